Context: an optimization exercise on an open-source flow, tuned for small area, a short achievable clock period and few clock cycles per item. The choices shown serve that exercise and are no tape-out recipe.
RTL that was checked went through simulation tests only; none was proved equivalent to the original.
Order is by start time. A run may have started before the one above it ended, and the first run may already hold edits.
Some runs may be left out. An edit can pass the tests and still lose a function that they never use.
For run 1, only the layout was checked, not whether the RTL still works.

==> flow/design.v <==
module xcorr_sdp_ram #(parameter AW = 6,
                       parameter DW = 18)
                      (input clk,
                       input we,
                       input [AW-1:0] waddr,
                       input [DW-1:0] din,
                       input [AW-1:0] raddr,
                       output reg [DW-1:0] dout);
    reg [DW-1:0] mem [0:(1<<AW)-1];
    always @(posedge clk) begin
        if (we)
            mem[waddr] <= din;
        dout <= mem[raddr];
    end
endmodule
module mic_data_store #(parameter N = 64,
                        parameter AW = 6)
                       (input clk,
                        input rst_n,
                        input signed [17:0]mic_1,
                        input start,
                        input finish_left_or_right,
                        input [AW-1:0]adb_cnt,
                        output signed [17:0]out_data,
                        output output_done_flag);
    reg start_temp;
    reg start_flag;
    reg done_flag;
    reg [AW-1:0]ada_cnt;
    assign output_done_flag = done_flag;
    always @(posedge clk or negedge rst_n)begin
        if (!rst_n)
            start_temp <= 0;
        else
            start_temp <= start;
    end
    always @(posedge clk or negedge rst_n)begin
        if (!rst_n)begin
            start_flag <= 0;
            done_flag  <= 0;
        end
        else if (!start_temp&start&!start_flag&!done_flag) 
            start_flag <= 1'b1;
        else if (start_flag&finish_left_or_right&(ada_cnt == N-1))
        begin
            start_flag <= 1'b0;
            done_flag  <= 1'b1;
        end
    end
    always @(posedge clk or negedge rst_n)begin
        if (!rst_n)
            ada_cnt <= 0;
        else if (start_flag)
        begin
            if (finish_left_or_right)
                ada_cnt <= ada_cnt+1'b1;
        end
        else
            ada_cnt <= 0;
    end
    xcorr_sdp_ram #(.AW(AW), .DW(18)) ram_inst(
    .clk(clk),
    .we(start_flag&finish_left_or_right),
    .waddr(ada_cnt),
    .din(mic_1),
    .raddr(adb_cnt),
    .dout(out_data)
    );
endmodule
module xcorr(input clk,
             input rst_n,
             input start_flag,
             input finish_left,
             input finish_right,
             input signed[17:0]mic_1,
             input signed[17:0]mic_2,
             output reg[5:0]sequence_num,
             output reg finished,
             output reg finished_temp1);
    localparam N    = 256;          
    localparam AW   = 8;            
    localparam MAXS = 30;           
    localparam AccW = 36+AW;        
    reg finished_temp;
    wire data_ok_1_flag;
    wire data_ok_2_flag;
    wire data_ok_all_flag = data_ok_1_flag & data_ok_2_flag;
    reg [AW-1:0]mic_1_cnt;
    reg [AW-1:0]mic_2_cnt;
    reg [AW:0]remain;
    reg [5:0]shift_index;
    reg rd_valid;
    reg signed[AccW-1:0] mul_add_result;
    reg signed[AccW-1:0] mul_add_max;
    wire signed[17:0]data_out_1;
    wire signed[17:0]data_out_2;
    wire signed[35:0]product = data_out_1*data_out_2;
    wire [5:0]next_index = shift_index+6'd1;
    wire [5:0]next_back  = next_index-MAXS;
    localparam state_0 = 3'd0;   
    localparam state_1 = 3'd1;   
    localparam state_2 = 3'd2;   
    localparam state_3 = 3'd3;   
    localparam state_4 = 3'd4;   
    reg [2:0]state;
    always @(posedge clk or negedge rst_n) begin
        if (!rst_n)
        begin
            finished_temp  <= 0;
            finished_temp1 <= 0;
        end
        else
        begin
            finished_temp  <= finished;
            finished_temp1 <= finished_temp;
        end
    end
    always @(posedge clk or negedge rst_n) begin
        if (!rst_n)
            rd_valid <= 0;
        else
            rd_valid <= (state == state_1);
    end
    always @(posedge clk or negedge rst_n) begin
        if (!rst_n)
        begin
            state          <= state_0;
            mic_1_cnt      <= 0;
            mic_2_cnt      <= 0;
            remain         <= 0;
            shift_index    <= 0;
            finished       <= 0;
            mul_add_max    <= 0;
            mul_add_result <= 0;
            sequence_num   <= 0;
        end
        else
        begin
            if (rd_valid)
                mul_add_result <= mul_add_result+{{(AccW-36){product[35]}},product};
            case (state)
                state_0:
                begin
                    if (data_ok_all_flag)
                    begin
                        mic_1_cnt      <= 0;
                        mic_2_cnt      <= 0;
                        remain         <= N;
                        shift_index    <= 0;
                        mul_add_result <= 0;
                        state          <= state_1;
                    end
                end
                state_1:
                begin
                    mic_1_cnt <= mic_1_cnt+1'b1;
                    mic_2_cnt <= mic_2_cnt+1'b1;
                    remain    <= remain-1'b1;
                    if (remain == 1)
                        state <= state_2;
                end
                state_2:
                    state <= state_3;
                state_3:
                begin
                    if (mul_add_result > mul_add_max)
                    begin
                        mul_add_max  <= mul_add_result;
                        sequence_num <= shift_index;
                    end
                    mul_add_result <= 0;
                    shift_index    <= next_index;
                    if (next_index <= MAXS)
                    begin
                        state     <= state_1;
                        mic_1_cnt <= 0;
                        mic_2_cnt <= next_index;
                        remain    <= N-next_index;
                    end
                    else if (next_index <= 2*MAXS)
                    begin
                        state     <= state_1;
                        mic_1_cnt <= next_back;
                        mic_2_cnt <= 0;
                        remain    <= N-next_back;
                    end
                    else
                        state <= state_4;
                end
                state_4:
                    finished <= 1;
                default:
                    state <= state_0;
            endcase
        end
    end
    mic_data_store #(.N(N), .AW(AW)) mic_data_store_inst1(
    .clk(clk),
    .rst_n(rst_n),
    .mic_1(mic_1),
    .start(start_flag),
    .finish_left_or_right(finish_right),
    .adb_cnt(mic_1_cnt),
    .out_data(data_out_1),
    .output_done_flag(data_ok_1_flag));
    mic_data_store #(.N(N), .AW(AW)) mic_data_store_inst2(
    .clk(clk),
    .rst_n(rst_n),
    .mic_1(mic_2),
    .start(start_flag),
    .finish_left_or_right(finish_left),
    .adb_cnt(mic_2_cnt),
    .out_data(data_out_2),
    .output_done_flag(data_ok_2_flag));
endmodule
==> flow/run.sh <==
#!/bin/bash
# synth_recipe.tcl (not shown) runs the flow's synth.tcl, then flattens the netlist and writes it again
# the make line also repeats each setting of config.mk as NAME=value (left out here)
make -C /OpenROAD-flow-scripts/flow DESIGN_CONFIG=/design/flow/config.mk WORK_HOME=/design/flow/orfs CLKGATE_MAP_FILE= SYNTH_SCRIPT=/design/flow/synth_recipe.tcl finish
==> flow/config.mk <==
export PLATFORM = sky130hd
export DESIGN_NAME = xcorr
export DESIGN_NICKNAME = xcorr
export VERILOG_FILES = /design/flow/design.v
export SDC_FILE = /design/flow/constraint.sdc
export NUM_CORES = 4
export LEC_CHECK = 0
export CAP_MARGIN = 20
export CORE_MARGIN = 2
export CORE_UTILIZATION = 40
export PLACE_DENSITY = 0.6
export SLEW_MARGIN = 20
export SYNTH_MEMORY_MAX_BITS = 16384
==> flow/constraint.sdc <==
create_clock -name core_clock -period 12.0 [get_ports {clk}]
set_input_delay 2.4000 -clock core_clock [delete_from_list [all_inputs] [get_ports {clk}]]
set_output_delay 2.4000 -clock core_clock [all_outputs]
set_load 0.01 [all_outputs]
==> out/results.tsv, run 1 <==
stage	metric	value	unit
detailed_routing	drt_first_pass_iters	6	
detailed_routing	drt-initial-drc-count	20600	
worst_hold_path	hold_depth	0	
global_route	met3_usage_grt	3.21	%
sta	achievable_freq	106	MHz
global_route	first_pass_grt_wire_length	1330000	um
cts	clock_sink_count	9405	
critical_path	timing.reg2reg.worst_path_depth	29	
cts	tritoncts_clock_tree	yes	
floorplan	initial_core_util	40.1	%
final_layout	finish.net_count	17500	
synth	avgSynthCellArea	23.2	sq um
floorplan	die_w	971	um
global_route	largest_net_degree_at_the_start_of_global_routing	177	
critical_path	crit_path_start_kind	register	
critical_path	critical_path.max_stage_delay	770	ps
critical_path	endpoint_kind	register	
critical_path	cp_slowest_cell	xnor2_1	
detailed_routing	remaining_drcs	0	
floorplan	dieHeight	971	um
synth	post_synth_num_cell_types	62	
global_route	antenna_found_initial	65	
final_layout	layout-area-overhead-vs-synth	13.4	%
synth	syn_nets	16700	
floorplan	boundaryPins	49	
detailed_routing	route.detailed.wl_per_inst	30.9	um
sta	final.period_utilization	78.9	%
synth	synth_seq_cells	9405	
critical_path	worst_path_arrival	10430	ps
cts	post-cts-setup-buffer-count	0	
sta	final_hold_viols	0	
final_layout	layout.filler_cells	76800	
cts	cts-buffers-inserted	949	
sta	fin_setup_tns	0	ps
placement	globalplace.congestion	0.793	
final_layout	final_common_cell	edfxtp_1	
global_route	vias_in_the_first_global_route	173000	
sta	slew_viol_final	0	
detailed_routing	drt-vias-per-instance	5.71	
floorplan	rows	355	
sta	worst_clock_skew	192	ps
synth	yosysSeqAreaShare	75.2	%
global_route	grt_busiest_layer	met2	
cts	ctsResizeCount	0	
cts	cts.htree.levels	6	
detailed_routing	routed-via-count	173000	
final_layout	most-common-layout-cells	edfxtp_1 (9216), mux4_2 (3060), clkbuf_16 (956)	
critical_path	cp.depth	29	
floorplan	core	0.933	sq mm
synth	synthArstFlopShare	1.63	%
sta	max_slew_margin	21.5	%
synth	synth_edf_count	9216	
sta	timing.final.crit_period	9460	ps
synth	post_synthesis_cell_area	0.374	sq mm
synth	ys.flop_type	edfxtp_1	
critical_path	critical-path-top-delay-family	adder cells	
floorplan	dieArea	0.943	sq mm
outcome	run_status	finished clean	
placement	io_buffer_count	48	
detailed_routing	detail-route-antenna-nets	0	
cts	number_of_buffers_on_the_longest_clock_path	5	
critical_path	crit_required	12960	ps
worst_hold_path	holdCritPathClass	register to register	
detailed_routing	wl	935000	um
global_route	grt_resource_usage_total	19.5	%
critical_path	worst-setup-path-type	register to register	
final_layout	drive_gt1_share	31.1	%
global_route	grt.overflow.total	0	
cts	cts_root_buffer	clkbuf_16	
synth	syn-instance-count	16100	
sta	grt_setup_unrepaired	false	
placement	dpl.hpwl	541000	um
cts	cts.reportedPaths.clkPinSlew	60	ps
synth	yosys_warnings	3	
sta	timing_worst_slew_pin_value	1180	ps
global_route	groute.layer.met1.usage	28.0	%
cts	cts_hold_buf	0	
cts	clock_latency_on_the_worst_skew_pair	1180	ps
sta	report.final.setup_viol	0	
critical_path	peak_fanout_along_the_critical_path	18	
critical_path	worstPathBufferInverterCount	5	
job	cap_violations	0	
global_route	groute.layer.met2.usage	31.3	%
synthesized netlist by cell type (10+ instances only):
| cell type | number | share of area [%] |
|---|---|---|
| buf_1 | 67 | 0.067 |
| and3_1 | 18 | 0.030 |
| mux2_2 | 50 | 0.15 |
| xnor2_1 | 66 | 0.15 |
| and2_1 | 196 | 0.33 |
| a211oi_1 | 11 | 0.022 |
| a31oi_1 | 19 | 0.032 |
| a21oi_1 | 87 | 0.12 |
| o21bai_1 | 10 | 0.020 |
| dfxtp_1 | 36 | 0.19 |
| nor3_1 | 23 | 0.031 |
| mux4_2 | 3060 | 18 |
| o21ai_0 | 85 | 0.11 |
| edfxtp_1 | 9216 | 74 |
| clkbuf_1 | 558 | 0.56 |
| xor2_1 | 28 | 0.066 |
| nor2_1 | 631 | 0.63 |
| dfrtp_1 | 153 | 1.0 |
| ha_1 | 201 | 0.67 |
| a21o_1 | 58 | 0.12 |
| nand3_1 | 39 | 0.052 |
| inv_1 | 440 | 0.44 |
| or3_1 | 11 | 0.018 |
| o21a_1 | 11 | 0.022 |
| nand4_1 | 26 | 0.043 |
| nand2b_1 | 23 | 0.038 |
| mux2i_1 | 45 | 0.12 |
| buf_2 | 214 | 0.29 |
| o211ai_1 | 10 | 0.020 |
| fa_1 | 330 | 1.8 |
| nor2b_1 | 24 | 0.040 |
| nand2_1 | 273 | 0.27 |
through the flow:
step | std cells | setup slack [ps] | hold WS (ps) | instance area [sq um] | util (%)
final | 30200 | 2540 | 336 | 425000 | 45.5
after global routing | 30200 | 1710 | 355 | 424000 | 45.5
after CTS | 30200 | 2460 | 333 | 424000 | 45.5
after detailed placement | 28400 | 2520 | 344 | 394000 | 42.2
after global placement | 28400 | 2470 | 345 | 394000 | 42.2
after floorplan | 16100 | 3580 | 331 | 374000 | -
worst paths after layout:
path / start / end / slack (ps)
worst max-delay path: mic_data_store_inst1.ram_inst.dout[17] / mul_add_result[43] / 2540
worst min-delay path: finished_temp / finished_temp1 / 340
worst max register to register: mic_data_store_inst1.ram_inst.dout[17] / mul_add_result[43] / 2540
worst min register to register: finished_temp / finished_temp1 / 340
max in group asynchronous: rst_n / mul_add_max[10] / 9260
min in group asynchronous: rst_n / mic_data_store_inst2.ada_cnt[4] / 1180
metal layers:
metal | up-vias | part of all wire, %
met2 | 6832 | 48
met1 | 95100 | 41
li1 | 69400 | -
met3 | 1247 | 7.5
met5 | - | 0.015
met4 | 20 | 2.8
worst register-to-register path: cells and delay by family (launching register included):
kind / cells / cell delay [ps]
adder cells (fa/ha/maj): 8 / 4070
AND/OR/NAND/NOR: 7 / 1590
AO/OA/AOI/OAI: 6 / 1350
XOR/XNOR: 1 / 770
flip-flops: 1 / 730
buffers and inverters: 5 / 480
multiplexers: 2 / 400
registers in the layout, indices dropped and copies added, names as in the netlist, 3 cells and up:
name and count:
mic_data_store_inst1.ada_cnt 8, mic_1_cnt 8, state 3, mul_add_max 44, mic_2_cnt 8, shift_index 6
mic_data_store_inst1.ram_inst.mem 4608, mic_data_store_inst2.ram_inst.mem 4608, mic_data_store_inst1.ram_inst.dout 18, sequence_num 6, remain 9, mul_add_result 44
mic_data_store_inst2.ada_cnt 8, mic_data_store_inst2.ram_inst.dout 18
cell type report:
class	instances	area [sq um]	share of cell area, %
sequential	9405	281000	66.3
multi-input combinational	5411	89200	21.0
clock buffer	1170	24900	5.87
tap	12500	15600	3.68
timing repair buffer	691	6060	1.43
clock inverter	565	5540	1.30
inverter	440	1650	0.389
antenna	47	118	0.0277
logic make-up after synthesis:
kind of cell / count (synthesis) / synth area share (%)
DFF: 9405 / 75.2
adders and majority gates: 531 / 2.44
AOI/OAI and AO/OA: 341 / 0.578
muxes: 3155 / 18.7
buffers and inverters: 1281 / 1.36
xor gates and xnor gates: 94 / 0.220
and+or+nand+nor: 1290 / 1.54
Power of run 1 is not shown: the default activity estimate is doubtful for this run.
==> inputs of run 2 (changes only) <==
==> flow/design.v (replaced) <==
module xcorr_sdp_ram #(parameter N = 256,
                       parameter DW = 18,
                       parameter NT = 31)
                      (input clk,
                       input shift,
                       input rot,
                       input [DW-1:0] din,
                       output [NT*DW-1:0] taps);
    reg [N*DW-1:0] mem;
    always @(posedge clk) begin
        if (shift)
            mem <= {mem[(N-1)*DW-1:0], rot ? mem[N*DW-1 -: DW] : din};
    end
    assign taps = mem[NT*DW-1:0];
endmodule
module mic_data_store #(parameter N = 256,
                        parameter AW = 8,
                        parameter NT = 31)
                       (input clk,
                        input rst_n,
                        input signed [17:0]mic_1,
                        input start,
                        input finish_left_or_right,
                        input step,
                        input drain,
                        input rot,
                        output reg p0_v,
                        output reg p1_v,
                        output [NT*18-1:0]taps,
                        output output_done_flag);
    reg start_temp;
    reg start_flag;
    reg done_flag;
    reg [AW-1:0]ada_cnt;
    assign output_done_flag = done_flag;
    always @(posedge clk or negedge rst_n)begin
        if (!rst_n)
            start_temp <= 0;
        else
            start_temp <= start;
    end
    always @(posedge clk or negedge rst_n)begin
        if (!rst_n)begin
            start_flag <= 0;
            done_flag  <= 0;
        end
        else if (!start_temp&start&!start_flag&!done_flag) 
            start_flag <= 1'b1;
        else if (start_flag&finish_left_or_right&(ada_cnt == N-1))
        begin
            start_flag <= 1'b0;
            done_flag  <= 1'b1;
        end
    end
    always @(posedge clk or negedge rst_n)begin
        if (!rst_n)
            ada_cnt <= 0;
        else if (start_flag)
        begin
            if (finish_left_or_right)
                ada_cnt <= ada_cnt+1'b1;
        end
        else
            ada_cnt <= 0;
    end
    wire take = start_flag & finish_left_or_right;
    reg [17:0] p0_d;
    reg [17:0] p1_d;
    wire pop = p0_v & (step | drain | p1_v);
    always @(posedge clk or negedge rst_n)begin
        if (!rst_n)begin
            p0_v <= 0;
            p1_v <= 0;
        end
        else if (pop)begin
            p0_v <= p1_v | take;
            p1_v <= p1_v & take;
        end
        else if (!p0_v)
            p0_v <= take;
        else
            p1_v <= take;
    end
    always @(posedge clk)begin
        p1_d <= mic_1;
        if (pop)
            p0_d <= p1_v ? p1_d : mic_1;
        else if (!p0_v)
            p0_d <= mic_1;
    end
    xcorr_sdp_ram #(.N(N), .DW(18), .NT(NT)) ram_inst(
    .clk(clk),
    .shift(pop | rot),
    .rot(rot),
    .din(p0_d),
    .taps(taps)
    );
endmodule
module xcorr(input clk,
             input rst_n,
             input start_flag,
             input finish_left,
             input finish_right,
             input signed[17:0]mic_1,
             input signed[17:0]mic_2,
             output reg[5:0]sequence_num,
             output reg finished,
             output reg finished_temp1);
    localparam N    = 256;          
    localparam AW   = 8;            
    localparam MAXS = 30;           
    localparam NT   = MAXS+1;       
    localparam AccW = 36+AW;        
    localparam NM   = 8;            
    reg finished_temp;
    always @(posedge clk or negedge rst_n) begin
        if (!rst_n)
        begin
            finished_temp  <= 0;
            finished_temp1 <= 0;
        end
        else
        begin
            finished_temp  <= finished;
            finished_temp1 <= finished_temp;
        end
    end
    wire p0_v1, p1_v1, p0_v2, p1_v2;
    wire done1, done2;
    wire [NT*18-1:0] t1;
    wire [NT*18-1:0] t2;
    reg [2:0] fc;           
    reg issuing;            
    reg [AW:0] kn;          
    reg [AW-1:0] k;         
    reg brk;                
    reg fb;                 
    wire can_start = (!issuing | (fc == 3'd7)) & ((kn == 0) | (fc == 3'd7)) & !kn[AW];
    wire ev_s = !brk & !fb & p0_v1 & p0_v2 & can_start;
    wire ev_f = fb & can_start;
    wire ev   = ev_s | ev_f;
    mic_data_store #(.N(N), .AW(AW), .NT(NT)) mic_data_store_inst1(
    .clk(clk),
    .rst_n(rst_n),
    .mic_1(mic_1),
    .start(start_flag),
    .finish_left_or_right(finish_right),
    .step(ev_s),
    .drain(brk),
    .rot(ev_f),
    .p0_v(p0_v1),
    .p1_v(p1_v1),
    .taps(t1),
    .output_done_flag(done1));
    mic_data_store #(.N(N), .AW(AW), .NT(NT)) mic_data_store_inst2(
    .clk(clk),
    .rst_n(rst_n),
    .mic_1(mic_2),
    .start(start_flag),
    .finish_left_or_right(finish_left),
    .step(ev_s),
    .drain(brk),
    .rot(ev_f),
    .p0_v(p0_v2),
    .p1_v(p1_v2),
    .taps(t2),
    .output_done_flag(done2));
    always @(posedge clk or negedge rst_n) begin
        if (!rst_n)
        begin
            fc      <= 0;
            issuing <= 0;
            kn      <= 0;
            k       <= 0;
            brk     <= 0;
            fb      <= 0;
        end
        else
        begin
            fc <= ev ? 3'd0 : fc+3'd1;
            if (ev)
                issuing <= 1'b1;
            else if (fc == 3'd7)
                issuing <= 1'b0;
            if (ev)
                k <= kn[AW-1:0];
            if (!fb & (p1_v1 | p1_v2) & !ev_s)
                brk <= 1'b1;
            if (brk & !fb & done1 & done2 & !p0_v1 & !p0_v2)
            begin
                fb <= 1'b1;
                kn <= 0;
            end
            else if (ev)
                kn <= kn+1'b1;
        end
    end
    wire first_i = issuing & (k == 0);
    wire last_i  = issuing & (k == N-1);
    reg first_o, first_p, last_o, last_p, last_a;
    always @(posedge clk or negedge rst_n) begin
        if (!rst_n)
        begin
            first_o <= 0;
            first_p <= 0;
            last_o  <= 0;
            last_p  <= 0;
            last_a  <= 0;
        end
        else
        begin
            first_o <= first_i;
            first_p <= first_o;
            last_o  <= last_i;
            last_p  <= last_o;
            last_a  <= last_p;
        end
    end
    wire [NM*AccW-1:0] head;    
    genvar m;
    generate
        for (m = 0; m < NM; m = m+1) begin : mac
            reg signed [17:0] opa;
            reg signed [17:0] opb;
            reg signed [26:0] plo;
            reg signed [26:0] phi;
            reg signed [AccW-1:0] acc [0:7];
            wire signed [9:0] blo = {1'b0, opb[8:0]};
            wire signed [8:0] bhi = opb[17:9];
            reg signed [17:0] a_n;
            reg signed [17:0] b_n;
            integer c, l;
            always @(*) begin
                a_n = 0;
                b_n = 0;
                for (c = 0; c < 8; c = c+1) begin
                    l = 8*c+m;
                    if (fc == c) begin
                        if (l <= MAXS) begin
                            a_n = t2[17:0];
                            b_n = (k >= l) ? t1[18*l +: 18] : 18'd0;
                        end
                        else if (l <= 2*MAXS) begin
                            a_n = t1[17:0];
                            b_n = (k >= l-MAXS) ? t2[18*(l-MAXS) +: 18] : 18'd0;
                        end
                    end
                end
                if (!issuing) begin
                    a_n = 0;
                    b_n = 0;
                end
            end
            always @(posedge clk) begin
                opa <= a_n;
                opb <= b_n;
                plo <= opa * blo;
                phi <= opa * bhi;
                acc[0] <= (first_p ? {AccW{1'b0}} : acc[7])
                          + {{(AccW-27){plo[26]}}, plo}
                          + {{(AccW-36){phi[26]}}, phi, 9'd0};
                acc[1] <= acc[0];
                acc[2] <= acc[1];
                acc[3] <= acc[2];
                acc[4] <= acc[3];
                acc[5] <= acc[4];
                acc[6] <= acc[5];
                acc[7] <= acc[6];
            end
            assign head[m*AccW +: AccW] = acc[0];
        end
    endgenerate
    reg v1, v2, v3;
    reg signed [AccW-1:0] w1 [0:3];
    reg [3:0] i1;
    reg signed [AccW-1:0] w2 [0:1];
    reg [1:0] i2hi;
    reg [1:0] i2lo;
    reg signed [AccW-1:0] w3;
    reg [2:0] i3;
    reg [2:0] grp;
    reg signed [AccW-1:0] best;
    reg [5:0] bidx;
    wire signed [AccW-1:0] h0 = head[0*AccW +: AccW];
    wire signed [AccW-1:0] h1 = head[1*AccW +: AccW];
    wire signed [AccW-1:0] h2 = head[2*AccW +: AccW];
    wire signed [AccW-1:0] h3 = head[3*AccW +: AccW];
    wire signed [AccW-1:0] h4 = head[4*AccW +: AccW];
    wire signed [AccW-1:0] h5 = head[5*AccW +: AccW];
    wire signed [AccW-1:0] h6 = head[6*AccW +: AccW];
    wire signed [AccW-1:0] h7 = head[7*AccW +: AccW];
    wire s10 = h1 > h0;
    wire s11 = h3 > h2;
    wire s12 = h5 > h4;
    wire s13 = h7 > h6;
    wire s20 = w1[1] > w1[0];
    wire s21 = w1[3] > w1[2];
    wire s3  = w2[1] > w2[0];
    wire sb  = w3 > best;
    wire [5:0] nidx = {grp, i3};
    always @(posedge clk) begin
        w1[0] <= s10 ? h1 : h0;
        w1[1] <= s11 ? h3 : h2;
        w1[2] <= s12 ? h5 : h4;
        w1[3] <= s13 ? h7 : h6;
        i1    <= {s13, s12, s11, s10};
        w2[0] <= s20 ? w1[1] : w1[0];
        w2[1] <= s21 ? w1[3] : w1[2];
        i2lo  <= {s21 ? i1[3] : i1[2], s20 ? i1[1] : i1[0]};
        i2hi  <= {s21, s20};
        w3    <= s3 ? w2[1] : w2[0];
        i3    <= s3 ? {1'b1, i2hi[1], i2lo[1]} : {1'b0, i2hi[0], i2lo[0]};
    end
    always @(posedge clk or negedge rst_n) begin
        if (!rst_n)
        begin
            v1           <= 0;
            v2           <= 0;
            v3           <= 0;
            grp          <= 0;
            best         <= 0;
            bidx         <= 0;
            finished     <= 0;
            sequence_num <= 0;
        end
        else
        begin
            v1 <= last_a;
            v2 <= v1;
            v3 <= v2;
            if (ev & (kn == N-1))
            begin
                grp  <= 0;
                best <= 0;
                bidx <= 0;
            end
            else if (v3)
            begin
                grp <= grp+3'd1;
                if (sb)
                begin
                    best <= w3;
                    bidx <= nidx;
                end
                if (grp == 3'd7)
                begin
                    finished     <= 1'b1;
                    sequence_num <= sb ? nidx : bidx;
                end
            end
        end
    end
endmodule
==> run 2 against run 1 <==
Via count is 37% higher. Area after synthesis is 32% higher. Sequential share of layout area is 2.5 points lower. Critical path type unchanged.
==> out/results.tsv, run 2 <==
stage	metric	value	unit	change
sta	timing_worst_slew_pin_value	1350	ps	was 1180 ps
synth	post_synthesis_cell_area	0.495	sq mm	was 0.374 sq mm
placement	globalplace.congestion	0.921		was 0.793
synth	synth_seq_cells	13200		was 9405
global_route	antenna_found_initial	122		was 65
synth	largest_family_of_logic_cells_by_synthesized_area	adder cells		was multiplexers
synth	post_synth_mux_area_share	0.835	%	was 18.7%
final_layout	reg.largest.list	mic_data_store_inst1.ram_inst.mem (4608), mic_data_store_inst2.ram_inst.mem (4608), mac.acc (2816)		was mic_data_store_inst1.ram_inst.mem (4608), mic_data_store_inst2.ram_inst.mem (4608)
sta	final.period_utilization	60.6	%	was 78.9%
global_route	largest_net_degree_at_the_start_of_global_routing	223		was 177
detailed_routing	wl	1050000	um	was 935000 um
floorplan	dieHeight	1120	um	was 971 um
sta	max_slew_margin	10.1	%	was 21.5%
sta	report.final.setup_viol	0		unchanged
floorplan	initial_core_util	40.1	%	about the same
synth	syn_nets	33900		was 16700
critical_path	worst-setup-path-type	register to register		unchanged
detailed_routing	drt-vias-per-instance	4.88		was 5.71
final_layout	finish.net_count	34900		was 17500
sta	grt_setup_unrepaired	false		unchanged
synth	avgSynthCellArea	16.6	sq um	was 23.2 sq um
synth	yosysSeqAreaShare	72.1	%	was 75.2%
synth	yosys_warnings	13		was 3
detailed_routing	drt-initial-drc-count	21700		was 20600
critical_path	peak_fanout_along_the_critical_path	37		was 18
synth	yosysMostFrequentCell	edfxtp_1		unchanged
critical_path	crit_path_start_kind	register		unchanged
cts	clock_sink_count	13200		was 9405
synth	synth_edf_count	9252		was 9216
outcome	run_status	finished clean		unchanged
sta	final_hold_viols	0		unchanged
synth	synth_area_leader_cell	edfxtp_1		unchanged
synth	yosys.area_share.simple	5.17	%	was 1.54%
final_layout	register_area	0.357	sq mm	was 0.281 sq mm
cts	cts_hold_buf	0		unchanged
cts	cts_root_buffer	clkbuf_16		unchanged
critical_path	endpoint_kind	register		unchanged
floorplan	die_w	1120	um	was 971 um
placement	io_buffer_count	48		unchanged
job	cap_violations	0		unchanged
final_layout	multi_input_gate_area_in_the_final_layout	0.126	sq mm	was 0.0892 sq mm
synth	synthArstFlopShare	0.896	%	was 1.63%
global_route	first_pass_grt_wire_length	1570000	um	was 1330000 um
critical_path	cp_slowest_cell	a2111oi_0		was xnor2_1
placement	dpl.hpwl	695000	um	was 541000 um
critical_path	worst_path_arrival	8370	ps	was 10430 ps
final_layout	layout-area-overhead-vs-synth	13.2	%	was 13.4%
synth	syn-instance-count	29800		was 16100
synth	fraction_of_the_mapped_netlist_area_in_compound_gates	4.00	%	was 0.578%
sta	timing.final.crit_period	7280	ps	was 9460 ps
floorplan	core	1.23	sq mm	was 0.933 sq mm
global_route	grt.overflow.total	0		unchanged
critical_path	crit_required	13090	ps	was 12960 ps
cts	cts-buffers-inserted	1378		was 949
worst_hold_path	holdCritPathClass	register to register		unchanged
final_layout	drive_gt1_share	8.75	%	was 31.1%
global_route	grt_resource_usage_total	16.6	%	was 19.5%
cts	cts.htree.levels	7		was 6
sta	hold_slack	230	ps	was 336 ps
cts	tritoncts_clock_tree	yes		unchanged
sta	fin_setup_tns	0	ps	unchanged
cts	clock_latency_on_the_worst_skew_pair	1280	ps	was 1180 ps
global_route	vias_in_the_first_global_route	243000		was 173000
sta	achievable_freq	137	MHz	was 106 MHz
synth	yosys_top_cell_area_share	56.2	%	was 74.0%
floorplan	boundaryPins	49		unchanged
sta	worst_clock_skew	129	ps	was 192 ps
final_layout	finish.cell_count_without_fillers	48300		was 30200
synth	synthXorXnorAreaFrac	1.37	%	was 0.220%
sta	slew_viol_final	0		unchanged
synth	synth_fa_ha_area_share	14.0	%	was 2.44%
cts	number_of_buffers_on_the_longest_clock_path	6		was 5
cts	ctsResizeCount	0		unchanged
synth	post_synth_num_cell_types	84		was 62
floorplan	dieArea	1.25	sq mm	was 0.943 sq mm
synth	synth_commonest_cells	edfxtp_1 (9252), dfxtp_1 (3801), inv_1 (2480)		was edfxtp_1 (9216), mux4_2 (3060), nor2_1 (631)
final_layout	final_common_cell	edfxtp_1		unchanged
critical_path	worstPathCellList	buf_4 -> buf_4 -> buf_4 -> and2_1 -> ha_1 -> inv_1 -> fa_1 -> inv_1 -> fa_1 -> fa_1 -> inv_1 -> fa_1 -> inv_1 -> ha_1 -> nand3_1 -> a211oi_1 -> o21a_1 -> a21oi_1 -> a2111oi_0 -> buf_4 -> o21a_1 -> o21ai_0 -> a21oi_1 -> xnor2_1		
floorplan	rows	408		was 355
cts	cts.reportedPaths.clkPinSlew	60	ps	about the same
detailed_routing	drt_first_pass_iters	8		was 6
cts	post-cts-setup-buffer-count	0		unchanged
detailed_routing	routed-via-count	236000		was 173000
placement	placed_cells_incl_taps	45800		was 28400
detailed_routing	route.detailed.wl_per_inst	21.8	um	was 30.9 um
final_layout	most-common-layout-cells	edfxtp_1 (9252), dfxtp_1 (3769), inv_1 (2480)		was edfxtp_1 (9216), mux4_2 (3060), clkbuf_16 (956)
synth	ys.flop_type	edfxtp_1		unchanged
critical_path	critical_path.max_stage_delay	680	ps	was 770 ps
final_layout	layout.filler_cells	106000		was 76800
detailed_routing	detail-route-antenna-nets	0		unchanged
synth	top_post_synthesis_cells_by_area	edfxtp_1 (56%), dfxtp_1 (15%), fa_1 (9.7%)		was edfxtp_1 (74%), mux4_2 (18%), fa_1 (1.8%)
detailed_routing	remaining_drcs	0		unchanged
## run 2: cell count changes after synthesis, moves of 521 or more
cell,previous run,this run
inv_1,440,2480
o21ai_0,85,663
a21oi_1,87,796
nand2_1,273,1717
xnor2_1,66,587
mux4_2,3060,0
fa_1,330,2408
and2_1,196,1470
dfxtp_1,36,3801
ha_1,201,1693
## run 2: critical path: cells and delay by family (launching register included)
family,cells,cell delay (ps)
buf+inv,8,1930
simple gates,2,310
compound gates,7,2020
fa+ha+maj,6,2390
flops,1,310
xor+xnor,1,100
## run 2: metrics by stage
step           worst slack [ps]  util (%)  area (sq um)
2_1_floorplan            -22020         -        495000
4_1_cts                    4690      45.4        560000
5_1_grt                    4250      45.4        560000
3_3_place_gp               4460      41.8        516000
6_report                   4720      45.4        560000
3_5_place_dp               4770      41.8        516000
## run 2: area by class of cell
class,count,share of cell area (%)
Timing Repair Buffer,362,0.612
Multi-Input combinational cell,13400,22.5
Clock buffer,1717,6.57
Clock inverter,664,1.18
Tap cell,16400,3.66
Sequential cell,13200,63.7
Antenna cell,98,0.0438
Inverter,2481,1.66
## run 2: worst paths after layout
path	end	cells past startpoint	startpoint	slack, ps
setup reg to reg	mac[3].plo[26]	24	mac[4].opa[1]	4720
max in group asynchronous	k[2]	2	rst_n	9620
min in group asynchronous	v1	1	rst_n	1060
setup / recovery	mac[3].plo[26]	24	mac[4].opa[1]	4720
hold / removal	mac[4].acc[5][36]	0	mac[4].acc[4][36]	230
hold reg to reg	mac[4].acc[5][36]	0	mac[4].acc[4][36]	230
## run 2: metal layers
layer | track usage, % | part of all wire (%)
met1 | 24.2 | 46
met2 | 25.0 | 44
met3 | 2.74 | 5.9
met4 | 6.93 | 4.5
met5 | 0 | 0.0094
## run 2: cell families (layout without fill, tap and decap cells)
| kind of cell | count (synthesis) | count (layout) |
|---|---|---|
| and+or+nand+nor | 5072 | 5072 |
| DFF | 13200 | 13200 |
| buffers and inverters | 3246 | 5224 |
| other | 0 | 98 |
| xor gates and xnor gates | 776 | 776 |
| muxes | 369 | 369 |
| adders and majority gates | 4101 | 4101 |
| AOI/OAI and AO/OA | 3047 | 3047 |
Testbench counts for the RTL of run 2, summed over its fixed seeds: cycles 65,952, items 32.
Power of run 2 is not shown: the default activity estimate is doubtful for this run.
==> inputs of run 3 (changes only) <==
--- a/flow/design.v
+++ b/flow/design.v
@@ -13,6 +13,515 @@
     end
     assign taps = mem[NT*DW-1:0];
 endmodule
+module xcorr_benc(input [17:0] b,
+                  output [8:0] one,
+                  output [8:0] two,
+                  output [8:0] neg);
+    wire [18:0] bx = {b, 1'b0};
+    genvar j;
+    generate
+        for (j = 0; j < 9; j = j+1) begin : dig
+            assign one[j] = bx[2*j+1] ^ bx[2*j];
+            assign two[j] = (bx[2*j+2] & ~bx[2*j+1] & ~bx[2*j]) | (~bx[2*j+2] & bx[2*j+1] & bx[2*j]);
+            assign neg[j] = bx[2*j+2];
+        end
+    endgenerate
+endmodule
+module xcorr_bmul(input [17:0] a,
+                  input [8:0] one,
+                  input [8:0] two,
+                  input [8:0] neg,
+                  output [35:0] s,
+                  output [35:0] c);
+    wire one0 = one[0];
+    wire two0 = two[0];
+    wire neg0 = neg[0];
+    wire one1 = one[1];
+    wire two1 = two[1];
+    wire neg1 = neg[1];
+    wire one2 = one[2];
+    wire two2 = two[2];
+    wire neg2 = neg[2];
+    wire one3 = one[3];
+    wire two3 = two[3];
+    wire neg3 = neg[3];
+    wire one4 = one[4];
+    wire two4 = two[4];
+    wire neg4 = neg[4];
+    wire one5 = one[5];
+    wire two5 = two[5];
+    wire neg5 = neg[5];
+    wire one6 = one[6];
+    wire two6 = two[6];
+    wire neg6 = neg[6];
+    wire one7 = one[7];
+    wire two7 = two[7];
+    wire neg7 = neg[7];
+    wire one8 = one[8];
+    wire two8 = two[8];
+    wire neg8 = neg[8];
+    wire pp0_0 = (((one0 & a[0]) | (two0 & 1'b0)) ^ neg0);
+    wire pp0_1 = (((one0 & a[1]) | (two0 & a[0])) ^ neg0);
+    wire pp0_2 = (((one0 & a[2]) | (two0 & a[1])) ^ neg0);
+    wire pp0_3 = (((one0 & a[3]) | (two0 & a[2])) ^ neg0);
+    wire pp0_4 = (((one0 & a[4]) | (two0 & a[3])) ^ neg0);
+    wire pp0_5 = (((one0 & a[5]) | (two0 & a[4])) ^ neg0);
+    wire pp0_6 = (((one0 & a[6]) | (two0 & a[5])) ^ neg0);
+    wire pp0_7 = (((one0 & a[7]) | (two0 & a[6])) ^ neg0);
+    wire pp0_8 = (((one0 & a[8]) | (two0 & a[7])) ^ neg0);
+    wire pp0_9 = (((one0 & a[9]) | (two0 & a[8])) ^ neg0);
+    wire pp0_10 = (((one0 & a[10]) | (two0 & a[9])) ^ neg0);
+    wire pp0_11 = (((one0 & a[11]) | (two0 & a[10])) ^ neg0);
+    wire pp0_12 = (((one0 & a[12]) | (two0 & a[11])) ^ neg0);
+    wire pp0_13 = (((one0 & a[13]) | (two0 & a[12])) ^ neg0);
+    wire pp0_14 = (((one0 & a[14]) | (two0 & a[13])) ^ neg0);
+    wire pp0_15 = (((one0 & a[15]) | (two0 & a[14])) ^ neg0);
+    wire pp0_16 = (((one0 & a[16]) | (two0 & a[15])) ^ neg0);
+    wire pp0_17 = (((one0 & a[17]) | (two0 & a[16])) ^ neg0);
+    wire pp0_18 = ~(((one0 & a[17]) | (two0 & a[17])) ^ neg0);
+    wire pp1_0 = (((one1 & a[0]) | (two1 & 1'b0)) ^ neg1);
+    wire pp1_1 = (((one1 & a[1]) | (two1 & a[0])) ^ neg1);
+    wire pp1_2 = (((one1 & a[2]) | (two1 & a[1])) ^ neg1);
+    wire pp1_3 = (((one1 & a[3]) | (two1 & a[2])) ^ neg1);
+    wire pp1_4 = (((one1 & a[4]) | (two1 & a[3])) ^ neg1);
+    wire pp1_5 = (((one1 & a[5]) | (two1 & a[4])) ^ neg1);
+    wire pp1_6 = (((one1 & a[6]) | (two1 & a[5])) ^ neg1);
+    wire pp1_7 = (((one1 & a[7]) | (two1 & a[6])) ^ neg1);
+    wire pp1_8 = (((one1 & a[8]) | (two1 & a[7])) ^ neg1);
+    wire pp1_9 = (((one1 & a[9]) | (two1 & a[8])) ^ neg1);
+    wire pp1_10 = (((one1 & a[10]) | (two1 & a[9])) ^ neg1);
+    wire pp1_11 = (((one1 & a[11]) | (two1 & a[10])) ^ neg1);
+    wire pp1_12 = (((one1 & a[12]) | (two1 & a[11])) ^ neg1);
+    wire pp1_13 = (((one1 & a[13]) | (two1 & a[12])) ^ neg1);
+    wire pp1_14 = (((one1 & a[14]) | (two1 & a[13])) ^ neg1);
+    wire pp1_15 = (((one1 & a[15]) | (two1 & a[14])) ^ neg1);
+    wire pp1_16 = (((one1 & a[16]) | (two1 & a[15])) ^ neg1);
+    wire pp1_17 = (((one1 & a[17]) | (two1 & a[16])) ^ neg1);
+    wire pp1_18 = ~(((one1 & a[17]) | (two1 & a[17])) ^ neg1);
+    wire pp2_0 = (((one2 & a[0]) | (two2 & 1'b0)) ^ neg2);
+    wire pp2_1 = (((one2 & a[1]) | (two2 & a[0])) ^ neg2);
+    wire pp2_2 = (((one2 & a[2]) | (two2 & a[1])) ^ neg2);
+    wire pp2_3 = (((one2 & a[3]) | (two2 & a[2])) ^ neg2);
+    wire pp2_4 = (((one2 & a[4]) | (two2 & a[3])) ^ neg2);
+    wire pp2_5 = (((one2 & a[5]) | (two2 & a[4])) ^ neg2);
+    wire pp2_6 = (((one2 & a[6]) | (two2 & a[5])) ^ neg2);
+    wire pp2_7 = (((one2 & a[7]) | (two2 & a[6])) ^ neg2);
+    wire pp2_8 = (((one2 & a[8]) | (two2 & a[7])) ^ neg2);
+    wire pp2_9 = (((one2 & a[9]) | (two2 & a[8])) ^ neg2);
+    wire pp2_10 = (((one2 & a[10]) | (two2 & a[9])) ^ neg2);
+    wire pp2_11 = (((one2 & a[11]) | (two2 & a[10])) ^ neg2);
+    wire pp2_12 = (((one2 & a[12]) | (two2 & a[11])) ^ neg2);
+    wire pp2_13 = (((one2 & a[13]) | (two2 & a[12])) ^ neg2);
+    wire pp2_14 = (((one2 & a[14]) | (two2 & a[13])) ^ neg2);
+    wire pp2_15 = (((one2 & a[15]) | (two2 & a[14])) ^ neg2);
+    wire pp2_16 = (((one2 & a[16]) | (two2 & a[15])) ^ neg2);
+    wire pp2_17 = (((one2 & a[17]) | (two2 & a[16])) ^ neg2);
+    wire pp2_18 = ~(((one2 & a[17]) | (two2 & a[17])) ^ neg2);
+    wire pp3_0 = (((one3 & a[0]) | (two3 & 1'b0)) ^ neg3);
+    wire pp3_1 = (((one3 & a[1]) | (two3 & a[0])) ^ neg3);
+    wire pp3_2 = (((one3 & a[2]) | (two3 & a[1])) ^ neg3);
+    wire pp3_3 = (((one3 & a[3]) | (two3 & a[2])) ^ neg3);
+    wire pp3_4 = (((one3 & a[4]) | (two3 & a[3])) ^ neg3);
+    wire pp3_5 = (((one3 & a[5]) | (two3 & a[4])) ^ neg3);
+    wire pp3_6 = (((one3 & a[6]) | (two3 & a[5])) ^ neg3);
+    wire pp3_7 = (((one3 & a[7]) | (two3 & a[6])) ^ neg3);
+    wire pp3_8 = (((one3 & a[8]) | (two3 & a[7])) ^ neg3);
+    wire pp3_9 = (((one3 & a[9]) | (two3 & a[8])) ^ neg3);
+    wire pp3_10 = (((one3 & a[10]) | (two3 & a[9])) ^ neg3);
+    wire pp3_11 = (((one3 & a[11]) | (two3 & a[10])) ^ neg3);
+    wire pp3_12 = (((one3 & a[12]) | (two3 & a[11])) ^ neg3);
+    wire pp3_13 = (((one3 & a[13]) | (two3 & a[12])) ^ neg3);
+    wire pp3_14 = (((one3 & a[14]) | (two3 & a[13])) ^ neg3);
+    wire pp3_15 = (((one3 & a[15]) | (two3 & a[14])) ^ neg3);
+    wire pp3_16 = (((one3 & a[16]) | (two3 & a[15])) ^ neg3);
+    wire pp3_17 = (((one3 & a[17]) | (two3 & a[16])) ^ neg3);
+    wire pp3_18 = ~(((one3 & a[17]) | (two3 & a[17])) ^ neg3);
+    wire pp4_0 = (((one4 & a[0]) | (two4 & 1'b0)) ^ neg4);
+    wire pp4_1 = (((one4 & a[1]) | (two4 & a[0])) ^ neg4);
+    wire pp4_2 = (((one4 & a[2]) | (two4 & a[1])) ^ neg4);
+    wire pp4_3 = (((one4 & a[3]) | (two4 & a[2])) ^ neg4);
+    wire pp4_4 = (((one4 & a[4]) | (two4 & a[3])) ^ neg4);
+    wire pp4_5 = (((one4 & a[5]) | (two4 & a[4])) ^ neg4);
+    wire pp4_6 = (((one4 & a[6]) | (two4 & a[5])) ^ neg4);
+    wire pp4_7 = (((one4 & a[7]) | (two4 & a[6])) ^ neg4);
+    wire pp4_8 = (((one4 & a[8]) | (two4 & a[7])) ^ neg4);
+    wire pp4_9 = (((one4 & a[9]) | (two4 & a[8])) ^ neg4);
+    wire pp4_10 = (((one4 & a[10]) | (two4 & a[9])) ^ neg4);
+    wire pp4_11 = (((one4 & a[11]) | (two4 & a[10])) ^ neg4);
+    wire pp4_12 = (((one4 & a[12]) | (two4 & a[11])) ^ neg4);
+    wire pp4_13 = (((one4 & a[13]) | (two4 & a[12])) ^ neg4);
+    wire pp4_14 = (((one4 & a[14]) | (two4 & a[13])) ^ neg4);
+    wire pp4_15 = (((one4 & a[15]) | (two4 & a[14])) ^ neg4);
+    wire pp4_16 = (((one4 & a[16]) | (two4 & a[15])) ^ neg4);
+    wire pp4_17 = (((one4 & a[17]) | (two4 & a[16])) ^ neg4);
+    wire pp4_18 = ~(((one4 & a[17]) | (two4 & a[17])) ^ neg4);
+    wire pp5_0 = (((one5 & a[0]) | (two5 & 1'b0)) ^ neg5);
+    wire pp5_1 = (((one5 & a[1]) | (two5 & a[0])) ^ neg5);
+    wire pp5_2 = (((one5 & a[2]) | (two5 & a[1])) ^ neg5);
+    wire pp5_3 = (((one5 & a[3]) | (two5 & a[2])) ^ neg5);
+    wire pp5_4 = (((one5 & a[4]) | (two5 & a[3])) ^ neg5);
+    wire pp5_5 = (((one5 & a[5]) | (two5 & a[4])) ^ neg5);
+    wire pp5_6 = (((one5 & a[6]) | (two5 & a[5])) ^ neg5);
+    wire pp5_7 = (((one5 & a[7]) | (two5 & a[6])) ^ neg5);
+    wire pp5_8 = (((one5 & a[8]) | (two5 & a[7])) ^ neg5);
+    wire pp5_9 = (((one5 & a[9]) | (two5 & a[8])) ^ neg5);
+    wire pp5_10 = (((one5 & a[10]) | (two5 & a[9])) ^ neg5);
+    wire pp5_11 = (((one5 & a[11]) | (two5 & a[10])) ^ neg5);
+    wire pp5_12 = (((one5 & a[12]) | (two5 & a[11])) ^ neg5);
+    wire pp5_13 = (((one5 & a[13]) | (two5 & a[12])) ^ neg5);
+    wire pp5_14 = (((one5 & a[14]) | (two5 & a[13])) ^ neg5);
+    wire pp5_15 = (((one5 & a[15]) | (two5 & a[14])) ^ neg5);
+    wire pp5_16 = (((one5 & a[16]) | (two5 & a[15])) ^ neg5);
+    wire pp5_17 = (((one5 & a[17]) | (two5 & a[16])) ^ neg5);
+    wire pp5_18 = ~(((one5 & a[17]) | (two5 & a[17])) ^ neg5);
+    wire pp6_0 = (((one6 & a[0]) | (two6 & 1'b0)) ^ neg6);
+    wire pp6_1 = (((one6 & a[1]) | (two6 & a[0])) ^ neg6);
+    wire pp6_2 = (((one6 & a[2]) | (two6 & a[1])) ^ neg6);
+    wire pp6_3 = (((one6 & a[3]) | (two6 & a[2])) ^ neg6);
+    wire pp6_4 = (((one6 & a[4]) | (two6 & a[3])) ^ neg6);
+    wire pp6_5 = (((one6 & a[5]) | (two6 & a[4])) ^ neg6);
+    wire pp6_6 = (((one6 & a[6]) | (two6 & a[5])) ^ neg6);
+    wire pp6_7 = (((one6 & a[7]) | (two6 & a[6])) ^ neg6);
+    wire pp6_8 = (((one6 & a[8]) | (two6 & a[7])) ^ neg6);
+    wire pp6_9 = (((one6 & a[9]) | (two6 & a[8])) ^ neg6);
+    wire pp6_10 = (((one6 & a[10]) | (two6 & a[9])) ^ neg6);
+    wire pp6_11 = (((one6 & a[11]) | (two6 & a[10])) ^ neg6);
+    wire pp6_12 = (((one6 & a[12]) | (two6 & a[11])) ^ neg6);
+    wire pp6_13 = (((one6 & a[13]) | (two6 & a[12])) ^ neg6);
+    wire pp6_14 = (((one6 & a[14]) | (two6 & a[13])) ^ neg6);
+    wire pp6_15 = (((one6 & a[15]) | (two6 & a[14])) ^ neg6);
+    wire pp6_16 = (((one6 & a[16]) | (two6 & a[15])) ^ neg6);
+    wire pp6_17 = (((one6 & a[17]) | (two6 & a[16])) ^ neg6);
+    wire pp6_18 = ~(((one6 & a[17]) | (two6 & a[17])) ^ neg6);
+    wire pp7_0 = (((one7 & a[0]) | (two7 & 1'b0)) ^ neg7);
+    wire pp7_1 = (((one7 & a[1]) | (two7 & a[0])) ^ neg7);
+    wire pp7_2 = (((one7 & a[2]) | (two7 & a[1])) ^ neg7);
+    wire pp7_3 = (((one7 & a[3]) | (two7 & a[2])) ^ neg7);
+    wire pp7_4 = (((one7 & a[4]) | (two7 & a[3])) ^ neg7);
+    wire pp7_5 = (((one7 & a[5]) | (two7 & a[4])) ^ neg7);
+    wire pp7_6 = (((one7 & a[6]) | (two7 & a[5])) ^ neg7);
+    wire pp7_7 = (((one7 & a[7]) | (two7 & a[6])) ^ neg7);
+    wire pp7_8 = (((one7 & a[8]) | (two7 & a[7])) ^ neg7);
+    wire pp7_9 = (((one7 & a[9]) | (two7 & a[8])) ^ neg7);
+    wire pp7_10 = (((one7 & a[10]) | (two7 & a[9])) ^ neg7);
+    wire pp7_11 = (((one7 & a[11]) | (two7 & a[10])) ^ neg7);
+    wire pp7_12 = (((one7 & a[12]) | (two7 & a[11])) ^ neg7);
+    wire pp7_13 = (((one7 & a[13]) | (two7 & a[12])) ^ neg7);
+    wire pp7_14 = (((one7 & a[14]) | (two7 & a[13])) ^ neg7);
+    wire pp7_15 = (((one7 & a[15]) | (two7 & a[14])) ^ neg7);
+    wire pp7_16 = (((one7 & a[16]) | (two7 & a[15])) ^ neg7);
+    wire pp7_17 = (((one7 & a[17]) | (two7 & a[16])) ^ neg7);
+    wire pp7_18 = ~(((one7 & a[17]) | (two7 & a[17])) ^ neg7);
+    wire pp8_0 = (((one8 & a[0]) | (two8 & 1'b0)) ^ neg8);
+    wire pp8_1 = (((one8 & a[1]) | (two8 & a[0])) ^ neg8);
+    wire pp8_2 = (((one8 & a[2]) | (two8 & a[1])) ^ neg8);
+    wire pp8_3 = (((one8 & a[3]) | (two8 & a[2])) ^ neg8);
+    wire pp8_4 = (((one8 & a[4]) | (two8 & a[3])) ^ neg8);
+    wire pp8_5 = (((one8 & a[5]) | (two8 & a[4])) ^ neg8);
+    wire pp8_6 = (((one8 & a[6]) | (two8 & a[5])) ^ neg8);
+    wire pp8_7 = (((one8 & a[7]) | (two8 & a[6])) ^ neg8);
+    wire pp8_8 = (((one8 & a[8]) | (two8 & a[7])) ^ neg8);
+    wire pp8_9 = (((one8 & a[9]) | (two8 & a[8])) ^ neg8);
+    wire pp8_10 = (((one8 & a[10]) | (two8 & a[9])) ^ neg8);
+    wire pp8_11 = (((one8 & a[11]) | (two8 & a[10])) ^ neg8);
+    wire pp8_12 = (((one8 & a[12]) | (two8 & a[11])) ^ neg8);
+    wire pp8_13 = (((one8 & a[13]) | (two8 & a[12])) ^ neg8);
+    wire pp8_14 = (((one8 & a[14]) | (two8 & a[13])) ^ neg8);
+    wire pp8_15 = (((one8 & a[15]) | (two8 & a[14])) ^ neg8);
+    wire pp8_16 = (((one8 & a[16]) | (two8 & a[15])) ^ neg8);
+    wire pp8_17 = (((one8 & a[17]) | (two8 & a[16])) ^ neg8);
+    wire pp8_18 = ~(((one8 & a[17]) | (two8 & a[17])) ^ neg8);
+    wire s1 = pp0_16 ^ pp1_14;
+    wire c2 = pp0_16 & pp1_14;
+    wire s3 = pp0_17 ^ pp1_15;
+    wire c4 = pp0_17 & pp1_15;
+    wire s5 = pp0_18 ^ pp1_16 ^ pp2_14;
+    wire c6 = (pp0_18 & pp1_16) | (pp0_18 & pp2_14) | (pp1_16 & pp2_14);
+    wire s7 = pp1_17 ^ pp2_15;
+    wire c8 = pp1_17 & pp2_15;
+    wire s9 = pp0_10 ^ pp1_8;
+    wire c10 = pp0_10 & pp1_8;
+    wire s11 = pp0_11 ^ pp1_9;
+    wire c12 = pp0_11 & pp1_9;
+    wire s13 = pp0_12 ^ pp1_10 ^ pp2_8;
+    wire c14 = (pp0_12 & pp1_10) | (pp0_12 & pp2_8) | (pp1_10 & pp2_8);
+    wire s15 = pp3_6 ^ pp4_4;
+    wire c16 = pp3_6 & pp4_4;
+    wire s17 = pp0_13 ^ pp1_11 ^ pp2_9;
+    wire c18 = (pp0_13 & pp1_11) | (pp0_13 & pp2_9) | (pp1_11 & pp2_9);
+    wire s19 = pp3_7 ^ pp4_5;
+    wire c20 = pp3_7 & pp4_5;
+    wire s21 = pp0_14 ^ pp1_12 ^ pp2_10;
+    wire c22 = (pp0_14 & pp1_12) | (pp0_14 & pp2_10) | (pp1_12 & pp2_10);
+    wire s23 = pp3_8 ^ pp4_6 ^ pp5_4;
+    wire c24 = (pp3_8 & pp4_6) | (pp3_8 & pp5_4) | (pp4_6 & pp5_4);
+    wire s25 = pp6_2 ^ pp7_0;
+    wire c26 = pp6_2 & pp7_0;
+    wire s27 = pp0_15 ^ pp1_13 ^ pp2_11;
+    wire c28 = (pp0_15 & pp1_13) | (pp0_15 & pp2_11) | (pp1_13 & pp2_11);
+    wire s29 = pp3_9 ^ pp4_7 ^ pp5_5;
+    wire c30 = (pp3_9 & pp4_7) | (pp3_9 & pp5_5) | (pp4_7 & pp5_5);
+    wire s31 = pp6_3 ^ pp7_1;
+    wire c32 = pp6_3 & pp7_1;
+    wire s33 = s1 ^ pp2_12 ^ pp3_10;
+    wire c34 = (s1 & pp2_12) | (s1 & pp3_10) | (pp2_12 & pp3_10);
+    wire s35 = pp4_8 ^ pp5_6 ^ pp6_4;
+    wire c36 = (pp4_8 & pp5_6) | (pp4_8 & pp6_4) | (pp5_6 & pp6_4);
+    wire s37 = pp7_2 ^ pp8_0 ^ neg8;
+    wire c38 = (pp7_2 & pp8_0) | (pp7_2 & neg8) | (pp8_0 & neg8);
+    wire s39 = c2 ^ s3 ^ pp2_13;
+    wire c40 = (c2 & s3) | (c2 & pp2_13) | (s3 & pp2_13);
+    wire s41 = pp3_11 ^ pp4_9 ^ pp5_7;
+    wire c42 = (pp3_11 & pp4_9) | (pp3_11 & pp5_7) | (pp4_9 & pp5_7);
+    wire s43 = pp6_5 ^ pp7_3 ^ pp8_1;
+    wire c44 = (pp6_5 & pp7_3) | (pp6_5 & pp8_1) | (pp7_3 & pp8_1);
+    wire s45 = c4 ^ s5 ^ pp3_12;
+    wire c46 = (c4 & s5) | (c4 & pp3_12) | (s5 & pp3_12);
+    wire s47 = pp4_10 ^ pp5_8 ^ pp6_6;
+    wire c48 = (pp4_10 & pp5_8) | (pp4_10 & pp6_6) | (pp5_8 & pp6_6);
+    wire s49 = pp7_4 ^ pp8_2 ^ 1'b1;
+    wire c50 = (pp7_4 & pp8_2) | (pp7_4 & 1'b1) | (pp8_2 & 1'b1);
+    wire s51 = c6 ^ s7 ^ pp3_13;
+    wire c52 = (c6 & s7) | (c6 & pp3_13) | (s7 & pp3_13);
+    wire s53 = pp4_11 ^ pp5_9 ^ pp6_7;
+    wire c54 = (pp4_11 & pp5_9) | (pp4_11 & pp6_7) | (pp5_9 & pp6_7);
+    wire s55 = pp7_5 ^ pp8_3 ^ 1'b1;
+    wire c56 = (pp7_5 & pp8_3) | (pp7_5 & 1'b1) | (pp8_3 & 1'b1);
+    wire s57 = c8 ^ pp1_18 ^ pp2_16;
+    wire c58 = (c8 & pp1_18) | (c8 & pp2_16) | (pp1_18 & pp2_16);
+    wire s59 = pp3_14 ^ pp4_12 ^ pp5_10;
+    wire c60 = (pp3_14 & pp4_12) | (pp3_14 & pp5_10) | (pp4_12 & pp5_10);
+    wire s61 = pp6_8 ^ pp7_6 ^ pp8_4;
+    wire c62 = (pp6_8 & pp7_6) | (pp6_8 & pp8_4) | (pp7_6 & pp8_4);
+    wire s63 = pp2_17 ^ pp3_15 ^ pp4_13;
+    wire c64 = (pp2_17 & pp3_15) | (pp2_17 & pp4_13) | (pp3_15 & pp4_13);
+    wire s65 = pp5_11 ^ pp6_9 ^ pp7_7;
+    wire c66 = (pp5_11 & pp6_9) | (pp5_11 & pp7_7) | (pp6_9 & pp7_7);
+    wire s67 = pp8_5 ^ 1'b1;
+    wire c68 = pp8_5 & 1'b1;
+    wire s69 = pp2_18 ^ pp3_16 ^ pp4_14;
+    wire c70 = (pp2_18 & pp3_16) | (pp2_18 & pp4_14) | (pp3_16 & pp4_14);
+    wire s71 = pp5_12 ^ pp6_10 ^ pp7_8;
+    wire c72 = (pp5_12 & pp6_10) | (pp5_12 & pp7_8) | (pp6_10 & pp7_8);
+    wire s73 = pp3_17 ^ pp4_15 ^ pp5_13;
+    wire c74 = (pp3_17 & pp4_15) | (pp3_17 & pp5_13) | (pp4_15 & pp5_13);
+    wire s75 = pp6_11 ^ pp7_9;
+    wire c76 = pp6_11 & pp7_9;
+    wire s77 = pp3_18 ^ pp4_16 ^ pp5_14;
+    wire c78 = (pp3_18 & pp4_16) | (pp3_18 & pp5_14) | (pp4_16 & pp5_14);
+    wire s79 = pp4_17 ^ pp5_15;
+    wire c80 = pp4_17 & pp5_15;
+    wire s81 = pp0_6 ^ pp1_4;
+    wire c82 = pp0_6 & pp1_4;
+    wire s83 = pp0_7 ^ pp1_5;
+    wire c84 = pp0_7 & pp1_5;
+    wire s85 = pp0_8 ^ pp1_6 ^ pp2_4;
+    wire c86 = (pp0_8 & pp1_6) | (pp0_8 & pp2_4) | (pp1_6 & pp2_4);
+    wire s87 = pp3_2 ^ pp4_0;
+    wire c88 = pp3_2 & pp4_0;
+    wire s89 = pp0_9 ^ pp1_7 ^ pp2_5;
+    wire c90 = (pp0_9 & pp1_7) | (pp0_9 & pp2_5) | (pp1_7 & pp2_5);
+    wire s91 = pp3_3 ^ pp4_1;
+    wire c92 = pp3_3 & pp4_1;
+    wire s93 = s9 ^ pp2_6 ^ pp3_4;
+    wire c94 = (s9 & pp2_6) | (s9 & pp3_4) | (pp2_6 & pp3_4);
+    wire s95 = pp4_2 ^ pp5_0 ^ neg5;
+    wire c96 = (pp4_2 & pp5_0) | (pp4_2 & neg5) | (pp5_0 & neg5);
+    wire s97 = c10 ^ s11 ^ pp2_7;
+    wire c98 = (c10 & s11) | (c10 & pp2_7) | (s11 & pp2_7);
+    wire s99 = pp3_5 ^ pp4_3 ^ pp5_1;
+    wire c100 = (pp3_5 & pp4_3) | (pp3_5 & pp5_1) | (pp4_3 & pp5_1);
+    wire s101 = c12 ^ s13 ^ s15;
+    wire c102 = (c12 & s13) | (c12 & s15) | (s13 & s15);
+    wire s103 = pp5_2 ^ pp6_0 ^ neg6;
+    wire c104 = (pp5_2 & pp6_0) | (pp5_2 & neg6) | (pp6_0 & neg6);
+    wire s105 = c14 ^ c16 ^ s17;
+    wire c106 = (c14 & c16) | (c14 & s17) | (c16 & s17);
+    wire s107 = s19 ^ pp5_3 ^ pp6_1;
+    wire c108 = (s19 & pp5_3) | (s19 & pp6_1) | (pp5_3 & pp6_1);
+    wire s109 = c18 ^ c20 ^ s21;
+    wire c110 = (c18 & c20) | (c18 & s21) | (c20 & s21);
+    wire s111 = s23 ^ s25 ^ neg7;
+    wire c112 = (s23 & s25) | (s23 & neg7) | (s25 & neg7);
+    wire s113 = c22 ^ c24 ^ c26;
+    wire c114 = (c22 & c24) | (c22 & c26) | (c24 & c26);
+    wire s115 = s27 ^ s29 ^ s31;
+    wire c116 = (s27 & s29) | (s27 & s31) | (s29 & s31);
+    wire s117 = c28 ^ c30 ^ c32;
+    wire c118 = (c28 & c30) | (c28 & c32) | (c30 & c32);
+    wire s119 = s33 ^ s35 ^ s37;
+    wire c120 = (s33 & s35) | (s33 & s37) | (s35 & s37);
+    wire s121 = c34 ^ c36 ^ c38;
+    wire c122 = (c34 & c36) | (c34 & c38) | (c36 & c38);
+    wire s123 = s39 ^ s41 ^ s43;
+    wire c124 = (s39 & s41) | (s39 & s43) | (s41 & s43);
+    wire s125 = c40 ^ c42 ^ c44;
+    wire c126 = (c40 & c42) | (c40 & c44) | (c42 & c44);
+    wire s127 = s45 ^ s47 ^ s49;
+    wire c128 = (s45 & s47) | (s45 & s49) | (s47 & s49);
+    wire s129 = c46 ^ c48 ^ c50;
+    wire c130 = (c46 & c48) | (c46 & c50) | (c48 & c50);
+    wire s131 = s51 ^ s53 ^ s55;
+    wire c132 = (s51 & s53) | (s51 & s55) | (s53 & s55);
+    wire s133 = c52 ^ c54 ^ c56;
+    wire c134 = (c52 & c54) | (c52 & c56) | (c54 & c56);
+    wire s135 = s57 ^ s59 ^ s61;
+    wire c136 = (s57 & s59) | (s57 & s61) | (s59 & s61);
+    wire s137 = c58 ^ c60 ^ c62;
+    wire c138 = (c58 & c60) | (c58 & c62) | (c60 & c62);
+    wire s139 = s63 ^ s65 ^ s67;
+    wire c140 = (s63 & s65) | (s63 & s67) | (s65 & s67);
+    wire s141 = c64 ^ c66 ^ c68;
+    wire c142 = (c64 & c66) | (c64 & c68) | (c66 & c68);
+    wire s143 = s69 ^ s71 ^ pp8_6;
+    wire c144 = (s69 & s71) | (s69 & pp8_6) | (s71 & pp8_6);
+    wire s145 = c70 ^ c72 ^ s73;
+    wire c146 = (c70 & c72) | (c70 & s73) | (c72 & s73);
+    wire s147 = s75 ^ pp8_7 ^ 1'b1;
+    wire c148 = (s75 & pp8_7) | (s75 & 1'b1) | (pp8_7 & 1'b1);
+    wire s149 = c74 ^ c76 ^ s77;
+    wire c150 = (c74 & c76) | (c74 & s77) | (c76 & s77);
+    wire s151 = pp6_12 ^ pp7_10 ^ pp8_8;
+    wire c152 = (pp6_12 & pp7_10) | (pp6_12 & pp8_8) | (pp7_10 & pp8_8);
+    wire s153 = c78 ^ s79 ^ pp6_13;
+    wire c154 = (c78 & s79) | (c78 & pp6_13) | (s79 & pp6_13);
+    wire s155 = pp7_11 ^ pp8_9 ^ 1'b1;
+    wire c156 = (pp7_11 & pp8_9) | (pp7_11 & 1'b1) | (pp8_9 & 1'b1);
+    wire s157 = c80 ^ pp4_18 ^ pp5_16;
+    wire c158 = (c80 & pp4_18) | (c80 & pp5_16) | (pp4_18 & pp5_16);
+    wire s159 = pp6_14 ^ pp7_12 ^ pp8_10;
+    wire c160 = (pp6_14 & pp7_12) | (pp6_14 & pp8_10) | (pp7_12 & pp8_10);
+    wire s161 = pp5_17 ^ pp6_15 ^ pp7_13;
+    wire c162 = (pp5_17 & pp6_15) | (pp5_17 & pp7_13) | (pp6_15 & pp7_13);
+    wire s163 = pp8_11 ^ 1'b1;
+    wire c164 = pp8_11 & 1'b1;
+    wire s165 = pp5_18 ^ pp6_16 ^ pp7_14;
+    wire c166 = (pp5_18 & pp6_16) | (pp5_18 & pp7_14) | (pp6_16 & pp7_14);
+    wire s167 = pp6_17 ^ pp7_15;
+    wire c168 = pp6_17 & pp7_15;
+    wire s169 = pp0_4 ^ pp1_2;
+    wire c170 = pp0_4 & pp1_2;
+    wire s171 = pp0_5 ^ pp1_3;
+    wire c172 = pp0_5 & pp1_3;
+    wire s173 = s81 ^ pp2_2 ^ pp3_0;
+    wire c174 = (s81 & pp2_2) | (s81 & pp3_0) | (pp2_2 & pp3_0);
+    wire s175 = c82 ^ s83 ^ pp2_3;
+    wire c176 = (c82 & s83) | (c82 & pp2_3) | (s83 & pp2_3);
+    wire s177 = c84 ^ s85 ^ s87;
+    wire c178 = (c84 & s85) | (c84 & s87) | (s85 & s87);
+    wire s179 = c86 ^ c88 ^ s89;
+    wire c180 = (c86 & c88) | (c86 & s89) | (c88 & s89);
+    wire s181 = c90 ^ c92 ^ s93;
+    wire c182 = (c90 & c92) | (c90 & s93) | (c92 & s93);
+    wire s183 = c94 ^ c96 ^ s97;
+    wire c184 = (c94 & c96) | (c94 & s97) | (c96 & s97);
+    wire s185 = c98 ^ c100 ^ s101;
+    wire c186 = (c98 & c100) | (c98 & s101) | (c100 & s101);
+    wire s187 = c102 ^ c104 ^ s105;
+    wire c188 = (c102 & c104) | (c102 & s105) | (c104 & s105);
+    wire s189 = c106 ^ c108 ^ s109;
+    wire c190 = (c106 & c108) | (c106 & s109) | (c108 & s109);
+    wire s191 = c110 ^ c112 ^ s113;
+    wire c192 = (c110 & c112) | (c110 & s113) | (c112 & s113);
+    wire s193 = c114 ^ c116 ^ s117;
+    wire c194 = (c114 & c116) | (c114 & s117) | (c116 & s117);
+    wire s195 = c118 ^ c120 ^ s121;
+    wire c196 = (c118 & c120) | (c118 & s121) | (c120 & s121);
+    wire s197 = c122 ^ c124 ^ s125;
+    wire c198 = (c122 & c124) | (c122 & s125) | (c124 & s125);
+    wire s199 = c126 ^ c128 ^ s129;
+    wire c200 = (c126 & c128) | (c126 & s129) | (c128 & s129);
+    wire s201 = c130 ^ c132 ^ s133;
+    wire c202 = (c130 & c132) | (c130 & s133) | (c132 & s133);
+    wire s203 = c134 ^ c136 ^ s137;
+    wire c204 = (c134 & c136) | (c134 & s137) | (c136 & s137);
+    wire s205 = c138 ^ c140 ^ s141;
+    wire c206 = (c138 & c140) | (c138 & s141) | (c140 & s141);
+    wire s207 = c142 ^ c144 ^ s145;
+    wire c208 = (c142 & c144) | (c142 & s145) | (c144 & s145);
+    wire s209 = c146 ^ c148 ^ s149;
+    wire c210 = (c146 & c148) | (c146 & s149) | (c148 & s149);
+    wire s211 = c150 ^ c152 ^ s153;
+    wire c212 = (c150 & c152) | (c150 & s153) | (c152 & s153);
+    wire s213 = c154 ^ c156 ^ s157;
+    wire c214 = (c154 & c156) | (c154 & s157) | (c156 & s157);
+    wire s215 = c158 ^ c160 ^ s161;
+    wire c216 = (c158 & c160) | (c158 & s161) | (c160 & s161);
+    wire s217 = c162 ^ c164 ^ s165;
+    wire c218 = (c162 & c164) | (c162 & s165) | (c164 & s165);
+    wire s219 = c166 ^ s167 ^ pp8_13;
+    wire c220 = (c166 & s167) | (c166 & pp8_13) | (s167 & pp8_13);
+    wire s221 = c168 ^ pp6_18 ^ pp7_16;
+    wire c222 = (c168 & pp6_18) | (c168 & pp7_16) | (pp6_18 & pp7_16);
+    wire s223 = pp7_17 ^ pp8_15;
+    wire c224 = pp7_17 & pp8_15;
+    wire s225 = pp0_2 ^ pp1_0;
+    wire c226 = pp0_2 & pp1_0;
+    wire s227 = pp0_3 ^ pp1_1;
+    wire c228 = pp0_3 & pp1_1;
+    wire s229 = s169 ^ pp2_0 ^ neg2;
+    wire c230 = (s169 & pp2_0) | (s169 & neg2) | (pp2_0 & neg2);
+    wire s231 = c170 ^ s171 ^ pp2_1;
+    wire c232 = (c170 & s171) | (c170 & pp2_1) | (s171 & pp2_1);
+    wire s233 = c172 ^ s173 ^ neg3;
+    wire c234 = (c172 & s173) | (c172 & neg3) | (s173 & neg3);
+    wire s235 = c174 ^ s175 ^ pp3_1;
+    wire c236 = (c174 & s175) | (c174 & pp3_1) | (s175 & pp3_1);
+    wire s237 = c176 ^ s177 ^ neg4;
+    wire c238 = (c176 & s177) | (c176 & neg4) | (s177 & neg4);
+    wire s239 = c178 ^ s179 ^ s91;
+    wire c240 = (c178 & s179) | (c178 & s91) | (s179 & s91);
+    wire s241 = c180 ^ s181 ^ s95;
+    wire c242 = (c180 & s181) | (c180 & s95) | (s181 & s95);
+    wire s243 = c182 ^ s183 ^ s99;
+    wire c244 = (c182 & s183) | (c182 & s99) | (s183 & s99);
+    wire s245 = c184 ^ s185 ^ s103;
+    wire c246 = (c184 & s185) | (c184 & s103) | (s185 & s103);
+    wire s247 = c186 ^ s187 ^ s107;
+    wire c248 = (c186 & s187) | (c186 & s107) | (s187 & s107);
+    wire s249 = c188 ^ s189 ^ s111;
+    wire c250 = (c188 & s189) | (c188 & s111) | (s189 & s111);
+    wire s251 = c190 ^ s191 ^ s115;
+    wire c252 = (c190 & s191) | (c190 & s115) | (s191 & s115);
+    wire s253 = c192 ^ s193 ^ s119;
+    wire c254 = (c192 & s193) | (c192 & s119) | (s193 & s119);
+    wire s255 = c194 ^ s195 ^ s123;
+    wire c256 = (c194 & s195) | (c194 & s123) | (s195 & s123);
+    wire s257 = c196 ^ s197 ^ s127;
+    wire c258 = (c196 & s197) | (c196 & s127) | (s197 & s127);
+    wire s259 = c198 ^ s199 ^ s131;
+    wire c260 = (c198 & s199) | (c198 & s131) | (s199 & s131);
+    wire s261 = c200 ^ s201 ^ s135;
+    wire c262 = (c200 & s201) | (c200 & s135) | (s201 & s135);
+    wire s263 = c202 ^ s203 ^ s139;
+    wire c264 = (c202 & s203) | (c202 & s139) | (s203 & s139);
+    wire s265 = c204 ^ s205 ^ s143;
+    wire c266 = (c204 & s205) | (c204 & s143) | (s205 & s143);
+    wire s267 = c206 ^ s207 ^ s147;
+    wire c268 = (c206 & s207) | (c206 & s147) | (s207 & s147);
+    wire s269 = c208 ^ s209 ^ s151;
+    wire c270 = (c208 & s209) | (c208 & s151) | (s209 & s151);
+    wire s271 = c210 ^ s211 ^ s155;
+    wire c272 = (c210 & s211) | (c210 & s155) | (s211 & s155);
+    wire s273 = c212 ^ s213 ^ s159;
+    wire c274 = (c212 & s213) | (c212 & s159) | (s213 & s159);
+    wire s275 = c214 ^ s215 ^ s163;
+    wire c276 = (c214 & s215) | (c214 & s163) | (s215 & s163);
+    wire s277 = c216 ^ s217 ^ pp8_12;
+    wire c278 = (c216 & s217) | (c216 & pp8_12) | (s217 & pp8_12);
+    wire s279 = c218 ^ s219 ^ 1'b1;
+    wire c280 = (c218 & s219) | (c218 & 1'b1) | (s219 & 1'b1);
+    wire s281 = c220 ^ s221 ^ pp8_14;
+    wire c282 = (c220 & s221) | (c220 & pp8_14) | (s221 & pp8_14);
+    wire s283 = c222 ^ s223 ^ 1'b1;
+    wire c284 = (c222 & s223) | (c222 & 1'b1) | (s223 & 1'b1);
+    wire s285 = c224 ^ pp7_18 ^ pp8_16;
+    wire c286 = (c224 & pp7_18) | (c224 & pp8_16) | (pp7_18 & pp8_16);
+    wire s287 = pp8_17 ^ 1'b1;
+    wire c288 = pp8_17 & 1'b1;
+    assign s = {1'b0, c288, c286, c284, c282, c280, c278, c276, c274, c272, c270, c268, c266, c264, c262, c260, c258, c256, c254, c252, c250, c248, c246, c244, c242, c240, c238, c236, c234, c232, c230, c228, c226, s225, pp0_1, pp0_0};
+    assign c = {1'b0, pp8_18, s287, s285, s283, s281, s279, s277, s275, s273, s271, s269, s267, s265, s263, s261, s259, s257, s255, s253, s251, s249, s247, s245, s243, s241, s239, s237, s235, s233, s231, s229, s227, neg1, 1'b0, neg0};
+endmodule
 module mic_data_store #(parameter N = 256,
                         parameter AW = 8,
                         parameter NT = 31)
@@ -197,7 +706,7 @@
     end
     wire first_i = issuing & (k == 0);
     wire last_i  = issuing & (k == N-1);
-    reg first_o, first_p, last_o, last_p, last_a;
+    reg first_o, first_p, last_o, last_p, last_a, last_b;
     always @(posedge clk or negedge rst_n) begin
         if (!rst_n)
         begin
@@ -206,6 +715,7 @@
             last_o  <= 0;
             last_p  <= 0;
             last_a  <= 0;
+            last_b  <= 0;
         end
         else
         begin
@@ -214,21 +724,32 @@
             last_o  <= last_i;
             last_p  <= last_o;
             last_a  <= last_p;
+            last_b  <= last_a;
         end
     end
     wire [NM*AccW-1:0] head;    
+    localparam LW = 22;               
+    localparam HW = AccW-LW;
     genvar m;
     generate
         for (m = 0; m < NM; m = m+1) begin : mac
-            reg signed [17:0] opa;
-            reg signed [17:0] opb;
-            reg signed [26:0] plo;
-            reg signed [26:0] phi;
-            reg signed [AccW-1:0] acc [0:7];
-            wire signed [9:0] blo = {1'b0, opb[8:0]};
-            wire signed [8:0] bhi = opb[17:9];
-            reg signed [17:0] a_n;
-            reg signed [17:0] b_n;
+            reg [17:0] opa;
+            reg [8:0] bone;
+            reg [8:0] btwo;
+            reg [8:0] bneg;
+            reg [35:0] ps;
+            reg [35:0] pc;
+            reg [35-LW:0] hs;
+            reg [35-LW:0] hc;
+            reg [1:0] cy;
+            reg [AccW-1:0] acc [0:7];
+            wire [35:0] ms;
+            wire [35:0] mc;
+            wire [8:0] eone;
+            wire [8:0] etwo;
+            wire [8:0] eneg;
+            reg [17:0] a_n;
+            reg [17:0] b_n;
             integer c, l;
             always @(*) begin
                 a_n = 0;
@@ -251,15 +772,25 @@
                     b_n = 0;
                 end
             end
+            xcorr_benc enc(.b(b_n), .one(eone), .two(etwo), .neg(eneg));
+            xcorr_bmul mul(.a(opa), .one(bone), .two(btwo), .neg(bneg), .s(ms), .c(mc));
+            wire [AccW-1:0] base = first_p ? {AccW{1'b0}} : acc[7];
+            wire [LW+1:0] lo = {2'b00, base[LW-1:0]} + {2'b00, ps[LW-1:0]} + {2'b00, pc[LW-1:0]};
+            wire [HW-1:0] hi = acc[0][AccW-1:LW] + {{(HW-36+LW){1'b0}}, hs}
+                               + {{(HW-36+LW){1'b0}}, hc} + {{(HW-2){1'b0}}, cy}
+                               - {{(HW-36+LW){1'b0}}, 1'b1, {(35-LW){1'b0}}};
             always @(posedge clk) begin
-                opa <= a_n;
-                opb <= b_n;
-                plo <= opa * blo;
-                phi <= opa * bhi;
-                acc[0] <= (first_p ? {AccW{1'b0}} : acc[7])
-                          + {{(AccW-27){plo[26]}}, plo}
-                          + {{(AccW-36){phi[26]}}, phi, 9'd0};
-                acc[1] <= acc[0];
+                opa    <= a_n;
+                bone   <= eone;
+                btwo   <= etwo;
+                bneg   <= eneg;
+                ps     <= ms;
+                pc     <= mc;
+                hs     <= ps[35:LW];
+                hc     <= pc[35:LW];
+                cy     <= lo[LW+1:LW];
+                acc[0] <= {base[AccW-1:LW], lo[LW-1:0]};
+                acc[1] <= {hi, acc[0][LW-1:0]};
                 acc[2] <= acc[1];
                 acc[3] <= acc[2];
                 acc[4] <= acc[3];
@@ -267,7 +798,7 @@
                 acc[6] <= acc[5];
                 acc[7] <= acc[6];
             end
-            assign head[m*AccW +: AccW] = acc[0];
+            assign head[m*AccW +: AccW] = acc[1];
         end
     endgenerate
     reg v1, v2, v3;
@@ -325,7 +856,7 @@
         end
         else
         begin
-            v1 <= last_a;
+            v1 <= last_b;
             v2 <= v1;
             v3 <= v2;
             if (ev & (kn == N-1))
==> run 3 against run 2 <==
Critical path depth shrank 16. Routed wire length down 8.7%. Synthesized cell count down 12%. Largest cell class unchanged.
==> out/results.tsv, run 3 <==
stage	metric	value	unit	change
outcome	run_status	finished clean		unchanged
synth	top_post_synthesis_cells_by_area	edfxtp_1 (59%), dfxtp_1 (18%), fa_1 (5.0%)		was edfxtp_1 (56%), dfxtp_1 (15%), fa_1 (9.7%)
critical_path	peak_fanout_along_the_critical_path	169		was 37
global_route	vias_in_the_first_global_route	217000		was 243000
floorplan	core	1.17	sq mm	was 1.23 sq mm
synth	synthArstFlopShare	0.876	%	was 0.896%
placement	detailed_place.area	0.487	sq mm	was 0.516 sq mm
detailed_routing	routed-via-count	215000		was 236000
synth	synth_edf_count	9252		unchanged
synth	post_synth_num_cell_types	98		was 84
sta	worst_clock_skew	131	ps	was 129 ps
sta	final.period_utilization	53.4	%	was 60.6%
final_layout	final_common_cell	edfxtp_1		unchanged
sta	timing_worst_slew_pin_value	1330	ps	was 1350 ps
synth	post_synthesis_cell_area	0.467	sq mm	was 0.495 sq mm
synth	syn-instance-count	26200		was 29800
critical_path	crit_path_start_kind	register		unchanged
detailed_routing	remaining_drcs	0		unchanged
critical_path	endpoint_kind	register		unchanged
cts	tritoncts_clock_tree	yes		unchanged
critical_path	worst-r2r-setup-slack	5590	ps	was 4720 ps
sta	max_slew_margin	10.4	%	was 10.1%
critical_path	crit_start	fc[2]		was mac[4].opa[1]
floorplan	rows	397		was 408
global_route	antenna_found_initial	84		was 122
synth	yosys_warnings	13		unchanged
detailed_routing	route.detailed.wl_per_inst	22.0	um	was 21.8 um
cts	post-cts-setup-buffer-count	0		unchanged
placement	placed_cells_incl_taps	41200		was 45800
sta	grt_setup_unrepaired	false		unchanged
synth	synth_seq_cells	13600		was 13200
critical_path	worst-setup-path-type	register to register		unchanged
cts	clock_sink_count	13600		was 13200
global_route	grt.overflow.total	0		unchanged
final_layout	finish.net_count	29300		was 34900
synth	syn_nets	28500		was 33900
synth	yosys_top_cell_area_share	59.5	%	was 56.2%
global_route	first_pass_grt_wire_length	1410000	um	was 1570000 um
critical_path	worst_r2r_startpoint	fc[2]		was mac[4].opa[1]
detailed_routing	detail-route-antenna-nets	0		unchanged
critical_path	r2r_end	mic_data_store_inst2.ram_inst.mem[1871]		was mac[3].plo[26]
final_layout	design_area	0.531	sq mm	was 0.560 sq mm
cts	cts-buffers-inserted	1397		was 1378
floorplan	dieArea	1.18	sq mm	was 1.25 sq mm
cts	cts.reportedPaths.clkPinSlew	60	ps	about the same
detailed_routing	wl	960000	um	was 1050000 um
worst_hold_path	holdCritPathClass	register to register		unchanged
synth	ys.flop_type	edfxtp_1		unchanged
global_route	grt_resource_usage_total	15.9	%	was 16.6%
global_route	largest_net_degree_at_the_start_of_global_routing	211		was 223
final_layout	layout-area-overhead-vs-synth	13.7	%	was 13.2%
final_layout	most-common-layout-cells	edfxtp_1 (9252), dfxtp_1 (4180), inv_1 (1713)		was edfxtp_1 (9252), dfxtp_1 (3769), inv_1 (2480)
sta	slew_viol_final	0		unchanged
floorplan	die_w	1080	um	was 1120 um
synth	synth_area_leader_cell	edfxtp_1		unchanged
cts	ctsResizeCount	0		unchanged
placement	dpl.hpwl	603000	um	was 695000 um
critical_path	worst_path_arrival	7240	ps	was 8370 ps
floorplan	boundaryPins	49		unchanged
detailed_routing	drt-initial-drc-count	20800		was 21700
synth	avgSynthCellArea	17.8	sq um	was 16.6 sq um
critical_path	timing.reg2reg.worst_path_depth	8		was 24
sta	final_hold_viols	0		unchanged
sta	timing.final.crit_period	6410	ps	was 7280 ps
job	cap_violations	0		unchanged
cts	clock_latency_on_the_worst_skew_pair	1290	ps	was 1280 ps
detailed_routing	drt-vias-per-instance	4.92		was 4.88
floorplan	dieHeight	1080	um	was 1120 um
cts	cts.htree.levels	7		unchanged
sta	report.final.setup_viol	0		unchanged
sta	fin_setup_tns	0	ps	unchanged
synth	yosysMostFrequentCell	edfxtp_1		unchanged
final_layout	reg.largest.list	mic_data_store_inst1.ram_inst.mem (4608), mic_data_store_inst2.ram_inst.mem (4608), mac.acc (2816)		unchanged
cts	number_of_buffers_on_the_longest_clock_path	6		unchanged
sta	achievable_freq	156	MHz	was 137 MHz
critical_path	crit_required	12830	ps	was 13090 ps
final_layout	layout.filler_cells	99000		was 106000
final_layout	drive_gt1_share	10.2	%	was 8.75%
placement	io_buffer_count	48		unchanged
synth	yosysSeqAreaShare	78.2	%	was 72.1%
floorplan	initial_core_util	40.0	%	was 40.1%
placement	globalplace.congestion	0.891		was 0.921
critical_path	setup.worst_path.end	mic_data_store_inst2.ram_inst.mem[1871]		was mac[3].plo[26]
cts	cts_hold_buf	0		unchanged
final_layout	post-route-util	45.5	%	was 45.4%
detailed_routing	drt_first_pass_iters	8		unchanged
synth	synth_commonest_cells	edfxtp_1 (9252), dfxtp_1 (4217), inv_1 (1715)		was edfxtp_1 (9252), dfxtp_1 (3801), inv_1 (2480)
final_layout	finish.cell_count_without_fillers	43700		was 48300
cts	cts_root_buffer	clkbuf_16		unchanged
-- run 3: cell types whose count changed in the layout (fill, tap and decap cells not counted), sizes merged, moves of 434 or more --
cell / delta
nand2: -1164
ha: -616
xor2: +434
a22oi: +1039
xnor2: +544
fa: -1232
inv: -751
and2: -1407
-- run 3: metal layers --
layer | track usage [%] | part of all wire [%]
met2 | 24.0 | 44
met5 | 0 | 0.016
met3 | 3.04 | 6.5
met4 | 7.28 | 4.9
met1 | 22.4 | 44
-- run 3: logic make-up after synthesis --
family | share of synthesized area, %
XOR/XNOR | 3.29
AO/OA/AOI/OAI | 5.02
adder cells (fa/ha/maj) | 7.93
multiplexers | 1.09
flip-flops | 78.2
buffers and inverters | 2.23
AND/OR/NAND/NOR | 2.25
-- run 3: final cells by class --
class / count / area [sq um] / area share (%)
Clock buffer: 1775 / 37700 / 7.10
Tap cell: 15600 / 19500 / 3.67
Timing Repair Buffer: 435 / 4010 / 0.754
Multi-Input combinational cell: 9907 / 92000 / 17.3
Antenna cell: 49 / 123 / 0.0231
Clock inverter: 630 / 6130 / 1.15
Inverter: 1724 / 6470 / 1.22
Sequential cell: 13600 / 365000 / 68.8
-- run 3: how the worst min path moves through the flow --
stage / end / start / slack (ps) / depth (start not counted)
after CTS: mac[5].acc[4][38] / mac[5].acc[3][38] / 280 / 0
final: mac[5].acc[4][38] / mac[5].acc[3][38] / 280 / 0
after detailed placement: mac[0].acc[6][29] / mac[0].acc[5][29] / 310 / 0
after global routing: mac[5].acc[4][38] / mac[5].acc[3][38] / 280 / 0
after global placement: mac[5].acc[3][35] / mac[5].acc[2][35] / 310 / 0
after floorplan: mac[0].acc[1][0] / mac[0].acc[0][0] / 310 / 0
-- run 3: critical path, cell delays in order (launching register included) --
cell and delay [ps]:
dfrtp_1 770, ha_2 620, a21oi_1 140, nor2_1 240
and2_2 870, nand2b_4 840, buf_4 550, buf_12 630
buf_4 890
-- run 3: through the flow --
| stage | hold slack [ps] | worst slack [ps] |
|---|---|---|
| finish | 283 | 5590 |
| global route | 282 | 5310 |
| CTS | 277 | 5610 |
| detailed placement | 312 | 5610 |
| global placement | 309 | 5890 |
| floorplan | 310 | -22060 |
Testbench counts for the RTL of run 3, summed over its fixed seeds: cycles 65,984, items 32.
Power of run 3 is not shown: the default activity estimate is doubtful for this run.
==> inputs of run 4 (changes only) <==
--- a/flow/config.mk
+++ b/flow/config.mk
@@ -7,7 +7,8 @@
 export LEC_CHECK = 0
 export CAP_MARGIN = 20
 export CORE_MARGIN = 2
-export CORE_UTILIZATION = 40
-export PLACE_DENSITY = 0.6
+export CORE_UTILIZATION = 50
+export CTS_CLUSTER_SIZE = 30
+export PLACE_DENSITY = 0.7
 export SLEW_MARGIN = 20
 export SYNTH_MEMORY_MAX_BITS = 16384
==> run 4 against run 3 <==
Final area shrank 0.91%. Routed wire length increased by 1.3%. Critical path type unchanged. Core utilization increased by 11 points. Hold slack improved by 5.1 ps. Fmax up 7.6%.
==> out/results.tsv, run 4 <==
stage	metric	value	unit	change
sta	timing.final.crit_period	5960	ps	was 6410 ps
global_route	first_pass_grt_wire_length	1430000	um	was 1410000 um
floorplan	dieHeight	971	um	was 1080 um
synth	avgSynthCellArea	17.8	sq um	unchanged
sta	hold_slack	288	ps	was 283 ps
critical_path	crit_start	first_p		was fc[2]
final_layout	layout.filler_cells	69400		was 99000
cts	cts_hold_buf	0		unchanged
critical_path	peak_fanout_along_the_critical_path	92		was 169
sta	achievable_freq	168	MHz	was 156 MHz
global_route	largest_net_degree_at_the_start_of_global_routing	235		was 211
sta	worst_clock_skew	93.7	ps	was 131 ps
detailed_routing	routed-via-count	217000		was 215000
floorplan	dieArea	0.942	sq mm	was 1.18 sq mm
sta	timing_worst_slew_pin_value	1360	ps	was 1330 ps
sta	final.period_utilization	49.6	%	was 53.4%
cts	cts_root_buffer	clkbuf_16		unchanged
critical_path	worst-r2r-setup-slack	6040	ps	was 5590 ps
synth	syn-instance-count	26200		unchanged
cts	cts.htree.levels	7		unchanged
final_layout	reg.largest.list	mic_data_store_inst1.ram_inst.mem (4608), mic_data_store_inst2.ram_inst.mem (4608), mac.acc (2816)		unchanged
placement	dpl.hpwl	590000	um	was 603000 um
cts	cts.reportedPaths.clkPinSlew	60	ps	about the same
detailed_routing	drt-vias-per-instance	5.37		was 4.92
global_route	vias_in_the_first_global_route	218000		was 217000
detailed_routing	route.detailed.wl_per_inst	24.1	um	was 22.0 um
detailed_routing	detail-route-antenna-nets	0		unchanged
placement	io_buffer_count	48		unchanged
synth	largest_family_of_logic_cells_by_synthesized_area	adder cells		unchanged
global_route	antenna_found_initial	99		was 84
cts	clock_sink_count	13600		unchanged
detailed_routing	remaining_drcs	0		unchanged
detailed_routing	wl	972000	um	was 960000 um
final_layout	finish.net_count	29200		was 29300
cts	clock_latency_on_the_worst_skew_pair	1140	ps	was 1290 ps
sta	fin_setup_tns	0	ps	unchanged
critical_path	worst_path_arrival	6910	ps	was 7240 ps
synth	fraction_of_the_mapped_netlist_area_in_compound_gates	5.02	%	unchanged
floorplan	die_w	971	um	was 1080 um
critical_path	worst_r2r_startpoint	first_p		was fc[2]
synth	yosysSeqAreaShare	78.2	%	unchanged
worst_hold_path	holdCritPathClass	register to register		unchanged
sta	max_slew_margin	8.80	%	was 10.4%
critical_path	crit_required	12960	ps	was 12830 ps
synth	yosysMostFrequentCell	edfxtp_1		unchanged
critical_path	worst-setup-path-type	register to register		unchanged
placement	globalplace.congestion	0.964		was 0.891
final_layout	finish.cell_count_without_fillers	40400		was 43700
floorplan	rows	355		was 397
global_route	grt_resource_usage_total	20.3	%	was 15.9%
detailed_routing	drt_first_pass_iters	10		was 8
cts	cts-buffers-inserted	1309		was 1397
final_layout	drive_gt1_share	10.1	%	was 10.2%
final_layout	final_common_cell	edfxtp_1		unchanged
synth	synthArstFlopShare	0.876	%	unchanged
synth	yosys_top_cell_area_share	59.5	%	unchanged
synth	top_post_synthesis_cells_by_area	edfxtp_1 (59%), dfxtp_1 (18%), fa_1 (5.0%)		unchanged
critical_path	r2r_end	mac[1].acc[0][21]		was mic_data_store_inst2.ram_inst.mem[1871]
placement	placed_cells_incl_taps	38000		was 41200
critical_path	setup.worst_path.end	mac[1].acc[0][21]		was mic_data_store_inst2.ram_inst.mem[1871]
critical_path	endpoint_kind	register		unchanged
final_layout	layout-area-overhead-vs-synth	12.7	%	was 13.7%
synth	post_synth_mux_area_share	1.09	%	unchanged
cts	tritoncts_clock_tree	yes		unchanged
final_layout	most-common-layout-cells	edfxtp_1 (9252), dfxtp_1 (4174), inv_1 (1718)		was edfxtp_1 (9252), dfxtp_1 (4180), inv_1 (1713)
floorplan	boundaryPins	49		unchanged
synth	post_synth_num_cell_types	98		unchanged
synth	synth_area_leader_cell	edfxtp_1		unchanged
global_route	grt.overflow.total	0		unchanged
job	cap_violations	0		unchanged
synth	post_synthesis_cell_area	0.467	sq mm	unchanged
synth	yosys.area_share.simple	2.25	%	unchanged
critical_path	crit_path_start_kind	register		unchanged
synth	synth_commonest_cells	edfxtp_1 (9252), dfxtp_1 (4217), inv_1 (1715)		unchanged
sta	slew_viol_final	0		unchanged
synth	synthXorXnorAreaFrac	3.29	%	unchanged
sta	grt_setup_unrepaired	false		unchanged
sta	report.final.setup_viol	0		unchanged
critical_path	timing.reg2reg.worst_path_depth	16		was 8
synth	syn_nets	28500		unchanged
cts	post-cts-setup-buffer-count	0		unchanged
synth	yosys_warnings	13		unchanged
cts	number_of_buffers_on_the_longest_clock_path	5		was 6
outcome	run_status	finished clean		unchanged
detailed_routing	drt-initial-drc-count	23800		was 20800
floorplan	initial_core_util	50.1	%	was 40.0%
floorplan	core	0.933	sq mm	was 1.17 sq mm
cts	ctsResizeCount	0		unchanged
synth	ys.flop_type	edfxtp_1		unchanged
synth	synth_fa_ha_area_share	7.93	%	unchanged
synth	synth_edf_count	9252		unchanged
synth	synth_seq_cells	13600		unchanged
sta	final_hold_viols	0		unchanged
run 4: cell count changes in the layout (fill, tap and decap cells not counted), sizes merged:
cell / before / now
bufinv: 105 / 120
inv: 1772 / 1798
buf: 388 / 371
diode: 49 / 119
clkbuf: 1775 / 1649
clkinvlp: 47 / 46
clkinv: 430 / 461
run 4: worst min path at each step:
stage / startpoint / end / slack, ps / depth (start not counted)
floorplan: mac[0].acc[0][0] / mac[0].acc[1][0] / 310 / 0
detailed placement: mac[0].acc[6][3] / mac[0].acc[7][3] / 310 / 0
global route: mac[2].acc[0][0] / mac[2].acc[1][0] / 290 / 0
global placement: mac[7].acc[3][16] / mac[7].acc[4][16] / 310 / 0
CTS: mac[2].acc[0][0] / mac[2].acc[1][0] / 280 / 0
finish: mac[0].acc[2][16] / mac[0].acc[3][16] / 290 / 0
run 4: logic make-up (layout without fill, tap and decap cells):
family / count (synthesis) / count (layout)
AOI/OAI and AO/OA: 3345 / 3345
xor gates and xnor gates: 1754 / 1754
adders and majority gates: 2253 / 2253
buffers and inverters: 2746 / 4492
DFF: 13600 / 13600
muxes: 461 / 461
other: 0 / 119
and+or+nand+nor: 2094 / 2094
run 4: metrics by stage:
stage / util [%] / cell area, sq um / setup slack (ps)
detailed placement: 51.8 / 483000 / 6060
global route: 56.4 / 526000 / 5630
finish: 56.4 / 526000 / 6040
floorplan: - / 467000 / -22060
CTS: 56.4 / 526000 / 5980
global placement: 51.8 / 483000 / 5910
run 4: critical path: stages, from the launching register on:
cell      delay (ps)
dfrtp_4          830
buf_12           470
buf_4            820
nor2b_1          150
ha_1             320
ha_1             220
fa_1             460
a21o_1           180
a21oi_1          240
nor2b_1           90
o21a_1           190
o41ai_1          520
o21a_1           350
o221ai_1         190
o21ai_0          270
a21oi_1          120
xor2_1           150
run 4: metal layers:
layer	global-route usage, %	vias up	routed length [um]
met5	0	-	204
met4	9.13	30	45200
met3	4.68	2283	82100
met2	30.0	8741	430000
met1	28.9	110000	415000
li1	-	96300	-
run 4: area by class of cell:
cell class / count / area (sq um) / area share (%)
Antenna cell: 119 / 298 / 0.0566
Clock buffer: 1647 / 35400 / 6.72
Clock inverter: 701 / 7720 / 1.47
Inverter: 1724 / 6470 / 1.23
Multi-Input combinational cell: 9907 / 92000 / 17.5
Sequential cell: 13600 / 365000 / 69.4
Tap cell: 12300 / 15400 / 2.93
Timing Repair Buffer: 420 / 3850 / 0.732
Power of run 4 is not shown: the default activity estimate is doubtful for this run.
==> inputs of run 5 (changes only) <==
--- a/flow/design.v
+++ b/flow/design.v
@@ -597,11 +597,26 @@
         else if (!p0_v)
             p0_d <= mic_1;
     end
+    reg sh_r;
+    reg rot_r;
+    reg [17:0] din_r;
+    always @(posedge clk or negedge rst_n)begin
+        if (!rst_n)begin
+            sh_r  <= 0;
+            rot_r <= 0;
+        end
+        else begin
+            sh_r  <= pop | rot;
+            rot_r <= rot;
+        end
+    end
+    always @(posedge clk)
+        din_r <= p0_d;
     xcorr_sdp_ram #(.N(N), .DW(18), .NT(NT)) ram_inst(
     .clk(clk),
-    .shift(pop | rot),
-    .rot(rot),
-    .din(p0_d),
+    .shift(sh_r),
+    .rot(rot_r),
+    .din(din_r),
     .taps(taps)
     );
 endmodule
@@ -704,29 +719,43 @@
                 kn <= kn+1'b1;
         end
     end
-    wire first_i = issuing & (k == 0);
-    wire last_i  = issuing & (k == N-1);
-    reg first_o, first_p, last_o, last_p, last_a, last_b;
+    reg [7:0] oh;
+    reg [AW-1:0] ki;
+    reg first_step;         
+    reg last_o, last_p, last_a, last_b;
+    wire last_i = (oh != 0) & (ki == N-1);
     always @(posedge clk or negedge rst_n) begin
         if (!rst_n)
         begin
-            first_o <= 0;
-            first_p <= 0;
-            last_o  <= 0;
-            last_p  <= 0;
-            last_a  <= 0;
-            last_b  <= 0;
+            oh         <= 0;
+            ki         <= 0;
+            first_step <= 0;
+            last_o     <= 0;
+            last_p     <= 0;
+            last_a     <= 0;
+            last_b     <= 0;
         end
         else
         begin
-            first_o <= first_i;
-            first_p <= first_o;
-            last_o  <= last_i;
-            last_p  <= last_o;
-            last_a  <= last_p;
-            last_b  <= last_a;
+            oh <= issuing ? (8'd1 << fc) : 8'd0;
+            ki <= k;
+            if (ev)
+                first_step <= (kn == 0);
+            else if (fc == 3'd7)
+                first_step <= 1'b0;
+            last_o <= last_i;
+            last_p <= last_o;
+            last_a <= last_p;
+            last_b <= last_a;
         end
     end
+    wire [MAXS:0] kge;
+    genvar g;
+    generate
+        for (g = 0; g <= MAXS; g = g+1) begin : kg
+            assign kge[g] = (ki >= g);
+        end
+    endgenerate
     wire [NM*AccW-1:0] head;    
     localparam LW = 22;               
     localparam HW = AccW-LW;
@@ -756,26 +785,19 @@
                 b_n = 0;
                 for (c = 0; c < 8; c = c+1) begin
                     l = 8*c+m;
-                    if (fc == c) begin
-                        if (l <= MAXS) begin
-                            a_n = t2[17:0];
-                            b_n = (k >= l) ? t1[18*l +: 18] : 18'd0;
-                        end
-                        else if (l <= 2*MAXS) begin
-                            a_n = t1[17:0];
-                            b_n = (k >= l-MAXS) ? t2[18*(l-MAXS) +: 18] : 18'd0;
-                        end
+                    if (l <= MAXS) begin
+                        a_n = a_n | (t2[17:0] & {18{oh[c]}});
+                        b_n = b_n | (t1[18*l +: 18] & {18{oh[c] & kge[l]}});
+                    end
+                    else if (l <= 2*MAXS) begin
+                        a_n = a_n | (t1[17:0] & {18{oh[c]}});
+                        b_n = b_n | (t2[18*(l-MAXS) +: 18] & {18{oh[c] & kge[l-MAXS]}});
                     end
-                end
-                if (!issuing) begin
-                    a_n = 0;
-                    b_n = 0;
                 end
             end
             xcorr_benc enc(.b(b_n), .one(eone), .two(etwo), .neg(eneg));
             xcorr_bmul mul(.a(opa), .one(bone), .two(btwo), .neg(bneg), .s(ms), .c(mc));
-            wire [AccW-1:0] base = first_p ? {AccW{1'b0}} : acc[7];
-            wire [LW+1:0] lo = {2'b00, base[LW-1:0]} + {2'b00, ps[LW-1:0]} + {2'b00, pc[LW-1:0]};
+            wire [LW+1:0] lo = {2'b00, acc[7][LW-1:0]} + {2'b00, ps[LW-1:0]} + {2'b00, pc[LW-1:0]};
             wire [HW-1:0] hi = acc[0][AccW-1:LW] + {{(HW-36+LW){1'b0}}, hs}
                                + {{(HW-36+LW){1'b0}}, hc} + {{(HW-2){1'b0}}, cy}
                                - {{(HW-36+LW){1'b0}}, 1'b1, {(35-LW){1'b0}}};
@@ -789,12 +811,12 @@
                 hs     <= ps[35:LW];
                 hc     <= pc[35:LW];
                 cy     <= lo[LW+1:LW];
-                acc[0] <= {base[AccW-1:LW], lo[LW-1:0]};
+                acc[0] <= {acc[7][AccW-1:LW], lo[LW-1:0]};
                 acc[1] <= {hi, acc[0][LW-1:0]};
                 acc[2] <= acc[1];
                 acc[3] <= acc[2];
                 acc[4] <= acc[3];
-                acc[5] <= acc[4];
+                acc[5] <= acc[4] & {AccW{~first_step}};
                 acc[6] <= acc[5];
                 acc[7] <= acc[6];
             end
==> flow/flow/run.sh (new file) <==
#!/bin/bash
# The standard ORFS layout, with repair_timing aiming for a larger setup
# slack than the default 0, so that paths well inside the clock period are
# still sped up. Constraints and clock period are the design's.
set -euo pipefail
bash standard.sh SETUP_SLACK_MARGIN=7.8 TNS_END_PERCENT=10 finish > standard.log 2>&1
==> flow/standard.sh (new file) <==
#!/bin/bash
# synth_recipe.tcl (not shown) runs the flow's synth.tcl, then flattens the netlist and writes it again
# the make line also repeats each setting of config.mk as NAME=value (left out here)
make -C /OpenROAD-flow-scripts/flow DESIGN_CONFIG=/design/flow/config.mk WORK_HOME=/design/flow/orfs CLKGATE_MAP_FILE= SYNTH_SCRIPT=/design/flow/synth_recipe.tcl "${@:-finish}"
--- a/flow/config.mk
+++ b/flow/config.mk
@@ -7,8 +7,7 @@
 export LEC_CHECK = 0
 export CAP_MARGIN = 20
 export CORE_MARGIN = 2
-export CORE_UTILIZATION = 50
-export CTS_CLUSTER_SIZE = 30
-export PLACE_DENSITY = 0.7
+export CORE_UTILIZATION = 40
+export PLACE_DENSITY = 0.6
 export SLEW_MARGIN = 20
 export SYNTH_MEMORY_MAX_BITS = 16384
removed: flow/run.sh
==> run 5 against run 4 <==
Still clean on timing, DRC and antenna. Clock-buffer cell count increased by 119. Hold slack worse by 30 ps. Global-route usage decreased by 4.2 points. Critical path depth shrank 6. First-iteration DRC count is 14% lower. Area after synthesis fell by 0.63%. Flip-flop and latch count grew 54. Via count decreased by 3.4%. Cell count increased by 6.1%. Fmax grew 41%. Register-to-register slack improved by 1700 ps. Non-clock buffer count down 16. Largest cell class unchanged.
==> out/results.tsv, run 5 <==
stage	metric	value	unit	change
outcome	run_status	finished clean		unchanged
global_route	first_pass_grt_wire_length	1410000	um	was 1430000 um
cts	cts.reportedPaths.clkPinSlew	70	ps	was 60 ps
cts	cts_hold_buf	0		unchanged
sta	worst_clock_skew	123	ps	was 93.7 ps
job	cap_violations	0		unchanged
synth	post_synth_num_cell_types	84		was 98
final_layout	reg.largest.list	mic_data_store_inst1.ram_inst.mem (4608), mic_data_store_inst2.ram_inst.mem (4608), mac.acc (2816)		unchanged
critical_path	worstPathCellList	buf_8 -> a22oi_1 -> xnor2_1 -> fa_1 -> fa_1 -> inv_1 -> fa_1 -> fa_1 -> inv_1 -> fa_1		was buf_12 -> buf_4 -> nor2b_1 -> ha_1 -> ha_1 -> fa_1 -> a21o_1 -> a21oi_1 -> nor2b_1 -> o21a_1 -> o41ai_1 -> o21a_1 -> o221ai_1 -> o21ai_0 -> a21oi_1 -> xor2_1
synth	yosysSeqAreaShare	78.9	%	was 78.2%
floorplan	dieHeight	1080	um	was 971 um
cts	cts_root_buffer	clkbuf_16		unchanged
final_layout	post-route-util	45.8	%	was 56.4%
placement	dpl.hpwl	582000	um	was 590000 um
sta	report.final.setup_viol	0		unchanged
synth	synth_seq_cells	13600		about the same
placement	globalplace.congestion	0.865		was 0.964
cts	number_of_buffers_on_the_longest_clock_path	6		was 5
sta	final.period_utilization	35.1	%	was 49.6%
final_layout	register_area	0.366	sq mm	was 0.365 sq mm
worst_hold_path	holdCritPathClass	register to register		unchanged
floorplan	core	1.16	sq mm	was 0.933 sq mm
detailed_routing	dr_wl_met2	418000	um	was 430000 um
critical_path	worst-r2r-setup-slack	7780	ps	was 6040 ps
global_route	antenna_found_initial	58		was 99
detailed_routing	drt-vias-per-instance	4.89		was 5.37
synth	avgSynthCellArea	18.2	sq um	was 17.8 sq um
detailed_routing	top_layer_used	met5		unchanged
critical_path	critical_path.max_stage_delay	620	ps	was 830 ps
cts	tritoncts_clock_tree	yes		unchanged
final_layout	drive_gt1_share	11.1	%	was 10.1%
detailed_routing	route.detailed.wl_per_inst	22.3	um	was 24.1 um
detailed_routing	remaining_drcs	0		unchanged
sta	achievable_freq	237	MHz	was 168 MHz
placement	placed_cells_incl_taps	40400		was 38000
synth	synth_edf_count	9252		unchanged
sta	max_slew_margin	12.5	%	was 8.80%
synth	post_synthesis_cell_area	0.464	sq mm	was 0.467 sq mm
detailed_routing	detail-route-antenna-nets	0		unchanged
critical_path	cp_slowest_cell	dfxtp_4		was dfrtp_4
global_route	largest_net_degree_at_the_start_of_global_routing	215		was 235
final_layout	layout-area-overhead-vs-synth	14.1	%	was 12.7%
global_route	grt_resource_usage_total	16.0	%	was 20.3%
critical_path	worst-setup-path-type	register to register		unchanged
synth	syn-instance-count	25500		was 26200
final_layout	most-common-layout-cells	edfxtp_1 (9252), dfxtp_1 (4204), inv_1 (1757)		was edfxtp_1 (9252), dfxtp_1 (4174), inv_1 (1718)
critical_path	crit_path_start_kind	register		unchanged
detailed_routing	drt-initial-drc-count	20600		was 23800
critical_path	critical-path-top-delay-family	adder cells		was compound AO/OA/AOI/OAI gates
floorplan	dieArea	1.17	sq mm	was 0.942 sq mm
final_layout	finish.net_count	28600		was 29200
floorplan	rows	395		was 355
detailed_routing	route.met3.wl	66400	um	was 82100 um
synth	top_post_synthesis_cells_by_area	edfxtp_1 (60%), dfxtp_1 (18%), fa_1 (5.1%)		was edfxtp_1 (59%), dfxtp_1 (18%), fa_1 (5.0%)
sta	fin_setup_tns	0	ps	unchanged
synth	synth_area_leader_cell	edfxtp_1		unchanged
final_layout	finish.cell_count_without_fillers	42900		was 40400
placement	io_buffer_count	48		unchanged
synth	ys.flop_type	edfxtp_1		unchanged
detailed_routing	wl	958000	um	was 972000 um
sta	timing.final.crit_period	4220	ps	was 5960 ps
synth	synthArstFlopShare	1.00	%	was 0.876%
synth	yosysMostFrequentCell	edfxtp_1		unchanged
global_route	grt.overflow.total	0		unchanged
detailed_routing	routed-via-count	210000		was 217000
sta	timing_worst_slew_pin_value	1310	ps	was 1360 ps
cts	cts.htree.levels	7		unchanged
critical_path	worstPathBufferInverterCount	3		was 2
synth	synth_commonest_cells	edfxtp_1 (9252), dfxtp_1 (4253), inv_1 (1757)		was edfxtp_1 (9252), dfxtp_1 (4217), inv_1 (1715)
sta	grt_setup_unrepaired	true		was false
cts	clock_latency_on_the_worst_skew_pair	1280	ps	was 1140 ps
sta	hold_slack	258	ps	was 288 ps
floorplan	die_w	1080	um	was 971 um
floorplan	initial_core_util	40.1	%	was 50.1%
sta	final_hold_viols	0		unchanged
cts	clock_sink_count	13600		about the same
cts	cts-buffers-inserted	1414		was 1309
final_layout	multi_input_gate_area_in_the_final_layout	0.0881	sq mm	was 0.0920 sq mm
sta	slew_viol_final	0		unchanged
detailed_routing	drt_first_pass_iters	8		was 10
synth	yosys_warnings	13		unchanged
critical_path	cp_most_frequent_cell	fa_1		
global_route	vias_in_the_first_global_route	213000		was 218000
critical_path	peak_fanout_along_the_critical_path	54		was 92
detailed_routing	wirelength_met1	426000	um	was 415000 um
critical_path	endpoint_kind	register		unchanged
synth	syn_nets	27800		was 28500
critical_path	crit_required	13130	ps	was 12960 ps
final_layout	final_common_cell	edfxtp_1		unchanged
critical_path	worst_path_arrival	5350	ps	was 6910 ps
floorplan	boundaryPins	49		unchanged
synth	yosys_top_cell_area_share	59.9	%	was 59.5%
final_layout	layout.filler_cells	97500		was 69400
## run 5: cell types whose count changed after synthesis, moves of 59 or more
| cell | previous run | this run |
|---|---|---|
| mux2_1 | 85 | 0 |
| mux2_2 | 307 | 402 |
| nand3_1 | 109 | 186 |
| a21oi_1 | 652 | 331 |
| nand2b_1 | 116 | 57 |
| a222oi_1 | 22 | 170 |
| clkbuf_1 | 775 | 696 |
| a221oi_1 | 132 | 47 |
| nand2_1 | 552 | 444 |
| nor2_1 | 441 | 254 |
## run 5: layer usage
layer  up-vias  track usage [%]
li1      94000                -
met4         8             7.34
met3      2195             3.54
met1    107000             22.5
met2      6505             23.9
met5         -                0
## run 5: cell families after synthesis
kind of cell,count (synthesis),synth area share [%]
flip-flops,13600,78.9
AO/OA/AOI/OAI,2880,4.52
buffers and inverters,2709,2.22
adder cells (fa/ha/maj),2253,7.98
AND/OR/NAND/NOR,1782,1.97
XOR/XNOR,1752,3.31
multiplexers,442,1.06
## run 5: layout make-up
cell class | count | area share [%]
clock buffer | 1766 | 7.15
inverter | 1765 | 1.25
sequential | 13600 | 69.2
timing repair buffer | 404 | 0.748
tap | 15500 | 3.66
multi-input combinational | 9109 | 16.6
clock inverter | 708 | 1.31
antenna | 30 | 0.0142
## run 5: repair_timing
action	in CTS	in global routing
pin swaps	8	20
resized for setup	90	73
buffers inserted	6	13
endpoints found under the setup margin	206	990
## run 5: worst paths after layout
path	start	to	cells past startpoint
worst min-delay path	mac[0].acc[2][26]	mac[0].acc[3][26]	0
worst max-delay path	mac[2].opa[15]	mac[1].pc[19]	10
min in group asynchronous	rst_n	last_o	1
worst min register to register	mac[0].acc[2][26]	mac[0].acc[3][26]	0
max in group asynchronous	rst_n	sequence_num[1]	2
worst max register to register	mac[2].opa[15]	mac[1].pc[19]	10
## run 5: stage by stage
stage	worst slack, ps	area, sq um
detailed placement	6980	484000
global placement	6930	484000
finish	7780	529000
global route	7620	529000
floorplan	-19740	464000
CTS	7650	529000
Testbench counts for the RTL of run 5, summed over its fixed seeds: cycles 66,016, items 32.
Power of run 5 is not shown: the default activity estimate is doubtful for this run.
==> inputs of run 6 (changes only) <==
--- a/flow/design.v
+++ b/flow/design.v
@@ -32,7 +32,8 @@
                   input [8:0] two,
                   input [8:0] neg,
                   output [35:0] s,
-                  output [35:0] c);
+                  output [35:0] c,
+                  output [35:0] d);
     wire one0 = one[0];
     wire two0 = two[0];
     wire neg0 = neg[0];
@@ -455,72 +456,9 @@
     wire c222 = (c168 & pp6_18) | (c168 & pp7_16) | (pp6_18 & pp7_16);
     wire s223 = pp7_17 ^ pp8_15;
     wire c224 = pp7_17 & pp8_15;
-    wire s225 = pp0_2 ^ pp1_0;
-    wire c226 = pp0_2 & pp1_0;
-    wire s227 = pp0_3 ^ pp1_1;
-    wire c228 = pp0_3 & pp1_1;
-    wire s229 = s169 ^ pp2_0 ^ neg2;
-    wire c230 = (s169 & pp2_0) | (s169 & neg2) | (pp2_0 & neg2);
-    wire s231 = c170 ^ s171 ^ pp2_1;
-    wire c232 = (c170 & s171) | (c170 & pp2_1) | (s171 & pp2_1);
-    wire s233 = c172 ^ s173 ^ neg3;
-    wire c234 = (c172 & s173) | (c172 & neg3) | (s173 & neg3);
-    wire s235 = c174 ^ s175 ^ pp3_1;
-    wire c236 = (c174 & s175) | (c174 & pp3_1) | (s175 & pp3_1);
-    wire s237 = c176 ^ s177 ^ neg4;
-    wire c238 = (c176 & s177) | (c176 & neg4) | (s177 & neg4);
-    wire s239 = c178 ^ s179 ^ s91;
-    wire c240 = (c178 & s179) | (c178 & s91) | (s179 & s91);
-    wire s241 = c180 ^ s181 ^ s95;
-    wire c242 = (c180 & s181) | (c180 & s95) | (s181 & s95);
-    wire s243 = c182 ^ s183 ^ s99;
-    wire c244 = (c182 & s183) | (c182 & s99) | (s183 & s99);
-    wire s245 = c184 ^ s185 ^ s103;
-    wire c246 = (c184 & s185) | (c184 & s103) | (s185 & s103);
-    wire s247 = c186 ^ s187 ^ s107;
-    wire c248 = (c186 & s187) | (c186 & s107) | (s187 & s107);
-    wire s249 = c188 ^ s189 ^ s111;
-    wire c250 = (c188 & s189) | (c188 & s111) | (s189 & s111);
-    wire s251 = c190 ^ s191 ^ s115;
-    wire c252 = (c190 & s191) | (c190 & s115) | (s191 & s115);
-    wire s253 = c192 ^ s193 ^ s119;
-    wire c254 = (c192 & s193) | (c192 & s119) | (s193 & s119);
-    wire s255 = c194 ^ s195 ^ s123;
-    wire c256 = (c194 & s195) | (c194 & s123) | (s195 & s123);
-    wire s257 = c196 ^ s197 ^ s127;
-    wire c258 = (c196 & s197) | (c196 & s127) | (s197 & s127);
-    wire s259 = c198 ^ s199 ^ s131;
-    wire c260 = (c198 & s199) | (c198 & s131) | (s199 & s131);
-    wire s261 = c200 ^ s201 ^ s135;
-    wire c262 = (c200 & s201) | (c200 & s135) | (s201 & s135);
-    wire s263 = c202 ^ s203 ^ s139;
-    wire c264 = (c202 & s203) | (c202 & s139) | (s203 & s139);
-    wire s265 = c204 ^ s205 ^ s143;
-    wire c266 = (c204 & s205) | (c204 & s143) | (s205 & s143);
-    wire s267 = c206 ^ s207 ^ s147;
-    wire c268 = (c206 & s207) | (c206 & s147) | (s207 & s147);
-    wire s269 = c208 ^ s209 ^ s151;
-    wire c270 = (c208 & s209) | (c208 & s151) | (s209 & s151);
-    wire s271 = c210 ^ s211 ^ s155;
-    wire c272 = (c210 & s211) | (c210 & s155) | (s211 & s155);
-    wire s273 = c212 ^ s213 ^ s159;
-    wire c274 = (c212 & s213) | (c212 & s159) | (s213 & s159);
-    wire s275 = c214 ^ s215 ^ s163;
-    wire c276 = (c214 & s215) | (c214 & s163) | (s215 & s163);
-    wire s277 = c216 ^ s217 ^ pp8_12;
-    wire c278 = (c216 & s217) | (c216 & pp8_12) | (s217 & pp8_12);
-    wire s279 = c218 ^ s219 ^ 1'b1;
-    wire c280 = (c218 & s219) | (c218 & 1'b1) | (s219 & 1'b1);
-    wire s281 = c220 ^ s221 ^ pp8_14;
-    wire c282 = (c220 & s221) | (c220 & pp8_14) | (s221 & pp8_14);
-    wire s283 = c222 ^ s223 ^ 1'b1;
-    wire c284 = (c222 & s223) | (c222 & 1'b1) | (s223 & 1'b1);
-    wire s285 = c224 ^ pp7_18 ^ pp8_16;
-    wire c286 = (c224 & pp7_18) | (c224 & pp8_16) | (pp7_18 & pp8_16);
-    wire s287 = pp8_17 ^ 1'b1;
-    wire c288 = pp8_17 & 1'b1;
-    assign s = {1'b0, c288, c286, c284, c282, c280, c278, c276, c274, c272, c270, c268, c266, c264, c262, c260, c258, c256, c254, c252, c250, c248, c246, c244, c242, c240, c238, c236, c234, c232, c230, c228, c226, s225, pp0_1, pp0_0};
-    assign c = {1'b0, pp8_18, s287, s285, s283, s281, s279, s277, s275, s273, s271, s269, s267, s265, s263, s261, s259, s257, s255, s253, s251, s249, s247, s245, s243, s241, s239, s237, s235, s233, s231, s229, s227, neg1, 1'b0, neg0};
+    assign s = {1'b0, pp8_18, pp8_17, c224, c222, c220, c218, c216, c214, c212, c210, c208, c206, c204, c202, c200, c198, c196, c194, c192, c190, c188, c186, c184, c182, c180, c178, c176, c174, c172, c170, s169, pp0_3, pp0_2, pp0_1, pp0_0};
+    assign c = {1'b0, 1'b0, 1'b1, pp7_18, s223, s221, s219, s217, s215, s213, s211, s209, s207, s205, s203, s201, s199, s197, s195, s193, s191, s189, s187, s185, s183, s181, s179, s177, s175, s173, s171, pp2_0, pp1_1, pp1_0, 1'b0, neg0};
+    assign d = {1'b0, 1'b0, 1'b0, pp8_16, 1'b1, pp8_14, 1'b1, pp8_12, s163, s159, s155, s151, s147, s143, s139, s135, s131, s127, s123, s119, s115, s111, s107, s103, s99, s95, s91, neg4, pp3_1, neg3, pp2_1, neg2, 1'b0, neg1, 1'b0, 1'b0};
 endmodule
 module mic_data_store #(parameter N = 256,
                         parameter AW = 8,
@@ -768,12 +706,13 @@
             reg [8:0] bneg;
             reg [35:0] ps;
             reg [35:0] pc;
-            reg [35-LW:0] hs;
-            reg [35-LW:0] hc;
+            reg [35:0] pd;
+            reg [HW-1:0] hsum;
             reg [1:0] cy;
             reg [AccW-1:0] acc [0:7];
             wire [35:0] ms;
             wire [35:0] mc;
+            wire [35:0] md;
             wire [8:0] eone;
             wire [8:0] etwo;
             wire [8:0] eneg;
@@ -796,11 +735,14 @@
                 end
             end
             xcorr_benc enc(.b(b_n), .one(eone), .two(etwo), .neg(eneg));
-            xcorr_bmul mul(.a(opa), .one(bone), .two(btwo), .neg(bneg), .s(ms), .c(mc));
-            wire [LW+1:0] lo = {2'b00, acc[7][LW-1:0]} + {2'b00, ps[LW-1:0]} + {2'b00, pc[LW-1:0]};
-            wire [HW-1:0] hi = acc[0][AccW-1:LW] + {{(HW-36+LW){1'b0}}, hs}
-                               + {{(HW-36+LW){1'b0}}, hc} + {{(HW-2){1'b0}}, cy}
-                               - {{(HW-36+LW){1'b0}}, 1'b1, {(35-LW){1'b0}}};
+            xcorr_bmul mul(.a(opa), .one(bone), .two(btwo), .neg(bneg), .s(ms), .c(mc), .d(md));
+            wire [LW+1:0] lo = {2'b00, acc[7][LW-1:0]} + {2'b00, ps[LW-1:0]} + {2'b00, pc[LW-1:0]}
+                               + {2'b00, pd[LW-1:0]};
+            wire [HW-1:0] hsum_n = {{(HW-36+LW){1'b0}}, ps[35:LW]}
+                                   + {{(HW-36+LW){1'b0}}, pc[35:LW]}
+                                   + {{(HW-36+LW){1'b0}}, pd[35:LW]}
+                                   - {{(HW-36+LW){1'b0}}, 1'b1, {(35-LW){1'b0}}};
+            wire [HW-1:0] hi = acc[0][AccW-1:LW] + hsum + {{(HW-2){1'b0}}, cy};
             always @(posedge clk) begin
                 opa    <= a_n;
                 bone   <= eone;
@@ -808,8 +750,8 @@
                 bneg   <= eneg;
                 ps     <= ms;
                 pc     <= mc;
-                hs     <= ps[35:LW];
-                hc     <= pc[35:LW];
+                pd     <= md;
+                hsum   <= hsum_n;
                 cy     <= lo[LW+1:LW];
                 acc[0] <= {acc[7][AccW-1:LW], lo[LW-1:0]};
                 acc[1] <= {hi, acc[0][LW-1:0]};
==> flow/flow/run.sh (replaced) <==
#!/bin/bash
# The standard ORFS layout, with three changes to how it is made:
# - repair_timing aims for a larger setup slack than the default 0, so
#   that paths well inside the clock period are still sped up;
# - clock tree synthesis adds no dummy loads;
# - the port buffers are buf_4 cells rather than the default delay cells.
# Constraints and clock period are the design's.
set -euo pipefail
bash standard.sh SETUP_SLACK_MARGIN=8.2 TNS_END_PERCENT=10 \
    "CTS_ARGS=-sink_clustering_enable -repair_clock_nets -dont_use_dummy_load" \
    "BUFFER_PORTS_ARGS=-buffer_cell sky130_fd_sc_hd__buf_4" \
    finish > standard.log 2>&1
--- a/flow/config.mk
+++ b/flow/config.mk
@@ -7,7 +7,7 @@
 export LEC_CHECK = 0
 export CAP_MARGIN = 20
 export CORE_MARGIN = 2
-export CORE_UTILIZATION = 40
-export PLACE_DENSITY = 0.6
+export CORE_UTILIZATION = 50
+export PLACE_DENSITY = 0.7
 export SLEW_MARGIN = 20
 export SYNTH_MEMORY_MAX_BITS = 16384
==> run 6 against run 5 <==
Still clean on timing, DRC and antenna. Die area decreased by 19%. Area after synthesis increased by 1.3%. Global-route usage increased by 3.0 points. Via count increased by 1.4%. Cell count decreased by 7.4%. Hold slack got worse by 6.2 ps. Fmax increased by 3.6%. Synthesized cell count increased by 3.6%. Core utilization increased by 9.7 points.
==> out/results.tsv, run 6 <==
stage	metric	value	unit	change
outcome	run_status	finished clean		unchanged
floorplan	dieArea	0.948	sq mm	was 1.17 sq mm
global_route	vias_in_the_first_global_route	216000		was 213000
critical_path	worst-r2r-setup-slack	7950	ps	was 7780 ps
cts	clock_latency_on_the_worst_skew_pair	1160	ps	was 1280 ps
detailed_routing	detail-route-antenna-nets	0		unchanged
critical_path	worstPathCellList	buf_6		was buf_8 -> a22oi_1 -> xnor2_1 -> fa_1 -> fa_1 -> inv_1 -> fa_1 -> fa_1 -> inv_1 -> fa_1
cts	cts_root_buffer	clkbuf_16		unchanged
sta	worst_clock_skew	120	ps	was 123 ps
final_layout	drive_gt1_share	8.95	%	was 11.1%
critical_path	critical_path.max_stage_delay	440	ps	was 620 ps
detailed_routing	drt_first_pass_iters	8		unchanged
detailed_routing	remaining_drcs	0		unchanged
synth	synth_area_leader_cell	edfxtp_1		unchanged
cts	cts.reportedPaths.clkPinSlew	60	ps	was 70 ps
cts	number_of_buffers_on_the_longest_clock_path	5		was 6
final_layout	final_common_cell	edfxtp_1		unchanged
synth	yosysMostFrequentCell	edfxtp_1		unchanged
final_layout	layout-area-overhead-vs-synth	10.7	%	was 14.1%
critical_path	worst-setup-path-type	register to output port		was register to register
synth	yosysSeqAreaShare	78.5	%	was 78.9%
critical_path	worstPathBufferInverterCount	1		was 3
synth	synth_seq_cells	13800		was 13600
floorplan	core	0.939	sq mm	was 1.16 sq mm
global_route	grt_resource_usage_total	19.0	%	was 16.0%
placement	io_buffer_count	48		unchanged
sta	achievable_freq	246	MHz	was 237 MHz
final_layout	finish.net_count	29500		was 28600
critical_path	crit_required	9600	ps	was 13130 ps
synth	yosys_warnings	13		unchanged
synth	avgSynthCellArea	17.8	sq um	was 18.2 sq um
floorplan	boundaryPins	49		unchanged
sta	report.final.setup_viol	0		unchanged
sta	grt_setup_unrepaired	true		unchanged
global_route	grt.overflow.total	0		unchanged
cts	clock_sink_count	13800		was 13600
final_layout	layout.filler_cells	70800		was 97500
floorplan	dieHeight	974	um	was 1080 um
sta	max_slew_margin	16.1	%	was 12.5%
synth	syn_nets	28700		was 27800
cts	cts_hold_buf	0		unchanged
global_route	first_pass_grt_wire_length	1360000	um	was 1410000 um
synth	ys.flop_type	edfxtp_1		unchanged
global_route	largest_net_degree_at_the_start_of_global_routing	222		was 215
detailed_routing	routed-via-count	213000		was 210000
synth	post_synth_num_cell_types	90		was 84
detailed_routing	drt-initial-drc-count	22800		was 20600
final_layout	most-common-layout-cells	edfxtp_1 (9252), dfxtp_1 (4329), inv_1 (2154)		was edfxtp_1 (9252), dfxtp_1 (4204), inv_1 (1757)
cts	cts.htree.levels	7		unchanged
critical_path	endpoint_kind	output port		was register
synth	synthArstFlopShare	0.995	%	was 1.00%
floorplan	die_w	974	um	was 1080 um
critical_path	cp_slowest_cell	dfrtp_2		was dfxtp_4
final_layout	reg.largest.list	mic_data_store_inst1.ram_inst.mem (4608), mic_data_store_inst2.ram_inst.mem (4608), mac.acc (2816)		unchanged
detailed_routing	drt-vias-per-instance	5.35		was 4.89
critical_path	worst_path_arrival	1670	ps	was 5350 ps
sta	slew_viol_final	0		unchanged
sta	final.period_utilization	33.9	%	was 35.1%
floorplan	initial_core_util	50.1	%	was 40.1%
detailed_routing	wl	917000	um	was 958000 um
cts	cts-buffers-inserted	1338		was 1414
critical_path	crit_path_start_kind	register		unchanged
job	cap_violations	0		unchanged
synth	synth_edf_count	9252		unchanged
sta	fin_setup_tns	0	ps	unchanged
floorplan	rows	356		was 395
sta	timing_worst_slew_pin_value	1260	ps	was 1310 ps
detailed_routing	route.detailed.wl_per_inst	23.1	um	was 22.3 um
sta	timing.final.crit_period	4070	ps	was 4220 ps
worst_hold_path	holdCritPathClass	register to register		unchanged
placement	dpl.hpwl	565000	um	was 582000 um
synth	synth_commonest_cells	edfxtp_1 (9252), dfxtp_1 (4381), inv_1 (2155)		was edfxtp_1 (9252), dfxtp_1 (4253), inv_1 (1757)
synth	post_synthesis_cell_area	0.470	sq mm	was 0.464 sq mm
critical_path	critical-path-top-delay-family	flip-flops		was adder cells
sta	final_hold_viols	0		unchanged
synth	yosys_top_cell_area_share	59.1	%	was 59.9%
global_route	antenna_found_initial	68		was 58
critical_path	peak_fanout_along_the_critical_path	2		was 54
placement	globalplace.congestion	0.903		was 0.865
synth	top_post_synthesis_cells_by_area	edfxtp_1 (59%), dfxtp_1 (19%), fa_1 (4.7%)		was edfxtp_1 (60%), dfxtp_1 (18%), fa_1 (5.1%)
cts	tritoncts_clock_tree	yes		unchanged
synth	syn-instance-count	26400		was 25500
[run 6: changes by cell type after synthesis, moves of 35 or more]
cell / before / now
nor2_1: 254 / 334
inv_1: 1757 / 2155
xor2_1: 605 / 551
ha_1: 1077 / 1165
fa_1: 1176 / 1104
a222oi_1: 170 / 135
xnor2_1: 1147 / 1261
dfxtp_1: 4253 / 4381
a22o_1: 111 / 150
o21ai_0: 282 / 336
[run 6: cells by family after synthesis]
logic type,count (synthesis),synth area share (%)
and+or+nand+nor,1957,2.13
adders and majority gates,2269,7.80
DFF,13800,78.5
AOI/OAI and AO/OA,3036,4.69
muxes,432,1.03
buffers and inverters,3092,2.49
xor gates and xnor gates,1812,3.38
[run 6: final timing paths]
kind,startpoint,endpoint,cells after the start
worst max-delay path,sequence_num[0],sequence_num[0],1
worst min register to register,mac[2].acc[3][27],mac[2].acc[4][27],0
min in group asynchronous,rst_n,v1,1
worst max register to register,mac[2].opa[8],mac[3].pc[12],9
max in group asynchronous,rst_n,sequence_num[4],3
worst min-delay path,mac[2].acc[3][27],mac[2].acc[4][27],0
[run 6: layout make-up]
class	count	area (sq um)	area share, %
antenna	35	87.6	0.0168
tap	12500	15700	3.01
sequential	13800	369000	70.9
inverter	2155	8090	1.55
multi-input combinational	9507	90400	17.4
clock buffer	1338	33500	6.43
timing repair buffer	397	3690	0.709
[run 6: through the flow]
step / hold WS [ps] / instance area (sq um) / setup WS (ps) / instances / util [%]
detailed placement: 312 / 486000 / 7600 / 38300 / 51.8
floorplan: 310 / 470000 / -19740 / 26400 / -
global placement: 310 / 486000 / 7490 / 38300 / 51.8
CTS: 238 / 520000 / 7810 / 39700 / 55.4
finish: 252 / 520000 / 7930 / 39700 / 55.5
global route: 273 / 520000 / 7840 / 39700 / 55.4
[run 6: repair_timing]
| item | 4_1_cts | 5_1_grt |
|---|---|---|
| setup endpoints to repair | 1645 | 3160 |
| pin swaps | 19 | 28 |
| setup buffers | 9 | 13 |
| cloned | 1 | 1 |
| gates resized for setup | 60 | 68 |
[run 6: per-layer routing]
layer  share of wire, %  global-route usage (%)  vias to the layer above  wire length (um)
met1                 43                    26.6                   107000            395000
met3                8.1                    4.61                     2321             74300
met2                 44                    28.1                     7628            401000
li1                   -                       -                    95300                 -
met4                5.1                    9.23                        8             46600
met5             0.0062                       0                        -                57
Testbench counts for the RTL of run 6, summed over its fixed seeds: cycles 66,016, items 32.
Power of run 6 is not shown: the default activity estimate is doubtful for this run.
==> inputs of run 7 (changes only) <==
--- a/flow/design.v
+++ b/flow/design.v
@@ -32,8 +32,7 @@
                   input [8:0] two,
                   input [8:0] neg,
                   output [35:0] s,
-                  output [35:0] c,
-                  output [35:0] d);
+                  output [35:0] c);
     wire one0 = one[0];
     wire two0 = two[0];
     wire neg0 = neg[0];
@@ -456,9 +455,72 @@
     wire c222 = (c168 & pp6_18) | (c168 & pp7_16) | (pp6_18 & pp7_16);
     wire s223 = pp7_17 ^ pp8_15;
     wire c224 = pp7_17 & pp8_15;
-    assign s = {1'b0, pp8_18, pp8_17, c224, c222, c220, c218, c216, c214, c212, c210, c208, c206, c204, c202, c200, c198, c196, c194, c192, c190, c188, c186, c184, c182, c180, c178, c176, c174, c172, c170, s169, pp0_3, pp0_2, pp0_1, pp0_0};
-    assign c = {1'b0, 1'b0, 1'b1, pp7_18, s223, s221, s219, s217, s215, s213, s211, s209, s207, s205, s203, s201, s199, s197, s195, s193, s191, s189, s187, s185, s183, s181, s179, s177, s175, s173, s171, pp2_0, pp1_1, pp1_0, 1'b0, neg0};
-    assign d = {1'b0, 1'b0, 1'b0, pp8_16, 1'b1, pp8_14, 1'b1, pp8_12, s163, s159, s155, s151, s147, s143, s139, s135, s131, s127, s123, s119, s115, s111, s107, s103, s99, s95, s91, neg4, pp3_1, neg3, pp2_1, neg2, 1'b0, neg1, 1'b0, 1'b0};
+    wire s225 = pp0_2 ^ pp1_0;
+    wire c226 = pp0_2 & pp1_0;
+    wire s227 = pp0_3 ^ pp1_1;
+    wire c228 = pp0_3 & pp1_1;
+    wire s229 = s169 ^ pp2_0 ^ neg2;
+    wire c230 = (s169 & pp2_0) | (s169 & neg2) | (pp2_0 & neg2);
+    wire s231 = c170 ^ s171 ^ pp2_1;
+    wire c232 = (c170 & s171) | (c170 & pp2_1) | (s171 & pp2_1);
+    wire s233 = c172 ^ s173 ^ neg3;
+    wire c234 = (c172 & s173) | (c172 & neg3) | (s173 & neg3);
+    wire s235 = c174 ^ s175 ^ pp3_1;
+    wire c236 = (c174 & s175) | (c174 & pp3_1) | (s175 & pp3_1);
+    wire s237 = c176 ^ s177 ^ neg4;
+    wire c238 = (c176 & s177) | (c176 & neg4) | (s177 & neg4);
+    wire s239 = c178 ^ s179 ^ s91;
+    wire c240 = (c178 & s179) | (c178 & s91) | (s179 & s91);
+    wire s241 = c180 ^ s181 ^ s95;
+    wire c242 = (c180 & s181) | (c180 & s95) | (s181 & s95);
+    wire s243 = c182 ^ s183 ^ s99;
+    wire c244 = (c182 & s183) | (c182 & s99) | (s183 & s99);
+    wire s245 = c184 ^ s185 ^ s103;
+    wire c246 = (c184 & s185) | (c184 & s103) | (s185 & s103);
+    wire s247 = c186 ^ s187 ^ s107;
+    wire c248 = (c186 & s187) | (c186 & s107) | (s187 & s107);
+    wire s249 = c188 ^ s189 ^ s111;
+    wire c250 = (c188 & s189) | (c188 & s111) | (s189 & s111);
+    wire s251 = c190 ^ s191 ^ s115;
+    wire c252 = (c190 & s191) | (c190 & s115) | (s191 & s115);
+    wire s253 = c192 ^ s193 ^ s119;
+    wire c254 = (c192 & s193) | (c192 & s119) | (s193 & s119);
+    wire s255 = c194 ^ s195 ^ s123;
+    wire c256 = (c194 & s195) | (c194 & s123) | (s195 & s123);
+    wire s257 = c196 ^ s197 ^ s127;
+    wire c258 = (c196 & s197) | (c196 & s127) | (s197 & s127);
+    wire s259 = c198 ^ s199 ^ s131;
+    wire c260 = (c198 & s199) | (c198 & s131) | (s199 & s131);
+    wire s261 = c200 ^ s201 ^ s135;
+    wire c262 = (c200 & s201) | (c200 & s135) | (s201 & s135);
+    wire s263 = c202 ^ s203 ^ s139;
+    wire c264 = (c202 & s203) | (c202 & s139) | (s203 & s139);
+    wire s265 = c204 ^ s205 ^ s143;
+    wire c266 = (c204 & s205) | (c204 & s143) | (s205 & s143);
+    wire s267 = c206 ^ s207 ^ s147;
+    wire c268 = (c206 & s207) | (c206 & s147) | (s207 & s147);
+    wire s269 = c208 ^ s209 ^ s151;
+    wire c270 = (c208 & s209) | (c208 & s151) | (s209 & s151);
+    wire s271 = c210 ^ s211 ^ s155;
+    wire c272 = (c210 & s211) | (c210 & s155) | (s211 & s155);
+    wire s273 = c212 ^ s213 ^ s159;
+    wire c274 = (c212 & s213) | (c212 & s159) | (s213 & s159);
+    wire s275 = c214 ^ s215 ^ s163;
+    wire c276 = (c214 & s215) | (c214 & s163) | (s215 & s163);
+    wire s277 = c216 ^ s217 ^ pp8_12;
+    wire c278 = (c216 & s217) | (c216 & pp8_12) | (s217 & pp8_12);
+    wire s279 = c218 ^ s219 ^ 1'b1;
+    wire c280 = (c218 & s219) | (c218 & 1'b1) | (s219 & 1'b1);
+    wire s281 = c220 ^ s221 ^ pp8_14;
+    wire c282 = (c220 & s221) | (c220 & pp8_14) | (s221 & pp8_14);
+    wire s283 = c222 ^ s223 ^ 1'b1;
+    wire c284 = (c222 & s223) | (c222 & 1'b1) | (s223 & 1'b1);
+    wire s285 = c224 ^ pp7_18 ^ pp8_16;
+    wire c286 = (c224 & pp7_18) | (c224 & pp8_16) | (pp7_18 & pp8_16);
+    wire s287 = pp8_17 ^ 1'b1;
+    wire c288 = pp8_17 & 1'b1;
+    assign s = {1'b0, c288, c286, c284, c282, c280, c278, c276, c274, c272, c270, c268, c266, c264, c262, c260, c258, c256, c254, c252, c250, c248, c246, c244, c242, c240, c238, c236, c234, c232, c230, c228, c226, s225, pp0_1, pp0_0};
+    assign c = {1'b0, pp8_18, s287, s285, s283, s281, s279, s277, s275, s273, s271, s269, s267, s265, s263, s261, s259, s257, s255, s253, s251, s249, s247, s245, s243, s241, s239, s237, s235, s233, s231, s229, s227, neg1, 1'b0, neg0};
 endmodule
 module mic_data_store #(parameter N = 256,
                         parameter AW = 8,
@@ -706,13 +768,11 @@
             reg [8:0] bneg;
             reg [35:0] ps;
             reg [35:0] pc;
-            reg [35:0] pd;
             reg [HW-1:0] hsum;
             reg [1:0] cy;
             reg [AccW-1:0] acc [0:7];
             wire [35:0] ms;
             wire [35:0] mc;
-            wire [35:0] md;
             wire [8:0] eone;
             wire [8:0] etwo;
             wire [8:0] eneg;
@@ -735,12 +795,10 @@
                 end
             end
             xcorr_benc enc(.b(b_n), .one(eone), .two(etwo), .neg(eneg));
-            xcorr_bmul mul(.a(opa), .one(bone), .two(btwo), .neg(bneg), .s(ms), .c(mc), .d(md));
-            wire [LW+1:0] lo = {2'b00, acc[7][LW-1:0]} + {2'b00, ps[LW-1:0]} + {2'b00, pc[LW-1:0]}
-                               + {2'b00, pd[LW-1:0]};
+            xcorr_bmul mul(.a(opa), .one(bone), .two(btwo), .neg(bneg), .s(ms), .c(mc));
+            wire [LW+1:0] lo = {2'b00, acc[7][LW-1:0]} + {2'b00, ps[LW-1:0]} + {2'b00, pc[LW-1:0]};
             wire [HW-1:0] hsum_n = {{(HW-36+LW){1'b0}}, ps[35:LW]}
                                    + {{(HW-36+LW){1'b0}}, pc[35:LW]}
-                                   + {{(HW-36+LW){1'b0}}, pd[35:LW]}
                                    - {{(HW-36+LW){1'b0}}, 1'b1, {(35-LW){1'b0}}};
             wire [HW-1:0] hi = acc[0][AccW-1:LW] + hsum + {{(HW-2){1'b0}}, cy};
             always @(posedge clk) begin
@@ -750,7 +808,6 @@
                 bneg   <= eneg;
                 ps     <= ms;
                 pc     <= mc;
-                pd     <= md;
                 hsum   <= hsum_n;
                 cy     <= lo[LW+1:LW];
                 acc[0] <= {acc[7][AccW-1:LW], lo[LW-1:0]};
==> run 7 against run 6 <==
Sequential share of layout area hardly changed. Still clean on timing, DRC and antenna. Critical path depth increased by 8. Routed wire length rose by 6.4%. Hold slack worse by 19 ps. Area after synthesis down 1.3%. Synthesized cell count decreased by 2.5%. Non-clock buffer count is 29 higher.
==> out/results.tsv, run 7 <==
stage	metric	value	unit	change
synth	syn-instance-count	25700		was 26400
final_layout	register_area	0.365	sq mm	was 0.369 sq mm
placement	post-place-ws	6960	ps	was 7600 ps
detailed_routing	route.detailed.wl_per_inst	25.2	um	was 23.1 um
sta	achievable_freq	247	MHz	was 246 MHz
final_layout	finish.net_count	28800		was 29500
sta	fin_setup_tns	0	ps	unchanged
critical_path	crit_path_start_kind	register		unchanged
global_route	grt.overflow.total	0		unchanged
critical_path	endpoint_kind	register		was output port
placement	dpl.hpwl	572000	um	was 565000 um
final_layout	multi_input_gate_area_in_the_final_layout	0.0908	sq mm	was 0.0904 sq mm
detailed_routing	detail-route-antenna-nets	0		unchanged
cts	number_of_buffers_on_the_longest_clock_path	5		unchanged
final_layout	layout.filler_cells	69200		was 70800
sta	final_hold_viols	0		unchanged
floorplan	boundaryPins	49		unchanged
sta	timing.final.crit_period	4050	ps	was 4070 ps
synth	top_post_synthesis_cells_by_area	edfxtp_1 (60%), dfxtp_1 (18%), fa_1 (4.7%)		was edfxtp_1 (59%), dfxtp_1 (19%), fa_1 (4.7%)
sta	worst_clock_skew	164	ps	was 120 ps
global_route	vias_in_the_first_global_route	215000		was 216000
placement	placed_cells_incl_taps	37400		was 38300
synth	syn_nets	28000		was 28700
cts	clock_sink_count	13600		was 13800
floorplan	dieArea	0.936	sq mm	was 0.948 sq mm
synth	synthArstFlopShare	1.01	%	was 0.995%
final_layout	drive_gt1_share	9.04	%	was 8.95%
floorplan	die_w	968	um	was 974 um
final_layout	reg.largest.list	mic_data_store_inst1.ram_inst.mem (4608), mic_data_store_inst2.ram_inst.mem (4608), mac.acc (2816)		unchanged
detailed_routing	drt-initial-drc-count	22800		about the same
global_route	grt_resource_usage_total	20.2	%	was 19.0%
sta	max_slew_margin	18.7	%	was 16.1%
worst_hold_path	holdCritPathClass	register to register		unchanged
floorplan	initial_core_util	50.2	%	was 50.1%
critical_path	peak_fanout_along_the_critical_path	19		was 2
floorplan	core	0.925	sq mm	was 0.939 sq mm
sta	slew_viol_final	0		unchanged
global_route	largest_net_degree_at_the_start_of_global_routing	218		was 222
cts	cts.htree.levels	7		unchanged
detailed_routing	drt-vias-per-instance	5.45		was 5.35
critical_path	worstPathCellList	a21oi_1 -> o21ai_0 -> and2_2 -> nor2b_4 -> buf_4 -> a22oi_1 -> nand3_1 -> nand2b_1 -> o21ai_0		was buf_6
synth	synth_commonest_cells	edfxtp_1 (9252), dfxtp_1 (4165), inv_1 (1602)		was edfxtp_1 (9252), dfxtp_1 (4381), inv_1 (2155)
sta	report.final.setup_viol	0		unchanged
final_layout	most-common-layout-cells	edfxtp_1 (9252), dfxtp_1 (4052), inv_1 (1602)		was edfxtp_1 (9252), dfxtp_1 (4329), inv_1 (2154)
cts	cts_root_buffer	clkbuf_16		unchanged
detailed_routing	routed-via-count	211000		was 213000
detailed_routing	drt_first_pass_iters	9		was 8
synth	post_synth_num_cell_types	91		was 90
sta	postLayoutSetupSlackWorst	7950	ps	was 7930 ps
synth	ys.flop_type	edfxtp_1		unchanged
sta	final.period_utilization	33.8	%	was 33.9%
critical_path	crit_required	12880	ps	was 9600 ps
outcome	run_status	finished clean		unchanged
synth	synth_edf_count	9252		unchanged
cts	cts.reportedPaths.clkPinSlew	60	ps	about the same
detailed_routing	remaining_drcs	0		unchanged
critical_path	worst_path_arrival	4940	ps	was 1670 ps
floorplan	dieHeight	968	um	was 974 um
synth	synth_seq_cells	13600		was 13800
critical_path	worst-setup-path-type	register to register		was register to output port
critical_path	worstPathBufferInverterCount	1		unchanged
synth	yosys_top_cell_area_share	59.8	%	was 59.1%
job	cap_violations	0		unchanged
sta	timing_worst_slew_pin_value	1220	ps	was 1260 ps
sta	grt_setup_unrepaired	true		unchanged
critical_path	cp_most_frequent_cell	o21ai_0		
final_layout	finish.cell_count_without_fillers	38800		was 39700
cts	cts-buffers-inserted	1309		was 1338
synth	yosysMostFrequentCell	edfxtp_1		unchanged
sta	hold_slack	233	ps	was 252 ps
floorplan	rows	353		was 356
global_route	antenna_found_initial	63		was 68
critical_path	critical_path.max_stage_delay	890	ps	was 440 ps
detailed_routing	wl	976000	um	was 917000 um
cts	clock_latency_on_the_worst_skew_pair	1170	ps	was 1160 ps
synth	synth_area_leader_cell	edfxtp_1		unchanged
critical_path	critical-path-top-delay-family	simple AND/OR/NAND/NOR gates		was flip-flops
synth	avgSynthCellArea	18.1	sq um	was 17.8 sq um
global_route	first_pass_grt_wire_length	1420000	um	was 1360000 um
placement	globalplace.congestion	0.892		was 0.903
critical_path	cp_slowest_cell	and2_2		was dfrtp_2
final_layout	layout-area-overhead-vs-synth	10.8	%	was 10.7%
cts	tritoncts_clock_tree	yes		unchanged
placement	io_buffer_count	48		unchanged
synth	post_synthesis_cell_area	0.464	sq mm	was 0.470 sq mm
synth	yosysSeqAreaShare	78.5	%	about the same
final_layout	final_common_cell	edfxtp_1		unchanged
synth	yosys_warnings	13		unchanged
==> run 7: changes by cell type after synthesis, moves of 42 or more <==
cell	change
inv_1	-553
dfxtp_1	-216
mux2_2	-87
xnor2_1	-57
xor2_1	+55
o21a_1	+42
==> run 7: worst paths after layout <==
path                                        from               end  slack [ps]  cells past startpoint
max in group asynchronous                  rst_n   sequence_num[0]        9500                      3
worst max register to register             ki[2]    mac[5].btwo[6]        7950                      9
worst max-delay path                       ki[2]    mac[5].btwo[6]        7950                      9
worst min-delay path            mac[4].acc[2][8]  mac[4].acc[3][8]         230                      0
min in group asynchronous                  rst_n            last_o        1330                      1
worst min register to register  mac[4].acc[2][8]  mac[4].acc[3][8]         230                      0
==> run 7: layout make-up <==
type                       instances  share of cell area, %
antenna                           34                 0.0165
sequential                     13600                   70.9
clock buffer                    1309                   6.37
tap                            12200                   2.98
inverter                        1610                   1.17
multi-input combinational       9611                   17.6
timing repair buffer             426                  0.890
==> run 7: per-layer routing <==
metal	vias up	track usage [%]	wire length (um)
li1	94000	-	-
met3	2121	4.36	76100
met5	-	0	57
met4	10	9.34	50000
met1	107000	28.3	411000
met2	7860	30.6	439000
==> run 7: cell families after synthesis <==
kind of cell    count (synthesis)  share of synthesized area (%)
buf+inv                      2549                           2.08
flops                       13600                           78.5
compound gates               3097                           4.81
mux                           448                           1.11
fa+ha+maj                    2261                           7.85
simple gates                 1993                           2.19
xor+xnor                     1810                           3.41
==> run 7: worst reg2reg max path: cells and delay by family (launching register included) <==
kind,cells,cell delay (ps)
buf+inv,1,510
flops,1,730
compound gates,4,640
simple gates,4,2020
==> run 7: through the flow <==
| stage | util [%] | area [sq um] |
|---|---|---|
| 2_1_floorplan | - | 464000 |
| 3_3_place_gp | 51.9 | 480000 |
| 3_5_place_dp | 51.9 | 480000 |
| 4_1_cts | 55.5 | 514000 |
| 5_1_grt | 55.6 | 514000 |
| 6_report | 55.6 | 514000 |
==> run 7: what timing repair did <==
action / CTS / global route
setup endpoints to repair: 1414 / 3820
cloned: 13 / 3
pin swaps: 0 / 5
hold buffers: 0 / 0
gates resized for setup: 141 / 121
buffers inserted: 13 / 19
Testbench counts for the RTL of run 7, summed over its fixed seeds: cycles 66,016, items 32.
Power of run 7 is not shown: the default activity estimate is doubtful for this run.

## port drivers added, routing unchanged
Ports are ideal in the flow. The routed layouts listed here were re-timed in OpenROAD.
Step 1 assumes that a clkbuf_16 drives the clock port and a buf_2 every other input.
Step 2 also shifts input and output timing later by t, the mid clock arrival at the registers, as if the neighbouring blocks saw the same clock.
Three values: ideal, step 1, step 2; two values: the first two.
run | t, ns | setup WS [ns] | worst setup path after step 2 | slew at the worst register clock pin (ns) | worst slew at a driven data input, ns
run 1 | 1.240 | 2.535 / 2.535 / 2.535 | register to register | 0.07 / 0.07 | 0.18
run 2 | 1.381 | 4.722 / 4.722 / 4.722 | register to register | 0.07 / 0.07 | 0.48
run 3 | 1.373 | 5.594 / 5.594 / 5.594 | register to register | 0.07 / 0.07 | 0.15
run 4 | 1.244 | 6.044 / 6.044 / 6.044 | register to register | 0.08 / 0.08 | 0.09
run 5 | 1.370 | 7.784 / 7.654 / 7.784 | register to register | 0.07 / 0.07 | 0.06
run 6 | 1.231 | 7.931 / 7.784 / 7.954 | register to register | 0.07 / 0.07 | 0.05
run 7 | 1.224 | 7.948 / 7.872 / 7.948 | register to register | 0.09 / 0.09 | 0.11
After both steps every run listed still meets setup and hold.
